What follows belongs to an exercise in optimizing a design on an open flow for small area; a production flow would make more cautious choices. RTL that was checked went through simulation tests only; none was proved equivalent to the original. Order is by start time. A run may have started before the one above it ended, and the first run may already hold edits. Not every run is shown, and edits may drop behaviour that the tests do not exercise. Function not checked in runs 3, 4, 10, 17 and 18: the RTL went through the layout flow alone. The clock cells of runs 12 to 18 come from the design's own scripts or RTL, not from TritonCTS. No driver is modelled on the clock port, so clock power and skew are understated where the tree is cut down; a real chip needs a root buffer or a tree. No activity file was given, so power comes from the tool's default toggle rates.

<file path="flow/config.mk">
export PLATFORM = sky130hd
export DESIGN_NAME = router
export DESIGN_NICKNAME = router
export VERILOG_FILES = /design/flow/design.v
export SDC_FILE = /design/flow/constraint.sdc
export NUM_CORES = 4
export LEC_CHECK = 0
export CAP_MARGIN = 20
export CORE_MARGIN = 2
export CORE_UTILIZATION = 40
export SLEW_MARGIN = 20
</file>
<file path="flow/run.sh">
#!/bin/bash
# synth_recipe.tcl (not shown) runs the flow's synth.tcl, then flattens the netlist and writes it again
# the make line also repeats each setting of config.mk as NAME=value (left out here)
make -C /OpenROAD-flow-scripts/flow DESIGN_CONFIG=/design/flow/config.mk WORK_HOME=/design/flow/orfs CLKGATE_MAP_FILE= SYNTH_SCRIPT=/design/flow/synth_recipe.tcl finish
</file>
<file path="flow/constraint.sdc">
create_clock -name core_clock -period 3.2 [get_ports {clock}]
set_input_delay 0.6400 -clock core_clock [delete_from_list [all_inputs] [get_ports {clock}]]
set_output_delay 0.6400 -clock core_clock [all_outputs]
set_load 0.01 [all_outputs]
</file>
<file path="flow/design.v">
`timescale 1ns/1ps
module router(
  input         clock, input resetn,
  input         pkt_valid, input [7:0] data_in,
  input         read_enb_0, input read_enb_1, input read_enb_2,
  output [7:0]  data_out_0, output [7:0] data_out_1, output [7:0] data_out_2,
  output        vld_out_0,  output vld_out_1,  output vld_out_2,
  output        err, output busy
);
  reg [7:0] q0[0:7], q1[0:7], q2[0:7];
  reg [2:0] w0,r0, w1,r1, w2,r2;
  reg [3:0] c0,c1,c2;
  reg [1:0] dest; reg [5:0] remaining;
  reg in_pkt; reg [7:0] parity_acc; reg err_r; reg busy_r;
  assign err=err_r; assign busy=busy_r;
  wire v0 = (c0!=0), v1 = (c1!=0), v2 = (c2!=0);
  assign vld_out_0=v0; assign vld_out_1=v1; assign vld_out_2=v2;
  assign data_out_0 = v0 ? q0[r0] : 8'h00;
  assign data_out_1 = v1 ? q1[r1] : 8'h00;
  assign data_out_2 = v2 ? q2[r2] : 8'h00;
  wire pop0 = read_enb_0 && v0;
  wire pop1 = read_enb_1 && v1;
  wire pop2 = read_enb_2 && v2;
  wire store = in_pkt && pkt_valid && (remaining != 0);
  wire push0 = store && (dest == 2'd0) && (c0 != 4'd8);
  wire push1 = store && (dest == 2'd1) && (c1 != 4'd8);
  wire push2 = store && (dest[1])      && (c2 != 4'd8);
  always @(posedge clock) begin
    if(push0) q0[w0] <= data_in;
    if(push1) q1[w1] <= data_in;
    if(push2) q2[w2] <= data_in;
  end
  always @(posedge clock or negedge resetn) begin
    if(!resetn) begin
      w0<=0;w1<=0;w2<=0; r0<=0;r1<=0;r2<=0; c0<=0;c1<=0;c2<=0;
    end else begin
      if(pop0) r0<=r0+1'b1;
      if(pop1) r1<=r1+1'b1;
      if(pop2) r2<=r2+1'b1;
      if(push0) w0<=w0+1'b1;
      if(push1) w1<=w1+1'b1;
      if(push2) w2<=w2+1'b1;
      c0 <= c0 + {3'b0,push0} - {3'b0,pop0};
      c1 <= c1 + {3'b0,push1} - {3'b0,pop1};
      c2 <= c2 + {3'b0,push2} - {3'b0,pop2};
    end
  end
  always @(posedge clock) begin
    if(!in_pkt && pkt_valid) dest <= data_in[1:0];
  end
  always @(posedge clock or negedge resetn) begin
    if(!resetn) begin
      in_pkt<=1'b0; remaining<=6'd0; parity_acc<=8'h00; err_r<=1'b0; busy_r<=1'b0;
    end else begin
      err_r<=1'b0;
      if(!in_pkt && pkt_valid) begin
        remaining <= data_in[7:2];
        parity_acc <= data_in;
        in_pkt <= 1'b1;
        busy_r <= 1'b1;
      end else if(in_pkt) begin
        if(pkt_valid) begin
          parity_acc <= parity_acc ^ data_in;
          if(remaining != 0) remaining <= remaining - 1'b1;
        end else begin
          err_r <= (parity_acc != data_in);
          in_pkt <= 1'b0;
          busy_r <= 1'b0;
        end
      end
    end
  end
endmodule
</file>
==> impl_metrics.py, run 1 <==
metrics = {
    "synthesis": {
        "synthMuxAreaShare_pct": 10.4,
        "synth_top_family_by_area": "multiplexers",
        "seq_area_frac_synth_pct": 66.3,
        "synth.ff_latch_count": 241,
        "synth-compound-area-share_pct": 8.21,
        "synthSimpleGateAreaFrac_pct": 6.21,
        "synth_xor_area_share_pct": 2.16,
        "syn_area_sq_mm": 0.0106,
        "synth_cell_types": 52,
        "async_flop_share_pct": 19.5,
        "syn_nets": 740,
        "synth_edf_count": 194,
        "synth.avg_cell_area_sq_um": 15.2,
        "synth_fa_ha_area_share_pct": 3.89,
        "synthCells": 695,
        "synth_ff_type": "edfxtp_1",
        "yosys_warnings": 1,
    },
    "floorplan": {
        "start_util_pct": 40.6,
        "die_y_microns": 166,
        "core_area_sq_mm": 0.0260,
        "io_pins": 43,
        "std_cell_rows": 59,
        "die-area_sq_mm": 0.0277,
        "die_w_microns": 166,
    },
    "timing": {
        "min_period_over_period_pct": 95.9,
        "clock_skew_ps": 28.0,
        "final_max_slew_viol_count": 0,
        "setup_viol_count_final": 0,
        "worstMarginPinSlew_ps": 952,
        "finalCriticalPeriod_ps": 3070,
        "fmax_mhz": 326,
        "rsz0062_at_grt": "no",
        "fin_setup_tns_ps": 0,
        "maxSlewHeadroom_pct": 36.5,
        "finalHoldViolCount": 0,
    },
    "critical_path": {
        "end_kind": "output pin",
        "cp_slowest_cell": "or3b_2",
        "path_delay_family": "simple AND/OR/NAND/NOR gates",
        "crit_arrival_ps": 2430,
        "startpoint_type": "flip-flop",
        "crit_chain": "inv_1 > ha_1 > or3b_2 > and3_1 > clkdlybuf4s50_1",
        "critical_path_buf_inv_count": 2,
        "crit_type": "flip-flop to output pin",
        "cp_max_fo": 11,
        "required_ps": 2560,
        "critical_path.max_stage_delay_ps": 590,
    },
    "clock_network": {
        "numCtsBuffers": 27,
        "max-clock-path-buffers": 3,
        "clk_latency_ps": 540,
        "cts_root_buf": "clkbuf_16",
        "htreeDepth": 1,
        "cts_sinks": 241,
        "cts_tree": "built",
        "clk_pin_slew_ps": 60,
    },
    "route": {
        "wl_microns": 22500,
        "route.detailed.wl_per_inst_microns": 19.9,
        "first_pass_iters": 5,
        "vias": 5951,
        "drcViolationCount": 0,
        "via_per_inst": 5.26,
        "ant_nets": 0,
        "drt_iter0_markers": 431,
    },
    "place": {
        "placedCellCount": 1081,
        "gp_congestion": 0.759,
        "io_buffers": 42,
        "hpwl_microns": 14700,
    },
    "global_routing": {
        "antenna_found_initial": 0,
        "grt_pass1_vias": 6212,
        "gr-total-overflow": 0,
        "grt_pass1_wl_microns": 35000,
        "grt_usage_pct": 16.1,
        "grt_start_max_net_pins": 35,
    },
    "final_layout": {
        "final_nets": 820,
        "final_common_cell": "edfxtp_1",
        "regArea_sq_mm": 0.00700,
        "drive_above_1_share_pct": 14.7,
        "antenna_cells": 0,
        "nFillCells": 2208,
        "mostFrequentLayoutCells": "edfxtp_1 (194), mux2i_1 (101), a22oi_1 (48), dfrtp_1 (47)",
        "areaGrowthSynthToFinish_pct": 17.8,
        "final_cells": 1131,
        "multi_input_area_sq_mm": 0.00326,
    },
    "pwr": {
        "p_per_area_mw_per_mm2": 852,
        "p_leak_nw": 4.68,
        "ir_drop_mv": 0.665,
    },
    "status": {
        "run_status": "no timing/DRC/antenna violations",
    },
    "hold_path": {
        "hold_class": "input pin to asynchronous set/reset pin",
    },
    "run": {
        "maxCapViolations": 0,
    },
}
-- registers in the layout, indices dropped and copies added, names as in the netlist, 3 cells and up --
name        cells
q0             64
c2              4
w1              3
c1              4
c0              4
remaining       6
r1              3
q1             64
w0              3
r2              3
q2             64
parity_acc      8
r0              3
w2              3
-- kinds of logic after synthesis --
family | count (synthesis)
flops | 241
compound gates | 108
mux | 108
xor+xnor | 26
simple gates | 109
buf+inv | 72
fa+ha+maj | 31
-- timing repair --
| item | CTS | global route |
|---|---|---|
| resized for setup | 0 | 3 |
| endpoints found under the setup margin | 0 | 6 |
| buffers inserted | 0 | 0 |
| hold buffers | 0 | 0 |
-- power breakdown --
group / internal [mW] / switching [mW] / total [mW]
combinational: 1.81 / 1.82 / 3.64
clock: 1.64 / 1.21 / 2.86
sequential: 3.73 / 0.372 / 4.10
-- final timing paths --
path                                 endpoint  cells past startpoint          from  slack (ps)
worst max-delay path            data_out_0[7]                      5         c0[2]         130
worst min-delay path                    r2[0]                      1        resetn          90
worst max register to register          c2[3]                     10  remaining[0]         300
worst min register to register          w1[2]                      1         w1[2]         510
max in group asynchronous               w1[2]                      2        resetn        2430
min in group core_clock                 w1[2]                      1         w1[2]         510
-- area by class of cell --
| cell class | count | share of cell area [%] |
|---|---|---|
| flip-flops and latches | 241 | 56.3 |
| clock inverters | 17 | 1.06 |
| multi-input cells | 382 | 26.2 |
| well taps | 335 | 3.37 |
| clock buffers | 33 | 5.61 |
| inverters | 37 | 1.12 |
| repair buffers | 86 | 6.30 |
-- cells in the mapped netlist (2+ instances only) --
library cell  count  share of area (%)
edfxtp_1        194                 55
mux2i_1         101                9.6
a22oi_1          48                3.4
dfrtp_1          47                 11
inv_1            37                1.3
ha_1             28                3.3
and3_1           24                1.4
a21oi_1          21                1.0
xor2_1           15                1.2
nor2_1           13               0.46
o21ai_0          13               0.62
buf_2            12               0.57
clkbuf_1         12               0.43
xnor2_1          11               0.91
nor4_1           10               0.59
and2_1            9               0.53
buf_1             9               0.32
nor3_1            9               0.43
nand2b_1          8               0.47
nor2b_1           7               0.41
mux2_2            6               0.64
nand2_1           6               0.21
or3b_2            6               0.50
nand3_1           5               0.24
o2111ai_2         5               0.71
a21o_1            3               0.21
fa_1              3               0.57
o2bb2ai_1         3               0.25
buf_6             2               0.21
nor3b_1           2               0.14
o2111ai_4         2               0.50
o211ai_2          2               0.24
o311ai_2          2               0.31
or2_2             2               0.12
-- through the flow --
stage	worst slack (ps)	utilization [%]	total power, mW	hold slack, ps	cell area, sq um
3_5_place_dp	152	44.6	7.82	492	11600
3_3_place_gp	207	44.6	7.67	497	11600
4_1_cts	72.3	47.8	10.7	74.8	12400
2_1_floorplan	593	-	6.47	344	10600
6_report	130	47.9	10.6	92.6	12400
5_1_grt	15.8	47.9	11.2	95.9	12400
-- layer usage --
layer	global-route usage [%]	vias to the layer above	wire, microns
li1	-	2814	-
met5	0	-	0
met4	4.54	0	496
met1	20.4	2986	9740
met3	2.16	35	761
met2	28.9	116	11500
==> inputs of run 2 (changes only) <==
==> flow/design.v (replaced) <==
`timescale 1ns/1ps
module router_fifo(
  input        clock, input resetn,
  input        push_req, input read_enb, input [7:0] data_in,
  output [7:0] data_out, output vld
);
  reg [7:0] q[0:7];
  reg [3:0] s;
  assign vld = s[3];
  wire full = (s == 4'b1000);
  wire push = push_req && !full;
  wire pop  = read_enb && vld;
  wire [2:0] idx = ~s[2:0];
  assign data_out = vld ? q[idx] : 8'h00;
  integer i;
  always @(posedge clock) begin
    if (push) begin
      q[0] <= data_in;
      for (i = 1; i < 8; i = i + 1) q[i] <= q[i-1];
    end
  end
  always @(posedge clock or negedge resetn) begin
    if (!resetn) s <= 4'd0;
    else s <= s - {3'b0, push} + {3'b0, pop};
  end
endmodule
module router(
  input         clock, input resetn,
  input         pkt_valid, input [7:0] data_in,
  input         read_enb_0, input read_enb_1, input read_enb_2,
  output [7:0]  data_out_0, output [7:0] data_out_1, output [7:0] data_out_2,
  output        vld_out_0,  output vld_out_1,  output vld_out_2,
  output        err, output busy
);
  reg       in_pkt, err_r;
  reg [1:0] dest;
  reg [5:0] remaining;
  reg [7:0] parity_acc;
  assign busy = in_pkt;
  assign err  = err_r;
  wire [7:0] px = parity_acc ^ data_in;
  wire store = in_pkt && pkt_valid && (remaining != 6'd0);
  always @(posedge clock) begin
    parity_acc <= in_pkt ? px : data_in;
    remaining  <= in_pkt ? (remaining - {5'b0, remaining != 6'd0}) : data_in[7:2];
    if (!in_pkt) dest <= data_in[1:0];
  end
  always @(posedge clock or negedge resetn) begin
    if (!resetn) begin
      in_pkt <= 1'b0; err_r <= 1'b0;
    end else begin
      in_pkt <= in_pkt ? pkt_valid : pkt_valid;
      err_r  <= in_pkt && !pkt_valid && (px != 8'h00);
    end
  end
  router_fifo f0(.clock(clock), .resetn(resetn), .push_req(store && dest == 2'd0),
    .read_enb(read_enb_0), .data_in(data_in), .data_out(data_out_0), .vld(vld_out_0));
  router_fifo f1(.clock(clock), .resetn(resetn), .push_req(store && dest == 2'd1),
    .read_enb(read_enb_1), .data_in(data_in), .data_out(data_out_1), .vld(vld_out_1));
  router_fifo f2(.clock(clock), .resetn(resetn), .push_req(store && dest[1]),
    .read_enb(read_enb_2), .data_in(data_in), .data_out(data_out_2), .vld(vld_out_2));
endmodule
==> run 2 against run 1 <==
  * Still clean on timing, DRC and antenna
  * Count of clock-buffer cells in the layout is 3 higher
  * Utilization is 1.4 points higher
  * Hold slack improved by 350 ps
  * Sequential cell count down 19
  * Register-to-register slack better by 510 ps
  * Final cell count down 16%
  * Global-route usage down 0.70 points
  * Routed wire length fell by 18%
  * Critical path type unchanged
  * Largest cell class unchanged
  * Largest power group is now combinational cells
==> impl_metrics.py, run 2 <==
metrics = {
    "timing": {
        "finalCriticalPeriod_ps": 3090,
        "finalHoldViolCount": 0,
        "finalHoldWorstSlack_ps": 443,
        "final_max_slew_viol_count": 0,
        "clock_skew_ps": 8.37,
        "maxSlewHeadroom_pct": 39.5,
        "min_period_over_period_pct": 96.6,
        "rsz0062_at_grt": "no",
        "worstMarginPinSlew_ps": 905,
        "fmax_mhz": 323,
        "setup_viol_count_final": 0,
        "fin_setup_tns_ps": 0,
    },
    "route": {
        "first_pass_iters": 5,
        "route.detailed.wl_per_inst_microns": 19.3,
        "vias": 5074,
        "wl_microns": 18400,
        "drcViolationCount": 0,
        "drt_iter0_markers": 435,
        "via_per_inst": 5.32,
        "ant_nets": 0,
    },
    "synthesis": {
        "synth.ff_latch_count": 222,
        "synth_xor_area_share_pct": 2.40,
        "synth_ff_type": "edfxtp_1",
        "synth_area_leaders": "edfxtp_1 (64%), mux2i_1 (5.1%), dfrtp_1 (3.8%), ha_1 (3.1%), dfxtp_1 (3.1%)",
        "synth_fa_ha_area_share_pct": 3.81,
        "synth_cell_types": 48,
        "async_flop_share_pct": 6.31,
        "syn_nets": 618,
        "synth-compound-area-share_pct": 9.00,
        "synth.most_common_cell": "edfxtp_1",
        "yosysTopAreaCell": "edfxtp_1",
        "synth_top_family_by_area": "compound AO/OA/AOI/OAI gates",
        "syn_area_sq_mm": 0.00914,
        "synthSimpleGateAreaFrac_pct": 3.86,
        "synth.avg_cell_area_sq_um": 15.8,
        "seq_area_frac_synth_pct": 70.7,
        "synthCells": 578,
        "synthMuxAreaShare_pct": 7.37,
        "post-synth-top-area-fraction_pct": 63.8,
        "synth_edf_count": 194,
        "yosys_warnings": 3,
        "synth_common_cells": "edfxtp_1 (194), mux2i_1 (47), a21oi_1 (32), nand2_1 (32), o21ai_0 (25)",
    },
    "final_layout": {
        "utilization_pct": 49.3,
        "antenna_cells": 0,
        "mostFrequentLayoutCells": "edfxtp_1 (194), mux2i_1 (47), nand2_1 (32), a21oi_1 (30), clkdlybuf4s50_1 (26)",
        "drive_above_1_share_pct": 19.3,
        "final_common_cell": "edfxtp_1",
        "final_cells": 953,
        "areaGrowthSynthToFinish_pct": 21.4,
        "regArea_sq_mm": 0.00646,
        "multi_input_area_sq_mm": 0.00262,
        "final_nets": 690,
        "nFillCells": 1880,
        "design_area_sq_mm": 0.0111,
        "reg_top3": "f0.q: 64 flops, f1.q: 64 flops, f2.q: 64 flops",
    },
    "status": {
        "run_status": "no timing/DRC/antenna violations",
    },
    "pwr": {
        "p_leak_nw": 3.97,
        "p_per_area_mw_per_mm2": 924,
        "ir_drop_mv": 0.397,
    },
    "floorplan": {
        "die-area_sq_mm": 0.0241,
        "start_util_pct": 40.6,
        "die_w_microns": 155,
        "std_cell_rows": 55,
        "core_area_sq_mm": 0.0225,
        "die_y_microns": 155,
        "io_pins": 43,
    },
    "critical_path": {
        "crit_start": "f0.s[2]",
        "startpoint_type": "flip-flop",
        "crit_type": "flip-flop to output pin",
        "cp_max_fo": 10,
        "crit_arrival_ps": 2450,
        "rr_worst_depth": 10,
        "required_ps": 2560,
        "r2r-start": "f0.s[2]",
        "end_kind": "output pin",
    },
    "place": {
        "hpwl_microns": 11600,
        "io_buffers": 42,
        "placedCellCount": 896,
        "placed_area_sq_mm": 0.0100,
        "gp_congestion": 0.778,
    },
    "global_routing": {
        "antenna_found_initial": 0,
        "grt_start_max_net_pins": 65,
        "grtUsageMet2_pct": 24.4,
        "grt_usage_pct": 15.4,
        "met1_usage_pct": 22.2,
        "grt_pass1_vias": 5188,
        "grt_pass1_wl_microns": 29300,
        "gr-total-overflow": 0,
        "use_met3_pct": 2.56,
        "gr-max-usage-layer": "met2",
    },
    "clock_network": {
        "cts_sinks": 222,
        "htreeDepth": 1,
        "cts_root_buf": "clkbuf_16",
        "clk_pin_slew_ps": 60,
        "max-clock-path-buffers": 3,
        "numCtsBuffers": 25,
        "clk_latency_ps": 510,
        "cts_tree": "built",
    },
    "run": {
        "maxCapViolations": 0,
    },
    "hold_path": {
        "hold_start": "f0.q[3][5]",
        "whs_path_depth": 0,
        "hold_class": "flip-flop to flip-flop",
    },
}
[run 2: changes by cell type in the layout (fill, tap and decap cells not counted), sizes merged, moves of 23 or more]
cell   delta
mux2i    -54
a22oi    -45
dfrtp    -33
nand2    +26
and3     -23
[run 2: final timing paths]
path	to	slack, ps
min in group asynchronous	f1.s[0]	650
worst min-delay path	f0.q[4][5]	440
worst max-delay path	data_out_0[0]	110
worst min register to register	f0.q[4][5]	440
max in group asynchronous	f2.s[1]	1940
worst max register to register	f0.s[1]	810
[run 2: where the power goes]
part           total [mW]  switching [mW]  internal, mW
Clock                2.95            1.10          1.86
Combinational        3.66            1.91          1.75
Sequential           3.64           0.270          3.37
[run 2: through the flow]
| stage | power (mW) | worst slack [ps] |
|---|---|---|
| floorplan | 5.99 | -1230 |
| global placement | 6.99 | 273 |
| detailed placement | 7.08 | 227 |
| CTS | 10.2 | -6.94 |
| global route | 10.8 | 2.43 |
| finish | 10.2 | 108 |
[run 2: final cells by class]
type                       count  area share, %
clock buffer                  36           6.37
clock inverter                 9           1.39
inverter                      27           1.05
multi-input combinational    303           23.6
sequential                   222           58.3
tap                          285           3.22
timing repair buffer          71           6.06
[run 2: what timing repair did]
| action | 4_1_cts | 5_1_grt |
|---|---|---|
| pin swaps | 2 | 1 |
| resized for setup | 24 | 19 |
| hold buffers | 0 | 0 |
| setup buffers | 5 | 5 |
| gates cloned | 2 | 0 |
| setup endpoints to repair | 16 | 12 |
[run 2: kinds of logic after synthesis]
| kind of cell | Yosys count |
|---|---|
| buffers and inverters | 55 |
| and+or+nand+nor | 75 |
| DFF | 222 |
| muxes | 59 |
| AOI/OAI and AO/OA | 116 |
| adders and majority gates | 26 |
| xor gates and xnor gates | 25 |
[run 2: metal layers]
layer	vias up	share of wire, %
met5	-	0
met4	0	1.9
met3	25	4.6
met2	123	47
met1	2544	47
li1	2382	-
[run 2: critical path: stages, from the launching register on]
cell             delay [ps]
dfrtp_2                 490
or3b_2                  460
a21oi_1                 130
a31oi_1                  50
a21oi_1                 240
clkdlybuf4s50_1         580
==> inputs of run 3 (changes only) <==
--- a/flow/design.v
+++ b/flow/design.v
@@ -10,8 +10,15 @@
   wire full = (s == 4'b1000);
   wire push = push_req && !full;
   wire pop  = read_enb && vld;
-  wire [2:0] idx = ~s[2:0];
-  assign data_out = vld ? q[idx] : 8'h00;
+  wire [7:0] sel;
+  genvar k;
+  generate for (k = 0; k < 8; k = k + 1) begin : g_sel
+    assign sel[k] = vld && (s[2:0] == ~k[2:0]);
+  end endgenerate
+  assign data_out = ({8{sel[0]}} & q[0]) | ({8{sel[1]}} & q[1]) |
+                    ({8{sel[2]}} & q[2]) | ({8{sel[3]}} & q[3]) |
+                    ({8{sel[4]}} & q[4]) | ({8{sel[5]}} & q[5]) |
+                    ({8{sel[6]}} & q[6]) | ({8{sel[7]}} & q[7]);
   integer i;
   always @(posedge clock) begin
     if (push) begin
--- a/flow/config.mk
+++ b/flow/config.mk
@@ -7,5 +7,7 @@
 export LEC_CHECK = 0
 export CAP_MARGIN = 20
 export CORE_MARGIN = 2
-export CORE_UTILIZATION = 40
+export CORE_UTILIZATION = 60
+export CTS_BUF_LIST = sky130_fd_sc_hd__clkbuf_4 sky130_fd_sc_hd__clkbuf_8
+export PLACE_DENSITY = 0.7
 export SLEW_MARGIN = 20
==> run 3 against run 2 <==
  * First-iteration DRC count grew 8.0%
  * Global-route usage up 6.8 points
  * Count of clock-buffer cells in the layout is 20 higher
  * Clock power decreased by 13%
  * Critical path depth unchanged
  * Via count fell by 3.1%
  * Total power is 10% lower
  * Synthesized area decreased by 1.7%
  * Final cell count down 12%
  * Combinational power shrank 18%
  * Critical endpoint is now data_out_2[1]
  * Largest power group is now registers
==> impl_metrics.py, run 3 <==
metrics = {
    "status": {
        "run_status": "no timing/DRC/antenna violations",
    },
    "place": {
        "gp_congestion": 0.763,
        "post-place-ws_ps": 244,
        "hpwl_microns": 10600,
        "io_buffers": 42,
    },
    "synthesis": {
        "yosys_warnings": 3,
        "syn_area_sq_mm": 0.00898,
        "synth_ff_type": "edfxtp_1",
        "synth.avg_cell_area_sq_um": 16.6,
        "synth.most_common_cell": "edfxtp_1",
        "seq_area_frac_synth_pct": 71.9,
        "synthCells": 542,
        "synth.ff_latch_count": 222,
        "synth_common_cells": "edfxtp_1 (194), nand2_1 (42), mux4_2 (22)",
        "synth_area_leaders": "edfxtp_1 (65%), mux4_2 (5.5%), dfrtp_1 (3.9%), dfxtp_1 (3.1%), ha_1 (2.4%)",
        "synth_cell_types": 52,
        "synth_edf_count": 194,
        "async_flop_share_pct": 6.31,
        "yosysTopAreaCell": "edfxtp_1",
        "syn_nets": 576,
        "post-synth-top-area-fraction_pct": 64.9,
    },
    "timing": {
        "layout_setup_ws_ps": 117,
        "clock_skew_ps": 36.3,
        "worstMarginPinSlew_ps": 801,
        "maxSlewHeadroom_pct": 46.6,
        "setup_viol_count_final": 0,
        "final_max_slew_viol_count": 0,
        "finalHoldViolCount": 0,
        "fin_setup_tns_ps": 0,
        "min_period_over_period_pct": 96.3,
        "rsz0062_at_grt": "yes",
        "finalCriticalPeriod_ps": 3080,
        "fmax_mhz": 324,
    },
    "final_layout": {
        "utilization_pct": 72.6,
        "mostFrequentLayoutCells": "edfxtp_1 (194), nand2_1 (42), clkbuf_8 (42), clkdlybuf4s50_1 (40), mux4_2 (22)",
        "antenna_cells": 0,
        "reg_top3": "f0.q: 64 flops, f1.q: 64 flops, f2.q: 64 flops",
        "final_nets": 660,
        "areaGrowthSynthToFinish_pct": 18.0,
        "final_common_cell": "edfxtp_1",
        "drive_above_1_share_pct": 22.5,
    },
    "critical_path": {
        "required_ps": 2560,
        "end_kind": "output pin",
        "startpoint_type": "flip-flop",
        "cp_max_fo": 10,
        "crit_type": "flip-flop to output pin",
        "crit_arrival_ps": 2440,
    },
    "route": {
        "route.detailed.wl_per_inst_microns": 20.4,
        "wl_microns": 17100,
        "drcViolationCount": 0,
        "via_per_inst": 5.87,
        "drt_iter0_markers": 470,
        "ant_nets": 0,
        "vias": 4918,
        "first_pass_iters": 5,
    },
    "clock_network": {
        "max-clock-path-buffers": 3,
        "cts_hold_buf": 0,
        "clk_latency_ps": 540,
        "numCtsBuffers": 37,
        "clk_pin_slew_ps": 60,
        "cts_sinks": 222,
        "cts_root_buf": "clkbuf_8",
        "htreeDepth": 2,
        "cts_tree": "built",
    },
    "pwr": {
        "p_leak_nw": 3.73,
        "ir_drop_mv": 0.522,
        "p_per_area_mw_per_mm2": 869,
    },
    "global_routing": {
        "grt_pass1_vias": 5080,
        "gr-total-overflow": 0,
        "met1_usage_pct": 33.5,
        "grtUsageMet2_pct": 32.5,
        "grt_pass1_wl_microns": 27300,
        "grt_usage_pct": 22.2,
        "antenna_found_initial": 0,
        "use_met3_pct": 5.23,
        "gr-max-usage-layer": "met1",
        "grt_start_max_net_pins": 65,
    },
    "floorplan": {
        "die-area_sq_mm": 0.0160,
        "std_cell_rows": 44,
        "die_y_microns": 126,
        "start_util_pct": 61.6,
        "die_w_microns": 126,
        "core_area_sq_mm": 0.0146,
        "io_pins": 43,
    },
    "run": {
        "maxCapViolations": 0,
    },
    "hold_path": {
        "hold_class": "flip-flop to flip-flop",
    },
}
==> run 3: changes by cell type after synthesis, moves of 11 or more <==
cell / previous run / this run
a211oi_1: 13 / 1
a21boi_1: 0 / 12
o221a_2: 11 / 0
mux4_2: 6 / 22
o221ai_1: 16 / 0
a221oi_1: 1 / 12
o21ai_0: 25 / 4
mux2i_1: 47 / 15
a21oi_1: 32 / 14
==> run 3: worst max-delay path, cell delays in order (launching register included) <==
cell	delay, ps
dfrtp_2	480
buf_4	220
mux4_2	340
nand2_1	50
a21boi_1	250
clkdlybuf4s50_1	580
==> run 3: path summary, 6_finish.rpt <==
check / startpoint / to / slack [ps] / depth (start not counted)
setup / recovery: f2.s[1] / data_out_2[1] / 120 / 5
hold / removal: f2.q[4][3] / f2.q[5][3] / 440 / 0
setup reg to reg: remaining[3] / f0.s[2] / 520 / 10
hold reg to reg: f2.q[4][3] / f2.q[5][3] / 440 / 0
max in group asynchronous: resetn / f1.s[0] / 2100 / 1
min in group asynchronous: resetn / f0.s[0] / 550 / 1
==> run 3: per-layer routing <==
| metal | wire (microns) | part of all wire [%] |
|---|---|---|
| met2 | 7750 | 45 |
| met5 | 0 | 0 |
| met4 | 467 | 2.7 |
| met1 | 7870 | 46 |
| met3 | 1030 | 6.0 |
==> run 3: logic make-up (layout without fill, tap and decap cells) <==
logic type,Yosys count,in the layout,synth area share [%]
DFF,222,222,71.9
and+or+nand+nor,108,108,5.84
AOI/OAI and AO/OA,80,80,6.32
muxes,44,44,8.07
buffers and inverters,42,154,2.33
xor gates and xnor gates,26,26,2.54
adders and majority gates,20,20,3.04
==> run 3: repair_timing <==
action                                  CTS  global route
endpoints found under the setup margin   14            20
buffers inserted                          0             5
pin swaps                                 0             0
resized for setup                         4            11
endpoints found under the hold margin     0             0
==> run 3: area by class of cell <==
| cell class | count | area [sq um] |
|---|---|---|
| clock inverter | 11 | 83.8 |
| multi-input combinational | 278 | 2430 |
| timing repair buffer | 66 | 619 |
| fill | 927 | 3990 |
| tap | 184 | 230 |
| sequential | 222 | 6460 |
| clock buffer | 56 | 683 |
| inverter | 21 | 83.8 |
==> run 3: power breakdown <==
part / internal (mW) / leakage [nW] / switching, mW
Combinational: 1.54 / 1.28 / 1.46
Sequential: 3.36 / 2.04 / 0.280
Clock: 1.45 / 0.413 / 1.11
==> run 3: through the flow <==
step                      power (mW)  area (sq um)  instances  hold WS (ps)
after floorplan                 5.64          9100        542           344
after global placement          6.55          9750        766           422
after detailed placement        6.60          9750        766           428
after CTS                       9.21         10500        833           442
after global routing            9.72         10600        838           449
final                           9.21         10600        838           440
==> inputs of run 4 (changes only) <==
--- a/flow/config.mk
+++ b/flow/config.mk
@@ -7,7 +7,7 @@
 export LEC_CHECK = 0
 export CAP_MARGIN = 20
 export CORE_MARGIN = 2
-export CORE_UTILIZATION = 60
-export CTS_BUF_LIST = sky130_fd_sc_hd__clkbuf_4 sky130_fd_sc_hd__clkbuf_8
-export PLACE_DENSITY = 0.7
+export CORE_UTILIZATION = 70
+export CTS_BUF_LIST = sky130_fd_sc_hd__clkbuf_8
+export CTS_CLUSTER_SIZE = 30
 export SLEW_MARGIN = 20
==> run 4 against run 3 <==
  * Still clean
  * Cell area down 0.55%
  * Sequential power about the same
  * Register-to-register slack better by 20 ps
  * Critical path type unchanged
  * Critical endpoint is now data_out_2[2]
==> impl_metrics.py, run 4 <==
metrics = {
    "clock_network": {
        "htreeDepth": 2,
        "numCtsBuffers": 36,
        "cts_hold_buf": 0,
        "max-clock-path-buffers": 3,
        "clk_latency_ps": 520,
        "cts_root_buf": "clkbuf_8",
        "clk_pin_slew_ps": 60,
        "cts_sinks": 222,
        "cts_tree": "built",
    },
    "global_routing": {
        "antenna_found_initial": 0,
        "grt_pass1_vias": 5194,
        "grt_start_max_net_pins": 65,
        "grt_pass1_wl_microns": 27000,
        "gr-total-overflow": 0,
        "grt_usage_pct": 26.4,
    },
    "timing": {
        "finalCriticalPeriod_ps": 3130,
        "layout_setup_ws_ps": 72.4,
        "min_period_over_period_pct": 97.7,
        "maxSlewHeadroom_pct": 47.0,
        "worstMarginPinSlew_ps": 793,
        "clock_skew_ps": 21.7,
        "fmax_mhz": 320,
        "rsz0062_at_grt": "no",
        "setup_viol_count_final": 0,
        "final_max_slew_viol_count": 0,
        "finalHoldViolCount": 0,
        "finalHoldWorstSlack_ps": 437,
    },
    "final_layout": {
        "design_area_sq_mm": 0.0105,
        "final_nets": 660,
        "drive_above_1_share_pct": 20.9,
        "antenna_cells": 0,
        "mostFrequentLayoutCells": "edfxtp_1 (194), clkbuf_8 (47), nand2_1 (42), clkdlybuf4s50_1 (42)",
        "reg_top3": "f0.q: 64 flops, f1.q: 64 flops, f2.q: 64 flops",
        "multi_input_area_sq_mm": 0.00243,
        "areaGrowthSynthToFinish_pct": 17.3,
        "utilization_pct": 83.8,
        "regArea_sq_mm": 0.00646,
        "final_common_cell": "edfxtp_1",
        "nFillCells": 603,
    },
    "route": {
        "wl_microns": 17300,
        "vias": 5059,
        "wl_met3_microns": 1200,
        "route.detailed.wl_per_inst_microns": 21.0,
        "top_layer_used": "met4",
        "via_per_inst": 6.14,
        "first_pass_iters": 6,
        "drcViolationCount": 0,
        "met1Wirelength_microns": 7400,
        "ant_nets": 0,
        "routed-wl-met2_microns": 8370,
        "drt_iter0_markers": 802,
    },
    "critical_path": {
        "rr_worst_depth": 10,
        "crit_arrival_ps": 2490,
        "r2r-start": "remaining[2]",
        "end_kind": "output pin",
        "path_delay_family": "buffers and inverters",
        "cp_slowest_cell": "dfrtp_2",
        "ff2ff_setup_slack_ps": 540,
        "critical_path_buf_inv_count": 2,
        "critical_path.max_stage_delay_ps": 560,
        "crit_chain": "buf_6 > mux4_2 > nand2_1 > a21boi_1 > clkdlybuf4s50_1",
        "cp_max_fo": 15,
        "required_ps": 2560,
        "r2r_end": "f0.s[2]",
        "startpoint_type": "flip-flop",
        "crit_type": "flip-flop to output pin",
    },
    "synthesis": {
        "synth.ff_latch_count": 222,
        "synth_edf_count": 194,
        "synth_area_leaders": "edfxtp_1 (65%), mux4_2 (5.5%), dfrtp_1 (3.9%), dfxtp_1 (3.1%), ha_1 (2.4%)",
        "synth_cell_types": 52,
        "syn_area_sq_mm": 0.00898,
        "synth.most_common_cell": "edfxtp_1",
        "syn_nets": 576,
        "yosys_warnings": 3,
        "synth.avg_cell_area_sq_um": 16.6,
        "synth_ff_type": "edfxtp_1",
        "post-synth-top-area-fraction_pct": 64.9,
        "yosysTopAreaCell": "edfxtp_1",
        "synthCells": 542,
        "seq_area_frac_synth_pct": 71.9,
        "synth_common_cells": "edfxtp_1 (194), nand2_1 (42), mux4_2 (22)",
        "async_flop_share_pct": 6.31,
    },
    "hold_path": {
        "hold_start": "f0.q[4][7]",
        "whs_path_depth": 0,
        "hold_class": "flip-flop to flip-flop",
        "whs_endpoint": "f0.q[5][7]",
    },
    "floorplan": {
        "core_area_sq_mm": 0.0126,
        "std_cell_rows": 41,
        "io_pins": 43,
        "die_w_microns": 117,
        "start_util_pct": 71.5,
        "die-area_sq_mm": 0.0138,
        "die_y_microns": 117,
    },
    "place": {
        "placed_area_sq_mm": 0.00975,
        "gp_congestion": 0.787,
        "post-place-ws_ps": 287,
        "io_buffers": 42,
        "hpwl_microns": 10700,
    },
    "pwr": {
        "p_leak_nw": 3.72,
        "ir_drop_mv": 0.670,
        "p_per_area_mw_per_mm2": 863,
    },
    "status": {
        "run_status": "no timing/DRC/antenna violations",
    },
    "run": {
        "maxCapViolations": 0,
    },
}
[run 4: logic make-up after synthesis]
family                     Yosys count  synth area share (%)
AOI/OAI and AO/OA                   80                  6.32
and+or+nand+nor                    108                  5.84
adders and majority gates           20                  3.04
xor gates and xnor gates            26                  2.54
DFF                                222                  71.9
muxes                               44                  8.07
buffers and inverters               42                  2.33
[run 4: how the worst max path moves through the flow]
stage,start,to,slack [ps],cells after the start
final,f2.s[1],data_out_2[2],70,5
after global routing,f2.s[1],data_out_2[2],10,5
after CTS,f1.s[1],data_out_1[2],9,5
after detailed placement,pkt_valid,f0.s[2],290,9
after global placement,pkt_valid,f0.s[1],370,9
after floorplan,pkt_valid,f0.s[2],-1220,8
[run 4: layout make-up]
cell class              instances  area share [%]
repair buffers                 67            5.93
flip-flops and latches        222            61.3
inverters                      21           0.796
well taps                     172            2.04
multi-input cells             278            23.1
clock buffers                  47            6.14
clock inverters                17           0.701
[run 4: what timing repair did]
action,in CTS,in global routing
buffers inserted,0,6
setup endpoints to repair,11,14
resized for setup,5,7
pin swaps,0,0
[run 4: per-stage QoR]
| step | power, mW | setup TNS [ps] | instances |
|---|---|---|---|
| 6_report | 9.10 | 0 | 824 |
| 5_1_grt | 9.57 | 0 | 824 |
| 4_1_cts | 9.08 | 0 | 818 |
| 3_5_place_dp | 6.64 | 0 | 754 |
| 3_3_place_gp | 6.54 | 0 | 754 |
| 2_1_floorplan | 5.64 | -24580 | 542 |
[run 4: worst reg2reg max path, delay by kind of cell, from the launching register on]
family | cells | cell delay, ps
AO/OA/AOI/OAI | 1 | 60
buffers and inverters | 2 | 130
XOR/XNOR | 1 | 140
flip-flops | 1 | 340
adder cells (fa/ha/maj) | 3 | 860
AND/OR/NAND/NOR | 3 | 1010
[run 4: power by group]
| group | switching [mW] | leakage (nW) | internal [mW] |
|---|---|---|---|
| clock network | 1.08 | 0.416 | 1.32 |
| registers | 0.266 | 2.05 | 3.36 |
| logic | 1.52 | 1.25 | 1.56 |
[run 4: metal layers]
metal / up-vias / GRT usage (%)
li1: 2270 / -
met1: 2547 / 36.3
met2: 207 / 42.0
met3: 35 / 6.59
met4: 0 / 9.57
met5: - / 0
==> inputs of run 5 (changes only) <==
--- a/flow/design.v
+++ b/flow/design.v
@@ -1,4 +1,13 @@
 `timescale 1ns/1ps
+module router_aomux(input [7:0] sel, input [63:0] d, output [7:0] y);
+  genvar b;
+  generate for (b = 0; b < 8; b = b + 1) begin : g_bit
+    assign y[b] = (sel[0] & d[b])      | (sel[1] & d[8+b])  |
+                  (sel[2] & d[16+b])   | (sel[3] & d[24+b]) |
+                  (sel[4] & d[32+b])   | (sel[5] & d[40+b]) |
+                  (sel[6] & d[48+b])   | (sel[7] & d[56+b]);
+  end endgenerate
+endmodule
 module router_fifo(
   input        clock, input resetn,
   input        push_req, input read_enb, input [7:0] data_in,
@@ -15,10 +24,8 @@
   generate for (k = 0; k < 8; k = k + 1) begin : g_sel
     assign sel[k] = vld && (s[2:0] == ~k[2:0]);
   end endgenerate
-  assign data_out = ({8{sel[0]}} & q[0]) | ({8{sel[1]}} & q[1]) |
-                    ({8{sel[2]}} & q[2]) | ({8{sel[3]}} & q[3]) |
-                    ({8{sel[4]}} & q[4]) | ({8{sel[5]}} & q[5]) |
-                    ({8{sel[6]}} & q[6]) | ({8{sel[7]}} & q[7]);
+  router_aomux mux(.sel(sel),
+    .d({q[7], q[6], q[5], q[4], q[3], q[2], q[1], q[0]}), .y(data_out));
   integer i;
   always @(posedge clock) begin
     if (push) begin
==> flow/flow/run.sh (new file) <==
#!/bin/bash
# Standard ORFS layout with a leaner clock tree and small port buffers.
export BUFFER_PORTS_ARGS="-buffer_cell sky130_fd_sc_hd__buf_1"
export CTS_ARGS="-sink_clustering_enable -repair_clock_nets -dont_use_dummy_load -buf_list sky130_fd_sc_hd__clkbuf_16 -sink_clustering_size 30 -sink_clustering_max_diameter 200"
bash standard.sh > standard.log 2>&1
==> flow/standard.sh (new file) <==
#!/bin/bash
# synth_recipe.tcl (not shown) runs the flow's synth.tcl, then flattens the netlist and writes it again
# the make line also repeats each setting of config.mk as NAME=value (left out here)
make -C /OpenROAD-flow-scripts/flow DESIGN_CONFIG=/design/flow/config.mk WORK_HOME=/design/flow/orfs CLKGATE_MAP_FILE= SYNTH_SCRIPT=/design/flow/synth_recipe.tcl "${@:-finish}"
--- a/flow/config.mk
+++ b/flow/config.mk
@@ -7,7 +7,8 @@
 export LEC_CHECK = 0
 export CAP_MARGIN = 20
 export CORE_MARGIN = 2
-export CORE_UTILIZATION = 70
-export CTS_BUF_LIST = sky130_fd_sc_hd__clkbuf_8
-export CTS_CLUSTER_SIZE = 30
+export CORE_UTILIZATION = 60
+export PLACE_DENSITY = 0.7
 export SLEW_MARGIN = 20
+export SYNTH_HIERARCHICAL = 1
+export SYNTH_MINIMUM_KEEP_SIZE = 0
removed: flow/run.sh
==> run 5 against run 4 <==
  * Register-to-register slack gained 250 ps
  * Routed wire length shrank 13%
  * Synthesized cell count is 4.8% lower
  * Total power fell by 26%
==> impl_metrics.py, run 5 <==
metrics = {
    "status": {
        "run_status": "no timing/DRC/antenna violations",
    },
    "clock_network": {
        "cts_root_buf": "clkbuf_16",
        "cts_tree": "built",
        "numCtsBuffers": 11,
        "cts_setup_buffers": 0,
        "max-clock-path-buffers": 3,
        "cts_hold_buf": 0,
        "clk_pin_slew_ps": 120,
        "cts_sinks": 222,
        "htreeDepth": 1,
        "ctsResizeCount": 0,
        "clk_latency_ps": 470,
    },
    "global_routing": {
        "antenna_found_initial": 0,
        "grt_pass1_wl_microns": 23900,
        "gr-total-overflow": 0,
        "grt_start_max_net_pins": 65,
        "grt_pass1_vias": 4541,
        "grt_usage_pct": 20.4,
    },
    "final_layout": {
        "antenna_cells": 0,
        "areaGrowthSynthToFinish_pct": 6.92,
        "final_common_cell": "edfxtp_1",
        "drive_above_1_share_pct": 8.80,
        "mostFrequentLayoutCells": "edfxtp_1 (194), a22oi_1 (87), buf_1 (42), nor2_1 (26), nand2_1 (26)",
        "reg_top3": "f0.q: 64 flops, f1.q: 64 flops, f2.q: 64 flops",
        "design_area_sq_mm": 0.00920,
        "utilization_pct": 66.0,
        "nFillCells": 949,
        "final_nets": 593,
    },
    "pwr": {
        "p_per_area_mw_per_mm2": 735,
        "clkPwrFrac_pct": 21.1,
        "switchingPower_mw": 2.10,
        "combPwrFrac_pct": 26.8,
        "finalPower_mw": 6.77,
        "p_int_mw": 4.67,
        "switching_share_pct": 31.0,
        "seqPwrFrac_pct": 52.0,
        "p_leak_nw": 3.00,
        "ir_drop_mv": 0.568,
    },
    "synthesis": {
        "synthSimpleGateAreaFrac_pct": 5.51,
        "post-synth-top-area-fraction_pct": 67.7,
        "synth_xor_area_share_pct": 2.54,
        "synth_cell_types": 33,
        "synth_top_family_by_area": "compound AO/OA/AOI/OAI gates",
        "synthCells": 516,
        "syn_nets": 550,
        "synth-compound-area-share_pct": 10.4,
        "synth_edf_count": 194,
        "seq_area_frac_synth_pct": 75.0,
        "synthMuxAreaShare_pct": 0,
        "synth_area_leaders": "edfxtp_1 (68%), a22oi_1 (7.6%), dfrtp_1 (4.1%), dfxtp_1 (3.3%), ha_1 (2.5%)",
        "synth.most_common_cell": "edfxtp_1",
        "synth_common_cells": "edfxtp_1 (194), a22oi_1 (87), nand2_1 (27)",
        "synth_ff_type": "edfxtp_1",
        "async_flop_share_pct": 6.31,
        "yosys_warnings": 9,
        "synth.avg_cell_area_sq_um": 16.7,
        "synth_fa_ha_area_share_pct": 3.17,
        "synth.ff_latch_count": 222,
        "syn_area_sq_mm": 0.00861,
        "yosysTopAreaCell": "edfxtp_1",
    },
    "critical_path": {
        "startpoint_type": "flip-flop",
        "crit_arrival_ps": 2270,
        "end_kind": "output pin",
        "critical_path.max_stage_delay_ps": 650,
        "cp_max_fo": 8,
        "ff2ff_setup_slack_ps": 790,
        "cp_slowest_cell": "nor2_1",
        "crit_type": "flip-flop to output pin",
        "crit_chain": "nand2_1 > nor2_1 > a22oi_1 > nand4_1 > buf_1",
        "required_ps": 2560,
    },
    "floorplan": {
        "core_area_sq_mm": 0.0139,
        "die_w_microns": 124,
        "io_pins": 43,
        "die_y_microns": 124,
        "die-area_sq_mm": 0.0153,
        "start_util_pct": 61.8,
        "std_cell_rows": 43,
    },
    "route": {
        "vias": 4571,
        "drcViolationCount": 0,
        "first_pass_iters": 5,
        "wl_microns": 15000,
        "drt_iter0_markers": 462,
        "via_per_inst": 6.20,
        "route.detailed.wl_per_inst_microns": 20.4,
        "ant_nets": 0,
    },
    "place": {
        "gp_congestion": 0.790,
        "io_buffers": 42,
        "hpwl_microns": 9780,
        "post-place-ws_ps": 706,
        "placed_area_sq_mm": 0.00893,
    },
    "timing": {
        "final_max_slew_viol_count": 0,
        "min_period_over_period_pct": 90.9,
        "fmax_mhz": 344,
        "clock_skew_ps": 54.0,
        "rsz0062_at_grt": "no",
        "maxSlewHeadroom_pct": 38.9,
        "layout_setup_ws_ps": 291,
        "finalHoldViolCount": 0,
        "worstMarginPinSlew_ps": 916,
        "fin_setup_tns_ps": 0,
        "setup_viol_count_final": 0,
        "finalCriticalPeriod_ps": 2910,
    },
    "run": {
        "maxCapViolations": 0,
    },
    "hold_path": {
        "hold_class": "input pin to asynchronous set/reset pin",
    },
}
[run 5: cell types whose count changed in the layout (fill, tap and decap cells not counted), sizes merged, moves of 22 or more]
cell	before	now
mux4	22	0
a22oi	4	96
clkbuf	47	11
nand4	1	24
buf	25	56
clkdlybuf4s50	42	0
[run 5: per-layer routing]
layer  part of all wire [%]  routed length (microns)  global-route usage (%)
met5                      0                        0                       0
met4                    1.5                      225                    4.19
met3                    6.3                      942                    3.02
met1                     45                     6750                    31.1
met2                     47                     7130                    31.9
[run 5: power by group through the flow]
stage / Combinational (mW) / Clock (mW) / Sequential, mW
final: 1.82 / 1.43 / 3.52
after global routing: 2.03 / 1.56 / 3.55
after CTS: 1.83 / 1.47 / 3.52
after detailed placement: 1.82 / 0 / 3.59
after global placement: 1.76 / 0 / 3.57
after floorplan: 1.38 / 0 / 3.55
[run 5: cells by family (layout without fill, tap and decap cells)]
| logic type | after synthesis | after routing |
|---|---|---|
| flip-flops | 222 | 222 |
| AND/OR/NAND/NOR | 94 | 94 |
| buffers and inverters | 41 | 82 |
| AO/OA/AOI/OAI | 114 | 114 |
| adder cells (fa/ha/maj) | 20 | 20 |
| XOR/XNOR | 25 | 25 |
[run 5: per-module statistics from Yosys, one instance, submodules excluded]
module	cells inside	cell area, sq um	flip-flops and latches	times used
router_aomux	48	379	0	3
router_fifo	98	2220	68	3
router	78	802	18	1
[run 5: critical path: cells and delay by family (launching register included)]
family | cells | cell delay, ps
AO/OA/AOI/OAI | 1 | 230
AND/OR/NAND/NOR | 3 | 910
buffers and inverters | 1 | 170
flip-flops | 1 | 470
[run 5: worst paths after layout]
check                           startpoint            end  cells after the start
worst max-delay path               f0.s[0]  data_out_0[6]                      5
worst min register to register  f0.q[0][2]     f0.q[1][2]                      0
min in group core_clock         f0.q[0][2]     f0.q[1][2]                      0
worst max register to register      in_pkt     f0.q[6][2]                      4
worst min-delay path                resetn        f0.s[0]                      1
max in group asynchronous           resetn        f0.s[1]                      1
[run 5: metrics by stage]
| step | hold slack, ps | instances |
|---|---|---|
| 2_1_floorplan | 344 | 516 |
| 3_3_place_gp | 429 | 726 |
| 3_5_place_dp | 434 | 726 |
| 4_1_cts | 285 | 737 |
| 5_1_grt | 325 | 737 |
| 6_report | 268 | 737 |
[run 5: area by class of cell]
type / instances / area (sq um) / share of cell area (%)
Clock buffer: 11 / 275 / 2.99
Tap cell: 180 / 225 / 2.45
Sequential cell: 222 / 6460 / 70.2
Inverter: 15 / 56.3 / 0.612
Multi-Input combinational cell: 253 / 1930 / 20.9
Timing Repair Buffer: 56 / 263 / 2.86
==> inputs of run 6 (changes only) <==
==> flow/flow/run.sh (replaced) <==
#!/bin/bash
# Standard ORFS layout with a leaner clock tree and small port buffers.
export BUFFER_PORTS_ARGS="-buffer_cell sky130_fd_sc_hd__buf_1"
export CTS_ARGS="-sink_clustering_enable -repair_clock_nets -dont_use_dummy_load -buf_list sky130_fd_sc_hd__clkbuf_8 -sink_clustering_size 18 -sink_clustering_max_diameter 100"
bash standard.sh > standard.log 2>&1
==> run 6 against run 5 <==
  * Final cell count rose by 0.68%
  * Maximum frequency shrank 1.7%
  * Clock skew down 1.4 ps
  * Routed wire length is 0.49% higher
  * Critical path type unchanged
  * Largest cell class unchanged
==> impl_metrics.py, run 6 <==
metrics = {
    "status": {
        "run_status": "no timing/DRC/antenna violations",
    },
    "timing": {
        "fin_setup_tns_ps": 0,
        "rsz0062_at_grt": "no",
        "setup_viol_count_final": 0,
        "clock_skew_ps": 52.6,
        "min_period_over_period_pct": 92.5,
        "worstMarginPinSlew_ps": 905,
        "fmax_mhz": 338,
        "maxSlewHeadroom_pct": 39.7,
        "finalHoldViolCount": 0,
        "finalCriticalPeriod_ps": 2960,
        "final_max_slew_viol_count": 0,
        "layout_setup_ws_ps": 241,
    },
    "clock_network": {
        "clk_pin_slew_ps": 110,
        "cts_setup_buffers": 0,
        "numCtsBuffers": 16,
        "cts_sinks": 222,
        "max-clock-path-buffers": 3,
        "cts_root_buf": "clkbuf_8",
        "htreeDepth": 1,
        "cts_tree": "built",
        "clk_latency_ps": 510,
        "ctsResizeCount": 0,
        "cts_hold_buf": 0,
    },
    "synthesis": {
        "synth_xor_area_share_pct": 2.54,
        "synth_fa_ha_area_share_pct": 3.17,
        "post-synth-top-area-fraction_pct": 67.7,
        "synthCells": 516,
        "synthMuxAreaShare_pct": 0,
        "synth_area_leaders": "edfxtp_1 (68%), a22oi_1 (7.6%), dfrtp_1 (4.1%), dfxtp_1 (3.3%), ha_1 (2.5%)",
        "yosys_warnings": 9,
        "synth_top_family_by_area": "compound AO/OA/AOI/OAI gates",
        "syn_area_sq_mm": 0.00861,
        "synth.most_common_cell": "edfxtp_1",
        "seq_area_frac_synth_pct": 75.0,
        "synth-compound-area-share_pct": 10.4,
        "synth.ff_latch_count": 222,
        "async_flop_share_pct": 6.31,
        "synth.avg_cell_area_sq_um": 16.7,
        "synth_edf_count": 194,
        "synth_ff_type": "edfxtp_1",
        "synthSimpleGateAreaFrac_pct": 5.51,
        "synth_common_cells": "edfxtp_1 (194), a22oi_1 (87), nand2_1 (27)",
        "yosysTopAreaCell": "edfxtp_1",
        "syn_nets": 550,
        "synth_cell_types": 33,
    },
    "global_routing": {
        "grt_start_max_net_pins": 65,
        "gr-total-overflow": 0,
        "grt_pass1_wl_microns": 24100,
        "antenna_found_initial": 0,
        "grt_usage_pct": 20.5,
        "grt_pass1_vias": 4580,
    },
    "final_layout": {
        "antenna_cells": 0,
        "mostFrequentLayoutCells": "edfxtp_1 (194), a22oi_1 (87), buf_1 (42), nor2_1 (26), nand2_1 (26)",
        "final_common_cell": "edfxtp_1",
        "final_nets": 598,
        "areaGrowthSynthToFinish_pct": 6.28,
        "drive_above_1_share_pct": 9.61,
        "reg_top3": "f0.q: 64 flops, f1.q: 64 flops, f2.q: 64 flops",
    },
    "route": {
        "ant_nets": 0,
        "drcViolationCount": 0,
        "via_per_inst": 6.16,
        "vias": 4571,
        "route.detailed.wl_per_inst_microns": 20.4,
        "wl_microns": 15100,
        "first_pass_iters": 5,
        "drt_iter0_markers": 423,
    },
    "critical_path": {
        "required_ps": 2560,
        "r2r-start": "in_pkt",
        "critical_path.max_stage_delay_ps": 580,
        "rr_worst_depth": 4,
        "cp_max_fo": 8,
        "crit_end": "data_out_2[3]",
        "crit_chain": "inv_1 > nand2_1 > nor2_1 > a22oi_1 > nand4_1 > buf_1",
        "crit_arrival_ps": 2320,
        "r2r_end": "f0.q[1][0]",
        "ff2ff_setup_slack_ps": 710,
        "cp_slowest_cell": "nor2_1",
        "end_kind": "output pin",
        "startpoint_type": "flip-flop",
        "crit_type": "flip-flop to output pin",
        "crit_start": "f2.s[1]",
    },
    "floorplan": {
        "start_util_pct": 61.8,
        "std_cell_rows": 43,
        "io_pins": 43,
        "die_y_microns": 124,
        "die_w_microns": 124,
        "core_area_sq_mm": 0.0139,
        "die-area_sq_mm": 0.0153,
    },
    "pwr": {
        "p_leak_nw": 2.98,
        "ir_drop_mv": 0.535,
        "p_per_area_mw_per_mm2": 722,
    },
    "hold_path": {
        "hold_class": "input pin to asynchronous set/reset pin",
    },
    "place": {
        "hpwl_microns": 9780,
        "gp_congestion": 0.790,
        "io_buffers": 42,
        "post-place-ws_ps": 706,
    },
    "run": {
        "maxCapViolations": 0,
    },
}
-- run 6: cell counts after synthesis --
No cell type changed its count.
-- run 6: layer usage --
metal  up-vias  global-route usage (%)  share of wire [%]
met5         -                       0                  0
met4         0                    4.97                2.1
met3        18                    3.07                5.3
met2       117                    31.9                 47
met1      2327                    31.1                 46
li1       2109                       -                  -
-- run 6: power breakdown --
part	total (mW)	switching [mW]	internal (mW)
logic	1.81	1.11	0.702
registers	3.52	0.173	3.35
clock network	1.27	0.815	0.453
-- run 6: worst min path at each step --
stage / from / to / slack, ps / cells after the start
4_1_cts: resetn / err_r / 220 / 1
3_3_place_gp: f0.q[6][7] / f0.q[7][7] / 430 / 0
3_5_place_dp: f0.q[5][2] / f0.q[6][2] / 430 / 0
6_report: resetn / f2.s[2] / 220 / 1
2_1_floorplan: resetn / err_r / 340 / 0
5_1_grt: resetn / f0.s[0] / 270 / 1
-- run 6: stage by stage --
| step | power [mW] | utilization, % | cells | hold slack (ps) | instance area [sq um] |
|---|---|---|---|---|---|
| global route | 6.98 | 65.6 | 742 | 273 | 9150 |
| finish | 6.60 | 65.6 | 742 | 222 | 9150 |
| CTS | 6.65 | 65.6 | 742 | 222 | 9150 |
| global placement | 5.33 | 64.1 | 726 | 429 | 8930 |
| floorplan | 4.92 | - | 516 | 344 | 8670 |
| detailed placement | 5.41 | 64.1 | 726 | 434 | 8930 |
-- run 6: cell families (layout without fill, tap and decap cells) --
| logic type | Yosys count | count (layout) |
|---|---|---|
| buffers and inverters | 41 | 87 |
| xor gates and xnor gates | 25 | 25 |
| AOI/OAI and AO/OA | 114 | 114 |
| DFF | 222 | 222 |
| and+or+nand+nor | 94 | 94 |
| adders and majority gates | 20 | 20 |
-- run 6: modules after synthesis, one instance, submodules excluded --
module	area (sq um)	copies in the design	flops+latches
router	802	1	18
router_aomux	379	3	0
router_fifo	2220	3	68
-- run 6: layout make-up --
type	instances	area, sq um
Sequential cell	222	6460
Fill cell	961	4790
Multi-Input combinational cell	253	1930
Timing Repair Buffer	56	263
Tap cell	180	225
Clock buffer	16	220
Inverter	15	56.3
-- run 6: critical path: cells and delay by family, from the launching register on --
kind	cells	cell delay, ps
and+or+nand+nor	3	820
AOI/OAI and AO/OA	1	200
buffers and inverters	2	330
DFF	1	460
==> inputs of run 7 (changes only) <==
==> flow/flow/run.sh (replaced) <==
#!/bin/bash
# ORFS layout through standard.sh, with three changes:
#  - synthesis maps logic with an area-oriented ABC script (flow/abc_area.script);
#    flip-flop mapping, flattening and naming are untouched, so the registers are
#    exactly the standard synthesis's;
#  - port buffers use the smallest buffer cell;
#  - a lean clock tree: fewer, mid-size clock buffers and no dummy loads.
set -euo pipefail
here=$(pwd)
rm -rf "$here/scripts_area"
cp -r "$FLOW_HOME/scripts" "$here/scripts_area"
cp "$here/flow/abc_area.script" "$here/scripts_area/abc_speed.script"
bash standard.sh SCRIPTS_DIR="$here/scripts_area" synth > synth.log 2>&1
export BUFFER_PORTS_ARGS="-buffer_cell sky130_fd_sc_hd__buf_1"
export CTS_ARGS="-sink_clustering_enable -repair_clock_nets -dont_use_dummy_load -buf_list sky130_fd_sc_hd__clkbuf_8 -sink_clustering_size 18 -sink_clustering_max_diameter 100"
bash standard.sh > standard.log 2>&1
==> flow/flow/abc_area.script (new file) <==
strash
dch -f
map -a
topo
==> flow/config.mk (replaced) <==
export PLATFORM = sky130hd
export DESIGN_NAME = router
export DESIGN_NICKNAME = router
export VERILOG_FILES = /design/flow/design.v
export SDC_FILE = /design/flow/constraint.sdc
export NUM_CORES = 4
export LEC_CHECK = 0
export CAP_MARGIN = 0
export CORE_MARGIN = 2
export CORE_UTILIZATION = 80
export PLACE_DENSITY = 0.85
export SLEW_MARGIN = 0
export SYNTH_HIERARCHICAL = 1
export SYNTH_MINIMUM_KEEP_SIZE = 0
==> run 7 against run 6 <==
  * Still clean on timing, DRC and antenna
  * Non-clock buffer count down 11
  * Sequential power is essentially flat
  * Combinational power about the same
  * Die area down 27%
  * Count of clock-buffer cells in the layout is the same
  * Synthesized area fell by 4.0%
  * Clock skew is 2.4 ps higher
  * Critical endpoint is now data_out_1[1]
  * Highest routed layer unchanged
==> impl_metrics.py, run 7 <==
metrics = {
    "status": {
        "run_status": "no timing/DRC/antenna violations",
    },
    "critical_path": {
        "end_kind": "output pin",
        "required_ps": 2560,
        "crit_arrival_ps": 2490,
        "ff2ff_setup_slack_ps": 790,
        "crit_type": "flip-flop to output pin",
        "r2r-start": "remaining[2]",
        "cp_max_fo": 8,
        "startpoint_type": "flip-flop",
        "r2r_end": "f2.s[2]",
        "rr_worst_depth": 10,
    },
    "final_layout": {
        "final_nets": 599,
        "design_area_sq_mm": 0.00891,
        "multi_input_area_sq_mm": 0.00179,
        "antenna_cells": 0,
        "final_common_cell": "edfxtp_1",
        "regArea_sq_mm": 0.00646,
        "nFillCells": 443,
        "areaGrowthSynthToFinish_pct": 7.82,
        "reg_top3": "f0.q: 64 flops, f1.q: 64 flops, f2.q: 64 flops",
        "mostFrequentLayoutCells": "edfxtp_1 (194), a22oi_1 (96), buf_1 (42), nand2_1 (32), nor2_1 (29)",
        "final_cells": 699,
        "drive_above_1_share_pct": 6.39,
    },
    "timing": {
        "final_max_slew_viol_count": 0,
        "rsz0062_at_grt": "yes",
        "maxSlewHeadroom_pct": 42.6,
        "worstMarginPinSlew_ps": 861,
        "clock_skew_ps": 55.0,
        "finalCriticalPeriod_ps": 3130,
        "fin_setup_tns_ps": 0,
        "layout_setup_ws_ps": 65.0,
        "fmax_mhz": 319,
        "finalHoldViolCount": 0,
        "min_period_over_period_pct": 98.0,
        "setup_viol_count_final": 0,
        "finalHoldWorstSlack_ps": 224,
    },
    "synthesis": {
        "yosys_warnings": 9,
        "synthSimpleGateAreaFrac_pct": 5.70,
        "synth_area_leaders": "edfxtp_1 (71%), a22oi_1 (8.7%), dfrtp_1 (4.2%), dfxtp_1 (3.4%), ha_1 (2.6%)",
        "synth.ff_latch_count": 222,
        "syn_area_sq_mm": 0.00826,
        "synth_common_cells": "edfxtp_1 (194), a22oi_1 (96), nor2_1 (35)",
        "synth.avg_cell_area_sq_um": 16.5,
        "synthMuxAreaShare_pct": 0,
        "synth.most_common_cell": "edfxtp_1",
        "synth_fa_ha_area_share_pct": 3.30,
        "synth_top_family_by_area": "compound AO/OA/AOI/OAI gates",
        "seq_area_frac_synth_pct": 78.2,
        "synthCells": 502,
        "yosysTopAreaCell": "edfxtp_1",
        "synth-compound-area-share_pct": 10.2,
        "post-synth-top-area-fraction_pct": 70.5,
        "synth_xor_area_share_pct": 1.59,
        "synth_cell_types": 19,
        "synth_edf_count": 194,
        "async_flop_share_pct": 6.31,
        "syn_nets": 536,
        "synth_ff_type": "edfxtp_1",
    },
    "floorplan": {
        "io_pins": 43,
        "die_y_microns": 106,
        "die-area_sq_mm": 0.0112,
        "start_util_pct": 81.1,
        "core_area_sq_mm": 0.0102,
        "die_w_microns": 106,
        "std_cell_rows": 37,
    },
    "global_routing": {
        "grt_pass1_wl_microns": 25300,
        "gr-total-overflow": 0,
        "grt_usage_pct": 30.2,
        "grt_start_max_net_pins": 65,
        "antenna_found_initial": 0,
        "grt_pass1_vias": 4711,
    },
    "route": {
        "wl_microns": 16200,
        "first_pass_iters": 5,
        "drcViolationCount": 0,
        "drt_iter0_markers": 534,
        "vias": 4811,
        "route.detailed.wl_per_inst_microns": 23.1,
        "via_per_inst": 6.88,
        "ant_nets": 0,
    },
    "clock_network": {
        "numCtsBuffers": 16,
        "clk_latency_ps": 490,
        "max-clock-path-buffers": 3,
        "cts_sinks": 222,
        "cts_tree": "built",
        "htreeDepth": 1,
        "cts_root_buf": "clkbuf_8",
        "clk_pin_slew_ps": 110,
    },
    "run": {
        "maxCapViolations": 0,
    },
    "place": {
        "gp_congestion": 0.844,
        "post-place-ws_ps": 632,
        "placedCellCount": 683,
        "placed_area_sq_mm": 0.00867,
        "io_buffers": 42,
        "hpwl_microns": 11000,
    },
    "pwr": {
        "p_per_area_mw_per_mm2": 739,
        "ir_drop_mv": 0.624,
        "p_leak_nw": 2.84,
    },
    "hold_path": {
        "hold_class": "input pin to asynchronous set/reset pin",
    },
}
-- run 7: cell types whose count changed after synthesis, moves of 9 or more --
cell	previous run	this run
clkinv_1	0	23
a22oi_2	9	0
a22oi_1	87	96
inv_1	15	0
buf_6	15	0
nor2_1	26	35
o21ai_0	1	15
-- run 7: critical path, stage by stage (launching register included) --
cell and delay [ps]:
dfrtp_1 430, nor2_1 260, clkinv_1 160, nor2_1 570, a22oi_1 230, nand4_1 180
buf_1 160
-- run 7: worst max-delay path by stage --
| stage | start | to | slack [ps] | depth (start not counted) |
|---|---|---|---|---|
| after floorplan | pkt_valid | f0.s[1] | 4 | 7 |
| after global placement | pkt_valid | f2.s[2] | 760 | 9 |
| after detailed placement | pkt_valid | f2.s[2] | 630 | 9 |
| after CTS | f1.s[1] | data_out_1[6] | 120 | 6 |
| after global routing | f2.s[1] | data_out_2[2] | -2 | 6 |
| final | f1.s[1] | data_out_1[1] | 70 | 6 |
-- run 7: stage by stage --
stage               total power, mW  util (%)
floorplan                      4.71         -
global placement               5.18      85.1
detailed placement             5.35      85.1
CTS                            6.56      87.3
global route                   6.87      87.4
finish                         6.58      87.4
-- run 7: power by group --
group / internal [mW] / switching, mW
combinational: 0.622 / 1.21
sequential: 3.35 / 0.162
clock: 0.453 / 0.782
total: 4.43 / 2.15
-- run 7: cell families after synthesis --
| family | count (synthesis) |
|---|---|
| AO/OA/AOI/OAI | 119 |
| XOR/XNOR | 15 |
| buffers and inverters | 23 |
| AND/OR/NAND/NOR | 103 |
| adder cells (fa/ha/maj) | 20 |
| flip-flops | 222 |
-- run 7: metal layers --
layer / part of all wire (%) / vias up / track usage [%]
met3: 9.1 / 52 / 4.95
met4: 3.1 / 0 / 9.30
li1: - / 2112 / -
met5: 0 / - / 0
met1: 39 / 2366 / 43.4
met2: 49 / 281 / 49.1
-- run 7: cell type report --
| class | instances | share of cell area, % |
|---|---|---|
| clock buffers | 16 | 2.47 |
| inverters | 23 | 0.983 |
| multi-input cells | 257 | 20.1 |
| flip-flops and latches | 222 | 72.5 |
| well taps | 136 | 1.91 |
| repair buffers | 45 | 2.02 |
-- run 7: timing repair --
item                                    in CTS  in global routing
endpoints found under the setup margin       0                 13
gates resized for setup                      0                  6
hold endpoints to repair                     0                  0
setup buffers                                0                  0
hold buffers                                 0                  0
-- run 7: per-module statistics from Yosys (local to each module, per instance) --
module | area [sq um] | times used | flip-flops and latches
router_fifo | 2220 | 3 | 68
router | 727 | 1 | 18
router_aomux | 290 | 3 | 0
==> inputs of run 8 (changes only) <==
--- a/flow/flow/run.sh
+++ b/flow/flow/run.sh
@@ -12,5 +12,5 @@
 cp "$here/flow/abc_area.script" "$here/scripts_area/abc_speed.script"
 bash standard.sh SCRIPTS_DIR="$here/scripts_area" synth > synth.log 2>&1
 export BUFFER_PORTS_ARGS="-buffer_cell sky130_fd_sc_hd__buf_1"
-export CTS_ARGS="-sink_clustering_enable -repair_clock_nets -dont_use_dummy_load -buf_list sky130_fd_sc_hd__clkbuf_8 -sink_clustering_size 18 -sink_clustering_max_diameter 100"
+export CTS_ARGS="-sink_clustering_enable -repair_clock_nets -dont_use_dummy_load -root_buf sky130_fd_sc_hd__clkbuf_16 -buf_list sky130_fd_sc_hd__clkbuf_8 -sink_clustering_size 20 -sink_clustering_max_diameter 60"
 bash standard.sh > standard.log 2>&1
--- a/flow/config.mk
+++ b/flow/config.mk
@@ -9,6 +9,7 @@
 export CORE_MARGIN = 2
 export CORE_UTILIZATION = 80
 export PLACE_DENSITY = 0.85
+export SETUP_SLACK_MARGIN = 0.08
 export SLEW_MARGIN = 0
 export SYNTH_HIERARCHICAL = 1
 export SYNTH_MINIMUM_KEEP_SIZE = 0
==> run 8 against run 7 <==
  * Sequential share of layout area is 0.36 points lower
  * Final cell count stayed put
  * Utilization is 0.44 points higher
  * Synthesized cell count stayed put
  * Die area stayed put
  * Clock skew is 19 ps lower
  * First-iteration DRC count is 22% higher
  * Critical path type unchanged
  * Largest cell class unchanged
==> impl_metrics.py, run 8 <==
metrics = {
    "route": {
        "vias": 4821,
        "met1Wirelength_microns": 6280,
        "routed-wl-met2_microns": 7730,
        "ant_nets": 0,
        "top_layer_used": "met4",
        "first_pass_iters": 5,
        "drcViolationCount": 0,
        "drt_iter0_markers": 652,
        "wl_microns": 15900,
        "wl_met3_microns": 1530,
        "route.detailed.wl_per_inst_microns": 22.7,
        "via_per_inst": 6.90,
    },
    "global_routing": {
        "grt_usage_pct": 29.0,
        "grt_pass1_vias": 4712,
        "antenna_found_initial": 0,
        "gr-total-overflow": 0,
        "grt_start_max_net_pins": 65,
        "grt_pass1_wl_microns": 24800,
    },
    "critical_path": {
        "startpoint_type": "flip-flop",
        "rr_worst_depth": 10,
        "r2r_end": "f1.s[2]",
        "ff2ff_setup_slack_ps": 880,
        "end_kind": "output pin",
        "r2r-start": "remaining[2]",
        "cp_max_fo": 8,
        "required_ps": 2560,
        "crit_arrival_ps": 2400,
        "crit_type": "flip-flop to output pin",
    },
    "place": {
        "placedCellCount": 684,
        "gp_congestion": 0.823,
        "hpwl_microns": 10200,
        "io_buffers": 42,
    },
    "final_layout": {
        "final_nets": 599,
        "drive_above_1_share_pct": 7.10,
        "final_common_cell": "edfxtp_1",
        "final_cells": 699,
        "mostFrequentLayoutCells": "edfxtp_1 (194), a22oi_1 (96), buf_1 (42), nand2_1 (32), nor2_1 (29)",
        "nFillCells": 418,
        "utilization_pct": 87.9,
        "areaGrowthSynthToFinish_pct": 8.36,
        "regArea_sq_mm": 0.00646,
        "antenna_cells": 0,
        "reg_top3": "f0.q: 64 flops, f1.q: 64 flops, f2.q: 64 flops",
        "multi_input_area_sq_mm": 0.00181,
    },
    "pwr": {
        "p_leak_nw": 2.85,
        "ir_drop_mv": 0.503,
        "p_per_area_mw_per_mm2": 741,
    },
    "clock_network": {
        "htreeDepth": 1,
        "clk_latency_ps": 460,
        "clk_pin_slew_ps": 120,
        "numCtsBuffers": 15,
        "cts_root_buf": "clkbuf_16",
        "max-clock-path-buffers": 3,
        "cts_hold_buf": 0,
        "cts_tree": "built",
        "cts_sinks": 222,
    },
    "timing": {
        "setup_viol_count_final": 0,
        "fmax_mhz": 329,
        "maxSlewHeadroom_pct": 38.2,
        "worstMarginPinSlew_ps": 927,
        "finalCriticalPeriod_ps": 3040,
        "fin_setup_tns_ps": 0,
        "finalHoldWorstSlack_ps": 281,
        "final_max_slew_viol_count": 0,
        "finalHoldViolCount": 0,
        "min_period_over_period_pct": 95.0,
        "rsz0062_at_grt": "no",
        "clock_skew_ps": 36.2,
    },
    "floorplan": {
        "core_area_sq_mm": 0.0102,
        "die-area_sq_mm": 0.0112,
        "start_util_pct": 81.1,
        "std_cell_rows": 37,
        "io_pins": 43,
        "die_w_microns": 106,
        "die_y_microns": 106,
    },
    "synthesis": {
        "synth_edf_count": 194,
        "synth_area_leaders": "edfxtp_1 (71%), a22oi_1 (8.7%), dfrtp_1 (4.2%), dfxtp_1 (3.4%), ha_1 (2.6%)",
        "synthSimpleGateAreaFrac_pct": 5.70,
        "post-synth-top-area-fraction_pct": 70.5,
        "synthMuxAreaShare_pct": 0,
        "synthCells": 502,
        "async_flop_share_pct": 6.31,
        "synth.ff_latch_count": 222,
        "synth_cell_types": 19,
        "synth.avg_cell_area_sq_um": 16.5,
        "yosysTopAreaCell": "edfxtp_1",
        "seq_area_frac_synth_pct": 78.2,
        "syn_area_sq_mm": 0.00826,
        "syn_nets": 536,
        "yosys_warnings": 9,
        "synth.most_common_cell": "edfxtp_1",
        "synth_top_family_by_area": "compound AO/OA/AOI/OAI gates",
        "synth_ff_type": "edfxtp_1",
        "synth_xor_area_share_pct": 1.59,
        "synth_common_cells": "edfxtp_1 (194), a22oi_1 (96), nor2_1 (35)",
        "synth_fa_ha_area_share_pct": 3.30,
        "synth-compound-area-share_pct": 10.2,
    },
    "hold_path": {
        "hold_class": "input pin to asynchronous set/reset pin",
    },
    "run": {
        "maxCapViolations": 0,
    },
    "status": {
        "run_status": "no timing/DRC/antenna violations",
    },
}
run 8: layer usage:
| layer | vias up | GRT usage, % |
|---|---|---|
| li1 | 2112 | - |
| met3 | 45 | 4.58 |
| met5 | - | 0 |
| met4 | 0 | 7.14 |
| met1 | 2391 | 43.7 |
| met2 | 273 | 46.4 |
run 8: logic make-up (layout without fill, tap and decap cells):
kind of cell	count (synthesis)	after routing
xor+xnor	15	15
simple gates	103	103
fa+ha+maj	20	20
buf+inv	23	84
compound gates	119	119
flops	222	222
run 8: timing repair:
item	CTS	global route
endpoints found under the setup margin	0	16
buffers inserted	0	0
resized for setup	0	6
run 8: modules after synthesis (local to each module, per instance):
module        area, sq um  flip-flops and latches  times used  cells
router_fifo          2220                      68           3    100
router_aomux          290                       0           3     40
router                727                      18           1     82
run 8: layout make-up:
type,count,share of cell area (%)
tap,136,1.90
inverter,23,0.978
timing repair buffer,46,2.10
clock buffer,15,2.68
sequential,222,72.1
multi-input combinational,257,20.2
run 8: through the flow:
stage	area [sq um]	power, mW	setup slack [ps]
after global routing	8950	6.94	102
final	8950	6.63	159
after floorplan	8340	4.72	21.4
after global placement	8700	5.20	776
after detailed placement	8700	5.33	674
after CTS	8940	6.62	160
run 8: how the worst max path moves through the flow:
stage | from | endpoint | slack [ps] | cells past startpoint
after global routing | f0.s[0] | data_out_0[5] | 100 | 6
after detailed placement | f0.s[0] | data_out_0[4] | 670 | 6
after floorplan | pkt_valid | f0.s[1] | 20 | 7
after CTS | f1.s[0] | data_out_1[7] | 160 | 6
final | f0.s[0] | data_out_0[4] | 160 | 6
after global placement | f1.s[1] | data_out_1[0] | 780 | 6
run 8: worst max-delay path, stage by stage, from the launching register on:
cell      delay, ps
dfrtp_1         470
nor2_1          280
clkinv_1        180
nor2_1          500
a22oi_1         170
nand4_1         160
buf_1           180
run 8: report_power, final:
part           leakage (nW)  switching (mW)  total [mW]  internal (mW)
clock network         0.123           0.784        1.29          0.510
logic                 0.681            1.20        1.83          0.635
registers              2.05           0.159        3.51           3.35
total                  2.85            2.14        6.63           4.49
==> inputs of run 9 (changes only) <==
--- a/flow/flow/run.sh
+++ b/flow/flow/run.sh
@@ -12,5 +12,5 @@
 cp "$here/flow/abc_area.script" "$here/scripts_area/abc_speed.script"
 bash standard.sh SCRIPTS_DIR="$here/scripts_area" synth > synth.log 2>&1
 export BUFFER_PORTS_ARGS="-buffer_cell sky130_fd_sc_hd__buf_1"
-export CTS_ARGS="-sink_clustering_enable -repair_clock_nets -dont_use_dummy_load -root_buf sky130_fd_sc_hd__clkbuf_16 -buf_list sky130_fd_sc_hd__clkbuf_8 -sink_clustering_size 20 -sink_clustering_max_diameter 60"
+export CTS_ARGS="-sink_clustering_enable -repair_clock_nets -dont_use_dummy_load -buf_list sky130_fd_sc_hd__clkbuf_4 -sink_clustering_size 10 -sink_clustering_max_diameter 50"
 bash standard.sh > standard.log 2>&1
==> run 9 against run 8 <==
  * Clock skew increased by 26 ps
  * Register-to-register slack better by 20 ps
  * Non-clock buffer count unchanged
  * Still clean
  * Highest routed layer unchanged
  * Synthesized area unchanged
  * Cell area grew 0.34%
==> impl_metrics.py, run 9 <==
metrics = {
    "status": {
        "run_status": "no timing/DRC/antenna violations",
    },
    "synthesis": {
        "synth.avg_cell_area_sq_um": 16.5,
        "synth.most_common_cell": "edfxtp_1",
        "syn_nets": 536,
        "post-synth-top-area-fraction_pct": 70.5,
        "synth_edf_count": 194,
        "yosys_warnings": 9,
        "seq_area_frac_synth_pct": 78.2,
        "synthCells": 502,
        "async_flop_share_pct": 6.31,
        "synth_area_leaders": "edfxtp_1 (71%), a22oi_1 (8.7%), dfrtp_1 (4.2%), dfxtp_1 (3.4%), ha_1 (2.6%)",
        "synth_common_cells": "edfxtp_1 (194), a22oi_1 (96), nor2_1 (35)",
        "synth_ff_type": "edfxtp_1",
        "synth.ff_latch_count": 222,
        "yosysTopAreaCell": "edfxtp_1",
        "synth_cell_types": 19,
        "syn_area_sq_mm": 0.00826,
    },
    "final_layout": {
        "areaGrowthSynthToFinish_pct": 8.72,
        "final_cells": 711,
        "multi_input_area_sq_mm": 0.00188,
        "nFillCells": 408,
        "final_nets": 610,
        "final_common_cell": "edfxtp_1",
        "regArea_sq_mm": 0.00646,
        "mostFrequentLayoutCells": "edfxtp_1 (194), a22oi_1 (96), buf_1 (42), nand2_1 (32), nand4_1 (27)",
        "drive_above_1_share_pct": 11.1,
        "reg_top3": "f0.q: 64 flops, f1.q: 64 flops, f2.q: 64 flops",
    },
    "critical_path": {
        "crit_type": "flip-flop to output pin",
        "path_delay_family": "simple AND/OR/NAND/NOR gates",
        "crit_arrival_ps": 2400,
        "cp_slowest_cell": "dfrtp_1",
        "crit_end": "data_out_1[0]",
        "crit_start": "f1.s[0]",
        "end_kind": "output pin",
        "required_ps": 2560,
        "critical_path_buf_inv_count": 2,
        "ff2ff_setup_slack_ps": 900,
        "rr_worst_depth": 10,
        "r2r-start": "remaining[2]",
        "startpoint_type": "flip-flop",
        "cp_max_fo": 8,
        "cp_num_cells": 6,
        "critical_path.max_stage_delay_ps": 460,
        "r2r_end": "f2.s[2]",
        "crit_chain": "nor2_1 > clkinv_1 > nor2_4 > a22oi_1 > nand4_1 > buf_1",
    },
    "timing": {
        "min_period_over_period_pct": 95.0,
        "fin_setup_tns_ps": 0,
        "clock_skew_ps": 62.3,
        "worstMarginPinSlew_ps": 869,
        "maxSlewHeadroom_pct": 42.1,
        "final_max_slew_viol_count": 0,
        "finalCriticalPeriod_ps": 3040,
        "fmax_mhz": 329,
        "finalHoldViolCount": 0,
        "rsz0062_at_grt": "no",
        "setup_viol_count_final": 0,
    },
    "floorplan": {
        "std_cell_rows": 37,
        "die_y_microns": 106,
        "die-area_sq_mm": 0.0112,
        "start_util_pct": 81.1,
        "die_w_microns": 106,
        "core_area_sq_mm": 0.0102,
        "io_pins": 43,
    },
    "global_routing": {
        "grt_pass1_wl_microns": 24800,
        "grt_start_max_net_pins": 65,
        "grt_usage_pct": 29.4,
        "antenna_found_initial": 1,
        "grt_pass1_vias": 4770,
        "gr-total-overflow": 0,
    },
    "pwr": {
        "ir_drop_mv": 0.487,
        "p_per_area_mw_per_mm2": 738,
        "finalPower_mw": 6.63,
        "p_leak_nw": 2.85,
    },
    "clock_network": {
        "htreeDepth": 1,
        "cts_tree": "built",
        "numCtsBuffers": 26,
        "cts_hold_buf": 0,
        "max-clock-path-buffers": 3,
        "clk_latency_ps": 630,
        "cts_sinks": 222,
        "cts_root_buf": "clkbuf_4",
        "clk_pin_slew_ps": 110,
    },
    "route": {
        "vias": 4869,
        "ant_nets": 0,
        "wl_microns": 16000,
        "first_pass_iters": 5,
        "drt_iter0_markers": 576,
        "drcViolationCount": 0,
        "route.detailed.wl_per_inst_microns": 22.5,
        "via_per_inst": 6.85,
    },
    "hold_path": {
        "hold_class": "input pin to asynchronous set/reset pin",
    },
    "place": {
        "gp_congestion": 0.823,
        "placedCellCount": 684,
        "io_buffers": 42,
        "hpwl_microns": 10200,
    },
    "run": {
        "maxCapViolations": 0,
    },
}
-- run 9: cell counts after synthesis --
Identical to the previous run, type by type.
-- run 9: cell families after synthesis --
family	synth area share (%)
simple gates	5.70
fa+ha+maj	3.30
compound gates	10.2
xor+xnor	1.59
buf+inv	1.05
flops	78.2
-- run 9: layer usage --
layer | part of all wire, % | track usage, % | vias to the layer above
li1 | - | - | 2150
met4 | 2.8 | 10.7 | 0
met3 | 9.3 | 5.13 | 42
met2 | 48 | 44.9 | 267
met1 | 40 | 44.2 | 2410
met5 | 0 | 0 | -
-- run 9: how the worst min path moves through the flow --
stage	start	endpoint	slack, ps	cells past startpoint
after floorplan	resetn	err_r	340	0
after global placement	f2.q[6][0]	f2.q[7][0]	430	0
after detailed placement	f2.q[6][0]	f2.q[7][0]	430	0
after CTS	resetn	f2.s[3]	80	1
after global routing	resetn	f2.s[0]	130	1
final	resetn	f2.s[0]	80	1
-- run 9: area by class of cell --
class	instances	area share, %
diodes	1	0.0279
clock buffers	26	2.17
inverters	23	0.975
multi-input cells	257	21.0
flip-flops and latches	222	71.9
well taps	136	1.89
repair buffers	46	2.09
-- run 9: modules after synthesis, one instance, submodules excluded --
module / flip-flops and latches / cell area [sq um]
router_fifo: 68 / 2220
router: 18 / 727
router_aomux: 0 / 290
-- run 9: worst register-to-register path: cells and delay by family, from the launching register on --
family / cells / cell delay [ps]
adders and majority gates: 3 / 840
and+or+nand+nor: 4 / 640
DFF: 1 / 350
xor gates and xnor gates: 1 / 170
AOI/OAI and AO/OA: 1 / 150
buffers and inverters: 1 / 70
-- run 9: timing repair --
item / CTS / global route
pin swaps: 0 / 0
endpoints found under the setup margin: 21 / 24
buffers inserted: 0 / 0
resized for setup: 9 / 18
-- run 9: where the power goes --
part	switching, mW	internal, mW
sequential	0.158	3.35
clock	0.825	0.374
combinational	1.26	0.656
-- run 9: stage by stage --
step                setup WS (ps)  utilization, %  hold WS (ps)  area, sq um
global placement              776            85.4           428         8700
global route                 35.5            88.2           126         8980
floorplan                    21.4               -           344         8340
CTS                          90.8            87.5          85.0         8910
finish                        159            88.2          83.4         8980
detailed placement            674            85.4           434         8700
==> inputs of run 10 (changes only) <==
==> flow/design.v (replaced) <==
`timescale 1ns/1ps
module router_fifo_ctl(
  input        clock, input resetn,
  input        push_req, input read_enb,
  output       push, output vld, output [7:0] sel
);
  reg [3:0] s;
  assign vld = s[3];
  wire full = s[3] & ~s[2] & ~s[1] & ~s[0];
  assign push = push_req & ~full;
  wire pop  = read_enb & s[3];
  wire [3:0] lo = {~s[1] & ~s[0], ~s[1] & s[0], s[1] & ~s[0], s[1] & s[0]};
  wire [1:0] hi = {s[3] & ~s[2], s[3] & s[2]};
  genvar k;
  generate for (k = 0; k < 8; k = k + 1) begin : g_sel
    assign sel[k] = hi[k >> 2] & lo[k & 3];
  end endgenerate
  wire ch = push ^ pop;    
  wire dn = push & ~pop;   
  wire [3:0] t;
  assign t[0] = ch;
  assign t[1] = ch   & (dn ? ~s[0] : s[0]);
  assign t[2] = t[1] & (dn ? ~s[1] : s[1]);
  assign t[3] = t[2] & (dn ? ~s[2] : s[2]);
  always @(posedge clock or negedge resetn)
    if (!resetn) s <= 4'd0;
    else s <= s ^ t;
endmodule
module router_aomux(input [7:0] sel, input [63:0] d, output [7:0] y);
  genvar b;
  generate for (b = 0; b < 8; b = b + 1) begin : g_bit
    assign y[b] = (sel[0] & d[b])      | (sel[1] & d[8+b])  |
                  (sel[2] & d[16+b])   | (sel[3] & d[24+b]) |
                  (sel[4] & d[32+b])   | (sel[5] & d[40+b]) |
                  (sel[6] & d[48+b])   | (sel[7] & d[56+b]);
  end endgenerate
endmodule
module router_fifo(
  input        clock, input resetn,
  input        push_req, input read_enb, input [7:0] data_in,
  output [7:0] data_out, output vld
);
  reg [7:0] q[0:7];
  wire push;
  wire [7:0] sel;
  router_fifo_ctl ctl(.clock(clock), .resetn(resetn), .push_req(push_req),
    .read_enb(read_enb), .push(push), .vld(vld), .sel(sel));
  integer i;
  always @(posedge clock) begin
    if (push) begin
      q[0] <= data_in;
      for (i = 1; i < 8; i = i + 1) q[i] <= q[i-1];
    end
  end
  router_aomux mux(.sel(sel),
    .d({q[7], q[6], q[5], q[4], q[3], q[2], q[1], q[0]}), .y(data_out));
endmodule
module router(
  input         clock, input resetn,
  input         pkt_valid, input [7:0] data_in,
  input         read_enb_0, input read_enb_1, input read_enb_2,
  output [7:0]  data_out_0, output [7:0] data_out_1, output [7:0] data_out_2,
  output        vld_out_0,  output vld_out_1,  output vld_out_2,
  output        err, output busy
);
  reg       in_pkt, err_r;
  reg [1:0] dest;
  reg [5:0] remaining;
  reg [7:0] parity_acc;
  assign busy = in_pkt;
  assign err  = err_r;
  wire [7:0] pn = data_in ^ (parity_acc & {8{in_pkt}});
  wire nz = |remaining;
  wire store = in_pkt & pkt_valid & nz;
  wire [5:0] bt;
  assign bt[0] = nz;
  assign bt[1] = bt[0] & ~remaining[0];
  assign bt[2] = bt[1] & ~remaining[1];
  assign bt[3] = bt[2] & ~remaining[2];
  assign bt[4] = bt[3] & ~remaining[3];
  assign bt[5] = bt[4] & ~remaining[4];
  always @(posedge clock) begin
    parity_acc <= pn;
    remaining  <= in_pkt ? (remaining ^ bt) : data_in[7:2];
    if (!in_pkt) dest <= data_in[1:0];
  end
  always @(posedge clock or negedge resetn) begin
    if (!resetn) begin
      in_pkt <= 1'b0; err_r <= 1'b0;
    end else begin
      in_pkt <= pkt_valid;
      err_r  <= in_pkt & ~pkt_valid & (|pn);
    end
  end
  router_fifo f0(.clock(clock), .resetn(resetn), .push_req(store & ~dest[1] & ~dest[0]),
    .read_enb(read_enb_0), .data_in(data_in), .data_out(data_out_0), .vld(vld_out_0));
  router_fifo f1(.clock(clock), .resetn(resetn), .push_req(store & ~dest[1] & dest[0]),
    .read_enb(read_enb_1), .data_in(data_in), .data_out(data_out_1), .vld(vld_out_1));
  router_fifo f2(.clock(clock), .resetn(resetn), .push_req(store & dest[1]),
    .read_enb(read_enb_2), .data_in(data_in), .data_out(data_out_2), .vld(vld_out_2));
endmodule
--- a/flow/flow/run.sh
+++ b/flow/flow/run.sh
@@ -12,5 +12,5 @@
 cp "$here/flow/abc_area.script" "$here/scripts_area/abc_speed.script"
 bash standard.sh SCRIPTS_DIR="$here/scripts_area" synth > synth.log 2>&1
 export BUFFER_PORTS_ARGS="-buffer_cell sky130_fd_sc_hd__buf_1"
-export CTS_ARGS="-sink_clustering_enable -repair_clock_nets -dont_use_dummy_load -buf_list sky130_fd_sc_hd__clkbuf_4 -sink_clustering_size 10 -sink_clustering_max_diameter 50"
+export CTS_ARGS="-sink_clustering_enable -repair_clock_nets -dont_use_dummy_load -root_buf sky130_fd_sc_hd__clkbuf_16 -buf_list sky130_fd_sc_hd__clkbuf_8 -sink_clustering_size 20 -sink_clustering_max_diameter 60"
 bash standard.sh > standard.log 2>&1
==> run 10 against run 9 <==
  * Maximum frequency down 1.6%
  * Register-to-register slack got worse by 330 ps
  * Via count is 2.4% higher
  * Cell area decreased by 0.40%
  * Worst setup slack lost 50 ps
  * Utilization up 2.9 points
  * Count of clock-buffer cells in the layout down 11
  * Largest power group unchanged
==> impl_metrics.py, run 10 <==
metrics = {
    "pwr": {
        "switching_share_pct": 30.7,
        "clkPwrFrac_pct": 20.9,
        "switchingPower_mw": 1.93,
        "ir_drop_mv": 0.499,
        "p_per_area_mw_per_mm2": 701,
        "seqPwrFrac_pct": 56.3,
        "combPwrFrac_pct": 22.9,
        "p_leak_nw": 2.89,
        "p_int_mw": 4.34,
    },
    "floorplan": {
        "io_pins": 43,
        "std_cell_rows": 36,
        "start_util_pct": 82.6,
        "core_area_sq_mm": 0.00982,
        "die_w_microns": 105,
        "die-area_sq_mm": 0.0110,
        "die_y_microns": 105,
    },
    "critical_path": {
        "cp_max_fo": 7,
        "r2r-start": "f2.ctl.s[2]",
        "rr_worst_depth": 12,
        "required_ps": 2560,
        "crit_start": "f0.ctl.s[1]",
        "startpoint_type": "flip-flop",
        "r2r_end": "f2.ctl.s[3]",
        "crit_arrival_ps": 2450,
        "crit_type": "flip-flop to output pin",
        "end_kind": "output pin",
        "ff2ff_setup_slack_ps": 570,
    },
    "place": {
        "hpwl_microns": 10900,
        "io_buffers": 42,
        "placedCellCount": 692,
        "placed_area_sq_mm": 0.00868,
        "post-place-ws_ps": 589,
        "gp_congestion": 0.836,
    },
    "route": {
        "wl_microns": 17100,
        "first_pass_iters": 5,
        "ant_nets": 0,
        "top_layer_used": "met4",
        "route.detailed.wl_per_inst_microns": 24.2,
        "met1Wirelength_microns": 6330,
        "routed-wl-met2_microns": 8690,
        "drcViolationCount": 0,
        "wl_met3_microns": 1710,
        "drt_iter0_markers": 684,
        "vias": 4986,
        "via_per_inst": 7.05,
    },
    "clock_network": {
        "cts_tree": "built",
        "numCtsBuffers": 15,
        "cts_hold_buf": 0,
        "clk_latency_ps": 480,
        "cts_root_buf": "clkbuf_16",
        "cts_sinks": 222,
        "htreeDepth": 1,
        "max-clock-path-buffers": 3,
        "clk_pin_slew_ps": 120,
    },
    "hold_path": {
        "hold_class": "input pin to asynchronous set/reset pin",
    },
    "global_routing": {
        "grt_usage_pct": 31.9,
        "grt_pass1_vias": 4900,
        "antenna_found_initial": 0,
        "gr-total-overflow": 0,
        "grt_pass1_wl_microns": 26600,
        "grt_start_max_net_pins": 65,
    },
    "synthesis": {
        "synth_area_leaders": "edfxtp_1 (72%), a22oi_1 (8.9%), dfrtp_1 (4.3%), dfxtp_1 (3.5%), nand4_1 (1.9%)",
        "synth_ff_type": "edfxtp_1",
        "synth_cell_types": 17,
        "async_flop_share_pct": 6.31,
        "synth.avg_cell_area_sq_um": 16.7,
        "yosysTopAreaCell": "edfxtp_1",
        "syn_nets": 509,
        "synth.most_common_cell": "edfxtp_1",
        "synthCells": 487,
        "syn_area_sq_mm": 0.00811,
        "synth_edf_count": 194,
        "seq_area_frac_synth_pct": 79.6,
        "post-synth-top-area-fraction_pct": 71.8,
        "synth_common_cells": "edfxtp_1 (194), a22oi_1 (96), nor3_1 (27)",
        "yosys_warnings": 10,
        "synth.ff_latch_count": 222,
    },
    "final_layout": {
        "drive_above_1_share_pct": 9.23,
        "areaGrowthSynthToFinish_pct": 10.3,
        "mostFrequentLayoutCells": "edfxtp_1 (194), a22oi_1 (96), buf_1 (42), buf_4 (30), nand4_1 (25)",
        "final_cells": 707,
        "antenna_cells": 0,
        "final_nets": 598,
        "nFillCells": 358,
        "reg_top3": "f0.q: 64 flops, f1.q: 64 flops, f2.q: 64 flops",
        "final_common_cell": "edfxtp_1",
        "design_area_sq_mm": 0.00894,
    },
    "timing": {
        "fmax_mhz": 323,
        "layout_setup_ws_ps": 109,
        "rsz0062_at_grt": "yes",
        "finalHoldWorstSlack_ps": 230,
        "worstMarginPinSlew_ps": 850,
        "fin_setup_tns_ps": 0,
        "maxSlewHeadroom_pct": 43.3,
        "setup_viol_count_final": 0,
        "finalHoldViolCount": 0,
        "min_period_over_period_pct": 96.6,
        "clock_skew_ps": 60.1,
        "finalCriticalPeriod_ps": 3090,
        "final_max_slew_viol_count": 0,
    },
    "status": {
        "run_status": "no timing/DRC/antenna violations",
    },
    "run": {
        "maxCapViolations": 0,
    },
}
## run 10: worst max-delay path by stage
stage                     to  slack [ps]  cells past startpoint
2_1_floorplan    f0.ctl.s[3]         110                     10
3_3_place_gp   data_out_0[5]         750                      6
3_5_place_dp     f1.ctl.s[3]         590                     11
4_1_cts        data_out_0[2]         150                      6
5_1_grt        data_out_0[6]          60                      6
6_report       data_out_0[6]         110                      6
## run 10: kinds of logic after synthesis
| kind of cell | synth area share [%] |
|---|---|
| DFF | 79.6 |
| and+or+nand+nor | 6.12 |
| xor gates and xnor gates | 2.27 |
| buffers and inverters | 1.06 |
| adders and majority gates | 1.23 |
| AOI/OAI and AO/OA | 9.72 |
## run 10: stage by stage
step	total power, mW	utilization [%]
2_1_floorplan	4.35	-
3_3_place_gp	4.85	88.4
6_report	6.27	91.1
4_1_cts	6.23	91.0
3_5_place_dp	4.94	88.4
5_1_grt	6.49	91.1
## run 10: area by class of cell
type	count	area, sq um	area share (%)
Sequential cell	222	6460	72.2
Multi-Input combinational cell	242	1610	18.0
Timing Repair Buffer	72	383	4.28
Clock buffer	15	240	2.69
Tap cell	133	166	1.86
Inverter	23	86.3	0.965
## run 10: layer usage
metal,up-vias,global-route usage (%)
met5,-,0
met3,44,4.18
li1,2127,-
met1,2434,45.1
met4,0,7.71
met2,381,54.7
## run 10: per-module statistics from Yosys (local to each module, per instance)
module / flip-flops and latches / cell area [sq um]
router_fifo: 64 / 1920
router_aomux: 0 / 290
router_fifo_ctl: 4 / 259
router: 18 / 698
## run 10: worst max-delay path: stages (launching register included)
cell and delay, ps:
dfrtp_1 600, clkinv_1 300, nor3_2 480, buf_4 230, a22oi_1 100, nand4_1 100, buf_1 170
## run 10: timing repair
item                       in CTS  in global routing
resized for setup               3                  1
setup endpoints to repair       4                  6
setup buffers                   0                  0
## run 10: power groups by stage
stage               Sequential [mW]  Combinational [mW]  Clock [mW]
detailed placement             3.57                1.38           0
global route                   3.55                1.55        1.39
finish                         3.53                1.44        1.31
floorplan                      3.53               0.822           0
CTS                            3.52                1.41        1.31
global placement               3.55                1.30           0
==> inputs of run 11 (changes only) <==
--- a/flow/design.v
+++ b/flow/design.v
@@ -29,10 +29,10 @@
 module router_aomux(input [7:0] sel, input [63:0] d, output [7:0] y);
   genvar b;
   generate for (b = 0; b < 8; b = b + 1) begin : g_bit
-    assign y[b] = (sel[0] & d[b])      | (sel[1] & d[8+b])  |
-                  (sel[2] & d[16+b])   | (sel[3] & d[24+b]) |
-                  (sel[4] & d[32+b])   | (sel[5] & d[40+b]) |
-                  (sel[6] & d[48+b])   | (sel[7] & d[56+b]);
+    wire g0 = (sel[0] & d[b])    | (sel[1] & d[8+b])  | (sel[2] & d[16+b]);
+    wire g1 = (sel[3] & d[24+b]) | (sel[4] & d[32+b]) | (sel[5] & d[40+b]);
+    wire g2 = (sel[6] & d[48+b]) | (sel[7] & d[56+b]);
+    assign y[b] = g0 | g1 | g2;
   end endgenerate
 endmodule
 module router_fifo(
==> flow/flow/abc_area.script (replaced) <==
&get -n
&st
&dch
&nf -a
&put
==> run 11 against run 10 <==
  * Worst setup slack improved by 42 ps
  * Non-clock buffer count decreased by 21
  * First-iteration DRC count increased by 14%
  * Critical path type unchanged
  * Highest routed layer unchanged
==> impl_metrics.py, run 11 <==
metrics = {
    "pwr": {
        "switchingPower_mw": 1.54,
        "clkPwrFrac_pct": 22.5,
        "finalPower_mw": 5.71,
        "seqPwrFrac_pct": 61.2,
        "ir_drop_mv": 0.628,
        "p_int_mw": 4.17,
        "p_leak_nw": 2.81,
        "p_per_area_mw_per_mm2": 659,
        "switching_share_pct": 26.9,
        "combPwrFrac_pct": 16.3,
    },
    "floorplan": {
        "start_util_pct": 82.4,
        "die_w_microns": 104,
        "std_cell_rows": 36,
        "core_area_sq_mm": 0.00973,
        "die_y_microns": 104,
        "die-area_sq_mm": 0.0108,
        "io_pins": 43,
    },
    "synthesis": {
        "synth_area_leaders": "edfxtp_1 (73%), a222oi_1 (6.0%), dfrtp_1 (4.4%), dfxtp_1 (3.5%), xnor2_1 (2.3%)",
        "synthMuxAreaShare_pct": 0,
        "yosys_warnings": 10,
        "synth.avg_cell_area_sq_um": 18.0,
        "synth_fa_ha_area_share_pct": 1.25,
        "post-synth-top-area-fraction_pct": 72.7,
        "syn_area_sq_mm": 0.00801,
        "synth.most_common_cell": "edfxtp_1",
        "synth_cell_types": 19,
        "yosysTopAreaCell": "edfxtp_1",
        "synthCells": 446,
        "synth_common_cells": "edfxtp_1 (194), a222oi_1 (48), nor2_1 (28)",
        "synth_xor_area_share_pct": 3.28,
        "synth-compound-area-share_pct": 8.71,
        "syn_nets": 468,
        "async_flop_share_pct": 6.31,
        "synth_edf_count": 194,
        "seq_area_frac_synth_pct": 80.6,
        "synth_top_family_by_area": "compound AO/OA/AOI/OAI gates",
        "synth.ff_latch_count": 222,
        "synthSimpleGateAreaFrac_pct": 5.86,
        "synth_ff_type": "edfxtp_1",
    },
    "final_layout": {
        "reg_top3": "f0.q: 64 flops, f1.q: 64 flops, f2.q: 64 flops",
        "regArea_sq_mm": 0.00646,
        "antenna_cells": 0,
        "multi_input_area_sq_mm": 0.00155,
        "mostFrequentLayoutCells": "edfxtp_1 (194), a222oi_1 (48), buf_1 (42), nor2_1 (28), nand3_1 (26)",
        "final_nets": 536,
        "areaGrowthSynthToFinish_pct": 8.18,
        "design_area_sq_mm": 0.00867,
        "nFillCells": 387,
        "final_common_cell": "edfxtp_1",
        "drive_above_1_share_pct": 5.47,
    },
    "status": {
        "run_status": "no timing/DRC/antenna violations",
    },
    "hold_path": {
        "hold_class": "input pin to asynchronous set/reset pin",
    },
    "clock_network": {
        "cts_hold_buf": 0,
        "numCtsBuffers": 15,
        "clk_pin_slew_ps": 120,
        "clk_latency_ps": 460,
        "cts_setup_buffers": 0,
        "cts_sinks": 222,
        "htreeDepth": 1,
        "cts_root_buf": "clkbuf_16",
        "max-clock-path-buffers": 3,
        "cts_tree": "built",
        "ctsResizeCount": 0,
    },
    "timing": {
        "clock_skew_ps": 79.1,
        "fmax_mhz": 328,
        "worstMarginPinSlew_ps": 953,
        "rsz0062_at_grt": "no",
        "setup_viol_count_final": 0,
        "fin_setup_tns_ps": 0,
        "finalCriticalPeriod_ps": 3050,
        "finalHoldViolCount": 0,
        "maxSlewHeadroom_pct": 36.5,
        "final_max_slew_viol_count": 0,
        "finalHoldWorstSlack_ps": 292,
        "min_period_over_period_pct": 95.3,
    },
    "critical_path": {
        "crit_arrival_ps": 2410,
        "critical_path_buf_inv_count": 1,
        "path_delay_family": "simple AND/OR/NAND/NOR gates",
        "cp_slowest_cell": "nor2_1",
        "crit_type": "flip-flop to output pin",
        "crit_chain": "nand2b_1 > nor2_1 > a222oi_1 > nand3_1 > buf_1",
        "startpoint_type": "flip-flop",
        "end_kind": "output pin",
        "required_ps": 2560,
        "critical_path.max_stage_delay_ps": 660,
        "cp_max_fo": 8,
    },
    "route": {
        "wl_microns": 15200,
        "first_pass_iters": 7,
        "drt_iter0_markers": 783,
        "drcViolationCount": 0,
        "vias": 4523,
        "via_per_inst": 7.01,
        "ant_nets": 0,
        "route.detailed.wl_per_inst_microns": 23.6,
    },
    "global_routing": {
        "grt_pass1_wl_microns": 23700,
        "grt_usage_pct": 28.3,
        "antenna_found_initial": 0,
        "gr-total-overflow": 0,
        "grt_start_max_net_pins": 65,
        "grt_pass1_vias": 4472,
    },
    "place": {
        "io_buffers": 42,
        "hpwl_microns": 9720,
        "gp_congestion": 0.801,
        "placed_area_sq_mm": 0.00843,
    },
    "run": {
        "maxCapViolations": 0,
    },
}
-- run 11: cell types whose count changed after synthesis, moves of 4 or more --
cell,previous run,this run
a222oi_1,0,48
nor3_1,27,10
nand4_1,25,0
nand2b_1,0,9
clkinv_1,23,7
o21ai_0,4,0
nor2_1,23,28
a22oi_1,96,24
xnor2_1,12,21
nand3_1,2,26
nand2_1,24,17
-- run 11: stage by stage --
stage	setup slack [ps]	utilization, %	cells
after CTS	232	89.1	645
final	151	89.1	645
after floorplan	147	-	446
after detailed placement	734	86.6	630
after global placement	846	86.6	630
after global routing	112	89.1	645
-- run 11: layout make-up --
type | count | share of cell area, %
clock buffers | 15 | 2.77
well taps | 133 | 1.92
multi-input cells | 217 | 17.9
inverters | 7 | 0.303
flip-flops and latches | 222 | 74.5
repair buffers | 51 | 2.60
-- run 11: final timing paths --
| path | slack [ps] | start | depth (start not counted) | to |
|---|---|---|---|---|
| min in group core_clock | 310 | pkt_valid | 1 | in_pkt |
| max | 150 | f1.ctl.s[2] | 5 | data_out_1[1] |
| max in group asynchronous | 2270 | resetn | 1 | in_pkt |
| max reg2reg | 720 | in_pkt | 7 | f1.ctl.s[3] |
| min reg2reg | 400 | f1.q[4][3] | 0 | f1.q[5][3] |
| min | 290 | resetn | 1 | f1.ctl.s[2] |
-- run 11: metal layers --
metal  track usage (%)  wire, microns
met1              40.7           5790
met2              46.0           7500
met4              8.01            292
met3              5.26           1620
met5                 0              0
-- run 11: logic make-up after synthesis --
family	count (synthesis)
adders and majority gates	8
and+or+nand+nor	100
buffers and inverters	7
AOI/OAI and AO/OA	79
xor gates and xnor gates	30
DFF	222
-- run 11: per-module statistics from Yosys, one instance, submodules excluded --
module	copies in the design	flops+latches	cells inside	area, sq um
router	1	18	68	693
router_aomux	3	0	32	260
router_fifo	3	64	64	1920
router_fifo_ctl	3	4	30	258
-- run 11: power by group through the flow --
stage	Sequential [mW]	Combinational [mW]	Clock, mW
2_1_floorplan	3.51	0.611	0
6_report	3.49	0.933	1.28
5_1_grt	3.52	1.01	1.40
3_5_place_dp	3.55	0.913	0
4_1_cts	3.49	0.929	1.30
3_3_place_gp	3.53	0.863	0
==> inputs of run 12 (changes only) <==
==> flow/flow/run.sh (replaced) <==
#!/bin/bash
# ORFS layout through standard.sh, run on a copy of the ORFS scripts
# with two of them replaced:
#  - abc_speed.script: an area-oriented ABC mapping (flow/abc_area.script);
#    flip-flop mapping, flattening and naming are untouched, so the registers
#    are exactly the standard synthesis's;
#  - cts.tcl: a two-level clock tree (flow/cts.tcl) instead of TritonCTS.
# Port buffers use the smallest buffer cell.
set -euo pipefail
here=$(pwd)
rm -rf "$here/scripts_area"
cp -r "$FLOW_HOME/scripts" "$here/scripts_area"
cp "$here/flow/abc_area.script" "$here/scripts_area/abc_speed.script"
cp "$here/flow/cts.tcl" "$here/scripts_area/cts.tcl"
export BUFFER_PORTS_ARGS="-buffer_cell sky130_fd_sc_hd__buf_1"
export FLOW_CTS_MAX_SINKS=19
bash standard.sh SCRIPTS_DIR="$here/scripts_area" > standard.log 2>&1
==> flow/flow/cts.tcl (new file) <==
# ORFS's cts.tcl with clock_tree_synthesis replaced by a two-level clock tree:
# the clock port drives one root buffer, which drives one leaf buffer per
# cluster of flip-flops (k-means on the placed clock pins).
utl::set_metrics_stage "cts__{}"
source $::env(SCRIPTS_DIR)/load.tcl
source $::env(SCRIPTS_DIR)/lec_check.tcl
erase_non_stage_variables cts
load_design 3_place.odb 3_place.sdc
source_step_tcl PRE CTS

repair_clock_inverters

proc save_progress { stage } {
  puts "Run 'make gui_$stage.odb' to load progress snapshot"
  orfs_write_db $::env(RESULTS_DIR)/$stage.odb
  orfs_write_sdc $::env(RESULTS_DIR)/$stage.sdc
}

set_dont_use $::env(DONT_USE_CELLS)

proc build_clock_tree { clk_port leaf_master root_master max_sinks iters } {
  set db [ord::get_db]
  set block [ord::get_db_block]
  set bterm [$block findBTerm $clk_port]
  set clk_net [$bterm getNet]
  set sinks {}
  foreach it [$clk_net getITerms] {
    lappend sinks $it
  }
  set n [llength $sinks]
  set k [expr {int(ceil(double($n) / $max_sinks))}]
  puts "clock tree: $n sinks, $k leaf buffers"
  # sink positions
  set xs {}
  set ys {}
  foreach it $sinks {
    set bb [[$it getInst] getBBox]
    lappend xs [expr {([$bb xMin] + [$bb xMax]) / 2.0}]
    lappend ys [expr {([$bb yMin] + [$bb yMax]) / 2.0}]
  }
  # initial centres: sinks sorted by y then x, evenly picked
  set order [lsort -indices -real [lmap x $xs y $ys {expr {$y * 1e7 + $x}}]]
  set cx {}
  set cy {}
  for {set c 0} {$c < $k} {incr c} {
    set i [lindex $order [expr {int(($c + 0.5) * $n / $k)}]]
    lappend cx [lindex $xs $i]
    lappend cy [lindex $ys $i]
  }
  # capacity-limited k-means: each pass assigns sinks (nearest first) to the
  # nearest centre that still has room, then moves centres to their means
  for {set it 0} {$it < $iters} {incr it} {
    set pairs {}
    for {set i 0} {$i < $n} {incr i} {
      set x [lindex $xs $i]
      set y [lindex $ys $i]
      for {set c 0} {$c < $k} {incr c} {
        set d [expr {abs($x - [lindex $cx $c]) + abs($y - [lindex $cy $c])}]
        lappend pairs [list $d $i $c]
      }
    }
    set pairs [lsort -real -index 0 $pairs]
    set assign [lrepeat $n -1]
    set fill [lrepeat $k 0]
    foreach p $pairs {
      lassign $p d i c
      if {[lindex $assign $i] >= 0} { continue }
      if {[lindex $fill $c] >= $max_sinks} { continue }
      lset assign $i $c
      lset fill $c [expr {[lindex $fill $c] + 1}]
    }
    set sx [lrepeat $k 0.0]
    set sy [lrepeat $k 0.0]
    for {set i 0} {$i < $n} {incr i} {
      set c [lindex $assign $i]
      lset sx $c [expr {[lindex $sx $c] + [lindex $xs $i]}]
      lset sy $c [expr {[lindex $sy $c] + [lindex $ys $i]}]
    }
    for {set c 0} {$c < $k} {incr c} {
      set f [lindex $fill $c]
      if {$f > 0} {
        lset cx $c [expr {[lindex $sx $c] / $f}]
        lset cy $c [expr {[lindex $sy $c] / $f}]
      }
    }
  }
  # root buffer at the centre of the leaf buffers
  set lm [$db findMaster $leaf_master]
  set rm [$db findMaster $root_master]
  set rx 0.0
  set ry 0.0
  for {set c 0} {$c < $k} {incr c} {
    set rx [expr {$rx + [lindex $cx $c]}]
    set ry [expr {$ry + [lindex $cy $c]}]
  }
  set rx [expr {int($rx / $k)}]
  set ry [expr {int($ry / $k)}]
  set root [odb::dbInst_create $block $rm "clkbuf_root"]
  $root setLocation $rx $ry
  $root setPlacementStatus PLACED
  set root_net [odb::dbNet_create $block "clknet_root"]
  $root_net setSigType CLOCK
  [$root findITerm X] connect $root_net
  set leaves {}
  for {set c 0} {$c < $k} {incr c} {
    set leaf [odb::dbInst_create $block $lm "clkbuf_leaf_$c"]
    $leaf setLocation [expr {int([lindex $cx $c])}] [expr {int([lindex $cy $c])}]
    $leaf setPlacementStatus PLACED
    set net [odb::dbNet_create $block "clknet_leaf_$c"]
    $net setSigType CLOCK
    [$leaf findITerm X] connect $net
    [$leaf findITerm A] connect $root_net
    lappend leaves $net
  }
  for {set i 0} {$i < $n} {incr i} {
    set it [lindex $sinks $i]
    $it disconnect
    $it connect [lindex $leaves [lindex $assign $i]]
  }
  [$root findITerm A] connect $clk_net
  $clk_net setSigType CLOCK
}

build_clock_tree clock sky130_fd_sc_hd__clkbuf_8 sky130_fd_sc_hd__clkbuf_16 \
  $::env(FLOW_CTS_MAX_SINKS) 20
set_propagated_clock [all_clocks]

utl::push_metrics_stage "cts__{}__pre_repair_timing"
log_cmd estimate_parasitics -placement
if { $::env(DETAILED_METRICS) } {
  report_metrics 4 "cts pre-repair-timing"
}
utl::pop_metrics_stage

set_placement_padding -global \
  -left $::env(CELL_PAD_IN_SITES_DETAIL_PLACEMENT) \
  -right $::env(CELL_PAD_IN_SITES_DETAIL_PLACEMENT)

set result [catch { detailed_placement } msg]
if { $result != 0 } {
  save_progress 4_1_error
  error "Detailed placement failed in CTS: $msg"
}

log_cmd estimate_parasitics -placement
report_clock_skew
report_checks -path_delay max -group_path_count 1

if { !$::env(SKIP_CTS_REPAIR_TIMING) } {
  repair_timing_helper

  set result [catch { detailed_placement } msg]
  if { $result != 0 } {
    save_progress 4_1_error
    error "Detailed placement failed in CTS: $msg"
  }

  check_placement -verbose
}

report_metrics 4 "cts final"

source_step_tcl POST CTS

orfs_write_db $::env(RESULTS_DIR)/4_1_cts.odb
orfs_write_sdc $::env(RESULTS_DIR)/4_cts.sdc
==> run 12 against run 11 <==
  * Via count barely moved
  * Highest routed layer unchanged
  * Still clean on timing, DRC and antenna
  * Sequential share of layout area rose by 0.43 points
  * Utilization fell by 0.51 points
  * Routed wire length rose by 0.51%
  * First-iteration DRC count rose by 10%
  * Cell area fell by 0.58%
  * Combinational power rose by 0.6%
  * Clock skew fell by 64 ps
  * Die area did not move
==> impl_metrics.py, run 12 <==
metrics = {
    "status": {
        "run_status": "no timing/DRC/antenna violations",
    },
    "timing": {
        "finalHoldViolCount": 0,
        "maxSlewHeadroom_pct": 38.8,
        "worstMarginPinSlew_ps": 918,
        "rsz0062_at_grt": "no",
        "finalCriticalPeriod_ps": 2910,
        "min_period_over_period_pct": 90.9,
        "final_max_slew_viol_count": 0,
        "clock_skew_ps": 15.2,
        "setup_viol_count_final": 0,
        "fmax_mhz": 344,
        "fin_setup_tns_ps": 0,
    },
    "final_layout": {
        "mostFrequentLayoutCells": "edfxtp_1 (194), a222oi_1 (48), buf_1 (42), nor2_1 (28), nand3_1 (26)",
        "areaGrowthSynthToFinish_pct": 7.56,
        "nFillCells": 405,
        "design_area_sq_mm": 0.00862,
        "final_nets": 534,
        "final_cells": 643,
        "drive_above_1_share_pct": 5.10,
        "reg_top3": "f0.q: 64 flops, f1.q: 64 flops, f2.q: 64 flops",
        "final_common_cell": "edfxtp_1",
        "utilization_pct": 88.6,
        "antenna_cells": 0,
    },
    "synthesis": {
        "synth-compound-area-share_pct": 8.71,
        "synthMuxAreaShare_pct": 0,
        "synth.ff_latch_count": 222,
        "seq_area_frac_synth_pct": 80.6,
        "synth.avg_cell_area_sq_um": 18.0,
        "synthSimpleGateAreaFrac_pct": 5.86,
        "synth_cell_types": 19,
        "syn_nets": 468,
        "synth_fa_ha_area_share_pct": 1.25,
        "synth_xor_area_share_pct": 3.28,
        "synth_top_family_by_area": "compound AO/OA/AOI/OAI gates",
        "synth_area_leaders": "edfxtp_1 (73%), a222oi_1 (6.0%), dfrtp_1 (4.4%), dfxtp_1 (3.5%), xnor2_1 (2.3%)",
        "synth_ff_type": "edfxtp_1",
        "yosys_warnings": 10,
        "synthCells": 446,
        "yosysTopAreaCell": "edfxtp_1",
        "syn_area_sq_mm": 0.00801,
        "synth.most_common_cell": "edfxtp_1",
        "post-synth-top-area-fraction_pct": 72.7,
        "synth_edf_count": 194,
        "synth_common_cells": "edfxtp_1 (194), a222oi_1 (48), nor2_1 (28)",
        "async_flop_share_pct": 6.31,
    },
    "route": {
        "drcViolationCount": 0,
        "vias": 4520,
        "wl_microns": 15300,
        "route.detailed.wl_per_inst_microns": 23.8,
        "first_pass_iters": 10,
        "drt_iter0_markers": 864,
        "via_per_inst": 7.03,
        "ant_nets": 0,
    },
    "clock_network": {
        "clk_latency_ps": 380,
        "clk_pin_slew_ps": 110,
        "cts_hold_buf": 0,
        "cts_setup_buffers": 0,
        "ctsResizeCount": 0,
    },
    "critical_path": {
        "startpoint_type": "flip-flop",
        "critical_path.max_stage_delay_ps": 650,
        "required_ps": 2560,
        "crit_chain": "nand2b_1 > nor2_1 > a222oi_1 > nand3_1 > buf_1",
        "end_kind": "output pin",
        "crit_type": "flip-flop to output pin",
        "cp_slowest_cell": "nor2_1",
        "cp_max_fo": 8,
        "ff2ff_setup_slack_ps": 690,
        "crit_arrival_ps": 2270,
    },
    "place": {
        "placed_area_sq_mm": 0.00843,
        "gp_congestion": 0.801,
        "io_buffers": 42,
        "placedCellCount": 630,
        "hpwl_microns": 9720,
    },
    "floorplan": {
        "std_cell_rows": 36,
        "core_area_sq_mm": 0.00973,
        "start_util_pct": 82.4,
        "die_w_microns": 104,
        "die_y_microns": 104,
        "io_pins": 43,
        "die-area_sq_mm": 0.0108,
    },
    "global_routing": {
        "gr-total-overflow": 0,
        "grt_pass1_wl_microns": 23400,
        "antenna_found_initial": 0,
        "grt_start_max_net_pins": 65,
        "grt_pass1_vias": 4394,
        "grt_usage_pct": 27.6,
    },
    "pwr": {
        "ir_drop_mv": 0.516,
        "p_per_area_mw_per_mm2": 646,
        "finalPower_mw": 5.56,
        "p_leak_nw": 2.79,
    },
    "hold_path": {
        "hold_class": "input pin to asynchronous set/reset pin",
    },
    "run": {
        "maxCapViolations": 0,
    },
}
## run 12: worst paths after layout
path	start	to	depth (start not counted)
min in group core_clock	pkt_valid	in_pkt	1
max in group asynchronous	resetn	in_pkt	1
hold reg to reg	f1.q[3][4]	f1.q[4][4]	0
setup reg to reg	in_pkt	f1.ctl.s[2]	7
hold / removal	resetn	f1.ctl.s[0]	1
setup / recovery	f1.ctl.s[2]	data_out_1[1]	5
## run 12: per-module statistics from Yosys, one instance, submodules excluded
module           flip-flops and latches  cell area [sq um]
router_aomux                          0                260
router_fifo                          64               1920
router_fifo_ctl                       4                258
router                               18                693
## run 12: layout make-up
type	count	area, sq um	share of cell area, %
Buffer	13	190	2.21
Tap cell	133	166	1.93
Sequential cell	222	6460	74.9
Inverter	7	26.3	0.305
Timing Repair Buffer	51	225	2.61
Multi-Input combinational cell	217	1550	18.0
## run 12: routing by layer
layer	track usage (%)	up-vias	wire length (microns)
met5	0	-	0
met4	5.21	0	320
met3	4.76	31	1670
met2	46.2	338	7640
met1	39.7	2180	5660
li1	-	1971	-
## run 12: per-stage QoR
step	hold WS (ps)	setup slack, ps
2_1_floorplan	344	147
3_3_place_gp	429	846
3_5_place_dp	434	734
4_1_cts	394	399
5_1_grt	398	226
6_report	365	291
## run 12: worst max-delay path, delay by kind of cell (launching register included)
kind / cells / cell delay [ps]
simple gates: 3 / 1020
flops: 1 / 450
compound gates: 1 / 240
buf+inv: 1 / 180
## run 12: report_power, final
group	switching (mW)	internal (mW)	leakage (nW)
logic	0.585	0.355	0.629
registers	0.183	3.31	2.06
clock network	0.735	0.399	0.0986
total	1.50	4.06	2.79
## run 12: kinds of logic after synthesis
logic type | Yosys count
flip-flops | 222
XOR/XNOR | 30
adder cells (fa/ha/maj) | 8
buffers and inverters | 7
AND/OR/NAND/NOR | 100
AO/OA/AOI/OAI | 79
==> inputs of run 13 (changes only) <==
--- a/flow/flow/cts.tcl
+++ b/flow/flow/cts.tcl
@@ -121,7 +121,7 @@
   $clk_net setSigType CLOCK
 }
 
-build_clock_tree clock sky130_fd_sc_hd__clkbuf_8 sky130_fd_sc_hd__clkbuf_16 \
+build_clock_tree clock sky130_fd_sc_hd__clkbuf_8 sky130_fd_sc_hd__clkbuf_8 \
   $::env(FLOW_CTS_MAX_SINKS) 20
 set_propagated_clock [all_clocks]
 
--- a/flow/config.mk
+++ b/flow/config.mk
@@ -8,6 +8,7 @@
 export CAP_MARGIN = 0
 export CORE_MARGIN = 2
 export CORE_UTILIZATION = 80
+export GPL_TIMING_DRIVEN = 0
 export PLACE_DENSITY = 0.85
 export SETUP_SLACK_MARGIN = 0.08
 export SLEW_MARGIN = 0
==> run 13 against run 12 <==
  * Cell area rose by 0.36%
  * Final cell count is 0.62% lower
  * Still clean
  * Routed wire length up 1.8%
  * Critical path type unchanged
  * Clock skew shrank 2.7 ps
  * Critical path depth unchanged
  * Maximum frequency decreased by 4.0%
  * Combinational power is essentially flat
  * Synthesized cell count stayed put
==> impl_metrics.py, run 13 <==
metrics = {
    "status": {
        "run_status": "no timing/DRC/antenna violations",
    },
    "global_routing": {
        "grt_pass1_wl_microns": 24300,
        "grt_usage_pct": 28.5,
        "antenna_found_initial": 0,
        "gr-total-overflow": 0,
        "grt_start_max_net_pins": 40,
        "grt_pass1_vias": 4648,
    },
    "final_layout": {
        "regArea_sq_mm": 0.00646,
        "antenna_cells": 0,
        "nFillCells": 383,
        "reg_top3": "f0.q: 64 flops, f1.q: 64 flops, f2.q: 64 flops",
        "mostFrequentLayoutCells": "edfxtp_1 (194), a222oi_1 (48), buf_1 (42), nor2_1 (27), nand3_1 (26)",
        "final_cells": 639,
        "areaGrowthSynthToFinish_pct": 7.95,
        "drive_above_1_share_pct": 5.73,
        "design_area_sq_mm": 0.00865,
        "multi_input_area_sq_mm": 0.00160,
        "final_common_cell": "edfxtp_1",
        "utilization_pct": 88.9,
        "final_nets": 530,
    },
    "route": {
        "vias": 4572,
        "ant_nets": 0,
        "first_pass_iters": 8,
        "route.detailed.wl_per_inst_microns": 24.3,
        "drcViolationCount": 0,
        "wl_microns": 15600,
        "via_per_inst": 7.15,
        "drt_iter0_markers": 649,
    },
    "critical_path": {
        "startpoint_type": "flip-flop",
        "crit_arrival_ps": 2390,
        "crit_type": "flip-flop to output pin",
        "cp_slowest_cell": "nor2_1",
        "cp_max_fo": 8,
        "r2r_end": "f2.ctl.s[3]",
        "crit_chain": "nand2b_1 > nor2_1 > a222oi_1 > nand3_1 > buf_1",
        "critical_path.max_stage_delay_ps": 600,
        "rr_worst_depth": 7,
        "ff2ff_setup_slack_ps": 320,
        "end_kind": "output pin",
        "required_ps": 2560,
        "r2r-start": "in_pkt",
    },
    "pwr": {
        "p_leak_nw": 2.77,
        "ir_drop_mv": 0.560,
        "p_per_area_mw_per_mm2": 642,
    },
    "clock_network": {
        "cts_hold_buf": 0,
        "cts_setup_buffers": 0,
        "clk_latency_ps": 460,
        "clk_pin_slew_ps": 110,
    },
    "timing": {
        "finalHoldWorstSlack_ps": 345,
        "rsz0062_at_grt": "yes",
        "finalCriticalPeriod_ps": 3030,
        "setup_viol_count_final": 0,
        "layout_setup_ws_ps": 170,
        "fmax_mhz": 330,
        "worstMarginPinSlew_ps": 1070,
        "finalHoldViolCount": 0,
        "maxSlewHeadroom_pct": 29.0,
        "min_period_over_period_pct": 94.7,
        "clock_skew_ps": 12.5,
        "final_max_slew_viol_count": 0,
    },
    "synthesis": {
        "synth_cell_types": 19,
        "synthCells": 446,
        "synth.ff_latch_count": 222,
        "synthSimpleGateAreaFrac_pct": 5.86,
        "synth-compound-area-share_pct": 8.71,
        "synthMuxAreaShare_pct": 0,
        "post-synth-top-area-fraction_pct": 72.7,
        "synth_common_cells": "edfxtp_1 (194), a222oi_1 (48), nor2_1 (28)",
        "synth_xor_area_share_pct": 3.28,
        "synth_area_leaders": "edfxtp_1 (73%), a222oi_1 (6.0%), dfrtp_1 (4.4%), dfxtp_1 (3.5%), xnor2_1 (2.3%)",
        "yosys_warnings": 10,
        "synth.most_common_cell": "edfxtp_1",
        "synth.avg_cell_area_sq_um": 18.0,
        "synth_ff_type": "edfxtp_1",
        "synth_fa_ha_area_share_pct": 1.25,
        "yosysTopAreaCell": "edfxtp_1",
        "syn_area_sq_mm": 0.00801,
        "syn_nets": 468,
        "async_flop_share_pct": 6.31,
        "synth_top_family_by_area": "compound AO/OA/AOI/OAI gates",
        "seq_area_frac_synth_pct": 80.6,
        "synth_edf_count": 194,
    },
    "place": {
        "placedCellCount": 624,
        "placed_area_sq_mm": 0.00842,
        "gp_congestion": 0.781,
        "post-place-ws_ps": -141,
        "hpwl_microns": 9740,
        "io_buffers": 42,
    },
    "hold_path": {
        "hold_class": "input pin to asynchronous set/reset pin",
    },
    "run": {
        "maxCapViolations": 0,
    },
    "floorplan": {
        "core_area_sq_mm": 0.00973,
        "die-area_sq_mm": 0.0108,
        "start_util_pct": 82.4,
        "die_y_microns": 104,
        "std_cell_rows": 36,
        "die_w_microns": 104,
        "io_pins": 43,
    },
}
==> run 13: cell counts after synthesis <==
Identical to the previous run, type by type.
==> run 13: power by group <==
| group | internal, mW | switching [mW] |
|---|---|---|
| Clock | 0.366 | 0.746 |
| Sequential | 3.31 | 0.198 |
| Combinational | 0.350 | 0.590 |
==> run 13: what timing repair did <==
action / in CTS / in global routing
resized for setup: 4 / 3
gates cloned: 0 / 2
endpoints found under the setup margin: 32 / 16
==> run 13: cell type report <==
cell class | instances | share of cell area (%)
Tap cell | 133 | 1.92
Timing Repair Buffer | 45 | 2.52
Buffer | 13 | 2.07
Inverter | 7 | 0.304
Multi-Input combinational cell | 219 | 18.5
Sequential cell | 222 | 74.7
==> run 13: logic make-up after synthesis <==
group,Yosys count
XOR/XNOR,30
AO/OA/AOI/OAI,79
flip-flops,222
buffers and inverters,7
AND/OR/NAND/NOR,100
adder cells (fa/ha/maj),8
==> run 13: per-stage QoR <==
step,total power [mW],TNS (ps)
after global placement,4.37,-2290
after global routing,5.75,0
after CTS,5.54,0
after detailed placement,4.45,-176
final,5.56,0
after floorplan,4.12,0
==> run 13: critical path, delay by kind of cell, from the launching register on <==
family	cells	cell delay, ps
and+or+nand+nor	3	1060
AOI/OAI and AO/OA	1	190
DFF	1	500
buffers and inverters	1	170
==> run 13: layer usage <==
metal	up-vias	wire length, microns	track usage (%)
li1	1968	-	-
met1	2294	5950	39.9
met2	268	7730	48.0
met3	42	1480	5.08
met4	0	400	7.34
met5	-	0	0
==> run 13: worst max-delay path by stage <==
stage | cells after the start | startpoint | slack (ps) | endpoint
6_report | 5 | f1.ctl.s[0] | 170 | data_out_1[7]
5_1_grt | 7 | in_pkt | 50 | f2.ctl.s[3]
4_1_cts | 5 | f2.ctl.s[3] | 110 | data_out_2[3]
3_5_place_dp | 7 | f2.ctl.s[2] | -140 | f2.ctl.s[3]
3_3_place_gp | 8 | pkt_valid | -380 | f1.ctl.s[3]
2_1_floorplan | 7 | pkt_valid | 150 | f1.ctl.s[3]
==> run 13: modules after synthesis, one instance, submodules excluded <==
module,flops+latches,copies in the design
router_fifo_ctl,4,3
router_aomux,0,3
router,18,1
router_fifo,64,3
==> inputs of run 14 (changes only) <==
--- a/flow/config.mk
+++ b/flow/config.mk
@@ -8,7 +8,6 @@
 export CAP_MARGIN = 0
 export CORE_MARGIN = 2
 export CORE_UTILIZATION = 80
-export GPL_TIMING_DRIVEN = 0
 export PLACE_DENSITY = 0.85
 export SETUP_SLACK_MARGIN = 0.08
 export SLEW_MARGIN = 0
==> run 14 against run 13 <==
  * Still clean on timing, DRC and antenna
  * Routed wire length shrank 4.3%
  * Sequential share of layout area grew 0.37 points
  * Global-route usage shrank 1.4 points
  * Die area is the same
  * Final cell count grew 0.63%
  * Maximum frequency grew 3.6%
  * Synthesized area is the same
  * Cell area shrank 0.49%
  * Critical path depth is the same
  * Clock power is essentially flat
  * Sequential cell count is the same
  * Total power shrank 0.68%
  * Critical endpoint is now data_out_1[1]
  * Largest cell class unchanged
==> impl_metrics.py, run 14 <==
metrics = {
    "pwr": {
        "ir_drop_mv": 0.516,
        "finalPower_mw": 5.52,
        "p_per_area_mw_per_mm2": 641,
        "switching_share_pct": 27.0,
        "p_leak_nw": 2.78,
        "switchingPower_mw": 1.49,
        "seqPwrFrac_pct": 63.2,
        "clkPwrFrac_pct": 19.9,
        "p_int_mw": 4.03,
        "combPwrFrac_pct": 16.9,
    },
    "final_layout": {
        "utilization_pct": 88.5,
        "antenna_cells": 0,
        "final_nets": 534,
        "regArea_sq_mm": 0.00646,
        "mostFrequentLayoutCells": "edfxtp_1 (194), a222oi_1 (48), buf_1 (42), nor2_1 (28), nand3_1 (26)",
        "drive_above_1_share_pct": 5.10,
        "multi_input_area_sq_mm": 0.00155,
        "reg_top3": "f0.q: 64 flops, f1.q: 64 flops, f2.q: 64 flops",
        "design_area_sq_mm": 0.00861,
        "final_common_cell": "edfxtp_1",
        "final_cells": 643,
        "nFillCells": 417,
        "areaGrowthSynthToFinish_pct": 7.42,
    },
    "floorplan": {
        "core_area_sq_mm": 0.00973,
        "die_y_microns": 104,
        "io_pins": 43,
        "die-area_sq_mm": 0.0108,
        "std_cell_rows": 36,
        "die_w_microns": 104,
        "start_util_pct": 82.4,
    },
    "timing": {
        "rsz0062_at_grt": "no",
        "fmax_mhz": 342,
        "clock_skew_ps": 16.5,
        "finalHoldViolCount": 0,
        "maxSlewHeadroom_pct": 40.5,
        "layout_setup_ws_ps": 277,
        "fin_setup_tns_ps": 0,
        "worstMarginPinSlew_ps": 893,
        "setup_viol_count_final": 0,
        "final_max_slew_viol_count": 0,
        "finalCriticalPeriod_ps": 2920,
        "finalHoldWorstSlack_ps": 300,
        "min_period_over_period_pct": 91.4,
    },
    "clock_network": {
        "clk_pin_slew_ps": 110,
        "ctsResizeCount": 0,
        "clk_latency_ps": 440,
        "cts_setup_buffers": 0,
        "cts_hold_buf": 0,
    },
    "global_routing": {
        "antenna_found_initial": 0,
        "grt_pass1_vias": 4379,
        "gr-total-overflow": 0,
        "grt_usage_pct": 27.2,
        "grt_pass1_wl_microns": 23200,
        "grt_start_max_net_pins": 65,
    },
    "route": {
        "vias": 4512,
        "ant_nets": 0,
        "drcViolationCount": 0,
        "wl_microns": 14900,
        "via_per_inst": 7.02,
        "route.detailed.wl_per_inst_microns": 23.1,
        "first_pass_iters": 7,
        "drt_iter0_markers": 749,
    },
    "critical_path": {
        "crit_chain": "nand2b_1 > nor2_1 > a222oi_1 > nand3_1 > buf_1",
        "cp_max_fo": 8,
        "startpoint_type": "flip-flop",
        "crit_arrival_ps": 2280,
        "critical_path_buf_inv_count": 1,
        "end_kind": "output pin",
        "ff2ff_setup_slack_ps": 840,
        "cp_slowest_cell": "nor2_1",
        "required_ps": 2560,
        "path_delay_family": "simple AND/OR/NAND/NOR gates",
        "crit_type": "flip-flop to output pin",
        "critical_path.max_stage_delay_ps": 640,
    },
    "place": {
        "hpwl_microns": 9720,
        "placed_area_sq_mm": 0.00843,
        "post-place-ws_ps": 734,
        "placedCellCount": 630,
        "io_buffers": 42,
        "gp_congestion": 0.801,
    },
    "synthesis": {
        "synth_top_family_by_area": "compound AO/OA/AOI/OAI gates",
        "post-synth-top-area-fraction_pct": 72.7,
        "synthMuxAreaShare_pct": 0,
        "syn_area_sq_mm": 0.00801,
        "synthSimpleGateAreaFrac_pct": 5.86,
        "yosys_warnings": 10,
        "synth_ff_type": "edfxtp_1",
        "synth_xor_area_share_pct": 3.28,
        "synthCells": 446,
        "synth.avg_cell_area_sq_um": 18.0,
        "synth_edf_count": 194,
        "synth_area_leaders": "edfxtp_1 (73%), a222oi_1 (6.0%), dfrtp_1 (4.4%), dfxtp_1 (3.5%), xnor2_1 (2.3%)",
        "yosysTopAreaCell": "edfxtp_1",
        "synth-compound-area-share_pct": 8.71,
        "synth_cell_types": 19,
        "synth.ff_latch_count": 222,
        "syn_nets": 468,
        "synth_common_cells": "edfxtp_1 (194), a222oi_1 (48), nor2_1 (28)",
        "synth.most_common_cell": "edfxtp_1",
        "seq_area_frac_synth_pct": 80.6,
        "synth_fa_ha_area_share_pct": 1.25,
        "async_flop_share_pct": 6.31,
    },
    "hold_path": {
        "hold_class": "input pin to asynchronous set/reset pin",
    },
    "run": {
        "maxCapViolations": 0,
    },
    "status": {
        "run_status": "no timing/DRC/antenna violations",
    },
}
==> run 14: cell counts after synthesis <==
No cell type changed its count.
==> run 14: layout make-up <==
type	instances	share of cell area [%]
Multi-Input combinational cell	217	18.0
Timing Repair Buffer	51	2.62
Inverter	7	0.305
Tap cell	133	1.93
Sequential cell	222	75.0
Buffer	13	2.08
==> run 14: kinds of logic after synthesis <==
| family | Yosys count |
|---|---|
| compound gates | 79 |
| xor+xnor | 30 |
| fa+ha+maj | 8 |
| buf+inv | 7 |
| flops | 222 |
| simple gates | 100 |
==> run 14: metal layers <==
| metal | part of all wire, % | track usage, % |
|---|---|---|
| met5 | 0 | 0 |
| met3 | 11 | 3.57 |
| met1 | 37 | 40.0 |
| met4 | 2.6 | 6.47 |
| met2 | 49 | 44.9 |
==> run 14: modules after synthesis, one instance, submodules excluded <==
module | times used | cell area [sq um] | cells | flops+latches
router_aomux | 3 | 260 | 32 | 0
router | 1 | 693 | 68 | 18
router_fifo_ctl | 3 | 258 | 30 | 4
router_fifo | 3 | 1920 | 64 | 64
==> run 14: worst paths after layout <==
kind                       cells after the start         from       endpoint
setup / recovery                               5  f1.ctl.s[0]  data_out_1[1]
hold / removal                                 1       resetn    f0.ctl.s[0]
setup reg to reg                               7       in_pkt    f1.ctl.s[2]
hold reg to reg                                0   f2.q[3][5]     f2.q[4][5]
max in group asynchronous                      1       resetn         in_pkt
min in group core_clock                        1    pkt_valid         in_pkt
==> run 14: power by group through the flow <==
stage | Sequential, mW | Clock, mW | Combinational, mW
6_report | 3.49 | 1.10 | 0.931
5_1_grt | 3.52 | 1.20 | 1.01
4_1_cts | 3.48 | 1.11 | 0.925
3_5_place_dp | 3.55 | 0 | 0.913
3_3_place_gp | 3.53 | 0 | 0.863
2_1_floorplan | 3.51 | 0 | 0.611
==> inputs of run 15 (changes only) <==
--- a/flow/flow/run.sh
+++ b/flow/flow/run.sh
@@ -13,5 +13,5 @@
 cp "$here/flow/abc_area.script" "$here/scripts_area/abc_speed.script"
 cp "$here/flow/cts.tcl" "$here/scripts_area/cts.tcl"
 export BUFFER_PORTS_ARGS="-buffer_cell sky130_fd_sc_hd__buf_1"
-export FLOW_CTS_MAX_SINKS=19
+export FLOW_CTS_MAX_SINKS=21
 bash standard.sh SCRIPTS_DIR="$here/scripts_area" > standard.log 2>&1
==> run 15 against run 14 <==
  * Critical path type unchanged
  * Sequential share of layout area rose by 0.12 points
  * Highest routed layer unchanged
  * Still clean
  * Final cell count fell by 0.16%
  * Largest cell class unchanged
  * Utilization fell by 0.14 points
==> impl_metrics.py, run 15 <==
metrics = {
    "synthesis": {
        "synth_cell_types": 19,
        "synthCells": 446,
        "syn_area_sq_mm": 0.00801,
        "async_flop_share_pct": 6.31,
        "synth_edf_count": 194,
        "synth.most_common_cell": "edfxtp_1",
        "yosysTopAreaCell": "edfxtp_1",
        "yosys_warnings": 10,
        "synth_common_cells": "edfxtp_1 (194), a222oi_1 (48), nor2_1 (28)",
        "syn_nets": 468,
        "seq_area_frac_synth_pct": 80.6,
        "post-synth-top-area-fraction_pct": 72.7,
        "synth.ff_latch_count": 222,
        "synth_ff_type": "edfxtp_1",
        "synth.avg_cell_area_sq_um": 18.0,
        "synth_area_leaders": "edfxtp_1 (73%), a222oi_1 (6.0%), dfrtp_1 (4.4%), dfxtp_1 (3.5%), xnor2_1 (2.3%)",
    },
    "final_layout": {
        "multi_input_area_sq_mm": 0.00155,
        "final_cells": 642,
        "utilization_pct": 88.3,
        "final_common_cell": "edfxtp_1",
        "mostFrequentLayoutCells": "edfxtp_1 (194), a222oi_1 (48), buf_1 (42), nor2_1 (28), nand3_1 (26)",
        "areaGrowthSynthToFinish_pct": 7.25,
        "final_nets": 533,
        "antenna_cells": 0,
        "reg_top3": "f0.q: 64 flops, f1.q: 64 flops, f2.q: 64 flops",
        "regArea_sq_mm": 0.00646,
        "drive_above_1_share_pct": 4.91,
        "nFillCells": 406,
    },
    "clock_network": {
        "ctsResizeCount": 0,
        "cts_setup_buffers": 0,
        "cts_hold_buf": 0,
        "clk_pin_slew_ps": 110,
        "clk_latency_ps": 440,
    },
    "status": {
        "run_status": "no timing/DRC/antenna violations",
    },
    "timing": {
        "final_max_slew_viol_count": 0,
        "worstMarginPinSlew_ps": 909,
        "rsz0062_at_grt": "no",
        "finalHoldViolCount": 0,
        "finalCriticalPeriod_ps": 3080,
        "setup_viol_count_final": 0,
        "maxSlewHeadroom_pct": 39.4,
        "fin_setup_tns_ps": 0,
        "clock_skew_ps": 16.1,
        "layout_setup_ws_ps": 117,
        "min_period_over_period_pct": 96.3,
        "fmax_mhz": 324,
    },
    "route": {
        "drt_iter0_markers": 652,
        "vias": 4491,
        "wl_microns": 14900,
        "via_per_inst": 7.00,
        "route.detailed.wl_per_inst_microns": 23.2,
        "met1Wirelength_microns": 5670,
        "first_pass_iters": 8,
        "drcViolationCount": 0,
        "routed-wl-met2_microns": 7420,
        "wl_met3_microns": 1500,
        "ant_nets": 0,
        "top_layer_used": "met4",
    },
    "critical_path": {
        "crit_arrival_ps": 2440,
        "crit_type": "flip-flop to output pin",
        "required_ps": 2560,
        "startpoint_type": "flip-flop",
        "crit_start": "f2.ctl.s[3]",
        "end_kind": "output pin",
        "cp_max_fo": 8,
        "r2r-start": "in_pkt",
    },
    "global_routing": {
        "grt_start_max_net_pins": 65,
        "gr-total-overflow": 0,
        "grt_pass1_vias": 4452,
        "grt_usage_pct": 27.0,
        "grt_pass1_wl_microns": 23000,
        "antenna_found_initial": 0,
    },
    "place": {
        "io_buffers": 42,
        "gp_congestion": 0.801,
        "placedCellCount": 630,
        "post-place-ws_ps": 734,
        "hpwl_microns": 9720,
    },
    "floorplan": {
        "die-area_sq_mm": 0.0108,
        "io_pins": 43,
        "die_w_microns": 104,
        "start_util_pct": 82.4,
        "core_area_sq_mm": 0.00973,
        "die_y_microns": 104,
        "std_cell_rows": 36,
    },
    "pwr": {
        "ir_drop_mv": 0.507,
        "finalPower_mw": 5.48,
        "p_leak_nw": 2.77,
        "p_per_area_mw_per_mm2": 638,
    },
    "run": {
        "maxCapViolations": 0,
    },
    "hold_path": {
        "hold_class": "input pin to asynchronous set/reset pin",
    },
}
## run 15: worst paths after layout
path                       slack [ps]  cells after the start             to
setup / recovery                  120                      5  data_out_2[6]
hold / removal                    300                      1    f0.ctl.s[1]
setup reg to reg                  800                      7    f1.ctl.s[3]
hold reg to reg                   460                      0     f2.q[3][7]
max in group asynchronous        2290                      1         in_pkt
min in group core_clock           340                      1         in_pkt
## run 15: critical path: stages, from the launching register on
cell	delay [ps]
dfrtp_1	460
nand2_1	160
nor2_1	720
a222oi_1	310
nand3_1	200
buf_1	170
## run 15: metal layers
layer  up-vias  track usage [%]
met5         -                0
li1       1970                -
met4         0             8.30
met3        31             3.26
met1      2188             38.9
met2       302             44.8
## run 15: logic make-up after synthesis
family          Yosys count  share of synthesized area [%]
flops                   222                           80.6
buf+inv                   7                          0.328
simple gates            100                           5.86
xor+xnor                 30                           3.28
fa+ha+maj                 8                           1.25
compound gates           79                           8.71
## run 15: where the power goes
part           switching [mW]  internal (mW)
sequential              0.180           3.31
clock                   0.722          0.340
combinational           0.578          0.355
total                    1.48           4.00
## run 15: layout make-up
cell class | count | share of cell area [%]
Sequential cell | 222 | 75.1
Inverter | 7 | 0.306
Tap cell | 133 | 1.94
Buffer | 12 | 1.92
Timing Repair Buffer | 51 | 2.62
Multi-Input combinational cell | 217 | 18.1
## run 15: metrics by stage
step           cell area (sq um)  hold WS, ps
2_1_floorplan               8040          344
5_1_grt                     8590          324
3_3_place_gp                8430          429
4_1_cts                     8590          316
6_report                    8590          300
3_5_place_dp                8430          434
## run 15: modules after synthesis (local to each module, per instance)
module           flops+latches  times used  cells inside
router                      18           1            68
router_fifo                 64           3            64
router_fifo_ctl              4           3            30
router_aomux                 0           3            32
==> inputs of run 16 (changes only) <==
--- a/flow/flow/run.sh
+++ b/flow/flow/run.sh
@@ -13,5 +13,5 @@
 cp "$here/flow/abc_area.script" "$here/scripts_area/abc_speed.script"
 cp "$here/flow/cts.tcl" "$here/scripts_area/cts.tcl"
 export BUFFER_PORTS_ARGS="-buffer_cell sky130_fd_sc_hd__buf_1"
-export FLOW_CTS_MAX_SINKS=21
+export FLOW_CTS_MAX_SINKS=19
 bash standard.sh SCRIPTS_DIR="$here/scripts_area" > standard.log 2>&1
--- a/flow/config.mk
+++ b/flow/config.mk
@@ -7,8 +7,8 @@
 export LEC_CHECK = 0
 export CAP_MARGIN = 0
 export CORE_MARGIN = 2
-export CORE_UTILIZATION = 80
-export PLACE_DENSITY = 0.85
+export CORE_UTILIZATION = 65
+export PLACE_DENSITY = 0.7
 export SETUP_SLACK_MARGIN = 0.08
 export SLEW_MARGIN = 0
 export SYNTH_HIERARCHICAL = 1
==> run 16 against run 15 <==
  * Sequential power about the same
  * Largest power group unchanged
  * Clock power up 5%
  * Hold slack better by 1.6 ps
  * Die area up 22%
  * Total power about the same
  * Combinational power down 4.1%
  * Global-route usage down 6.2 points
  * First-iteration DRC count up 7.1%
  * Critical path type unchanged
  * Sequential cell count unchanged
==> impl_metrics.py, run 16 <==
metrics = {
    "status": {
        "run_status": "no timing/DRC/antenna violations",
    },
    "timing": {
        "fmax_mhz": 351,
        "finalHoldViolCount": 0,
        "finalCriticalPeriod_ps": 2850,
        "rsz0062_at_grt": "no",
        "clock_skew_ps": 10.2,
        "fin_setup_tns_ps": 0,
        "worstMarginPinSlew_ps": 948,
        "min_period_over_period_pct": 89.1,
        "setup_viol_count_final": 0,
        "final_max_slew_viol_count": 0,
        "maxSlewHeadroom_pct": 36.8,
    },
    "final_layout": {
        "antenna_cells": 0,
        "mostFrequentLayoutCells": "edfxtp_1 (194), a222oi_1 (48), buf_1 (42), nor2_1 (28), nand3_1 (26)",
        "final_cells": 658,
        "drive_above_1_share_pct": 5.28,
        "final_nets": 535,
        "areaGrowthSynthToFinish_pct": 7.73,
        "reg_top3": "f0.q: 64 flops, f1.q: 64 flops, f2.q: 64 flops",
        "multi_input_area_sq_mm": 0.00155,
        "final_common_cell": "edfxtp_1",
        "regArea_sq_mm": 0.00646,
        "nFillCells": 760,
    },
    "critical_path": {
        "required_ps": 2560,
        "crit_arrival_ps": 2210,
        "cp_max_fo": 8,
        "startpoint_type": "flip-flop",
        "end_kind": "output pin",
        "crit_type": "flip-flop to output pin",
    },
    "clock_network": {
        "ctsResizeCount": 0,
        "cts_hold_buf": 0,
        "clk_pin_slew_ps": 110,
        "cts_setup_buffers": 0,
        "clk_latency_ps": 450,
    },
    "floorplan": {
        "start_util_pct": 66.7,
        "io_pins": 43,
        "die-area_sq_mm": 0.0132,
        "die_y_microns": 115,
        "core_area_sq_mm": 0.0120,
        "die_w_microns": 115,
        "std_cell_rows": 40,
    },
    "global_routing": {
        "gr-total-overflow": 0,
        "grt_pass1_wl_microns": 21700,
        "grt_start_max_net_pins": 65,
        "grt_usage_pct": 20.8,
        "grt_pass1_vias": 4096,
        "antenna_found_initial": 0,
    },
    "synthesis": {
        "synth-compound-area-share_pct": 8.71,
        "syn_nets": 468,
        "seq_area_frac_synth_pct": 80.6,
        "synth_xor_area_share_pct": 3.28,
        "synth.avg_cell_area_sq_um": 18.0,
        "synth_ff_type": "edfxtp_1",
        "post-synth-top-area-fraction_pct": 72.7,
        "synthSimpleGateAreaFrac_pct": 5.86,
        "yosys_warnings": 10,
        "synth.most_common_cell": "edfxtp_1",
        "synth_edf_count": 194,
        "yosysTopAreaCell": "edfxtp_1",
        "synth_common_cells": "edfxtp_1 (194), a222oi_1 (48), nor2_1 (28)",
        "synth_area_leaders": "edfxtp_1 (73%), a222oi_1 (6.0%), dfrtp_1 (4.4%), dfxtp_1 (3.5%), xnor2_1 (2.3%)",
        "synth_top_family_by_area": "compound AO/OA/AOI/OAI gates",
        "synthCells": 446,
        "synth_cell_types": 19,
        "synth.ff_latch_count": 222,
        "async_flop_share_pct": 6.31,
        "synth_fa_ha_area_share_pct": 1.25,
        "synthMuxAreaShare_pct": 0,
        "syn_area_sq_mm": 0.00801,
    },
    "place": {
        "gp_congestion": 0.786,
        "placedCellCount": 645,
        "hpwl_microns": 9150,
        "io_buffers": 42,
    },
    "hold_path": {
        "hold_class": "input pin to asynchronous set/reset pin",
    },
    "route": {
        "route.detailed.wl_per_inst_microns": 21.0,
        "ant_nets": 0,
        "drcViolationCount": 0,
        "vias": 4306,
        "drt_iter0_markers": 698,
        "first_pass_iters": 7,
        "via_per_inst": 6.54,
        "wl_microns": 13800,
    },
    "run": {
        "maxCapViolations": 0,
    },
    "pwr": {
        "ir_drop_mv": 0.421,
        "p_leak_nw": 2.79,
        "p_per_area_mw_per_mm2": 635,
    },
}
[run 16: cell counts after synthesis]
Identical to the previous run, type by type.
[run 16: final timing paths]
check | endpoint | slack (ps) | start | cells past startpoint
setup / recovery | data_out_2[2] | 350 | f2.ctl.s[2] | 5
hold / removal | f1.ctl.s[0] | 300 | resetn | 1
setup reg to reg | f0.q[7][0] | 900 | in_pkt | 4
hold reg to reg | f2.q[7][5] | 460 | f2.q[6][5] | 0
max in group asynchronous | in_pkt | 2260 | resetn | 1
min in group core_clock | in_pkt | 320 | pkt_valid | 1
[run 16: worst max-delay path: stages, from the launching register on]
cell and delay [ps]:
dfrtp_1 430, nand2b_1 210, nor2_1 580, a222oi_1 220, nand3_1 150, buf_1 160
[run 16: modules after synthesis, one instance, submodules excluded]
module / times used / flip-flops and latches / area [sq um]
router_fifo_ctl: 3 / 4 / 258
router: 1 / 18 / 693
router_fifo: 3 / 64 / 1920
router_aomux: 3 / 0 / 260
[run 16: cell type report]
| class | count | share of cell area (%) |
|---|---|---|
| timing repair buffer | 52 | 2.70 |
| tap | 147 | 2.13 |
| sequential | 222 | 74.8 |
| buffer | 13 | 2.07 |
| multi-input combinational | 217 | 18.0 |
| inverter | 7 | 0.304 |
[run 16: power by group]
part | total [mW] | leakage (nW) | internal, mW | switching (mW)
Clock | 1.11 | 0.0935 | 0.366 | 0.742
Sequential | 3.48 | 2.06 | 3.31 | 0.171
Combinational | 0.895 | 0.634 | 0.357 | 0.537
Total | 5.48 | 2.79 | 4.03 | 1.45
[run 16: kinds of logic after synthesis]
family                     after synthesis
DFF                                    222
and+or+nand+nor                        100
AOI/OAI and AO/OA                       79
xor gates and xnor gates                30
adders and majority gates                8
buffers and inverters                    7
[run 16: per-layer routing]
layer	wire [microns]	track usage, %
met1	6120	32.4
met2	6440	32.8
met3	1040	2.58
met4	221	3.69
met5	0	0
[run 16: stage by stage]
stage	worst slack, ps	instance area (sq um)	utilization (%)	power (mW)	hold WS [ps]
2_1_floorplan	147	8040	-	4.12	344
3_3_place_gp	858	8450	70.4	4.41	428
3_5_place_dp	761	8450	70.4	4.44	434
4_1_cts	349	8630	71.9	5.53	303
5_1_grt	269	8630	71.9	5.72	311
6_report	349	8630	71.9	5.48	301
==> inputs of run 17 (changes only) <==
--- a/flow/design.v
+++ b/flow/design.v
@@ -65,23 +65,23 @@
 );
   reg       in_pkt, err_r;
   reg [1:0] dest;
-  reg [5:0] remaining;
+  reg [5:0] rem_n;   
   reg [7:0] parity_acc;
   assign busy = in_pkt;
   assign err  = err_r;
   wire [7:0] pn = data_in ^ (parity_acc & {8{in_pkt}});
-  wire nz = |remaining;
+  wire nz = ~&rem_n;
   wire store = in_pkt & pkt_valid & nz;
-  wire [5:0] bt;
-  assign bt[0] = nz;
-  assign bt[1] = bt[0] & ~remaining[0];
-  assign bt[2] = bt[1] & ~remaining[1];
-  assign bt[3] = bt[2] & ~remaining[2];
-  assign bt[4] = bt[3] & ~remaining[3];
-  assign bt[5] = bt[4] & ~remaining[4];
+  wire [5:0] ct;
+  assign ct[0] = nz;
+  assign ct[1] = ct[0] & rem_n[0];
+  assign ct[2] = ct[1] & rem_n[1];
+  assign ct[3] = ct[2] & rem_n[2];
+  assign ct[4] = ct[3] & rem_n[3];
+  assign ct[5] = ct[4] & rem_n[4];
   always @(posedge clock) begin
     parity_acc <= pn;
-    remaining  <= in_pkt ? (remaining ^ bt) : data_in[7:2];
+    rem_n      <= in_pkt ? (rem_n ^ ct) : ~data_in[7:2];
     if (!in_pkt) dest <= data_in[1:0];
   end
   always @(posedge clock or negedge resetn) begin
--- a/flow/config.mk
+++ b/flow/config.mk
@@ -7,8 +7,8 @@
 export LEC_CHECK = 0
 export CAP_MARGIN = 0
 export CORE_MARGIN = 2
-export CORE_UTILIZATION = 65
-export PLACE_DENSITY = 0.7
+export CORE_UTILIZATION = 80
+export PLACE_DENSITY = 0.85
 export SETUP_SLACK_MARGIN = 0.08
 export SLEW_MARGIN = 0
 export SYNTH_HIERARCHICAL = 1
==> run 17 against run 16 <==
  * Cell area fell by 0.23%
  * Combinational power rose by 2.2%
  * Hold slack got worse by 1.2 ps
  * Critical path type unchanged
  * Critical endpoint is now data_out_1[0]
  * Die area fell by 18%
  * Critical path depth did not move
  * Synthesized cell count fell by 1.1%
  * Sequential share of layout area rose by 0.16 points
  * Still clean on timing, DRC and antenna
  * Via count rose by 6.2%
  * Synthesized area fell by 0.20%
  * Routed wire length rose by 12%
==> impl_metrics.py, run 17 <==
metrics = {
    "critical_path": {
        "startpoint_type": "flip-flop",
        "crit_type": "flip-flop to output pin",
        "cp_max_fo": 8,
        "end_kind": "output pin",
        "required_ps": 2560,
        "ff2ff_setup_slack_ps": 730,
        "rr_worst_depth": 8,
        "crit_arrival_ps": 2290,
    },
    "timing": {
        "finalHoldWorstSlack_ps": 300,
        "setup_viol_count_final": 0,
        "rsz0062_at_grt": "no",
        "fmax_mhz": 341,
        "layout_setup_ws_ps": 269,
        "worstMarginPinSlew_ps": 977,
        "clock_skew_ps": 16.7,
        "maxSlewHeadroom_pct": 34.9,
        "fin_setup_tns_ps": 0,
        "final_max_slew_viol_count": 0,
        "min_period_over_period_pct": 91.6,
        "finalCriticalPeriod_ps": 2930,
        "finalHoldViolCount": 0,
    },
    "pwr": {
        "seqPwrFrac_pct": 63.2,
        "p_leak_nw": 2.80,
        "switchingPower_mw": 1.51,
        "ir_drop_mv": 0.538,
        "p_int_mw": 4.02,
        "switching_share_pct": 27.4,
        "p_per_area_mw_per_mm2": 642,
        "clkPwrFrac_pct": 20.3,
        "combPwrFrac_pct": 16.5,
    },
    "floorplan": {
        "start_util_pct": 82.2,
        "die_w_microns": 104,
        "io_pins": 43,
        "core_area_sq_mm": 0.00973,
        "die-area_sq_mm": 0.0108,
        "std_cell_rows": 36,
        "die_y_microns": 104,
    },
    "final_layout": {
        "multi_input_area_sq_mm": 0.00156,
        "reg_top3": "f0.q: 64 flops, f1.q: 64 flops, f2.q: 64 flops",
        "antenna_cells": 0,
        "final_nets": 532,
        "mostFrequentLayoutCells": "edfxtp_1 (194), a222oi_1 (48), buf_1 (42), nand3_1 (26), a22oi_1 (24)",
        "regArea_sq_mm": 0.00646,
        "nFillCells": 403,
        "utilization_pct": 88.5,
        "final_common_cell": "edfxtp_1",
        "design_area_sq_mm": 0.00861,
        "drive_above_1_share_pct": 5.51,
        "areaGrowthSynthToFinish_pct": 7.70,
    },
    "synthesis": {
        "synthCells": 441,
        "syn_nets": 463,
        "synth_common_cells": "edfxtp_1 (194), a222oi_1 (48), nand3_1 (26)",
        "yosysTopAreaCell": "edfxtp_1",
        "synth_cell_types": 20,
        "yosys_warnings": 10,
        "syn_area_sq_mm": 0.00800,
        "async_flop_share_pct": 6.31,
        "synth_area_leaders": "edfxtp_1 (73%), a222oi_1 (6.0%), dfrtp_1 (4.4%), dfxtp_1 (3.5%), a22oi_1 (2.3%)",
        "synth.most_common_cell": "edfxtp_1",
        "synth_ff_type": "edfxtp_1",
        "synth_edf_count": 194,
        "synth.avg_cell_area_sq_um": 18.1,
        "synth.ff_latch_count": 222,
        "seq_area_frac_synth_pct": 80.7,
        "post-synth-top-area-fraction_pct": 72.9,
    },
    "global_routing": {
        "grt_pass1_vias": 4432,
        "grt_usage_pct": 28.3,
        "gr-total-overflow": 0,
        "antenna_found_initial": 0,
        "grt_start_max_net_pins": 65,
        "grt_pass1_wl_microns": 23900,
    },
    "clock_network": {
        "clk_latency_ps": 470,
        "cts_setup_buffers": 0,
        "ctsResizeCount": 0,
        "cts_hold_buf": 0,
        "clk_pin_slew_ps": 110,
    },
    "hold_path": {
        "hold_class": "input pin to asynchronous set/reset pin",
    },
    "route": {
        "drcViolationCount": 0,
        "vias": 4572,
        "wl_microns": 15500,
        "via_per_inst": 7.13,
        "route.detailed.wl_per_inst_microns": 24.2,
        "ant_nets": 0,
        "first_pass_iters": 7,
        "drt_iter0_markers": 692,
    },
    "place": {
        "io_buffers": 42,
        "hpwl_microns": 10400,
        "gp_congestion": 0.815,
        "post-place-ws_ps": 803,
        "placed_area_sq_mm": 0.00843,
    },
    "status": {
        "run_status": "no timing/DRC/antenna violations",
    },
    "run": {
        "maxCapViolations": 0,
    },
}
==> run 17: changes by cell type after synthesis, moves of 5 or more <==
cell / previous run / this run
clkinv_1: 7 / 2
nand2_1: 17 / 23
nor2_1: 28 / 22
a21oi_1: 6 / 0
o21ai_0: 0 / 6
==> run 17: worst paths after layout <==
path,from,endpoint
setup / recovery,f1.ctl.s[1],data_out_1[0]
hold / removal,resetn,f1.ctl.s[0]
setup reg to reg,f1.ctl.s[2],f1.ctl.s[3]
hold reg to reg,f2.q[4][7],f2.q[5][7]
max in group asynchronous,resetn,f0.ctl.s[2]
min in group core_clock,pkt_valid,in_pkt
==> run 17: kinds of logic after synthesis <==
logic type,share of synthesized area (%)
AND/OR/NAND/NOR,5.90
buffers and inverters,0.0939
AO/OA/AOI/OAI,8.73
flip-flops,80.7
adder cells (fa/ha/maj),1.25
XOR/XNOR,3.29
==> run 17: through the flow <==
stage / total power [mW] / std cells
floorplan: 4.09 / 441
detailed placement: 4.45 / 628
CTS: 5.52 / 641
global placement: 4.36 / 628
global route: 5.71 / 641
finish: 5.53 / 641
==> run 17: critical path, cell delays in order (launching register included) <==
cell      delay [ps]
dfrtp_1          490
nand2b_1         220
nor2_1           570
a222oi_1         220
nand3_1          150
buf_1            170
==> run 17: cell type report <==
class / count / share of cell area [%]
Buffer: 13 / 2.08
Sequential cell: 222 / 75.0
Inverter: 2 / 0.0872
Timing Repair Buffer: 54 / 2.88
Tap cell: 133 / 1.93
Multi-Input combinational cell: 217 / 18.1
==> run 17: routing by layer <==
layer  track usage, %  vias to the layer above  share of wire, %  routed length (microns)
li1                 -                     1965                 -                        -
met1             41.8                     2256                37                     5780
met2             47.5                      314                50                     7700
met3             3.20                       37                11                     1670
met4             5.89                        0               2.3                      360
met5                0                        -                 0                        0
==> run 17: power groups by stage <==
stage	logic, mW	registers [mW]	clock network [mW]
final	0.915	3.50	1.12
after global routing	0.988	3.51	1.21
after CTS	0.911	3.49	1.12
after detailed placement	0.901	3.55	0
after global placement	0.842	3.52	0
after floorplan	0.587	3.50	0
==> run 17: modules after synthesis (local to each module, per instance) <==
module / cells inside / area, sq um / flip-flops and latches
router_fifo_ctl: 30 / 258 / 4
router_aomux: 32 / 260 / 0
router: 63 / 677 / 18
router_fifo: 64 / 1920 / 64
==> inputs of run 18 (changes only) <==
--- a/flow/config.mk
+++ b/flow/config.mk
@@ -11,5 +11,3 @@
 export PLACE_DENSITY = 0.85
 export SETUP_SLACK_MARGIN = 0.08
 export SLEW_MARGIN = 0
-export SYNTH_HIERARCHICAL = 1
-export SYNTH_MINIMUM_KEEP_SIZE = 0
==> run 18 against run 17 <==
  * Utilization increased by 0.63 points
  * Still clean
  * Sequential share of layout area fell by 0.52 points
  * Synthesized cell count fell by 1.4%
  * Sequential cell count is the same
  * Total power is 0.63% higher
  * Sequential power hardly changed
  * Global-route usage up 1.7 points
  * First-iteration DRC count up 7.1%
  * Routed wire length increased by 2.6%
  * Largest power group unchanged
  * Critical path depth stayed put
==> impl_metrics.py, run 18 <==
metrics = {
    "floorplan": {
        "core_area_sq_mm": 0.00973,
        "io_pins": 43,
        "std_cell_rows": 36,
        "die_y_microns": 104,
        "start_util_pct": 82.0,
        "die-area_sq_mm": 0.0108,
        "die_w_microns": 104,
    },
    "critical_path": {
        "crit_type": "flip-flop to output pin",
        "required_ps": 2560,
        "cp_max_fo": 8,
        "end_kind": "output pin",
        "ff2ff_setup_slack_ps": 950,
        "crit_arrival_ps": 2330,
        "startpoint_type": "flip-flop",
    },
    "synthesis": {
        "synth_ff_type": "edfxtp_1",
        "seq_area_frac_synth_pct": 81.0,
        "synth_edf_count": 194,
        "syn_nets": 457,
        "synth.most_common_cell": "edfxtp_1",
        "synth_cell_types": 20,
        "post-synth-top-area-fraction_pct": 73.0,
        "syn_area_sq_mm": 0.00798,
        "synth.avg_cell_area_sq_um": 18.3,
        "yosys_warnings": 4,
        "synth.ff_latch_count": 222,
        "async_flop_share_pct": 6.31,
        "synth_common_cells": "edfxtp_1 (194), a222oi_1 (48), nand2_1 (26), nand3_1 (26), a22oi_1 (24)",
        "synth_area_leaders": "edfxtp_1 (73%), a222oi_1 (6.0%), dfrtp_1 (4.4%), dfxtp_1 (3.5%), a22oi_1 (2.3%)",
        "synthCells": 435,
        "yosysTopAreaCell": "edfxtp_1",
    },
    "timing": {
        "clock_skew_ps": 18.0,
        "finalCriticalPeriod_ps": 2970,
        "final_max_slew_viol_count": 0,
        "setup_viol_count_final": 0,
        "fmax_mhz": 336,
        "worstMarginPinSlew_ps": 908,
        "finalHoldViolCount": 0,
        "rsz0062_at_grt": "no",
        "finalHoldWorstSlack_ps": 272,
        "min_period_over_period_pct": 93.0,
        "maxSlewHeadroom_pct": 39.4,
    },
    "pwr": {
        "combPwrFrac_pct": 16.4,
        "switching_share_pct": 27.6,
        "seqPwrFrac_pct": 63.2,
        "clkPwrFrac_pct": 20.4,
        "p_int_mw": 4.03,
        "finalPower_mw": 5.57,
        "ir_drop_mv": 0.462,
        "p_leak_nw": 2.80,
        "p_per_area_mw_per_mm2": 642,
        "switchingPower_mw": 1.54,
    },
    "final_layout": {
        "design_area_sq_mm": 0.00867,
        "drive_above_1_share_pct": 7.52,
        "final_common_cell": "edfxtp_1",
        "antenna_cells": 0,
        "areaGrowthSynthToFinish_pct": 8.75,
        "final_nets": 529,
        "nFillCells": 365,
        "mostFrequentLayoutCells": "edfxtp_1 (194), a222oi_1 (48), buf_1 (42), nand2_1 (26), nand3_1 (25)",
        "regArea_sq_mm": 0.00646,
        "reg_top3": "f0.q: 64 flops, f1.q: 64 flops, f2.q: 64 flops",
        "multi_input_area_sq_mm": 0.00160,
    },
    "route": {
        "via_per_inst": 7.17,
        "drcViolationCount": 0,
        "route.detailed.wl_per_inst_microns": 24.9,
        "ant_nets": 0,
        "wl_microns": 15900,
        "first_pass_iters": 9,
        "drt_iter0_markers": 741,
        "vias": 4576,
    },
    "clock_network": {
        "cts_hold_buf": 0,
        "clk_latency_ps": 450,
        "clk_pin_slew_ps": 120,
        "ctsResizeCount": 0,
        "cts_setup_buffers": 0,
    },
    "place": {
        "placed_area_sq_mm": 0.00849,
        "gp_congestion": 0.811,
        "hpwl_microns": 10500,
        "io_buffers": 42,
    },
    "global_routing": {
        "antenna_found_initial": 0,
        "grt_usage_pct": 30.0,
        "gr-total-overflow": 0,
        "grt_start_max_net_pins": 65,
        "grt_pass1_wl_microns": 25100,
        "grt_pass1_vias": 4459,
    },
    "status": {
        "run_status": "no timing/DRC/antenna violations",
    },
    "hold_path": {
        "hold_class": "input pin to asynchronous set/reset pin",
    },
    "run": {
        "maxCapViolations": 0,
    },
}
[run 18: cell count changes in the layout (fill, tap and decap cells not counted), sizes merged]
cell,previous run,this run
nand2b,9,7
buf,54,57
nand2,23,26
nor4b,0,1
clkinv,2,1
nor3,10,9
nor3b,1,5
nor2b,3,0
nor2,22,17
nor4,5,3
[run 18: logic make-up (layout without fill, tap and decap cells)]
kind of cell / after synthesis / in the layout / share of synthesized area, %
AO/OA/AOI/OAI: 79 / 79 / 8.75
XOR/XNOR: 30 / 30 / 3.29
AND/OR/NAND/NOR: 95 / 95 / 5.69
adder cells (fa/ha/maj): 8 / 8 / 1.26
buffers and inverters: 1 / 71 / 0.0470
flip-flops: 222 / 222 / 81.0
[run 18: layer usage]
metal  global-route usage (%)  vias to the layer above  share of wire [%]
li1                         -                     1958                  -
met1                     44.2                     2264                 37
met2                     49.9                      317                 50
met3                     2.83                       37                 10
met4                     8.40                        0                2.6
met5                        0                        -                  0
[run 18: final timing paths]
| check | start | endpoint | depth (start not counted) |
|---|---|---|---|
| worst min register to register | f2.q[5][6] | f2.q[6][6] | 0 |
| max in group asynchronous | resetn | in_pkt | 1 |
| worst max register to register | f1.ctl.s[2] | f1.q[4][2] | 5 |
| worst max-delay path | f2.ctl.s[0] | data_out_2[3] | 5 |
| min in group core_clock | pkt_valid | in_pkt | 1 |
| worst min-delay path | resetn | f1.ctl.s[0] | 1 |
[run 18: critical path, cell delays in order (launching register included)]
cell and delay, ps:
dfrtp_1 620, nand2_1 160, nor2_1 550, a222oi_1 200, nand3_1 170, buf_1 170
[run 18: power by group through the flow]
| stage | Combinational, mW | Clock, mW | Sequential [mW] |
|---|---|---|---|
| finish | 0.914 | 1.13 | 3.52 |
| global route | 0.996 | 1.23 | 3.54 |
| CTS | 0.914 | 1.13 | 3.51 |
| detailed placement | 0.902 | 0 | 3.57 |
| global placement | 0.835 | 0 | 3.53 |
| floorplan | 0.588 | 0 | 3.52 |
[run 18: metrics by stage]
stage / TNS [ps] / setup slack [ps] / cells / util (%)
after floorplan: -29890 / -851 / 435 / -
after global placement: 0 / 895 / 625 / 87.3
after detailed placement: 0 / 788 / 625 / 87.3
after CTS: 0 / 259 / 638 / 89.1
after global routing: 0 / 85.4 / 638 / 89.1
final: 0 / 226 / 638 / 89.1
[run 18: cell type report]
cell class | count | share of cell area (%)
Sequential cell | 222 | 74.5
Multi-Input combinational cell | 212 | 18.4
Timing Repair Buffer | 57 | 3.12
Buffer | 13 | 2.06
Tap cell | 133 | 1.92
Inverter | 1 | 0.0433

re-timing with driven ports:
Ports are ideal in the flow. The routed layouts listed here were re-timed in OpenROAD. Step 1 sets driving cells, clkbuf_16 on the clock port and buf_2 on the other inputs (assumed; they add their load-dependent delay and slew). Step 2, shift: input delay + t, output delay - t, t = (earliest + latest rising clock arrival at the registers) / 2. This alone moves slack from input paths to output paths. Three values: no drivers, after step 1, after step 2; two values: the first two.
run	t (ns)	setup slack, ns	worst data-port slew with drivers (ns)
run 1	0.574	0.130 / 0.085 / 0.134	0.07
run 2	0.548	0.108 / 0.063 / 0.269	0.05
run 3	0.561	0.117 / 0.078 / 0.232	0.04
run 4	0.547	0.072 / 0.036 / 0.276	0.04
run 5	0.487	0.291 / 0.248 / 0.720	0.04
run 6	0.520	0.241 / 0.203 / 0.708	0.04
run 7	0.500	0.065 / 0.030 / 0.530	0.03
run 8	0.481	0.159 / 0.121 / 0.602	0.04
run 9	0.639	0.159 / 0.120 / 0.759	0.03
run 10	0.486	0.109 / 0.070 / 0.537	0.04
run 11	0.462	0.151 / 0.113 / 0.575	0.05
run 12	0.409	0.291 / 0.250 / 0.569	0.04
run 13	0.484	0.170 / 0.135 / 0.156	0.04
run 14	0.460	0.277 / 0.245 / 0.705	0.04
run 15	0.466	0.117 / 0.081 / 0.546	0.04
run 16	0.481	0.349 / 0.315 / 0.747	0.07
run 17	0.492	0.269 / 0.234 / 0.726	0.04
run 18	0.482	0.226 / 0.191 / 0.673	0.04
After both steps setup and hold are still met in every run listed. The setup slack of run 13, which loses most, moves by -0.035 ns with the drivers and by -0.014 ns with both steps.
